Source: an optimization exercise on an open RTL-to-GDS flow (aim: small area and a short achievable clock period). Production flows keep margins and buffers that such runs may drop.
Where RTL was checked, it was by simulation tests only, not by an equivalence proof against the original.
Runs are listed by start time; runs that overlapped did not see each other's results, and the first one shown may already differ from the original design.
The series may have gaps, and a smaller design here may also do less where the tests do not look.
Function not checked in runs 1 to 5, 7, 9, 10, 12, 13, 15 and 17: the RTL went through the layout flow alone.

$ cat config.mk
export PLATFORM = sky130hd
export DESIGN_NAME = full_mult
export DESIGN_NICKNAME = full_mult
export VERILOG_FILES = /design/flow/design.v
export SDC_FILE = /design/flow/constraint.sdc
export NUM_CORES = 4
export LEC_CHECK = 0
export CAP_MARGIN = 20
export CORE_MARGIN = 2
export CORE_UTILIZATION = 25
export PLACE_DENSITY = 0.45
export SLEW_MARGIN = 20
$ cat constraint.sdc
create_clock -name core_clock -period 9.0 [get_ports {src_clk}]
set_input_delay 1.8000 -clock core_clock [delete_from_list [all_inputs] [get_ports {src_clk}]]
set_output_delay 1.8000 -clock core_clock [all_outputs]
set_load 0.01 [all_outputs]
$ cat design.v
module Mem_Manager
(
    input clk,
    input rst,
    output reg part_real_done,
    output reg we_out,
    output reg [(7 - 1):0] Dir_M1,
    output reg [(7 - 1):0] Dir_M2
);
reg [(7 - 1):0] count;
reg [(7 - 1):0] slowcount;
always @(posedge clk or negedge rst)
begin
    if (!rst)
    begin
        we_out         <= 1'b1;
        count          <= 7'd0;
        slowcount      <= 7'd0;
        Dir_M1         <= 7'd0;
        Dir_M2         <= 7'd0;
        part_real_done <= 1'b0;
    end
    else if (count == 7'd56)
    begin
        count  <= 7'd0;
        Dir_M2 <= 7'd0;
        if (slowcount == 7'd56)
        begin
            slowcount      <= 7'd0;
            Dir_M1         <= 7'd0;
            part_real_done <= 1^part_real_done;  
        end
        else
        begin
            slowcount <= slowcount + 7'd8;
            Dir_M1    <= slowcount + 7'd8;
        end
    end
    else
    begin
        count  <= count + 7'd8;
        Dir_M2 <= count + 7'd8;
    end
end
endmodule
module single_port_ram
#(parameter DATA_WIDTH=8, parameter ADDR_WIDTH=6, parameter PARALLEL_READ=8)
(
	input signed [(DATA_WIDTH-1):0] data,
	input [(ADDR_WIDTH-1):0] addr,
	input we,clk,
	output signed [((DATA_WIDTH*PARALLEL_READ)-1):0] q
);
	reg [DATA_WIDTH-1:0] ram[2**ADDR_WIDTH-1:0];
	reg [ADDR_WIDTH-1:0] addr_reg;
	always @ (posedge clk)
	begin
		if (we)
			ram[addr] <= data;
		addr_reg <= addr;
	end
	genvar k;
	generate
		for (k = 0; k < PARALLEL_READ; k = k + 1) begin : rd
			wire [ADDR_WIDTH-1:0] a = addr_reg + k;
			assign q[(DATA_WIDTH*(PARALLEL_READ-k))-1 -: DATA_WIDTH] = ram[a];
		end
	endgenerate
endmodule
module Q_RAM
(
    input [3:0]we,
    input clk,we_in,
    input signed [(8-1):0] data_m1_real,data_m1_imag,data_m2_real,data_m2_imag,    
    input  [(7 - 1):0] Dir_M1, Dir_M2,  
    output reg we_out,
    output signed [((8*8)-1):0] Br_m1,
    output signed [((8*8)-1):0] Br_m2,
    output signed [((8*8)-1):0] Bi_m1,
    output signed [((8*8)-1):0] Bi_m2
);
single_port_ram M1_Real
(
    .data (data_m1_real),
    .addr (Dir_M1[(6-1):0]),
    .we   (we[0]),
    .clk  (clk),
    .q    (Br_m1)
);
single_port_ram M2_Real
(
    .data (data_m2_real),
    .addr (Dir_M2[(6-1):0]),
    .we   (we[1]),
    .clk  (clk),
    .q    (Br_m2)
);
single_port_ram M1_Imag
(
    .data (data_m1_imag),
    .addr (Dir_M1[(6-1):0]),
    .we   (we[2]),
    .clk  (clk),
    .q    (Bi_m1)
);
single_port_ram M2_Imag
(
    .data (data_m2_imag),
    .addr (Dir_M2[(6-1):0]),
    .we   (we[3]),
    .clk  (clk),
    .q    (Bi_m2)
);
always @(posedge clk) begin
    we_out <= we_in;
end
endmodule
module Block_Select 
(
    input state,
    input signed [((8*8)-1):0] Br_m1,
    input signed [((8*8)-1):0] Br_m2,
    input signed [((8*8)-1):0] Bi_m1,
    input signed [((8*8)-1):0] Bi_m2,
    output signed [((8*8)-1):0] MX_1,
    output signed [((8*8)-1):0] MX_2,
    output signed [((8*8)-1):0] MY_1,
    output signed [((8*8)-1):0] MY_2
);
assign MX_1 = Br_m1;
assign MX_2 = (state==1'b0)? Br_m2:Bi_m2;   
assign MY_1 = Bi_m1;                             
assign MY_2 = (state==1'b0)? Bi_m2:Br_m2;
endmodule
module Fxp_Mult
(
input signed [((8*8)-1):0] Mult_1,
input signed [((8*8)-1):0] Mult_2,
output signed [((8*8)-1):0] Out_1
);
wire signed [(2*(8*8)-1):0] Prod;
genvar k;
generate
    for (k = 0; k < 8; k = k + 1) begin : lane
        assign Prod[(2*8*(k+1))-1 -: 2*8] =
            $signed(Mult_1[(8*(k+1))-1 -: 8]) * $signed(Mult_2[(8*(k+1))-1 -: 8]);
        assign Out_1[(8*(k+1))-1 -: 8] = Prod[(2*8*(k+1))-1 -: 8];
    end
endgenerate
endmodule
module pipe_Sum_0
(
input clk, we_in,
input signed [((8*8)-1):0] In_1,
output reg we_out,
output signed [((4*8) - 1):0] partial_sum_0
);
reg signed[(8-1):0] buffer [0:(8 - 1)];
reg signed [8:0] suma_acumulada [0:3]; 
integer b;
always @(*)
begin
    for (b = 0; b < 8; b = b + 1)
        buffer[b] = In_1[(8*b) +: 8];
end
always @(posedge clk)
begin
        we_out <= we_in;
        suma_acumulada[0] <= buffer[0] + buffer[1];
        suma_acumulada[1] <= buffer[2] + buffer[3];
        suma_acumulada[2] <= buffer[4] + buffer[5];
        suma_acumulada[3] <= buffer[6] + buffer[7];
end
assign partial_sum_0 [(8*1)-1 -: 8] = suma_acumulada[0][8:1];
assign partial_sum_0 [(8*2)-1 -: 8] = suma_acumulada[1][8:1];
assign partial_sum_0 [(8*3)-1 -: 8] = suma_acumulada[2][8:1];
assign partial_sum_0 [(8*4)-1 -: 8] = suma_acumulada[3][8:1];
endmodule
module pipe_Sum_1
(
input clk, we_in,
input signed [((8*4)-1):0] In_2,
output reg we_out,
output signed [((8*2)-1):0] partial_sum_1
);
reg signed [(8-1):0] buffer_1 [0:((8/2) - 1)];
reg signed [8:0] suma_acumulada_1 [0:((8/4) - 1)];
integer b;
always @(*)
begin
    for (b = 0; b < (8/2); b = b + 1)
        buffer_1[b] = In_2[(8*b) +: 8];
end
always @(posedge clk)
begin
        we_out <= we_in;
        suma_acumulada_1[0] <= buffer_1[0] + buffer_1[1];
        suma_acumulada_1[1] <= buffer_1[2] + buffer_1[3];
end
assign partial_sum_1[(8*1)-1 -: 8] = suma_acumulada_1[0][8:1];
assign partial_sum_1[(8*2)-1 -: 8] = suma_acumulada_1[1][8:1];
endmodule
module pipe_Sum_2
(
input clk, we_in,
input signed [((8*2)-1):0] In_3,
output reg we_out,
output signed [((8)-1):0] partial_sum_2
);
reg signed [((8)-1):0] buffer_2 [0:1];
reg signed [8:0] temp;
always @(*)
begin
    buffer_2[0] = In_3[(8*1)-1 -: 8];
    buffer_2[1] = In_3[(8*2)-1 -: 8];
end
always @(posedge clk)
begin
    we_out <= we_in;
    temp <= buffer_2[0] + buffer_2[1];
end
assign partial_sum_2 = temp[8:1];
endmodule
module pipe_Sum_3
(
 input clk, we_in1, we_in2, state,
 input signed [((8)-1):0] partial_sum_2,
 input signed [((8)-1):0] partial_sum_3,
output reg we_out,
 output signed [((8)-1):0] result
);
reg signed [8:0] temp;
always @(posedge clk)
begin
    if (we_in1 == 1 && we_in2==1)
        we_out <= 1'b1;
    else
        we_out <= 1'b0;
    if (!state)
        temp <= partial_sum_2 - partial_sum_3;
    else
        temp <= partial_sum_2 + partial_sum_3;
end
assign result = temp[8:1];
endmodule
module full_mult 
(
input [3:0]we, 
input src_clk, rst,
input signed [(8-1):0] data_m1_real,data_m1_imag,data_m2_real,data_m2_imag,    
input[(7 - 1):0] Dir_M1, Dir_M2,
output signed [((8)-1):0] coefficient
);
wire flag;
wire [(7 - 1):0] Dir_Matrix_1, Dir_Matrix_2;
wire [(7 - 1):0] Dir_Mmanager_1, Dir_Mmanager_2;
wire signed [((8*8)-1):0] Br_m1;
wire signed [((8*8)-1):0] Br_m2;
wire signed [((8*8)-1):0] Bi_m1;
wire signed [((8*8)-1):0] Bi_m2;
wire signed [((8*8)-1):0] MX_1;
wire signed [((8*8)-1):0] MX_2;
wire signed [((8*8)-1):0] MY_1;
wire signed [((8*8)-1):0] MY_2;
wire signed [((8*8)-1):0] Out_1;
wire signed [((8*8)-1):0] Out_2;
wire signed [((8*4)-1):0] sum_0;
wire signed [((8*4)-1):0] sum_1;
wire signed [((8*2)-1):0] sum_2;
wire signed [((8*2)-1):0] sum_3;
wire signed [((8)-1):0] sum_4;
wire signed [((8)-1):0] sum_5;
wire we_out0;
wire we_out1;
wire we_out2;
wire we_out3;
wire we_out4;
wire we_out12;
wire we_out13;
wire we_out14;
wire we_out_final;
reg [3:0] flag_pipe;
always @(posedge src_clk)
    flag_pipe <= {flag_pipe[2:0], flag};
assign Dir_Matrix_1 = (we == 4'b0000)? Dir_Mmanager_1:Dir_M1;
assign Dir_Matrix_2 = (we == 4'b0000)? Dir_Mmanager_2:Dir_M2;
Mem_Manager DUT 
(
    .clk(src_clk),
    .rst(rst),
    .part_real_done (flag),
	 .we_out(we_out0),
    .Dir_M1(Dir_Mmanager_1),
    .Dir_M2(Dir_Mmanager_2)
);
Q_RAM Q_RAM
(
    .we(we),
	 .we_in(we_out0),
    .clk(src_clk),
    .data_m1_real(data_m1_real), 
    .data_m1_imag(data_m1_imag), 
    .data_m2_real(data_m2_real), 
    .data_m2_imag(data_m2_imag), 
	.we_out(we_out1),
    .Dir_M1(Dir_Matrix_1),   
    .Dir_M2(Dir_Matrix_2),  
    .Br_m1(Br_m1),
    .Br_m2(Br_m2),
    .Bi_m1(Bi_m1),
    .Bi_m2(Bi_m2) 
);
Block_Select Select
(
    .state (flag_pipe[0]),
    .Br_m1 (Br_m1),
    .Br_m2 (Br_m2),
    .Bi_m1 (Bi_m1),
    .Bi_m2 (Bi_m2),
    .MX_1  (MX_1),
    .MX_2  (MX_2),
    .MY_1  (MY_1),
    .MY_2  (MY_2)
 );
Fxp_Mult Mult_0
(
    .Mult_1 (MX_1),
    .Mult_2 (MX_2),
    .Out_1 (Out_1)
);
Fxp_Mult Mult_1
(
    .Mult_1 (MY_1),
    .Mult_2 (MY_2),
    .Out_1 (Out_2)
);
pipe_Sum_0  Firstsum_0
(
    .clk (src_clk),
	 .In_1 (Out_1),
	 .we_in(we_out1),
	 .we_out(we_out2),
    .partial_sum_0 (sum_0)
);
pipe_Sum_0  Firstsum_1
(
    .clk (src_clk),
	 .In_1 (Out_2),
	 .we_in(we_out1),
	 .we_out(we_out12),
    .partial_sum_0 (sum_1)
);
pipe_Sum_1 Secondsum_0
(
    .clk (src_clk),
    .In_2 (sum_0),
    .we_in(we_out2),
	 .we_out(we_out3),
    .partial_sum_1 (sum_2)
);
pipe_Sum_1 Secondsum_1
(
    .clk  (src_clk),
    .In_2 (sum_1),
	 .we_in(we_out12),
    .we_out (we_out13),
    .partial_sum_1 (sum_3)
);
pipe_Sum_2 Thirdsum_0
(
    .clk (src_clk),    
    .In_3 (sum_2),
    .we_in(we_out3),
	 .we_out(we_out4),
    .partial_sum_2 (sum_4)
);
pipe_Sum_2 Thirdsum_1
(
    .clk (src_clk),    
    .In_3 (sum_3),
	.we_in(we_out13),
	 .we_out (we_out14),
    .partial_sum_2 (sum_5)
);
pipe_Sum_3 Result
( 
	 .clk (src_clk),
	 .we_in1(we_out4),
	 .we_in2(we_out14),
	 .state (flag_pipe[3]),
	 .partial_sum_2 (sum_4),
	 .partial_sum_3 (sum_5),
    .we_out(we_out_final),
    .result (coefficient)
);
endmodule
$ cat run.sh
#!/bin/bash
# synth_recipe.tcl (not shown) runs the flow's synth.tcl, then flattens the netlist and writes it again
# the make line also repeats each setting of config.mk as NAME=value (left out here)
make -C /OpenROAD-flow-scripts/flow DESIGN_CONFIG=/design/flow/config.mk WORK_HOME=/design/flow/orfs CLKGATE_MAP_FILE= SYNTH_SCRIPT=/design/flow/synth_recipe.tcl finish
==> notes.md, run 1 <==
- Minimum clock period: about 8.8 ns
- Maximum Capacitance Violations: 0
- Max-slew headroom: 0.144
- Gr usage total: 0.199
- Vias per inst: 5.55
- Clk buf depth: 4
- RSZ-0062 raised after global routing: yes
- Post-route cell area: 223000 um2
- Hold crit path type: reg2reg
- Netlist Area Pre-Place: approximately 190000 um2
- Status: no timing/DRC/antenna violations
- Share of layout cells above drive strength 1: 0.377
- PnR worst setup slack: 0.222 ns
- Worst Path Buf+Inv: 10
- Place WS: -0.258 ns
- Worst Path Arrival: 9.62 ns
- Slowest CP cell: fa_1
- Clk slew on worst S/H paths: 0.06 ns
- Largest net degree at the start of global routing: 150
- First-pass GRT wire length: 1070000 um
- DR pass1 iterations: 6
- Placed cells: 23594
- Post-synthesis sequential area ratio: 0.340
- Top Ports: 60
- Vias in the first global route: approximately 130k
- Synth area leader: mux4_2
- Crit path max fanout: 16
- Core Area: 755000 um2
- Synth warn: 13
- WS Path Type: reg2reg
- Chip width: 875 um
- Initial antenna violation count: just under 50
- RD Place Congestion: 0.945
- H-tree Lvls: 5
- Die Ht: a little under 900 um
- Wire per inst: 32.9 um
- Congestion Overflow GR: 0
- CTS Hold Bufs: 0
- Post-Layout Cell Count: approximately 24000
- Initial drt markers: 17269
- Count leader, synth: mux4_2
- Synth-to-Final Area Change: 17.8%
- Initial core utilization: 0.251
- Port Buffers: 57
- Final period util: 0.975
- Distinct cell type count after synthesis: 82
- Nets: 15326
- Critical Path Sink Type: flip-flop
- Final hold slack: roughly 0.33 ns
- CTS tree: built
- Area of the multi-input gates: approximately 120000 um2
- Share of the synthesized area in the top cell type: 0.350
- CTS sink count: 2193
- Synthesized Nets: 14383
- Syn Inst Count: 12907
- Post-synth EDFFs: 2048
- ANT nets after route: 0
- Clk Latency, worst-skew pair: a little over 1 ns
- Post-synth ARST share: 0.00410
- DP Area: 212000 um2
- Fmax: 114 MHz
- Main synth FF type: edfxtp_1
- Crit-path leading delay family: adder cells
- DRT Wirelength: 796000 um
- Root Buffer Master: clkbuf_16
- Most frequent CP cell: fa_1
- # setup viols final: 0
- Commonest cells post-synth: mux4_2 (2947), edfxtp_1 (2048), inv_1 (1201)
- DRC: 0
- Rows: 319
- Max Slew Vio Count: 0
- Detailed Place HPWL: 583000 um
- Final Hold Fails: 0
- Max incr delay on CP: 0.54 ns
- Die area: about 770000 um2
- Flip-flop and latch area: 64500 um2
- Worst EP required: 9.84 ns
- Fill cells: 75600
- CTS Buf Count: 287
- Number of synthesized register bits: 2193
- Clk_skew: 0.0953 ns
- Worst slew pin tran: 1.28 ns
- Nature of the critical path startpoint: flip-flop
- Synth top area cells: mux4_2 (35%), edfxtp_1 (32%), fa_1 (9.2%), ha_1 (3.7%), inv_1 (2.4%)
- Via count of the routed design: 134310
- Syn avg cell area: 14.7 um2
[per-layer routing]
| layer | track usage | vias up | routed length (um) |
|---|---|---|---|
| li1 | - | 53007 | - |
| met4 | 0.100 | 16 | 49200 |
| met1 | 0.255 | 71700 | 301000 |
| met3 | 0.0594 | 1496 | 90200 |
| met5 | 0 | - | 111 |
| met2 | 0.307 | 8091 | 355000 |
[cells in the final DEF (no fill, tap or decap), types with 40 or more instances in the layout]
cell type | netlist | routed
mux4_2 | 2947 | 2947
edfxtp_1 | 2048 | 2048
inv_1 | 1201 | 1199
buf_4 | 82 | 1199
nor2_1 | 963 | 887
fa_1 | 867 | 867
nand2_1 | 625 | 614
ha_1 | 557 | 549
clkbuf_16 | 0 | 325
xnor2_1 | 261 | 238
mux2i_1 | 250 | 218
nor2b_1 | 210 | 208
a21oi_1 | 200 | 196
and2_1 | 161 | 162
o21ai_0 | 162 | 152
buf_12 | 0 | 149
nand3_1 | 135 | 131
nand2b_1 | 128 | 128
dfxtp_1 | 136 | 123
nor3_1 | 109 | 107
mux2_2 | 83 | 82
a22oi_1 | 79 | 75
o22ai_1 | 78 | 74
or2_2 | 73 | 73
nor2_2 | 0 | 67
xor2_1 | 82 | 67
clkinv_2 | 0 | 44
clkbuf_1 | 281 | 44
clkinv_1 | 0 | 44
a22o_1 | 41 | 41
o21ai_1 | 38 | 41
o211ai_1 | 40 | 40
[cells by family (layout without fill, tap and decap cells)]
group / after synthesis / in the layout / share of synthesized area
flops: 2193 / 2193 / 0.340
simple gates: 2579 / 2579 / 0.0631
other cells: 0 / 24 / 0
xor+xnor: 358 / 358 / 0.0171
fa+ha+maj: 1424 / 1424 / 0.128
mux: 3304 / 3304 / 0.370
buf+inv: 2050 / 3212 / 0.0460
compound gates: 999 / 999 / 0.0355
[timing repair]
item / in CTS / in global routing
gates cloned: 0 / 30
pin swaps: 0 / 10
setup buffers: 1 / 45
endpoints found under the setup margin: 15 / 44
resized for setup: 8 / 190
[layout make-up]
class,count,share of cell area
diodes,24,0.000269
clock buffers,346,0.0342
clock inverters,162,0.00750
inverters,1209,0.0204
multi-input cells,8664,0.528
flip-flops and latches,2193,0.289
well taps,10111,0.0566
repair buffers,1495,0.0643
[metrics by stage]
| step | util | TNS [ns] |
|---|---|---|
| 3_3_place_gp | 0.281 | -2.12 |
| 6_report | 0.296 | 0 |
| 5_1_grt | 0.296 | -0.117 |
| 4_1_cts | 0.293 | 0 |
| 2_1_floorplan | - | 0 |
| 3_5_place_dp | 0.281 | -1.24 |
[worst paths after layout]
path / startpoint / to / slack, ns / depth (start not counted)
max in group asynchronous: rst / DUT.Dir_M2[6] / 7.57 / 1
setup reg to reg: Q_RAM.M2_Real.addr_reg[0] / Firstsum_1.suma_acumulada[1][8] / 0.22 / 33
setup / recovery: Q_RAM.M2_Real.addr_reg[0] / Firstsum_1.suma_acumulada[1][8] / 0.22 / 33
hold reg to reg: flag_pipe[2] / flag_pipe[3] / 0.33 / 0
min in group asynchronous: rst / DUT.Dir_M2[4] / 1.14 / 1
hold / removal: flag_pipe[2] / flag_pipe[3] / 0.33 / 0
Power of run 1 is not shown: default switching activity piles up to over one toggle a cycle in this logic, so the estimate is an artifact.
==> run 2, diff against run 1 <==
==> design.v (replaced) <==
module full_mult
(
    input  [3:0] we,
    input  src_clk, rst,
    input  signed [7:0] data_m1_real, data_m1_imag, data_m2_real, data_m2_imag,
    input  [6:0] Dir_M1, Dir_M2,
    output signed [7:0] coefficient
);
reg [511:0] m1r, m1i, m2r, m2i;
integer w;
always @(posedge src_clk) begin
    for (w = 0; w < 64; w = w + 1) begin
        if (we[0] && Dir_M1[5:0] == w) m1r[8*w +: 8] <= data_m1_real;
        if (we[2] && Dir_M1[5:0] == w) m1i[8*w +: 8] <= data_m1_imag;
        if (we[1] && Dir_M2[5:0] == w) m2r[8*w +: 8] <= data_m2_real;
        if (we[3] && Dir_M2[5:0] == w) m2i[8*w +: 8] <= data_m2_imag;
    end
end
reg [6:0] n;
reg [7:0] ih, jh;    
always @(posedge src_clk or negedge rst) begin
    if (!rst) begin
        n  <= 7'd0;
        ih <= 8'd1;
        jh <= 8'd1;
    end else begin
        n  <= n + 7'd1;
        jh <= {jh[6:0], jh[7]};
        if (n[2:0] == 3'd7) ih <= {ih[6:0], ih[7]};
    end
end
reg [63:0] ar, ai, br, bi;
integer r;
always @(*) begin
    ar = 64'd0; ai = 64'd0; br = 64'd0; bi = 64'd0;
    for (r = 0; r < 8; r = r + 1) begin
        ar = ar | (m1r[64*r +: 64] & {64{ih[r]}});
        ai = ai | (m1i[64*r +: 64] & {64{ih[r]}});
        br = br | (m2r[64*r +: 64] & {64{jh[r]}});
        bi = bi | (m2i[64*r +: 64] & {64{jh[r]}});
    end
end
reg [63:0] s1_ar, s1_ai, s1_bx, s1_by;
reg s1_im;
always @(posedge src_clk) begin
    s1_ar <= ar;
    s1_ai <= ai;
    s1_bx <= n[6] ? bi : br;
    s1_by <= n[6] ? br : bi;
    s1_im <= n[6];
end
reg [63:0] s2_px, s2_py;
reg s2_im;
integer k;
reg signed [15:0] tx, ty;
always @(posedge src_clk) begin
    for (k = 0; k < 8; k = k + 1) begin
        tx = $signed(s1_ar[8*k +: 8]) * $signed(s1_bx[8*k +: 8]);
        ty = $signed(s1_ai[8*k +: 8]) * $signed(s1_by[8*k +: 8]);
        s2_px[8*k +: 8] <= tx[15:8];
        s2_py[8*k +: 8] <= ty[15:8];
    end
    s2_im <= s1_im;
end
reg [31:0] s3_x, s3_y;
reg s3_im;
integer q;
reg signed [8:0] sx, sy;
always @(posedge src_clk) begin
    for (q = 0; q < 4; q = q + 1) begin
        sx = $signed(s2_px[16*q +: 8]) + $signed(s2_px[16*q+8 +: 8]);
        sy = $signed(s2_py[16*q +: 8]) + $signed(s2_py[16*q+8 +: 8]);
        s3_x[8*q +: 8] <= sx[8:1];
        s3_y[8*q +: 8] <= sy[8:1];
    end
    s3_im <= s2_im;
end
reg signed [8:0] lx0, lx1, ly0, ly1, lx, ly;
reg [7:0] s4_x, s4_y;
reg s4_im;
always @(*) begin
    lx0 = $signed(s3_x[7:0])   + $signed(s3_x[15:8]);
    lx1 = $signed(s3_x[23:16]) + $signed(s3_x[31:24]);
    ly0 = $signed(s3_y[7:0])   + $signed(s3_y[15:8]);
    ly1 = $signed(s3_y[23:16]) + $signed(s3_y[31:24]);
    lx  = $signed(lx0[8:1]) + $signed(lx1[8:1]);
    ly  = $signed(ly0[8:1]) + $signed(ly1[8:1]);
end
always @(posedge src_clk) begin
    s4_x  <= lx[8:1];
    s4_y  <= ly[8:1];
    s4_im <= s3_im;
end
reg signed [8:0] fin;
reg [7:0] s5;
always @(*) begin
    if (s4_im) fin = $signed(s4_x) + $signed(s4_y);
    else       fin = $signed(s4_x) - $signed(s4_y);
end
always @(posedge src_clk)
    s5 <= fin[8:1];
assign coefficient = s5;
endmodule
==> notes.md, run 2 <==
- Commonest cells post-synth: edfxtp_1 (2048), inv_1 (1216), a22oi_1 (1024)
- Final Hold Fails: 0 (unchanged)
- ANT nets after route: 0 (unchanged)
- Worst Reg-to-Reg Cells: 14 (-58%)
- RD Place Congestion: 0.825 (-13%)
- Synth-to-Final Area Change: 14.4%
- Worst-path cell chain: nand2_1, fa_1, inv_1, fa_1, fa_1, inv_1, fa_1, inv_1, ha_1, or3_1, o211a_1, o41ai_2, o21bai_1, xor2_1
- Largest net degree at the start of global routing: 98 (-35%)
- Wire per inst: 22.1 um (-33%)
- Syn Inst Count: 9346 (-28%)
- Post-synthesis sequential area ratio: 0.569 (+0.229)
- Fill cells: 50716 (-33%)
- Post-CTS resize count: 0 (-8)
- DR pass1 iterations: 5 (-1)
- Fmax: 189 MHz (+66%)
- Synthesized Nets: 10801 (-25%)
- Congestion Overflow GR: 0 (unchanged)
- Initial core utilization: 0.251 (about the same)
- Hold depth: 0 (unchanged)
- Post-CTS Setup Bufs: 0 (-1)
- Via count of the routed design: 73786 (-45%)
- Worst Path Arrival: 5.99 ns (-3.63 ns)
- Worst slew pin tran: 1.27 ns (-0.0130 ns)
- CTS sink count: 2547 (+16%)
- Count leader, synth: edfxtp_1
- Chip width: 714 um (-18%)
- DRT Wirelength: 364000 um (-54%)
- Critical Path Sink Type: flip-flop
- Root Buffer Master: clkbuf_16
- Die area: 509000 um2 (-33%)
- Distinct cell type count after synthesis: 58 (-29%)
- Gr usage total: 0.140 (-0.0589)
- Nets: 10976 (-28%)
- Syn avg cell area: 13.5 um2 (-8.3%)
- Core Area: 502000 um2 (-34%)
- Number of synthesized register bits: 2547 (+16%)
- # setup viols final: 0 (unchanged)
- Share of the synthesized area in the top cell type: 0.488 (+0.139)
- Synth top area cells: edfxtp_1 (49%), fa_1 (14%), dfxtp_1 (7.6%), a22oi_1 (6.1%), ha_1 (5.4%)
- CTS Buf Count: 293 (+2.1%)
- DRC: 0 (unchanged)
- Rows: 260 (-18%)
- Clk_skew: 0.0635 ns (-0.0317 ns)
- Port Buffers: 57 (unchanged)
- Max incr delay on CP: 0.82 ns (+0.28 ns)
- Netlist Area Pre-Place: 126000 um2 (-34%)
- Post-synth ARST share: 0.00903 (+0.00493)
- Post-synth EDFFs: 2048 (unchanged)
- CTS Hold Bufs: 0 (unchanged)
- Clk buf depth: 4 (unchanged)
- Max-slew headroom: 0.147 (+0.00349)
- Vias in the first global route: 77867 (-40%)
- Hold crit path type: reg2reg
- Top Ports: 60 (unchanged)
- Nature of the critical path startpoint: flip-flop
- Most common cell after layout, fill and taps aside: edfxtp_1
- Slowest CP cell: xor2_1
- Max Slew Vio Count: 0 (unchanged)
- Main synth FF type: edfxtp_1
- Commonest cells after routing, fill and taps aside: edfxtp_1 (2048), inv_1 (1215), a22oi_1 (1024), fa_1 (863), and2_1 (633)
- Hold path start: s2_im
- Maximum Capacitance Violations: 0 (unchanged)
- Vias per inst: 4.48 (-19%)
- Detailed Place HPWL: 244000 um (-58%)
- Status: no timing/DRC/antenna violations
- Worst EP required: 9.69 ns (-0.15 ns)
- Minimum clock period: 5.29 ns (-3.48 ns)
- WS Path Type: reg2reg
- Crit path max fanout: 8 (-8)
- CTS tree: built
- RSZ-0062 raised after global routing: no
- Clk Latency, worst-skew pair: 0.91 ns (-0.10 ns)
- Initial drt markers: 5134 (-70%)
- Initial antenna violation count: 28 (-43%)
- First-pass GRT wire length: 533000 um (-50%)
- Die Ht: 714 um (-18%)
- Post-Layout Cell Count: 16452 (-32%)
- Share of layout cells above drive strength 1: 0.0653 (-0.312)
- Worst Setup SP: s1_by[26]
- Synth warn: 1 (-12)
- H-tree Lvls: 5 (unchanged)
- Sum Neg Setup Slack: 0 ns (unchanged)
- Most frequent CP cell: fa_1
- Clk slew on worst S/H paths: 0.06 ns (about the same)
- Origin of the critical flop-to-flop path: s1_by[26]
- Placed cells: 15904 (-33%)
- Synth area leader: edfxtp_1
- Final period util: 0.588 (-0.387)
run 2: changes by cell type after synthesis, moves of 95 or more:
cell	delta
mux2i_1	-248
a22oi_1	+945
nand4_1	+177
nand3_1	-101
and2_1	+472
dfxtp_1	+340
buf_2	-350
nand2b_1	-95
mux4_2	-2947
nand2_1	-352
nor2_1	-454
run 2: kinds of logic (layout without fill, tap and decap cells):
kind of cell	Yosys count	after routing	share of synthesized area
AO/OA/AOI/OAI	1591	1591	0.0886
flip-flops	2547	2547	0.569
XOR/XNOR	283	283	0.0197
buffers and inverters	1486	1899	0.0443
other	0	12	0
AND/OR/NAND/NOR	2010	2010	0.0855
adder cells (fa/ha/maj)	1403	1403	0.191
multiplexers	26	26	0.00231
run 2: critical path: cells and delay by family, from the launching register on:
family | cells | cell delay (ns)
adder cells (fa/ha/maj) | 5 | 2.23
buffers and inverters | 3 | 0.17
XOR/XNOR | 1 | 0.82
AND/OR/NAND/NOR | 2 | 0.53
AO/OA/AOI/OAI | 3 | 0.83
flip-flops | 1 | 0.54
run 2: area by class of cell:
cell class / count / area [um2] / area share
Timing Repair Buffer: 150 / 1140 / 0.00791
Antenna cell: 12 / 30.0 / 0.000208
Multi-Input combinational cell: 5313 / 48800 / 0.339
Sequential cell: 2547 / 71700 / 0.498
Inverter: 1216 / 4570 / 0.0317
Clock buffer: 392 / 8030 / 0.0557
Clock inverter: 141 / 1430 / 0.00995
Tap cell: 6681 / 8360 / 0.0580
run 2: path summary, 6_finish.rpt:
| check | to | slack, ns |
|---|---|---|
| setup reg to reg | s2_py[30] | 3.71 |
| min in group asynchronous | jh[1] | 0.98 |
| hold reg to reg | s3_im | 0.33 |
| setup / recovery | s2_py[30] | 3.71 |
| max in group asynchronous | n[6] | 7.38 |
| hold / removal | s3_im | 0.33 |
run 2: stage by stage:
stage                     cell area (um2)  hold WS, ns   util  worst slack (ns)
after floorplan                    126000        0.310      -              4.65
after global placement             134000        0.322  0.268              3.63
after detailed placement           135000        0.312  0.268              3.68
after CTS                          144000        0.326  0.287              3.70
after global routing               144000        0.330  0.287              3.47
final                              144000        0.326  0.287              3.71
run 2: routing by layer:
metal  vias to the layer above  wire length [um]  track usage
li1                      33490                 -            -
met1                     38277            161000        0.186
met2                      1614            179000        0.244
met3                       401             17500       0.0191
met4                         4              7080       0.0294
met5                         -                22            0
Power of run 2 is not shown: the default activity estimate is doubtful for this run.
==> run 3, diff against run 2 <==
--- a/design.v
+++ b/design.v
@@ -1,3 +1,93 @@
+module mulhi8 (input [7:0] a, input [7:0] b, output [7:0] p);
+    wire t1 = (a[0] & b[6]) ^ (a[1] & b[5]);
+    wire t2 = (a[0] & b[6]) & (a[1] & b[5]);
+    wire t3 = ~(a[0] & b[7]) ^ (a[1] & b[6]) ^ (a[2] & b[5]);
+    wire t4 = (~(a[0] & b[7]) & (a[1] & b[6])) | (~(a[0] & b[7]) & (a[2] & b[5])) | ((a[1] & b[6]) & (a[2] & b[5]));
+    wire t5 = (a[3] & b[4]) ^ (a[4] & b[3]);
+    wire t6 = (a[3] & b[4]) & (a[4] & b[3]);
+    wire t7 = ~(a[1] & b[7]) ^ (a[2] & b[6]) ^ (a[3] & b[5]);
+    wire t8 = (~(a[1] & b[7]) & (a[2] & b[6])) | (~(a[1] & b[7]) & (a[3] & b[5])) | ((a[2] & b[6]) & (a[3] & b[5]));
+    wire t9 = (a[4] & b[4]) ^ (a[5] & b[3]) ^ (a[6] & b[2]);
+    wire t10 = ((a[4] & b[4]) & (a[5] & b[3])) | ((a[4] & b[4]) & (a[6] & b[2])) | ((a[5] & b[3]) & (a[6] & b[2]));
+    wire t11 = ~(a[2] & b[7]) ^ (a[3] & b[6]) ^ (a[4] & b[5]);
+    wire t12 = (~(a[2] & b[7]) & (a[3] & b[6])) | (~(a[2] & b[7]) & (a[4] & b[5])) | ((a[3] & b[6]) & (a[4] & b[5]));
+    wire t13 = (a[0] & b[4]) ^ (a[1] & b[3]);
+    wire t14 = (a[0] & b[4]) & (a[1] & b[3]);
+    wire t15 = (a[0] & b[5]) ^ (a[1] & b[4]) ^ (a[2] & b[3]);
+    wire t16 = ((a[0] & b[5]) & (a[1] & b[4])) | ((a[0] & b[5]) & (a[2] & b[3])) | ((a[1] & b[4]) & (a[2] & b[3]));
+    wire t17 = (a[3] & b[2]) ^ (a[4] & b[1]);
+    wire t18 = (a[3] & b[2]) & (a[4] & b[1]);
+    wire t19 = t1 ^ (a[2] & b[4]) ^ (a[3] & b[3]);
+    wire t20 = (t1 & (a[2] & b[4])) | (t1 & (a[3] & b[3])) | ((a[2] & b[4]) & (a[3] & b[3]));
+    wire t21 = (a[4] & b[2]) ^ (a[5] & b[1]) ^ (a[6] & b[0]);
+    wire t22 = ((a[4] & b[2]) & (a[5] & b[1])) | ((a[4] & b[2]) & (a[6] & b[0])) | ((a[5] & b[1]) & (a[6] & b[0]));
+    wire t23 = t3 ^ t5 ^ (a[5] & b[2]);
+    wire t24 = (t3 & t5) | (t3 & (a[5] & b[2])) | (t5 & (a[5] & b[2]));
+    wire t25 = (a[6] & b[1]) ^ ~(a[7] & b[0]) ^ t2;
+    wire t26 = ((a[6] & b[1]) & ~(a[7] & b[0])) | ((a[6] & b[1]) & t2) | (~(a[7] & b[0]) & t2);
+    wire t27 = t7 ^ t9 ^ ~(a[7] & b[1]);
+    wire t28 = (t7 & t9) | (t7 & ~(a[7] & b[1])) | (t9 & ~(a[7] & b[1]));
+    wire t29 = 1'b1 ^ t4 ^ t6;
+    wire t30 = (1'b1 & t4) | (1'b1 & t6) | (t4 & t6);
+    wire t31 = t11 ^ (a[5] & b[4]) ^ (a[6] & b[3]);
+    wire t32 = (t11 & (a[5] & b[4])) | (t11 & (a[6] & b[3])) | ((a[5] & b[4]) & (a[6] & b[3]));
+    wire t33 = ~(a[7] & b[2]) ^ t8 ^ t10;
+    wire t34 = (~(a[7] & b[2]) & t8) | (~(a[7] & b[2]) & t10) | (t8 & t10);
+    wire t35 = ~(a[3] & b[7]) ^ (a[4] & b[6]) ^ (a[5] & b[5]);
+    wire t36 = (~(a[3] & b[7]) & (a[4] & b[6])) | (~(a[3] & b[7]) & (a[5] & b[5])) | ((a[4] & b[6]) & (a[5] & b[5]));
+    wire t37 = (a[6] & b[4]) ^ ~(a[7] & b[3]) ^ t12;
+    wire t38 = ((a[6] & b[4]) & ~(a[7] & b[3])) | ((a[6] & b[4]) & t12) | (~(a[7] & b[3]) & t12);
+    wire t39 = ~(a[4] & b[7]) ^ (a[5] & b[6]) ^ (a[6] & b[5]);
+    wire t40 = (~(a[4] & b[7]) & (a[5] & b[6])) | (~(a[4] & b[7]) & (a[6] & b[5])) | ((a[5] & b[6]) & (a[6] & b[5]));
+    wire t41 = (a[0] & b[3]) ^ (a[1] & b[2]);
+    wire t42 = (a[0] & b[3]) & (a[1] & b[2]);
+    wire t43 = t13 ^ (a[2] & b[2]) ^ (a[3] & b[1]);
+    wire t44 = (t13 & (a[2] & b[2])) | (t13 & (a[3] & b[1])) | ((a[2] & b[2]) & (a[3] & b[1]));
+    wire t45 = t15 ^ t17 ^ (a[5] & b[0]);
+    wire t46 = (t15 & t17) | (t15 & (a[5] & b[0])) | (t17 & (a[5] & b[0]));
+    wire t47 = t19 ^ t21 ^ t16;
+    wire t48 = (t19 & t21) | (t19 & t16) | (t21 & t16);
+    wire t49 = t23 ^ t25 ^ t20;
+    wire t50 = (t23 & t25) | (t23 & t20) | (t25 & t20);
+    wire t51 = t27 ^ t29 ^ t24;
+    wire t52 = (t27 & t29) | (t27 & t24) | (t29 & t24);
+    wire t53 = t31 ^ t33 ^ t28;
+    wire t54 = (t31 & t33) | (t31 & t28) | (t33 & t28);
+    wire t55 = t35 ^ t37 ^ t32;
+    wire t56 = (t35 & t37) | (t35 & t32) | (t37 & t32);
+    wire t57 = t39 ^ ~(a[7] & b[4]) ^ t36;
+    wire t58 = (t39 & ~(a[7] & b[4])) | (t39 & t36) | (~(a[7] & b[4]) & t36);
+    wire t59 = ~(a[5] & b[7]) ^ (a[6] & b[6]) ^ ~(a[7] & b[5]);
+    wire t60 = (~(a[5] & b[7]) & (a[6] & b[6])) | (~(a[5] & b[7]) & ~(a[7] & b[5])) | ((a[6] & b[6]) & ~(a[7] & b[5]));
+    wire t61 = (a[0] & b[2]) ^ (a[1] & b[1]);
+    wire t62 = (a[0] & b[2]) & (a[1] & b[1]);
+    wire t63 = t41 ^ (a[2] & b[1]) ^ (a[3] & b[0]);
+    wire t64 = (t41 & (a[2] & b[1])) | (t41 & (a[3] & b[0])) | ((a[2] & b[1]) & (a[3] & b[0]));
+    wire t65 = t43 ^ (a[4] & b[0]) ^ t42;
+    wire t66 = (t43 & (a[4] & b[0])) | (t43 & t42) | ((a[4] & b[0]) & t42);
+    wire t67 = t45 ^ t14 ^ t44;
+    wire t68 = (t45 & t14) | (t45 & t44) | (t14 & t44);
+    wire t69 = t47 ^ t18 ^ t46;
+    wire t70 = (t47 & t18) | (t47 & t46) | (t18 & t46);
+    wire t71 = t49 ^ t22 ^ t48;
+    wire t72 = (t49 & t22) | (t49 & t48) | (t22 & t48);
+    wire t73 = t51 ^ t26 ^ t50;
+    wire t74 = (t51 & t26) | (t51 & t50) | (t26 & t50);
+    wire t75 = t53 ^ t30 ^ t52;
+    wire t76 = (t53 & t30) | (t53 & t52) | (t30 & t52);
+    wire t77 = t55 ^ t34 ^ t54;
+    wire t78 = (t55 & t34) | (t55 & t54) | (t34 & t54);
+    wire t79 = t57 ^ t38 ^ t56;
+    wire t80 = (t57 & t38) | (t57 & t56) | (t38 & t56);
+    wire t81 = t59 ^ t40 ^ t58;
+    wire t82 = (t59 & t40) | (t59 & t58) | (t40 & t58);
+    wire t83 = ~(a[6] & b[7]) ^ ~(a[7] & b[6]) ^ t60;
+    wire t84 = (~(a[6] & b[7]) & ~(a[7] & b[6])) | (~(a[6] & b[7]) & t60) | (~(a[7] & b[6]) & t60);
+    wire [15:0] r0 = {1'b1, (a[7] & b[7]), t83, t81, t79, t77, t75, t73, t71, t69, t67, t65, t63, t61, (a[0] & b[1]), (a[0] & b[0])};
+    wire [15:0] r1 = {1'b0, t84, t82, t80, t78, t76, t74, t72, t70, t68, t66, t64, t62, (a[2] & b[0]), (a[1] & b[0]), 1'b0};
+    wire [15:0] s = r0 + r1;
+    assign p = s[15:8];
+endmodule
 module full_mult
 (
     input  [3:0] we,
@@ -51,15 +141,17 @@
 end
 reg [63:0] s2_px, s2_py;
 reg s2_im;
-integer k;
-reg signed [15:0] tx, ty;
+wire [63:0] px, py;
+genvar g;
+generate
+    for (g = 0; g < 8; g = g + 1) begin : lane
+        mulhi8 mx (.a(s1_ar[8*g +: 8]), .b(s1_bx[8*g +: 8]), .p(px[8*g +: 8]));
+        mulhi8 my (.a(s1_ai[8*g +: 8]), .b(s1_by[8*g +: 8]), .p(py[8*g +: 8]));
+    end
+endgenerate
 always @(posedge src_clk) begin
-    for (k = 0; k < 8; k = k + 1) begin
-        tx = $signed(s1_ar[8*k +: 8]) * $signed(s1_bx[8*k +: 8]);
-        ty = $signed(s1_ai[8*k +: 8]) * $signed(s1_by[8*k +: 8]);
-        s2_px[8*k +: 8] <= tx[15:8];
-        s2_py[8*k +: 8] <= ty[15:8];
-    end
+    s2_px <= px;
+    s2_py <= py;
     s2_im <= s1_im;
 end
 reg [31:0] s3_x, s3_y;
--- a/config.mk
+++ b/config.mk
@@ -5,8 +5,10 @@
 export SDC_FILE = /design/flow/constraint.sdc
 export NUM_CORES = 4
 export LEC_CHECK = 0
+export ABC_CLOCK_PERIOD_IN_PS = 4000
 export CAP_MARGIN = 20
 export CORE_MARGIN = 2
-export CORE_UTILIZATION = 25
-export PLACE_DENSITY = 0.45
+export CORE_UTILIZATION = 45
+export PLACE_DENSITY = 0.6
+export SETUP_SLACK_MARGIN = 5
 export SLEW_MARGIN = 20
==> notes.md, run 3 <==
- # setup viols final: 0 (unchanged)
- DRC: 0 (unchanged)
- CTS sink count: 2547 (unchanged)
- Rows: 185 (-29%)
- CTS Buf Count: 290 (-1.0%)
- Post-synth EDFFs: 2048 (unchanged)
- Top Ports: 60 (unchanged)
- Vias per inst: 5.63 (+26%)
- H-tree Lvls: 5 (unchanged)
- Reg-to-Reg End: s2_px[54]
- WS Path Type: reg2reg
- Distinct cell type count after synthesis: 65 (+12%)
- Final Hold Fails: 0 (unchanged)
- GRT busiest layer: met2
- Core Area: 254000 um2 (-49%)
- Die area: 260000 um2 (-49%)
- Worst-path cell chain: and2_4, fa_1, fa_1, inv_2, fa_1, inv_1, fa_1, ha_2, a2111oi_4, o21ai_1, o22a_1, a211o_1, a2111oi_4, a21oi_2, xor2_2
- CTS Hold Bufs: 0 (unchanged)
- Max-slew headroom: 0.216 (+0.0687)
- CTS tree: built
- Synthesized Nets: 9472 (-12%)
- DP Area: 120000 um2 (-11%)
- Status: no timing/DRC/antenna violations
- Max Slew Vio Count: 0 (unchanged)
- Worst Path Buf+Inv: 2 (-1)
- Nature of the critical path startpoint: flip-flop
- Initial core utilization: 0.453 (+0.202)
- Initial drt markers: 6631 (+29%)
- Synth top area cells: edfxtp_1 (53%), fa_1 (10%), dfxtp_1 (8.3%), a22oi_1 (6.7%), ha_1 (4.6%)
- Clk buf depth: 4 (unchanged)
- Maximum Capacitance Violations: 0 (unchanged)
- RD Place Congestion: 0.864 (+4.8%)
- Grt met3 use: 0.0406 (+0.0214)
- Slowest CP cell: fa_1
- Share of the synthesized area in the top cell type: 0.533 (+0.0448)
- Netlist Area Pre-Place: 115000 um2 (-8.4%)
- Number of synthesized register bits: 2547 (unchanged)
- Root Buffer Master: clkbuf_16
- Most common cell after layout, fill and taps aside: edfxtp_1
- Crit-path leading delay family: adder cells
- Hold depth: 0 (unchanged)
- ANT nets after route: 0 (unchanged)
- Hold path start: s2_im
- Fill cells: 20906 (-59%)
- Share of layout cells above drive strength 1: 0.138 (+0.0725)
- DRT Wirelength: 307000 um (-16%)
- Gr usage total: 0.234 (+0.0940)
- Crit path max fanout: 8 (unchanged)
- Routing usage on met1: 0.315 (+0.129)
- Post-synth ARST share: 0.00903 (unchanged)
- Max incr delay on CP: 0.52 ns (-0.30 ns)
- Hold crit path type: reg2reg
- Worst Path Arrival: 5.24 ns (-0.75 ns)
- Post-synthesis sequential area ratio: 0.621 (+0.0522)
- Congestion Overflow GR: 0 (unchanged)
- Wire per inst: 24.8 um (+12%)
- Detailed Place HPWL: 196000 um (-20%)
- Most frequent CP cell: fa_1
- Clk slew on worst S/H paths: 0.06 ns (about the same)
- First-pass GRT wire length: 453000 um (-15%)
- Commonest cells post-synth: edfxtp_1 (2048), a22oi_1 (1025), inv_1 (864)
- Worst EP required: 9.77 ns (+0.08 ns)
- Synth warn: 1 (unchanged)
- Main synth FF type: edfxtp_1
- Final period util: 0.497 (-0.0914)
- Chip width: 510 um (-29%)
- Minimum clock period: 4.47 ns (-0.823 ns)
- Die Ht: 510 um (-29%)
- FF-to-FF setup slack: 4.53 ns (+0.82 ns)
- Fmax: 224 MHz (+18%)
- Count leader, synth: edfxtp_1
- Worst slew pin tran: 1.17 ns (-0.0972 ns)
- Commonest cells after routing, fill and taps aside: edfxtp_1 (2048), a22oi_1 (1024), inv_1 (846), fa_1 (570), nand2_1 (545)
- Port Buffers: 57 (unchanged)
- Clk_skew: 0.102 ns (+0.0389 ns)
- Synth area leader: edfxtp_1
- Nets: 9816 (-11%)
- Worst Reg-to-Reg Cells: 15 (+1)
- RSZ-0062 raised after global routing: yes
- Syn Inst Count: 8417 (-9.9%)
- Largest net degree at the start of global routing: 97 (-1.0%)
- Worst hold endpoint: s3_im
- Sum Neg Setup Slack: 0 ns (unchanged)
- Via count of the routed design: 69626 (-5.6%)
- Origin of the critical flop-to-flop path: s1_bx[53]
- Syn avg cell area: 13.7 um2 (+1.7%)
- Met2 global-route usage: 0.385 (+0.140)
- Post-route cell area: 133000 um2 (-7.9%)
- Initial antenna violation count: 29 (+3.6%)
- Clk Latency, worst-skew pair: 0.96 ns (+0.05 ns)
- Vias in the first global route: 71109 (-8.7%)
- DR pass1 iterations: 6 (+1)
- Synth-to-Final Area Change: 15.1%
- Critical Path Sink Type: flip-flop
[run 3: cell types whose count changed in the layout (fill, tap and decap cells not counted), moves of 42 or more]
cell	change
inv_1	-369
fa_1	-293
nand2_1	+272
dfxtp_1	-203
and2_1	-182
buf_4	+168
dfxtp_4	+165
ha_1	-156
xnor2_1	-102
nor2b_1	-83
o21ai_0	-49
and3_1	-45
a21oi_1	-42
[run 3: logic make-up (layout without fill, tap and decap cells)]
logic type	after synthesis	after routing	share of synthesized area
AOI/OAI and AO/OA	1567	1567	0.0964
DFF	2547	2547	0.621
buffers and inverters	1134	1691	0.0369
other	0	18	0
and+or+nand+nor	1979	1979	0.0849
adders and majority gates	1003	1003	0.146
muxes	17	17	0.00166
xor gates and xnor gates	170	170	0.0129
[run 3: metal layers]
metal / routed length [um] / share of wire
met3: 21300 / 0.069
met5: 34 / 0.00011
met1: 127000 / 0.41
met2: 147000 / 0.48
met4: 11100 / 0.036
[run 3: stage by stage]
| stage | cells | setup slack [ns] | hold slack (ns) | util |
|---|---|---|---|---|
| final | 12358 | 4.53 | 0.326 | 0.522 |
| after global routing | 12344 | 4.40 | 0.331 | 0.522 |
| after CTS | 12254 | 4.48 | 0.326 | 0.515 |
| after detailed placement | 11626 | 4.02 | 0.313 | 0.470 |
| after global placement | 11626 | 4.09 | 0.311 | 0.470 |
| after floorplan | 8417 | 4.88 | 0.310 | - |
[run 3: timing repair]
item	in CTS	in global routing
pin swaps	137	121
endpoints found under the setup margin	104	157
buffers inserted	123	86
cloned	0	0
resized for setup	432	228
[run 3: cell type report]
cell class,instances,area (um2),area share
inverters,864,3250,0.0245
repair buffers,322,2570,0.0193
clock inverters,142,1320,0.00991
multi-input cells,4736,41200,0.311
flip-flops and latches,2547,72300,0.545
well taps,3366,4210,0.0317
diodes,18,45.0,0.000339
clock buffers,363,7770,0.0585
[run 3: worst register-to-register path, stage by stage, from the launching register on]
cell       delay [ns]
dfxtp_4          0.37
and2_4           0.17
fa_1             0.47
fa_1             0.52
inv_2            0.04
fa_1             0.48
inv_1            0.05
fa_1             0.45
ha_2             0.23
a2111oi_4        0.18
o21ai_1          0.12
o22a_1           0.24
a211o_1          0.33
a2111oi_4        0.37
a21oi_2          0.10
xor2_2           0.22
[run 3: worst max-delay path by stage]
stage / startpoint / endpoint / slack [ns] / cells past startpoint
floorplan: s1_bx[42] / s2_px[45] / 4.88 / 15
global placement: Dir_M2[3] / m2r[90] / 4.09 / 4
detailed placement: Dir_M2[3] / m2r[90] / 4.02 / 4
CTS: s1_ar[50] / s2_px[55] / 4.48 / 15
global route: s1_bx[53] / s2_px[54] / 4.40 / 15
finish: s1_bx[53] / s2_px[54] / 4.53 / 15
Power of run 3 is not shown: the default activity estimate is doubtful for this run.
==> run 4, diff against run 3 <==
--- a/design.v
+++ b/design.v
@@ -1,4 +1,4 @@
-module mulhi8 (input [7:0] a, input [7:0] b, output [7:0] p);
+module mulcs8 (input [7:0] a, input [7:0] b, output [7:0] h0, output [7:0] h1, output c);
     wire t1 = (a[0] & b[6]) ^ (a[1] & b[5]);
     wire t2 = (a[0] & b[6]) & (a[1] & b[5]);
     wire t3 = ~(a[0] & b[7]) ^ (a[1] & b[6]) ^ (a[2] & b[5]);
@@ -85,8 +85,10 @@
     wire t84 = (~(a[6] & b[7]) & ~(a[7] & b[6])) | (~(a[6] & b[7]) & t60) | (~(a[7] & b[6]) & t60);
     wire [15:0] r0 = {1'b1, (a[7] & b[7]), t83, t81, t79, t77, t75, t73, t71, t69, t67, t65, t63, t61, (a[0] & b[1]), (a[0] & b[0])};
     wire [15:0] r1 = {1'b0, t84, t82, t80, t78, t76, t74, t72, t70, t68, t66, t64, t62, (a[2] & b[0]), (a[1] & b[0]), 1'b0};
-    wire [15:0] s = r0 + r1;
-    assign p = s[15:8];
+    wire [8:0] lo = r0[7:0] + r1[7:0];
+    assign h0 = r0[15:8];
+    assign h1 = r1[15:8];
+    assign c = lo[8];
 endmodule
 module full_mult
 (
@@ -139,20 +141,32 @@
     s1_by <= n[6] ? br : bi;
     s1_im <= n[6];
 end
-reg [63:0] s2_px, s2_py;
+reg [63:0] s2_hx0, s2_hx1, s2_hy0, s2_hy1;
+reg [7:0]  s2_cx, s2_cy;
 reg s2_im;
-wire [63:0] px, py;
+wire [63:0] hx0, hx1, hy0, hy1;
+wire [7:0]  cx, cy;
 genvar g;
 generate
     for (g = 0; g < 8; g = g + 1) begin : lane
-        mulhi8 mx (.a(s1_ar[8*g +: 8]), .b(s1_bx[8*g +: 8]), .p(px[8*g +: 8]));
-        mulhi8 my (.a(s1_ai[8*g +: 8]), .b(s1_by[8*g +: 8]), .p(py[8*g +: 8]));
+        mulcs8 mx (.a(s1_ar[8*g +: 8]), .b(s1_bx[8*g +: 8]),
+                   .h0(hx0[8*g +: 8]), .h1(hx1[8*g +: 8]), .c(cx[g]));
+        mulcs8 my (.a(s1_ai[8*g +: 8]), .b(s1_by[8*g +: 8]),
+                   .h0(hy0[8*g +: 8]), .h1(hy1[8*g +: 8]), .c(cy[g]));
     end
 endgenerate
 always @(posedge src_clk) begin
-    s2_px <= px;
-    s2_py <= py;
-    s2_im <= s1_im;
+    s2_hx0 <= hx0; s2_hx1 <= hx1; s2_cx <= cx;
+    s2_hy0 <= hy0; s2_hy1 <= hy1; s2_cy <= cy;
+    s2_im  <= s1_im;
+end
+reg [63:0] px, py;
+integer k;
+always @(*) begin
+    for (k = 0; k < 8; k = k + 1) begin
+        px[8*k +: 8] = s2_hx0[8*k +: 8] + s2_hx1[8*k +: 8] + s2_cx[k];
+        py[8*k +: 8] = s2_hy0[8*k +: 8] + s2_hy1[8*k +: 8] + s2_cy[k];
+    end
 end
 reg [31:0] s3_x, s3_y;
 reg s3_im;
@@ -160,8 +174,8 @@
 reg signed [8:0] sx, sy;
 always @(posedge src_clk) begin
     for (q = 0; q < 4; q = q + 1) begin
-        sx = $signed(s2_px[16*q +: 8]) + $signed(s2_px[16*q+8 +: 8]);
-        sy = $signed(s2_py[16*q +: 8]) + $signed(s2_py[16*q+8 +: 8]);
+        sx = $signed(px[16*q +: 8]) + $signed(px[16*q+8 +: 8]);
+        sy = $signed(py[16*q +: 8]) + $signed(py[16*q+8 +: 8]);
         s3_x[8*q +: 8] <= sx[8:1];
         s3_y[8*q +: 8] <= sy[8:1];
     end
--- a/config.mk
+++ b/config.mk
@@ -9,6 +9,8 @@
 export CAP_MARGIN = 20
 export CORE_MARGIN = 2
 export CORE_UTILIZATION = 45
+export CTS_BUF_LIST = sky130_fd_sc_hd__clkbuf_8
+export CTS_CLUSTER_SIZE = 20
 export PLACE_DENSITY = 0.6
 export SETUP_SLACK_MARGIN = 5
 export SLEW_MARGIN = 20
==> notes.md, run 4 <==
- Status: no timing/DRC/antenna violations
- RD Place Congestion: 0.871 (+0.76%)
- Chip width: 516 um (+1.1%)
- Commonest cells post-synth: edfxtp_1 (2048), a22oi_1 (1024), inv_1 (726)
- # setup viols final: 0 (unchanged)
- GRT busiest layer: met2
- Worst Path Arrival: 4.35 ns (-0.89 ns)
- Distinct cell type count after synthesis: 53 (-18%)
- Post-synth EDFFs: 2048 (unchanged)
- Root Buffer Master: clkbuf_8
- CTS tree: built
- Place WS: 4.27 ns (+0.250 ns)
- Final cell utilization of the core: 0.502 (-0.0194)
- Nets: 9798 (-0.18%)
- Most common cell after layout, fill and taps aside: edfxtp_1
- Fmax: 266 MHz (+19%)
- Crit path max fanout: 8 (unchanged)
- Synthesized Nets: 9518 (+0.49%)
- CTS Buf Count: 427 (+47%)
- Minimum clock period: 3.76 ns (-0.712 ns)
- First-pass GRT wire length: 452000 um (-0.19%)
- Clk slew on worst S/H paths: 0.07 ns (about the same)
- Max-slew headroom: 0.184 (-0.0323)
- H-tree Lvls: 5 (unchanged)
- Commonest cells after routing, fill and taps aside: edfxtp_1 (2048), a22oi_1 (1024), inv_1 (847), and2_1 (630), fa_1 (607)
- Number of synthesized register bits: 2659 (+4.4%)
- Clk_skew: 0.0780 ns (-0.0244 ns)
- Share of layout cells above drive strength 1: 0.0787 (-0.0590)
- Routing usage on met1: 0.307 (-0.00848)
- Gr usage total: 0.227 (-0.00753)
- Worst Setup EP: m1r[110]
- Critical Path Sink Type: flip-flop
- Syn Inst Count: 8447 (+0.36%)
- Largest net degree at the start of global routing: 82 (-15%)
- Final period util: 0.418 (-0.0791)
- Maximum Capacitance Violations: 0 (unchanged)
- DP Area: 122000 um2 (+2.0%)
- Post-CTS Setup Bufs: 0 (-100%)
- Port Buffers: 57 (unchanged)
- Vias per inst: 5.54 (-1.6%)
- Initial core utilization: 0.453 (about the same)
- Rows: 187 (+1.1%)
- Synth top area cells: edfxtp_1 (52%), fa_1 (10%), dfxtp_1 (10%), a22oi_1 (6.5%), ha_1 (4.4%)
- DRC: 0 (unchanged)
- Via count of the routed design: 69967 (+0.49%)
- Die Ht: 516 um (+1.1%)
- DRT Wirelength: 304000 um (-0.88%)
- Sum Neg Setup Slack: 0 ns (unchanged)
- FF-to-FF setup slack: 5.29 ns (+0.76 ns)
- Initial antenna violation count: 40 (+38%)
- Vias in the first global route: 71002 (-0.15%)
- Worst Reg-to-Reg Cells: 6 (-9)
- ANT nets after route: 0 (unchanged)
- Synth-to-Final Area Change: 10.8%
- Syn avg cell area: 14.0 um2 (+1.9%)
- RSZ-0062 raised after global routing: no
- Core Area: 260000 um2 (+2.3%)
- Synth warn: 1 (unchanged)
- Post-synth ARST share: 0.00865 (-0.000380)
- Main synth FF type: edfxtp_1
- Wire per inst: 24.1 um (-2.9%)
- Congestion Overflow GR: 0 (unchanged)
- Clk buf depth: 4 (unchanged)
- Met2 global-route usage: 0.370 (-0.0150)
- Netlist Area Pre-Place: 118000 um2 (+2.2%)
- Hold crit path type: reg2reg
- CTS Hold Bufs: 0 (unchanged)
- Clk Latency, worst-skew pair: 1.05 ns (+0.09 ns)
- Post-route cell area: 131000 um2 (-1.5%)
- Detailed Place HPWL: 200000 um (+2.2%)
- PnR worst setup slack: 5.24 ns (+0.712 ns)
- Max Slew Vio Count: 0 (unchanged)
- Fill cells: 22291 (+6.6%)
- Initial drt markers: 6635 (+0.060%)
- Reg-to-Reg End: s1_bx[57]
- Die area: 266000 um2 (+2.2%)
- Synth area leader: edfxtp_1
- WS Path Type: in2reg
- Origin of the critical flop-to-flop path: jh[5]
- Top Ports: 60 (unchanged)
- DR pass1 iterations: 5 (-1)
- CTS sink count: 2659 (+4.4%)
- Nature of the critical path startpoint: input pin
- Worst slew pin tran: 1.22 ns (+0.0484 ns)
- Share of the synthesized area in the top cell type: 0.522 (-0.0117)
- Post-CTS resize count: 0 (-100%)
- Worst Setup SP: Dir_M1[0]
- Final Hold Fails: 0 (unchanged)
- Worst EP required: 9.59 ns (-0.18 ns)
- Post-synthesis sequential area ratio: 0.626 (+0.00544)
- Grt met3 use: 0.0354 (-0.00516)
- Count leader, synth: edfxtp_1
## run 4: changes by cell type in the layout (fill, tap and decap cells not counted), moves of 40 or more
cell	change
dfxtp_4	-165
and2_1	+179
dfxtp_1	+315
ha_4	-40
buf_4	-190
clkbuf_1	-55
clkbuf_8	+465
clkbuf_16	-295
## run 4: through the flow
step	hold WS [ns]	instances
finish	0.316	12622
global route	0.313	12613
CTS	0.305	12577
detailed placement	0.312	11794
global placement	0.314	11794
floorplan	0.310	8447
## run 4: how the worst min path moves through the flow
stage / start / to / cells after the start
after floorplan: s1_im / s2_im / 0
after global placement: s1_im / s2_im / 0
after detailed placement: s1_im / s2_im / 0
after CTS: s3_im / s4_im / 0
after global routing: s3_im / s4_im / 0
final: s3_im / s4_im / 0
## run 4: critical path: stages
cell,delay (ns)
clkdlybuf4s50_1,0.64
nor2b_1,0.30
nand3_1,0.69
nor2_1,0.90
## run 4: cell families (layout without fill, tap and decap cells)
family / after synthesis / in the layout / share of synthesized area
adder cells (fa/ha/maj): 1019 / 1019 / 0.147
AO/OA/AOI/OAI: 1533 / 1533 / 0.0917
buffers and inverters: 996 / 1630 / 0.0328
other: 0 / 45 / 0
XOR/XNOR: 158 / 158 / 0.0117
AND/OR/NAND/NOR: 2072 / 2072 / 0.0897
flip-flops: 2659 / 2659 / 0.626
multiplexers: 10 / 10 / 0.000945
## run 4: layout make-up
type | instances | area [um2] | area share
antenna | 45 | 113 | 0.000862
clock buffer | 478 | 6580 | 0.0503
clock inverter | 305 | 1890 | 0.0145
inverter | 726 | 2730 | 0.0209
multi-input combinational | 4792 | 40200 | 0.308
sequential | 2659 | 73900 | 0.566
tap | 3496 | 4370 | 0.0335
timing repair buffer | 121 | 896 | 0.00686
## run 4: metal layers
layer	up-vias	routed length (um)
li1	31316	-
met1	35656	128000
met2	2537	145000
met3	446	20200
met4	12	11100
met5	-	67
Power of run 4 is not shown: the default activity estimate is doubtful for this run.
==> run 5, diff against run 4 <==
--- a/config.mk
+++ b/config.mk
@@ -8,9 +8,10 @@
 export ABC_CLOCK_PERIOD_IN_PS = 4000
 export CAP_MARGIN = 20
 export CORE_MARGIN = 2
-export CORE_UTILIZATION = 45
-export CTS_BUF_LIST = sky130_fd_sc_hd__clkbuf_8
-export CTS_CLUSTER_SIZE = 20
-export PLACE_DENSITY = 0.6
+export CORE_UTILIZATION = 55
+export CTS_BUF_LIST = sky130_fd_sc_hd__clkbuf_8 sky130_fd_sc_hd__clkbuf_16
+export CTS_CLUSTER_DIAMETER = 60
+export CTS_CLUSTER_SIZE = 30
+export PLACE_DENSITY = 0.7
 export SETUP_SLACK_MARGIN = 5
 export SLEW_MARGIN = 20
==> notes.md, run 5 <==
- Post-synth EDFFs: 2048 (unchanged)
- Sum Neg Setup Slack: 0 ns (unchanged)
- Rows: 169 (-9.6%)
- Chip width: 467 um (-9.5%)
- Hold crit path type: reg2reg
- Count leader, synth: edfxtp_1
- Synth warn: 1 (unchanged)
- ANT nets after route: 0 (unchanged)
- Clk slew on worst S/H paths: 0.09 ns (+0.02 ns)
- Port Buffers: 57 (unchanged)
- Netlist Area Pre-Place: 118000 um2 (unchanged)
- Commonest cells post-synth: edfxtp_1 (2048), a22oi_1 (1024), inv_1 (726)
- CTS tree: built
- WS Path Type: in2reg
- CTS Hold Bufs: 0 (unchanged)
- Crit path max fanout: 16 (+8)
- Status: no timing/DRC/antenna violations
- Final period util: 0.438 (+0.0208)
- Root Buffer Master: clkbuf_16
- Share of the synthesized area in the top cell type: 0.522 (unchanged)
- Share of layout cells above drive strength 1: 0.0495 (-0.0292)
- Main synth FF type: edfxtp_1
- Synth area leader: edfxtp_1
- Final hold slack: 0.335 ns (+0.0187 ns)
- Commonest cells after routing, fill and taps aside: edfxtp_1 (2048), a22oi_1 (1024), inv_1 (734), and2_1 (630), fa_1 (607)
- Die area: 218000 um2 (-18%)
- Worst Reg-to-Reg Cells: 6 (unchanged)
- Worst hold endpoint: s4_im
- H-tree Lvls: 4 (-1)
- Nets: 9531 (-2.7%)
- Max Slew Vio Count: 0 (unchanged)
- Post-Layout Cell Count: 11457 (-9.2%)
- Vias in the first global route: 68852 (-3.0%)
- DRC: 0 (unchanged)
- Synthesized Nets: 9518 (unchanged)
- Critical Path Sink Type: flip-flop
- Clk Latency, worst-skew pair: 0.88 ns (-0.17 ns)
- Final Hold Fails: 0 (unchanged)
- Initial core utilization: 0.555 (+0.102)
- CTS sink count: 2659 (unchanged)
- Slowest CP cell: nor2_1
- CTS Buf Count: 162 (-62%)
- Hold depth: 0 (unchanged)
- Nature of the critical path startpoint: input pin
- RSZ-0062 raised after global routing: no
- FF-to-FF setup slack: 5.09 ns (-0.20 ns)
- Crit-path leading delay family: simple AND/OR/NAND/NOR gates
- Most common cell after layout, fill and taps aside: edfxtp_1
- Core Area: 213000 um2 (-18%)
- Largest net degree at the start of global routing: 83 (+1.2%)
- Via count of the routed design: 68954 (-1.4%)
- Gr usage total: 0.263 (+0.0357)
- Detailed Place HPWL: 191000 um (-4.5%)
- Maximum Capacitance Violations: 0 (unchanged)
- Worst-path cell chain: clkdlybuf4s50_1, nor2b_1, nand2_1, nor2_1
- Post-CTS resize count: 0 (unchanged)
- Die Ht: 467 um (-9.5%)
- RD Place Congestion: 0.879 (+0.99%)
- Top Ports: 60 (unchanged)
- First-pass GRT wire length: 429000 um (-5.1%)
- Syn Inst Count: 8447 (unchanged)
- Max-slew headroom: 0.200 (+0.0169)
- Hold path start: s3_im
- Placed cells: 11117 (-5.7%)
- Post-synth ARST share: 0.00865 (unchanged)
- Synth top area cells: edfxtp_1 (52%), fa_1 (10%), dfxtp_1 (10%), a22oi_1 (6.5%), ha_1 (4.4%)
- Max incr delay on CP: 1.00 ns (+0.10 ns)
- Clk buf depth: 3 (-1)
- Post-CTS Setup Bufs: 0 (unchanged)
- Synth-to-Final Area Change: 8.07%
- Fmax: 253 MHz (-4.8%)
- Vias per inst: 6.02 (+8.6%)
- Worst EP required: 9.43 ns (-0.16 ns)
- Number of synthesized register bits: 2659 (unchanged)
- Worst Path Arrival: 4.37 ns (+0.02 ns)
- Worst slew pin tran: 1.20 ns (-0.0248 ns)
- Origin of the critical flop-to-flop path: jh[6]
- Syn avg cell area: 14.0 um2 (unchanged)
- Post-synthesis sequential area ratio: 0.626 (unchanged)
- Wire per inst: 25.0 um (+3.6%)
- # setup viols final: 0 (unchanged)
- DR pass1 iterations: 6 (+1)
- DRT Wirelength: 286000 um (-6.0%)
- Worst Path Buf+Inv: 1 (unchanged)
- Congestion Overflow GR: 0 (unchanged)
- Minimum clock period: 3.95 ns (+0.188 ns)
- Initial drt markers: 7392 (+11%)
- Final cell utilization of the core: 0.600 (+0.0973)
- Initial antenna violation count: 29 (-28%)
- Distinct cell type count after synthesis: 53 (unchanged)
- Clk_skew: 0.0772 ns (-0.000792 ns)
- Reg-to-Reg End: s1_bx[18]
run 5: cell count changes in the layout (fill, tap and decap cells not counted), moves of 16 or more:
| cell | change |
|---|---|
| bufinv_16 | -16 |
| clkbuf_16 | +164 |
| clkbuf_8 | -476 |
| clkinv_1 | -81 |
| clkinv_2 | -49 |
| clkinv_8 | +21 |
| inv_1 | -113 |
| inv_8 | +16 |
run 5: logic make-up after synthesis:
| logic type | Yosys count | synth area share |
|---|---|---|
| xor+xnor | 158 | 0.0117 |
| fa+ha+maj | 1019 | 0.147 |
| mux | 10 | 0.000945 |
| simple gates | 2072 | 0.0897 |
| buf+inv | 996 | 0.0328 |
| compound gates | 1533 | 0.0917 |
| flops | 2659 | 0.626 |
run 5: layer usage:
metal,global-route usage,share of wire,vias up
met5,0,0.00044,-
met3,0.0426,0.078,437
met2,0.426,0.48,2990
met4,0.104,0.042,20
li1,-,-,30626
met1,0.356,0.40,34881
run 5: worst max path at each step:
stage	from	end	depth (start not counted)
3_5_place_dp	Dir_M1[5]	m1r[335]	4
4_1_cts	Dir_M1[5]	m1r[270]	4
5_1_grt	jh[6]	s1_bx[57]	6
2_1_floorplan	s1_ar[2]	s2_cx[0]	10
6_report	Dir_M1[5]	m1r[270]	4
3_3_place_gp	Dir_M2[5]	m2i[281]	4
run 5: worst register-to-register path: cells and delay by family, from the launching register on:
family / cells / cell delay [ns]
AOI/OAI and AO/OA: 2 / 1.09
DFF: 1 / 0.77
buffers and inverters: 2 / 1.44
and+or+nand+nor: 2 / 0.37
run 5: metrics by stage:
| stage | setup WS, ns | cell area, um2 |
|---|---|---|
| after detailed placement | 4.34 | 121000 |
| after floorplan | 5.93 | 118000 |
| after global placement | 4.37 | 121000 |
| after global routing | 5.05 | 127000 |
| final | 5.05 | 127000 |
| after CTS | 5.20 | 127000 |
run 5: final cells by class:
class / instances / area [um2]
inverters: 726 / 2730
flip-flops and latches: 2659 / 73900
well taps: 2821 / 3530
repair buffers: 119 / 878
diodes: 38 / 95.1
fillers: 15926 / 85100
clock inverters: 136 / 1940
clock buffers: 166 / 4130
multi-input cells: 4792 / 40200
Power of run 5 is not shown: the default activity estimate is doubtful for this run.
==> run 6, diff against run 5 <==
--- a/design.v
+++ b/design.v
@@ -98,14 +98,26 @@
     input  [6:0] Dir_M1, Dir_M2,
     output signed [7:0] coefficient
 );
+reg [3:0] wr_we;
+reg [5:0] wr_a1, wr_a2;
+reg [7:0] wr_d1r, wr_d1i, wr_d2r, wr_d2i;
+always @(posedge src_clk) begin
+    wr_we  <= we;
+    wr_a1  <= Dir_M1[5:0];
+    wr_a2  <= Dir_M2[5:0];
+    wr_d1r <= data_m1_real;
+    wr_d1i <= data_m1_imag;
+    wr_d2r <= data_m2_real;
+    wr_d2i <= data_m2_imag;
+end
 reg [511:0] m1r, m1i, m2r, m2i;
 integer w;
 always @(posedge src_clk) begin
     for (w = 0; w < 64; w = w + 1) begin
-        if (we[0] && Dir_M1[5:0] == w) m1r[8*w +: 8] <= data_m1_real;
-        if (we[2] && Dir_M1[5:0] == w) m1i[8*w +: 8] <= data_m1_imag;
-        if (we[1] && Dir_M2[5:0] == w) m2r[8*w +: 8] <= data_m2_real;
-        if (we[3] && Dir_M2[5:0] == w) m2i[8*w +: 8] <= data_m2_imag;
+        if (wr_we[0] && wr_a1 == w) m1r[8*w +: 8] <= wr_d1r;
+        if (wr_we[2] && wr_a1 == w) m1i[8*w +: 8] <= wr_d1i;
+        if (wr_we[1] && wr_a2 == w) m2r[8*w +: 8] <= wr_d2r;
+        if (wr_we[3] && wr_a2 == w) m2i[8*w +: 8] <= wr_d2i;
     end
 end
 reg [6:0] n;
@@ -121,11 +133,27 @@
         if (n[2:0] == 3'd7) ih <= {ih[6:0], ih[7]};
     end
 end
+reg [7:0] byp1r, byp1i, byp2r, byp2i;
+integer k;
+always @(*) begin
+    for (k = 0; k < 8; k = k + 1) begin
+        byp1r[k] = wr_we[0] && wr_a1 == k;
+        byp1i[k] = wr_we[2] && wr_a1 == k;
+        byp2r[k] = wr_we[1] && wr_a2 == k;
+        byp2i[k] = wr_we[3] && wr_a2 == k;
+    end
+end
 reg [63:0] ar, ai, br, bi;
 integer r;
 always @(*) begin
     ar = 64'd0; ai = 64'd0; br = 64'd0; bi = 64'd0;
-    for (r = 0; r < 8; r = r + 1) begin
+    for (k = 0; k < 8; k = k + 1) begin
+        ar[8*k +: 8] = (m1r[8*k +: 8] & {8{ih[0] & ~byp1r[k]}})  | (wr_d1r & {8{byp1r[k]}});
+        ai[8*k +: 8] = (m1i[8*k +: 8] & {8{ih[0] & ~byp1i[k]}}) | (wr_d1i & {8{byp1i[k]}});
+        br[8*k +: 8] = (m2r[8*k +: 8] & {8{jh[0] & ~byp2r[k]}})  | (wr_d2r & {8{byp2r[k]}});
+        bi[8*k +: 8] = (m2i[8*k +: 8] & {8{jh[0] & ~byp2i[k]}}) | (wr_d2i & {8{byp2i[k]}});
+    end
+    for (r = 1; r < 8; r = r + 1) begin
         ar = ar | (m1r[64*r +: 64] & {64{ih[r]}});
         ai = ai | (m1i[64*r +: 64] & {64{ih[r]}});
         br = br | (m2r[64*r +: 64] & {64{jh[r]}});
@@ -161,7 +189,6 @@
     s2_im  <= s1_im;
 end
 reg [63:0] px, py;
-integer k;
 always @(*) begin
     for (k = 0; k < 8; k = k + 1) begin
         px[8*k +: 8] = s2_hx0[8*k +: 8] + s2_hx1[8*k +: 8] + s2_cx[k];
--- a/config.mk
+++ b/config.mk
@@ -8,10 +8,10 @@
 export ABC_CLOCK_PERIOD_IN_PS = 4000
 export CAP_MARGIN = 20
 export CORE_MARGIN = 2
-export CORE_UTILIZATION = 55
-export CTS_BUF_LIST = sky130_fd_sc_hd__clkbuf_8 sky130_fd_sc_hd__clkbuf_16
+export CORE_UTILIZATION = 45
+export CTS_BUF_LIST = sky130_fd_sc_hd__clkbuf_16
 export CTS_CLUSTER_DIAMETER = 60
 export CTS_CLUSTER_SIZE = 30
-export PLACE_DENSITY = 0.7
+export PLACE_DENSITY = 0.6
 export SETUP_SLACK_MARGIN = 5
 export SLEW_MARGIN = 20
==> notes.md, run 6 <==
- Status: no timing/DRC/antenna violations
- Number of synthesized register bits: 2707 (+1.8%)
- Slowest CP cell: nor2_2
- Post-synth EDFFs: 2048 (unchanged)
- Clk_skew: 0.0645 ns (-0.0127 ns)
- Worst EP required: 9.71 ns (+0.28 ns)
- Minimum clock period: 3.75 ns (-0.198 ns)
- Commonest cells after routing, fill and taps aside: edfxtp_1 (2048), inv_1 (761), nand2_1 (671), and2_1 (647), fa_1 (607)
- Most common cell after layout, fill and taps aside: edfxtp_1
- Nature of the critical path startpoint: flip-flop
- Via count of the routed design: 70985 (+2.9%)
- Max Slew Vio Count: 0 (unchanged)
- Clk buf depth: 4 (+1)
- Max incr delay on CP: 0.86 ns (-0.14 ns)
- Distinct cell type count after synthesis: 59 (+11%)
- ANT nets after route: 0 (unchanged)
- Die Ht: 522 um (+12%)
- Worst Path Arrival: 4.46 ns (+0.09 ns)
- Worst Path Buf+Inv: 0 (-1)
- CTS tree: built
- Post-synthesis sequential area ratio: 0.619 (-0.00722)
- DR pass1 iterations: 8 (+2)
- # setup viols final: 0 (unchanged)
- Synthesized Nets: 9696 (+1.9%)
- Core Area: 267000 um2 (+26%)
- Gr usage total: 0.228 (-0.0349)
- Final Hold Fails: 0 (unchanged)
- Top Ports: 60 (unchanged)
- Worst slew pin tran: 1.18 ns (-0.0137 ns)
- Sum Neg Setup Slack: 0 ns (unchanged)
- WS Path Type: reg2reg
- Detailed Place HPWL: 208000 um (+8.9%)
- Fill cells: 22668 (+42%)
- Rows: 190 (+12%)
- Syn Inst Count: 8625 (+2.1%)
- Main synth FF type: edfxtp_1
- Die area: 273000 um2 (+25%)
- Wire per inst: 25.3 um (+1.3%)
- Worst-path cell chain: nand4b_1, nor2_2, nor2b_1, a221o_1, mux2_2
- Initial antenna violation count: 18 (-38%)
- Post-CTS Setup Bufs: 0 (unchanged)
- Synth top area cells: edfxtp_1 (51%), dfxtp_1 (11%), fa_1 (10%), ha_1 (4.3%), and2_1 (3.3%)
- Crit-path leading delay family: simple AND/OR/NAND/NOR gates
- Final period util: 0.416 (-0.0220)
- Synth warn: 1 (unchanged)
- CTS sink count: 2707 (+1.8%)
- RSZ-0062 raised after global routing: no
- Clk Latency, worst-skew pair: 0.93 ns (+0.05 ns)
- Share of the synthesized area in the top cell type: 0.509 (-0.0126)
- Initial core utilization: 0.452 (-0.103)
- Congestion Overflow GR: 0 (unchanged)
- Root Buffer Master: clkbuf_16
- Initial drt markers: 7853 (+6.2%)
- Largest net degree at the start of global routing: 83 (unchanged)
- Vias in the first global route: 70986 (+3.1%)
- RD Place Congestion: 0.865 (-1.6%)
- DRT Wirelength: 313000 um (+9.4%)
- Vias per inst: 5.74 (-4.7%)
- Maximum Capacitance Violations: 0 (unchanged)
- Final cell utilization of the core: 0.495 (-0.104)
- Chip width: 522 um (+12%)
- Synth area leader: edfxtp_1
- Commonest cells post-synth: edfxtp_1 (2048), inv_1 (751), nand2_1 (671)
- Hold crit path type: reg2reg
- H-tree Lvls: 4 (unchanged)
- Max-slew headroom: 0.208 (+0.00740)
- Share of layout cells above drive strength 1: 0.0707 (+0.0212)
- Crit path max fanout: 17 (+1)
- Netlist Area Pre-Place: 121000 um2 (+2.5%)
- CTS Buf Count: 191 (+18%)
- Critical Path Sink Type: flip-flop
- Clk slew on worst S/H paths: 0.09 ns (about the same)
- Nets: 9721 (+2.0%)
- DRC: 0 (unchanged)
- Synth-to-Final Area Change: 9.66%
- DP Area: 125000 um2 (+3.4%)
- Syn avg cell area: 14.0 um2 (+0.37%)
- Port Buffers: 57 (unchanged)
- First-pass GRT wire length: 463000 um (+7.7%)
- Fmax: 267 MHz (+5.3%)
- Count leader, synth: edfxtp_1
- Post-synth ARST share: 0.00850 (-0.000153)
- Post-route cell area: 133000 um2 (+4.0%)
run 6: worst paths after layout:
path / slack [ns] / from / endpoint / cells past startpoint
min in group asynchronous: 1.29 / rst / jh[4] / 2
min reg2reg: 0.33 / s2_im / s3_im / 0
max in group asynchronous: 7.17 / rst / ih[1] / 2
min: 0.33 / s2_im / s3_im / 0
max: 5.25 / wr_a2[2] / s1_bx[59] / 5
max reg2reg: 5.25 / wr_a2[2] / s1_bx[59] / 5
run 6: area by class of cell:
| cell class | count | area, um2 | share of cell area |
|---|---|---|---|
| antenna | 13 | 32.5 | 0.000246 |
| clock buffer | 195 | 4880 | 0.0368 |
| clock inverter | 159 | 2210 | 0.0167 |
| inverter | 767 | 2880 | 0.0217 |
| multi-input combinational | 4850 | 42000 | 0.317 |
| sequential | 2707 | 74900 | 0.565 |
| tap | 3552 | 4440 | 0.0335 |
| timing repair buffer | 133 | 1140 | 0.00864 |
run 6: cell families after synthesis:
family                     after synthesis  share of synthesized area
buffers and inverters                 1068                     0.0334
and+or+nand+nor                       2245                     0.0924
AOI/OAI and AO/OA                     1295                     0.0878
xor gates and xnor gates               146                     0.0106
adders and majority gates             1019                      0.143
muxes                                  145                     0.0134
DFF                                   2707                      0.619
run 6: routing by layer:
metal | vias to the layer above | global-route usage | wire length (um)
li1 | 31690 | - | -
met1 | 36444 | 0.310 | 129000
met2 | 2419 | 0.374 | 151000
met3 | 426 | 0.0370 | 23000
met4 | 6 | 0.0697 | 10200
met5 | - | 0 | 45
run 6: metrics by stage:
stage / std cells / hold WS (ns) / setup WS (ns)
floorplan: 8625 / 0.310 / 5.93
global placement: 12008 / 0.319 / 5.35
detailed placement: 12008 / 0.322 / 5.21
CTS: 12362 / 0.337 / 5.17
global route: 12364 / 0.336 / 5.10
finish: 12376 / 0.334 / 5.25
run 6: timing repair:
item	4_1_cts	5_1_grt
gates resized for setup	0	1
setup endpoints to repair	0	3
hold buffers	0	0
Power of run 6 is not shown: the default activity estimate is doubtful for this run.
==> run 7, diff against run 6 <==
--- a/design.v
+++ b/design.v
@@ -98,26 +98,14 @@
     input  [6:0] Dir_M1, Dir_M2,
     output signed [7:0] coefficient
 );
-reg [3:0] wr_we;
-reg [5:0] wr_a1, wr_a2;
-reg [7:0] wr_d1r, wr_d1i, wr_d2r, wr_d2i;
-always @(posedge src_clk) begin
-    wr_we  <= we;
-    wr_a1  <= Dir_M1[5:0];
-    wr_a2  <= Dir_M2[5:0];
-    wr_d1r <= data_m1_real;
-    wr_d1i <= data_m1_imag;
-    wr_d2r <= data_m2_real;
-    wr_d2i <= data_m2_imag;
-end
 reg [511:0] m1r, m1i, m2r, m2i;
 integer w;
 always @(posedge src_clk) begin
     for (w = 0; w < 64; w = w + 1) begin
-        if (wr_we[0] && wr_a1 == w) m1r[8*w +: 8] <= wr_d1r;
-        if (wr_we[2] && wr_a1 == w) m1i[8*w +: 8] <= wr_d1i;
-        if (wr_we[1] && wr_a2 == w) m2r[8*w +: 8] <= wr_d2r;
-        if (wr_we[3] && wr_a2 == w) m2i[8*w +: 8] <= wr_d2i;
+        if (we[0] && Dir_M1[5:0] == w) m1r[8*w +: 8] <= data_m1_real;
+        if (we[2] && Dir_M1[5:0] == w) m1i[8*w +: 8] <= data_m1_imag;
+        if (we[1] && Dir_M2[5:0] == w) m2r[8*w +: 8] <= data_m2_real;
+        if (we[3] && Dir_M2[5:0] == w) m2i[8*w +: 8] <= data_m2_imag;
     end
 end
 reg [6:0] n;
@@ -133,27 +121,11 @@
         if (n[2:0] == 3'd7) ih <= {ih[6:0], ih[7]};
     end
 end
-reg [7:0] byp1r, byp1i, byp2r, byp2i;
-integer k;
-always @(*) begin
-    for (k = 0; k < 8; k = k + 1) begin
-        byp1r[k] = wr_we[0] && wr_a1 == k;
-        byp1i[k] = wr_we[2] && wr_a1 == k;
-        byp2r[k] = wr_we[1] && wr_a2 == k;
-        byp2i[k] = wr_we[3] && wr_a2 == k;
-    end
-end
 reg [63:0] ar, ai, br, bi;
 integer r;
 always @(*) begin
     ar = 64'd0; ai = 64'd0; br = 64'd0; bi = 64'd0;
-    for (k = 0; k < 8; k = k + 1) begin
-        ar[8*k +: 8] = (m1r[8*k +: 8] & {8{ih[0] & ~byp1r[k]}})  | (wr_d1r & {8{byp1r[k]}});
-        ai[8*k +: 8] = (m1i[8*k +: 8] & {8{ih[0] & ~byp1i[k]}}) | (wr_d1i & {8{byp1i[k]}});
-        br[8*k +: 8] = (m2r[8*k +: 8] & {8{jh[0] & ~byp2r[k]}})  | (wr_d2r & {8{byp2r[k]}});
-        bi[8*k +: 8] = (m2i[8*k +: 8] & {8{jh[0] & ~byp2i[k]}}) | (wr_d2i & {8{byp2i[k]}});
-    end
-    for (r = 1; r < 8; r = r + 1) begin
+    for (r = 0; r < 8; r = r + 1) begin
         ar = ar | (m1r[64*r +: 64] & {64{ih[r]}});
         ai = ai | (m1i[64*r +: 64] & {64{ih[r]}});
         br = br | (m2r[64*r +: 64] & {64{jh[r]}});
@@ -189,6 +161,7 @@
     s2_im  <= s1_im;
 end
 reg [63:0] px, py;
+integer k;
 always @(*) begin
     for (k = 0; k < 8; k = k + 1) begin
         px[8*k +: 8] = s2_hx0[8*k +: 8] + s2_hx1[8*k +: 8] + s2_cx[k];
==> notes.md, run 7 <==
- Status: no timing/DRC/antenna violations
- Root Buffer Master: clkbuf_16
- H-tree Lvls: 4 (unchanged)
- Nature of the critical path startpoint: input pin
- Max incr delay on CP: 0.88 ns (+0.02 ns)
- Final cell utilization of the core: 0.494 (-0.00175)
- ANT nets after route: 0 (unchanged)
- Clk slew on worst S/H paths: 0.08 ns (about the same)
- Sum Neg Setup Slack: 0 ns (unchanged)
- Hold path start: s1_im
- Max Slew Vio Count: 0 (unchanged)
- Final period util: 0.430 (+0.0132)
- Nets: 9539 (-1.9%)
- Initial drt markers: 6516 (-17%)
- Congestion Overflow GR: 0 (unchanged)
- Syn avg cell area: 14.0 um2 (-0.37%)
- Slowest CP cell: nor2_1
- Commonest cells after routing, fill and taps aside: edfxtp_1 (2048), a22oi_1 (1024), inv_1 (729), and2_1 (630), fa_1 (607)
- Share of the synthesized area in the top cell type: 0.522 (+0.0126)
- DRT Wirelength: 299000 um (-4.5%)
- Max-slew headroom: 0.153 (-0.0550)
- Post-CTS resize count: 0 (unchanged)
- # setup viols final: 0 (unchanged)
- Commonest cells post-synth: edfxtp_1 (2048), a22oi_1 (1024), inv_1 (726)
- Synth-to-Final Area Change: 8.95%
- Worst hold endpoint: s2_im
- DRC: 0 (unchanged)
- RSZ-0062 raised after global routing: no
- Share of layout cells above drive strength 1: 0.0512 (-0.0195)
- Post-synthesis sequential area ratio: 0.626 (+0.00722)
- CTS Hold Bufs: 0 (unchanged)
- Clk Latency, worst-skew pair: 0.88 ns (-0.05 ns)
- DR pass1 iterations: 6 (-2)
- Clk_skew: 0.0636 ns (-0.000953 ns)
- Number of synthesized register bits: 2659 (-1.8%)
- Count leader, synth: edfxtp_1
- Vias in the first global route: 68569 (-3.4%)
- WS Path Type: in2reg
- Synth top area cells: edfxtp_1 (52%), fa_1 (10%), dfxtp_1 (10%), a22oi_1 (6.5%), ha_1 (4.4%)
- CTS sink count: 2659 (-1.8%)
- First-pass GRT wire length: 444000 um (-3.9%)
- Top Ports: 60 (unchanged)
- Post-synth ARST share: 0.00865 (+0.000153)
- Post-synth EDFFs: 2048 (unchanged)
- Initial antenna violation count: 42 (+24)
- Minimum clock period: 3.87 ns (+0.119 ns)
- Synth warn: 1 (unchanged)
- CTS tree: built
- Clk buf depth: 3 (-1)
- Fmax: 259 MHz (-3.1%)
- Rows: 187 (-1.6%)
- Detailed Place HPWL: 200000 um (-3.9%)
- Chip width: 516 um (-1.2%)
- Main synth FF type: edfxtp_1
- Wire per inst: 24.6 um (-2.8%)
- Post-CTS Setup Bufs: 0 (unchanged)
- Syn Inst Count: 8447 (-2.1%)
- Synthesized Nets: 9518 (-1.8%)
- Crit path max fanout: 8 (-9)
- Port Buffers: 57 (unchanged)
- Initial core utilization: 0.453 (+0.00137)
- Worst EP required: 9.46 ns (-0.25 ns)
- Worst Path Arrival: 4.32 ns (-0.14 ns)
- Origin of the critical flop-to-flop path: jh[5]
- Final Hold Fails: 0 (unchanged)
- Synth area leader: edfxtp_1
- Distinct cell type count after synthesis: 53 (-10%)
- Hold crit path type: reg2reg
- Die Ht: 516 um (-1.2%)
- Critical Path Sink Type: flip-flop
- Via count of the routed design: 68150 (-4.0%)
- FF-to-FF setup slack: 5.30 ns (+0.05 ns)
- Largest net degree at the start of global routing: 82 (-1.2%)
- Most common cell after layout, fill and taps aside: edfxtp_1
- Worst Reg-to-Reg Cells: 6 (+1)
- Core Area: 260000 um2 (-2.7%)
- Maximum Capacitance Violations: 0 (unchanged)
- Worst-path cell chain: clkdlybuf4s50_1, nor2b_1, nand3_1, nor2_1
- CTS Buf Count: 168 (-12%)
- Netlist Area Pre-Place: 118000 um2 (-2.4%)
- Gr usage total: 0.224 (-0.00375)
- Die area: 266000 um2 (-2.4%)
- Hold depth: 0 (unchanged)
- RD Place Congestion: 0.871 (+0.67%)
- Reg-to-Reg End: s1_bx[51]
- Vias per inst: 5.60 (-2.3%)
- Worst slew pin tran: 1.25 ns (+0.0717 ns)
==> run 7: changes by cell type after synthesis, moves of 55 or more <==
| cell | previous run | this run |
|---|---|---|
| nand3_1 | 294 | 45 |
| a22oi_1 | 256 | 1024 |
| buf_2 | 24 | 104 |
| a21oi_1 | 122 | 247 |
| a221o_1 | 128 | 0 |
| a222oi_1 | 256 | 0 |
| nand2_1 | 671 | 529 |
| and4_1 | 0 | 64 |
| clkbuf_1 | 265 | 158 |
| nand4_1 | 144 | 199 |
| nor2_1 | 332 | 464 |
| a221oi_1 | 142 | 13 |
| a22o_1 | 128 | 0 |
| mux2_2 | 137 | 9 |
==> run 7: worst max-delay path: cells and delay by family <==
family        cells  cell delay [ns]
buf+inv           1             0.75
simple gates      3             1.76
==> run 7: logic make-up (layout without fill, tap and decap cells) <==
family / count (synthesis) / after routing / share of synthesized area
fa+ha+maj: 1019 / 1019 / 0.147
other cells: 0 / 54 / 0
mux: 10 / 10 / 0.000945
xor+xnor: 158 / 158 / 0.0117
buf+inv: 996 / 1159 / 0.0328
flops: 2659 / 2659 / 0.626
compound gates: 1533 / 1533 / 0.0917
simple gates: 2072 / 2072 / 0.0897
==> run 7: area by class of cell <==
type                       count  area, um2
fill                       22289     132000
inverter                     726       2730
timing repair buffer         121        896
sequential                  2659      73900
antenna                       54        135
clock inverter               141       1940
tap                         3496       4370
multi-input combinational   4792      40200
clock buffer                 171       4280
==> run 7: metal layers <==
layer / up-vias / share of wire / track usage
li1: 30690 / - / -
met1: 34988 / 0.42 / 0.308
met2: 2108 / 0.48 / 0.367
met3: 356 / 0.062 / 0.0300
met4: 8 / 0.034 / 0.0752
met5: - / 0.00014 / 0
==> run 7: worst max path at each step <==
| stage | startpoint | to | slack (ns) |
|---|---|---|---|
| finish | Dir_M2[1] | m2r[497] | 5.13 |
| global route | jh[5] | s1_bx[57] | 5.04 |
| CTS | Dir_M1[0] | m1r[107] | 5.21 |
| detailed placement | Dir_M1[0] | m1r[104] | 4.27 |
| global placement | Dir_M1[0] | m1r[105] | 4.32 |
| floorplan | s1_ar[2] | s2_cx[0] | 5.93 |
==> run 7: stage by stage <==
| step | setup slack, ns | cells | instance area (um2) | hold WS, ns |
|---|---|---|---|---|
| 2_1_floorplan | 5.93 | 8447 | 118000 | 0.310 |
| 3_3_place_gp | 4.32 | 11794 | 122000 | 0.314 |
| 3_5_place_dp | 4.27 | 11794 | 122000 | 0.312 |
| 4_1_cts | 5.21 | 12106 | 128000 | 0.330 |
| 5_1_grt | 5.04 | 12149 | 128000 | 0.353 |
| 6_report | 5.13 | 12160 | 128000 | 0.329 |
Power of run 7 is not shown: the default activity estimate is doubtful for this run.
==> run 8, diff against run 7 <==
--- a/design.v
+++ b/design.v
@@ -98,14 +98,26 @@
     input  [6:0] Dir_M1, Dir_M2,
     output signed [7:0] coefficient
 );
+reg [3:0] wr_we;
+reg [5:0] wr_a1, wr_a2;
+reg [7:0] wr_d1r, wr_d1i, wr_d2r, wr_d2i;
+always @(posedge src_clk) begin
+    wr_we  <= we;
+    wr_a1  <= Dir_M1[5:0];
+    wr_a2  <= Dir_M2[5:0];
+    wr_d1r <= data_m1_real;
+    wr_d1i <= data_m1_imag;
+    wr_d2r <= data_m2_real;
+    wr_d2i <= data_m2_imag;
+end
 reg [511:0] m1r, m1i, m2r, m2i;
 integer w;
 always @(posedge src_clk) begin
     for (w = 0; w < 64; w = w + 1) begin
-        if (we[0] && Dir_M1[5:0] == w) m1r[8*w +: 8] <= data_m1_real;
-        if (we[2] && Dir_M1[5:0] == w) m1i[8*w +: 8] <= data_m1_imag;
-        if (we[1] && Dir_M2[5:0] == w) m2r[8*w +: 8] <= data_m2_real;
-        if (we[3] && Dir_M2[5:0] == w) m2i[8*w +: 8] <= data_m2_imag;
+        if (wr_we[0] && wr_a1 == w) m1r[8*w +: 8] <= wr_d1r;
+        if (wr_we[2] && wr_a1 == w) m1i[8*w +: 8] <= wr_d1i;
+        if (wr_we[1] && wr_a2 == w) m2r[8*w +: 8] <= wr_d2r;
+        if (wr_we[3] && wr_a2 == w) m2i[8*w +: 8] <= wr_d2i;
     end
 end
 reg [6:0] n;
@@ -121,11 +133,27 @@
         if (n[2:0] == 3'd7) ih <= {ih[6:0], ih[7]};
     end
 end
+reg [7:0] byp1r, byp1i, byp2r, byp2i;
+integer k;
+always @(*) begin
+    for (k = 0; k < 8; k = k + 1) begin
+        byp1r[k] = wr_we[0] && wr_a1 == k;
+        byp1i[k] = wr_we[2] && wr_a1 == k;
+        byp2r[k] = wr_we[1] && wr_a2 == k;
+        byp2i[k] = wr_we[3] && wr_a2 == k;
+    end
+end
 reg [63:0] ar, ai, br, bi;
 integer r;
 always @(*) begin
     ar = 64'd0; ai = 64'd0; br = 64'd0; bi = 64'd0;
-    for (r = 0; r < 8; r = r + 1) begin
+    for (k = 0; k < 8; k = k + 1) begin
+        ar[8*k +: 8] = (m1r[8*k +: 8] & {8{ih[0] & ~byp1r[k]}})  | (wr_d1r & {8{byp1r[k]}});
+        ai[8*k +: 8] = (m1i[8*k +: 8] & {8{ih[0] & ~byp1i[k]}}) | (wr_d1i & {8{byp1i[k]}});
+        br[8*k +: 8] = (m2r[8*k +: 8] & {8{jh[0] & ~byp2r[k]}})  | (wr_d2r & {8{byp2r[k]}});
+        bi[8*k +: 8] = (m2i[8*k +: 8] & {8{jh[0] & ~byp2i[k]}}) | (wr_d2i & {8{byp2i[k]}});
+    end
+    for (r = 1; r < 8; r = r + 1) begin
         ar = ar | (m1r[64*r +: 64] & {64{ih[r]}});
         ai = ai | (m1i[64*r +: 64] & {64{ih[r]}});
         br = br | (m2r[64*r +: 64] & {64{jh[r]}});
@@ -161,7 +189,6 @@
     s2_im  <= s1_im;
 end
 reg [63:0] px, py;
-integer k;
 always @(*) begin
     for (k = 0; k < 8; k = k + 1) begin
         px[8*k +: 8] = s2_hx0[8*k +: 8] + s2_hx1[8*k +: 8] + s2_cx[k];
--- a/config.mk
+++ b/config.mk
@@ -5,7 +5,7 @@
 export SDC_FILE = /design/flow/constraint.sdc
 export NUM_CORES = 4
 export LEC_CHECK = 0
-export ABC_CLOCK_PERIOD_IN_PS = 4000
+export ABC_CLOCK_PERIOD_IN_PS = 2500
 export CAP_MARGIN = 20
 export CORE_MARGIN = 2
 export CORE_UTILIZATION = 45
==> notes.md, run 8 <==
- # setup viols final: 0 (unchanged)
- DR pass1 iterations: 8 (+2)
- Largest net degree at the start of global routing: 83 (+1.2%)
- Top Ports: 60 (unchanged)
- Origin of the critical flop-to-flop path: wr_a2[2]
- Final Hold Fails: 0 (unchanged)
- Hold crit path type: reg2reg
- Rows: 190 (+1.6%)
- Final hold slack: 0.334 ns (+0.00498 ns)
- CTS Buf Count: 191 (+14%)
- Worst EP required: 9.71 ns (+0.25 ns)
- WS Path Type: reg2reg
- Clk buf depth: 4 (+1)
- Minimum clock period: 3.75 ns (-0.119 ns)
- Max incr delay on CP: 0.86 ns (-0.02 ns)
- Share of layout cells above drive strength 1: 0.0707 (+0.0195)
- GRT busiest layer: met2
- Slowest CP cell: nor2_2
- Status: no timing/DRC/antenna violations
- Die area: 273000 um2 (+2.5%)
- DRC: 0 (unchanged)
- Synth area leader: edfxtp_1
- Worst Path Buf+Inv: 0 (-1)
- Syn Inst Count: 8625 (+2.1%)
- RD Place Congestion: 0.865 (-0.67%)
- Critical Path Sink Type: flip-flop
- Core Area: 267000 um2 (+2.8%)
- Commonest cells post-synth: edfxtp_1 (2048), inv_1 (751), nand2_1 (671)
- Initial core utilization: 0.452 (-0.00137)
- Synth warn: 1 (unchanged)
- Fmax: 267 MHz (+3.2%)
- Gr usage total: 0.228 (+0.00375)
- Wire per inst: 25.3 um (+2.9%)
- Post-synth ARST share: 0.00850 (-0.000153)
- Fill cells: 22668 (+1.7%)
- DRT Wirelength: 313000 um (+4.7%)
- Vias in the first global route: 70986 (+3.5%)
- Vias per inst: 5.74 (+2.3%)
- RSZ-0062 raised after global routing: no
- Number of synthesized register bits: 2707 (+1.8%)
- CTS sink count: 2707 (+1.8%)
- Nature of the critical path startpoint: flip-flop
- Root Buffer Master: clkbuf_16
- Crit path max fanout: 17 (+9)
- Detailed Place HPWL: 208000 um (+4.0%)
- Share of the synthesized area in the top cell type: 0.509 (-0.0126)
- Maximum Capacitance Violations: 0 (unchanged)
- Clk Latency, worst-skew pair: 0.93 ns (+0.05 ns)
- Nets: 9721 (+1.9%)
- Met2 global-route usage: 0.374 (+0.00734)
- Main synth FF type: edfxtp_1
- Commonest cells after routing, fill and taps aside: edfxtp_1 (2048), inv_1 (761), nand2_1 (671), and2_1 (647), fa_1 (607)
- First-pass GRT wire length: 463000 um (+4.1%)
- Count leader, synth: edfxtp_1
- CTS tree: built
- Congestion Overflow GR: 0 (unchanged)
- Post-synthesis sequential area ratio: 0.619 (-0.00722)
- Synthesized Nets: 9696 (+1.9%)
- Crit-path leading delay family: simple AND/OR/NAND/NOR gates
- Post-synth EDFFs: 2048 (unchanged)
- Final period util: 0.416 (-0.0132)
- Via count of the routed design: 70985 (+4.2%)
- Clk slew on worst S/H paths: 0.09 ns (about the same)
- CTS Hold Bufs: 0 (unchanged)
- Worst Setup SP: wr_a2[2]
- Grt met3 use: 0.0370 (+0.00697)
- Worst-path cell chain: nand4b_1, nor2_2, nor2b_1, a221o_1, mux2_2
- Sum Neg Setup Slack: 0 ns (unchanged)
- Most common cell after layout, fill and taps aside: edfxtp_1
- Synth top area cells: edfxtp_1 (51%), dfxtp_1 (11%), fa_1 (10%), ha_1 (4.3%), and2_1 (3.3%)
- Max Slew Vio Count: 0 (unchanged)
- Distinct cell type count after synthesis: 59 (+11%)
- Syn avg cell area: 14.0 um2 (+0.37%)
- Initial drt markers: 7853 (+21%)
- Worst slew pin tran: 1.18 ns (-0.0717 ns)
- Routing usage on met1: 0.310 (+0.00254)
- Synth-to-Final Area Change: 9.66%
- ANT nets after route: 0 (unchanged)
- Final cell utilization of the core: 0.495 (+0.00175)
- Clk_skew: 0.0645 ns (+0.000953 ns)
- Die Ht: 522 um (+1.2%)
- Max-slew headroom: 0.208 (+0.0550)
- Port Buffers: 57 (unchanged)
- Worst Path Arrival: 4.46 ns (+0.14 ns)
- Hold path start: s2_im
- H-tree Lvls: 4 (unchanged)
- Chip width: 522 um (+1.2%)
- Initial antenna violation count: 18 (-57%)
- Netlist Area Pre-Place: 121000 um2 (+2.5%)
-- run 8: layer usage --
layer / share of wire / vias up / wire length, um
li1: - / 31690 / -
met1: 0.41 / 36444 / 129000
met2: 0.48 / 2419 / 151000
met3: 0.074 / 426 / 23000
met4: 0.032 / 6 / 10200
met5: 0.00014 / - / 45
-- run 8: path summary, 6_finish.rpt --
kind                             endpoint  slack, ns  cells past startpoint
min in group asynchronous           jh[4]       1.29                      2
worst min-delay path                s3_im       0.33                      0
worst max register to register  s1_bx[59]       5.25                      5
max in group asynchronous           ih[1]       7.17                      2
worst min register to register      s3_im       0.33                      0
worst max-delay path            s1_bx[59]       5.25                      5
-- run 8: cell families after synthesis --
kind of cell / after synthesis / share of synthesized area
compound gates: 1295 / 0.0878
xor+xnor: 146 / 0.0106
fa+ha+maj: 1019 / 0.143
buf+inv: 1068 / 0.0334
flops: 2707 / 0.619
mux: 145 / 0.0134
simple gates: 2245 / 0.0924
-- run 8: per-stage QoR --
step	instances	instance area, um2	worst slack, ns
after CTS	12362	132000	5.17
after detailed placement	12008	125000	5.21
final	12376	133000	5.25
after floorplan	8625	121000	5.93
after global routing	12364	132000	5.10
after global placement	12008	125000	5.35
-- run 8: timing repair --
action / 4_1_cts / 5_1_grt
setup buffers: 0 / 0
resized for setup: 0 / 1
endpoints found under the setup margin: 0 / 3
-- run 8: worst register-to-register path: stages, from the launching register on --
cell and delay [ns]:
dfxtp_1 0.79, nand4b_1 0.81, nor2_2 0.86, nor2b_1 0.31
a221o_1 0.39, mux2_2 0.40
-- run 8: cell type report --
cell class	count	area, um2	share of cell area
Sequential cell	2707	74900	0.565
Multi-Input combinational cell	4850	42000	0.317
Clock buffer	195	4880	0.0368
Tap cell	3552	4440	0.0335
Inverter	767	2880	0.0217
Clock inverter	159	2210	0.0167
Timing Repair Buffer	133	1140	0.00864
Antenna cell	13	32.5	0.000246
Power of run 8 is not shown: the default activity estimate is doubtful for this run.
==> run 9, diff against run 8 <==
--- a/design.v
+++ b/design.v
@@ -98,6 +98,7 @@
     input  [6:0] Dir_M1, Dir_M2,
     output signed [7:0] coefficient
 );
+reg [511:0] m1r, m1i, m2r, m2i;
 reg [3:0] wr_we;
 reg [5:0] wr_a1, wr_a2;
 reg [7:0] wr_d1r, wr_d1i, wr_d2r, wr_d2i;
@@ -110,10 +111,15 @@
     wr_d2r <= data_m2_real;
     wr_d2i <= data_m2_imag;
 end
-reg [511:0] m1r, m1i, m2r, m2i;
 integer w;
 always @(posedge src_clk) begin
-    for (w = 0; w < 64; w = w + 1) begin
+    for (w = 0; w < 8; w = w + 1) begin
+        if (we[0] && Dir_M1[5:0] == w) m1r[8*w +: 8] <= data_m1_real;
+        if (we[2] && Dir_M1[5:0] == w) m1i[8*w +: 8] <= data_m1_imag;
+        if (we[1] && Dir_M2[5:0] == w) m2r[8*w +: 8] <= data_m2_real;
+        if (we[3] && Dir_M2[5:0] == w) m2i[8*w +: 8] <= data_m2_imag;
+    end
+    for (w = 8; w < 64; w = w + 1) begin
         if (wr_we[0] && wr_a1 == w) m1r[8*w +: 8] <= wr_d1r;
         if (wr_we[2] && wr_a1 == w) m1i[8*w +: 8] <= wr_d1i;
         if (wr_we[1] && wr_a2 == w) m2r[8*w +: 8] <= wr_d2r;
@@ -133,27 +139,11 @@
         if (n[2:0] == 3'd7) ih <= {ih[6:0], ih[7]};
     end
 end
-reg [7:0] byp1r, byp1i, byp2r, byp2i;
-integer k;
-always @(*) begin
-    for (k = 0; k < 8; k = k + 1) begin
-        byp1r[k] = wr_we[0] && wr_a1 == k;
-        byp1i[k] = wr_we[2] && wr_a1 == k;
-        byp2r[k] = wr_we[1] && wr_a2 == k;
-        byp2i[k] = wr_we[3] && wr_a2 == k;
-    end
-end
 reg [63:0] ar, ai, br, bi;
 integer r;
 always @(*) begin
     ar = 64'd0; ai = 64'd0; br = 64'd0; bi = 64'd0;
-    for (k = 0; k < 8; k = k + 1) begin
-        ar[8*k +: 8] = (m1r[8*k +: 8] & {8{ih[0] & ~byp1r[k]}})  | (wr_d1r & {8{byp1r[k]}});
-        ai[8*k +: 8] = (m1i[8*k +: 8] & {8{ih[0] & ~byp1i[k]}}) | (wr_d1i & {8{byp1i[k]}});
-        br[8*k +: 8] = (m2r[8*k +: 8] & {8{jh[0] & ~byp2r[k]}})  | (wr_d2r & {8{byp2r[k]}});
-        bi[8*k +: 8] = (m2i[8*k +: 8] & {8{jh[0] & ~byp2i[k]}}) | (wr_d2i & {8{byp2i[k]}});
-    end
-    for (r = 1; r < 8; r = r + 1) begin
+    for (r = 0; r < 8; r = r + 1) begin
         ar = ar | (m1r[64*r +: 64] & {64{ih[r]}});
         ai = ai | (m1i[64*r +: 64] & {64{ih[r]}});
         br = br | (m2r[64*r +: 64] & {64{jh[r]}});
@@ -189,6 +179,7 @@
     s2_im  <= s1_im;
 end
 reg [63:0] px, py;
+integer k;
 always @(*) begin
     for (k = 0; k < 8; k = k + 1) begin
         px[8*k +: 8] = s2_hx0[8*k +: 8] + s2_hx1[8*k +: 8] + s2_cx[k];
--- a/config.mk
+++ b/config.mk
@@ -5,7 +5,7 @@
 export SDC_FILE = /design/flow/constraint.sdc
 export NUM_CORES = 4
 export LEC_CHECK = 0
-export ABC_CLOCK_PERIOD_IN_PS = 2500
+export ABC_CLOCK_PERIOD_IN_PS = 4000
 export CAP_MARGIN = 20
 export CORE_MARGIN = 2
 export CORE_UTILIZATION = 45
==> notes.md, run 9 <==
- Core Area: 263000 um2 (-1.8%)
- Vias per inst: 5.69 (-0.81%)
- Worst Reg-to-Reg Cells: 6 (+1)
- Distinct cell type count after synthesis: 52 (-12%)
- Detailed Place HPWL: 211000 um (+1.3%)
- Worst Path Arrival: 4.54 ns (+0.08 ns)
- Slowest CP cell: dfstp_4
- Flip-flop and latch area: 75000 um2 (about the same)
- Die area: 269000 um2 (-1.4%)
- Number of synthesized register bits: 2707 (unchanged)
- Final period util: 0.435 (+0.0185)
- Most frequent CP cell: buf_4
- Crit-path leading delay family: buffers and inverters
- Fill cells: 22168 (-2.2%)
- # setup viols final: 0 (unchanged)
- Sum Neg Setup Slack: 0 ns (unchanged)
- DRC: 0 (unchanged)
- Congestion Overflow GR: 0 (unchanged)
- CTS sink count: 2707 (unchanged)
- Synth warn: 1 (unchanged)
- Worst Path Buf+Inv: 2 (+2)
- Post-synthesis sequential area ratio: 0.628 (+0.00903)
- Via count of the routed design: 69548 (-2.0%)
- Die Ht: 518 um (-0.72%)
- Status: no timing/DRC/antenna violations
- RSZ-0062 raised after global routing: no
- Initial antenna violation count: 26 (+8)
- Hold crit path type: reg2reg
- Main synth FF type: edfxtp_1
- Post-Layout Cell Count: 12225 (-1.2%)
- Area of the multi-input gates: 40300 um2 (-3.9%)
- Worst hold endpoint: s4_im
- Initial core utilization: 0.453 (+0.00147)
- Share of layout cells above drive strength 1: 0.0503 (-0.0204)
- Clk Latency, worst-skew pair: 0.90 ns (-0.03 ns)
- Crit path max fanout: 52 (+35)
- Hold depth: 0 (unchanged)
- Gr usage total: 0.233 (+0.00563)
- First-pass GRT wire length: 466000 um (+0.75%)
- Synth top area cells: edfxtp_1 (52%), dfxtp_1 (11%), fa_1 (10%), a22oi_1 (6.5%), ha_1 (4.3%)
- WS Path Type: reg2reg
- Maximum Capacitance Violations: 0 (unchanged)
- Hold path start: s3_im
- Chip width: 518 um (-0.72%)
- Commonest cells post-synth: edfxtp_1 (2048), a22oi_1 (1024), inv_1 (739)
- Origin of the critical flop-to-flop path: jh[0]
- Post-synth ARST share: 0.00850 (unchanged)
- Synth area leader: edfxtp_1
- Final cell utilization of the core: 0.494 (-0.00132)
- Critical Path Sink Type: flip-flop
- Synth-to-Final Area Change: 9.02%
- Worst slew pin tran: 1.20 ns (+0.0215 ns)
- Synthesized Nets: 9606 (-0.93%)
- Placed cells: 11875 (-1.1%)
- Share of the synthesized area in the top cell type: 0.516 (+0.00742)
- Nets: 9607 (-1.2%)
- Netlist Area Pre-Place: 119000 um2 (-1.4%)
- Most common cell after layout, fill and taps aside: edfxtp_1
- Commonest cells after routing, fill and taps aside: edfxtp_1 (2048), a22oi_1 (1024), inv_1 (750), and2_1 (633), fa_1 (607)
- Post-CTS resize count: 0 (unchanged)
- RD Place Congestion: 0.860 (-0.59%)
- Initial drt markers: 7154 (-8.9%)
- CTS Hold Bufs: 0 (unchanged)
- Fmax: 255 MHz (-4.3%)
- DR pass1 iterations: 5 (-3)
- Reg-to-Reg End: s1_bx[55]
- Syn Inst Count: 8535 (-1.0%)
- Max incr delay on CP: 0.97 ns (+0.11 ns)
- Nature of the critical path startpoint: flip-flop
- Clk slew on worst S/H paths: 0.10 ns (about the same)
- DRT Wirelength: 318000 um (+1.5%)
- Worst EP required: 9.62 ns (-0.09 ns)
- Root Buffer Master: clkbuf_16
- Top Ports: 60 (unchanged)
- Clk_skew: 0.0782 ns (+0.0136 ns)
- Vias in the first global route: 69950 (-1.5%)
- FF-to-FF setup slack: 5.09 ns (-0.17 ns)
- H-tree Lvls: 4 (unchanged)
- ANT nets after route: 0 (unchanged)
- Worst-path cell chain: buf_4, buf_4, a22oi_1, nand4_1, nor2_1, a21oi_1
- Minimum clock period: 3.91 ns (+0.167 ns)
- Rows: 188 (-1.1%)
- Port Buffers: 57 (unchanged)
- Max Slew Vio Count: 0 (unchanged)
- Post-synth EDFFs: 2048 (unchanged)
- Max-slew headroom: 0.195 (-0.0131)
- Count leader, synth: edfxtp_1
- Wire per inst: 26.0 um (+2.7%)
- Clk buf depth: 3 (-1)
- CTS Buf Count: 171 (-10%)
- CTS tree: built
- Post-CTS Setup Bufs: 0 (unchanged)
- Syn avg cell area: 14.0 um2 (-0.40%)
- Final Hold Fails: 0 (unchanged)
- Largest net degree at the start of global routing: 87 (+4.8%)
==> run 9: per-layer routing <==
metal / global-route usage / part of all wire
met4: 0.0757 / 0.033
met5: 0 / 0.00014
met1: 0.320 / 0.42
met2: 0.384 / 0.48
met3: 0.0318 / 0.065
==> run 9: kinds of logic (layout without fill, tap and decap cells) <==
family	Yosys count	in the layout	synth area share
buffers and inverters	1008	1159	0.0332
AO/OA/AOI/OAI	1532	1532	0.0911
adder cells (fa/ha/maj)	1019	1019	0.145
AND/OR/NAND/NOR	2104	2104	0.0898
multiplexers	16	16	0.00144
other	0	24	0
flip-flops	2707	2707	0.628
XOR/XNOR	149	149	0.0110
==> run 9: layout make-up <==
class                           count  share of cell area
Antenna cell                       24            0.000463
Clock buffer                      175              0.0337
Clock inverter                    148              0.0154
Inverter                          739              0.0214
Multi-Input combinational cell   4820               0.311
Sequential cell                  2707               0.577
Tap cell                         3515              0.0339
Timing Repair Buffer               97             0.00705
==> run 9: through the flow <==
step                      area (um2)  hold WS [ns]  worst slack, ns
final                         130000         0.337             5.09
after global routing          130000         0.340             5.06
after CTS                     130000         0.338             5.23
after detailed placement      123000         0.320             4.61
after global placement        123000         0.317             4.58
after floorplan               119000         0.310             5.86
==> run 9: worst max-delay path by stage <==
stage               startpoint         to  slack (ns)  cells after the start
floorplan            Dir_M2[5]     m2r[0]        5.86                      3
global placement     Dir_M1[1]     m1r[5]        4.58                      4
detailed placement   Dir_M1[1]     m1r[7]        4.61                      4
CTS                      jh[0]  s1_bx[57]        5.23                      6
global route             jh[0]  s1_bx[54]        5.06                      6
finish                   jh[0]  s1_bx[55]        5.09                      6
Power of run 9 is not shown: the default activity estimate is doubtful for this run.
==> run 10, diff against run 9 <==
--- a/design.v
+++ b/design.v
@@ -127,16 +127,24 @@
     end
 end
 reg [6:0] n;
-reg [7:0] ih, jh;    
+reg [7:0] ih, jh, ih2, jh2;
+reg sw;
+wire [6:0] n_next = n + 7'd1;
 always @(posedge src_clk or negedge rst) begin
     if (!rst) begin
-        n  <= 7'd0;
-        ih <= 8'd1;
-        jh <= 8'd1;
+        n   <= 7'd0;
+        ih  <= 8'd1;
+        jh  <= 8'd1;
+        ih2 <= 8'd1;
+        jh2 <= 8'd1;
+        sw  <= 1'b0;
     end else begin
-        n  <= n + 7'd1;
-        jh <= {jh[6:0], jh[7]};
+        n   <= n_next;
+        jh  <= {jh[6:0], jh[7]};
         if (n[2:0] == 3'd7) ih <= {ih[6:0], ih[7]};
+        ih2 <= 8'd1 << n_next[5:3];
+        jh2 <= 8'd1 << n_next[2:0];
+        if (n[5:0] == 6'd63) sw <= ~sw;
     end
 end
 reg [63:0] ar, ai, br, bi;
@@ -145,9 +153,9 @@
     ar = 64'd0; ai = 64'd0; br = 64'd0; bi = 64'd0;
     for (r = 0; r < 8; r = r + 1) begin
         ar = ar | (m1r[64*r +: 64] & {64{ih[r]}});
-        ai = ai | (m1i[64*r +: 64] & {64{ih[r]}});
+        ai = ai | (m1i[64*r +: 64] & {64{ih2[r]}});
         br = br | (m2r[64*r +: 64] & {64{jh[r]}});
-        bi = bi | (m2i[64*r +: 64] & {64{jh[r]}});
+        bi = bi | (m2i[64*r +: 64] & {64{jh2[r]}});
     end
 end
 reg [63:0] s1_ar, s1_ai, s1_bx, s1_by;
@@ -155,7 +163,7 @@
 always @(posedge src_clk) begin
     s1_ar <= ar;
     s1_ai <= ai;
-    s1_bx <= n[6] ? bi : br;
+    s1_bx <= sw ? bi : br;
     s1_by <= n[6] ? br : bi;
     s1_im <= n[6];
 end
@@ -199,27 +207,26 @@
     end
     s3_im <= s2_im;
 end
-reg signed [8:0] lx0, lx1, ly0, ly1, lx, ly;
-reg [7:0] s4_x, s4_y;
+reg signed [8:0] lx0, lx1, ly0, ly1;
+reg [31:0] s4;
 reg s4_im;
 always @(*) begin
     lx0 = $signed(s3_x[7:0])   + $signed(s3_x[15:8]);
     lx1 = $signed(s3_x[23:16]) + $signed(s3_x[31:24]);
     ly0 = $signed(s3_y[7:0])   + $signed(s3_y[15:8]);
     ly1 = $signed(s3_y[23:16]) + $signed(s3_y[31:24]);
-    lx  = $signed(lx0[8:1]) + $signed(lx1[8:1]);
-    ly  = $signed(ly0[8:1]) + $signed(ly1[8:1]);
-end
-always @(posedge src_clk) begin
-    s4_x  <= lx[8:1];
-    s4_y  <= ly[8:1];
+end
+always @(posedge src_clk) begin
+    s4    <= {ly1[8:1], ly0[8:1], lx1[8:1], lx0[8:1]};
     s4_im <= s3_im;
 end
-reg signed [8:0] fin;
+reg signed [8:0] lx, ly, fin;
 reg [7:0] s5;
 always @(*) begin
-    if (s4_im) fin = $signed(s4_x) + $signed(s4_y);
-    else       fin = $signed(s4_x) - $signed(s4_y);
+    lx = $signed(s4[7:0])   + $signed(s4[15:8]);
+    ly = $signed(s4[23:16]) + $signed(s4[31:24]);
+    if (s4_im) fin = $signed(lx[8:1]) + $signed(ly[8:1]);
+    else       fin = $signed(lx[8:1]) - $signed(ly[8:1]);
 end
 always @(posedge src_clk)
     s5 <= fin[8:1];
--- a/config.mk
+++ b/config.mk
@@ -8,10 +8,10 @@
 export ABC_CLOCK_PERIOD_IN_PS = 4000
 export CAP_MARGIN = 20
 export CORE_MARGIN = 2
-export CORE_UTILIZATION = 45
+export CORE_UTILIZATION = 60
 export CTS_BUF_LIST = sky130_fd_sc_hd__clkbuf_16
 export CTS_CLUSTER_DIAMETER = 60
 export CTS_CLUSTER_SIZE = 30
-export PLACE_DENSITY = 0.6
+export PLACE_DENSITY = 0.75
 export SETUP_SLACK_MARGIN = 5
 export SLEW_MARGIN = 20
==> notes.md, run 10 <==
- Status: no timing/DRC/antenna violations
- Fmax: 271 MHz (+6.2%)
- Worst slew pin tran: 1.25 ns (+0.0482 ns)
- Clk Latency, worst-skew pair: 0.87 ns (-0.03 ns)
- Place WS: 4.87 ns (+0.259 ns)
- Most common cell after layout, fill and taps aside: edfxtp_1
- Rows: 163 (-13%)
- Clk_skew: 0.0558 ns (-0.0223 ns)
- Worst Setup SP: s4[17]
- Area of the multi-input gates: 39500 um2 (-2.1%)
- Main synth FF type: edfxtp_1
- Chip width: 449 um (-13%)
- Fill cells: 13655 (-38%)
- DRC: 0 (unchanged)
- Synth-to-Final Area Change: 7.84%
- Final Hold Fails: 0 (unchanged)
- Syn avg cell area: 14.1 um2 (+1.2%)
- FF-to-FF setup slack: 5.31 ns (+0.23 ns)
- WS Path Type: reg2reg
- Worst Path Arrival: 4.42 ns (-0.12 ns)
- Wire per inst: 26.7 um (+2.9%)
- Worst EP required: 9.74 ns (+0.12 ns)
- Hold crit path type: reg2reg
- CTS Buf Count: 158 (-7.6%)
- Synth area leader: edfxtp_1
- Routing usage on met1: 0.388 (+0.0678)
- Final period util: 0.410 (-0.0253)
- Max Slew Vio Count: 0 (unchanged)
- Crit path max fanout: 2 (-96%)
- First-pass GRT wire length: 443000 um (-5.0%)
- Origin of the critical flop-to-flop path: s4[17]
- Commonest cells post-synth: edfxtp_1 (2048), a22oi_1 (1024), inv_1 (758)
- ANT nets after route: 0 (unchanged)
- Nature of the critical path startpoint: flip-flop
- Netlist Area Pre-Place: 119000 um2 (-0.14%)
- Nets: 9456 (-1.6%)
- DR pass1 iterations: 7 (+2)
- Grt met3 use: 0.0673 (+0.0355)
- Gr usage total: 0.296 (+0.0630)
- Top Ports: 60 (unchanged)
- Share of layout cells above drive strength 1: 0.0504 (+0.0000590)
- DRT Wirelength: 299000 um (-6.0%)
- Vias per inst: 6.19 (+8.8%)
- Post-route cell area: 128000 um2 (-1.2%)
- CTS sink count: 2740 (+1.2%)
- Syn Inst Count: 8418 (-1.4%)
- CTS tree: built
- Worst Setup EP: s5[7]
- Synthesized Nets: 9493 (-1.2%)
- Post-synth EDFFs: 2048 (unchanged)
- Reg-to-Reg End: s5[7]
- Die Ht: 449 um (-13%)
- Worst Reg-to-Reg Cells: 15 (+9)
- Via count of the routed design: 69155 (-0.57%)
- Synth warn: 1 (unchanged)
- Met2 global-route usage: 0.474 (+0.0893)
- Port Buffers: 57 (unchanged)
- Max-slew headroom: 0.165 (-0.0297)
- H-tree Lvls: 4 (unchanged)
- Distinct cell type count after synthesis: 53 (+1.9%)
- Count leader, synth: edfxtp_1
- Largest net degree at the start of global routing: 78 (-10%)
- Core Area: 197000 um2 (-25%)
- Share of the synthesized area in the top cell type: 0.517 (+0.000750)
- Post-Layout Cell Count: 11172 (-8.6%)
- Sum Neg Setup Slack: 0 ns (unchanged)
- DP Area: 122000 um2 (-0.97%)
- Clk buf depth: 3 (unchanged)
- Congestion Overflow GR: 0 (unchanged)
- PnR worst setup slack: 5.31 ns (+0.228 ns)
- Maximum Capacitance Violations: 0 (unchanged)
- Vias in the first global route: 69805 (-0.21%)
- Minimum clock period: 3.69 ns (-0.228 ns)
- RD Place Congestion: 0.898 (+4.5%)
- Synth top area cells: edfxtp_1 (52%), dfxtp_1 (11%), fa_1 (10%), a22oi_1 (6.5%), ha_1 (4.4%)
- # setup viols final: 0 (unchanged)
- Number of synthesized register bits: 2740 (+1.2%)
- Die area: 202000 um2 (-25%)
- Initial drt markers: 8350 (+17%)
- GRT busiest layer: met2
- Root Buffer Master: clkbuf_16
- Critical Path Sink Type: flip-flop
- Flip-flop and latch area: 75700 um2 (+1.0%)
- Clk slew on worst S/H paths: 0.10 ns (about the same)
- Detailed Place HPWL: 197000 um (-6.6%)
- Placed cells: 10859 (-8.6%)
- Post-synthesis sequential area ratio: 0.635 (+0.00720)
- RSZ-0062 raised after global routing: no
- Post-synth ARST share: 0.0146 (+0.00610)
- Commonest cells after routing, fill and taps aside: edfxtp_1 (2048), a22oi_1 (1024), inv_1 (765), dfxtp_1 (620), fa_1 (607)
- Initial core utilization: 0.603 (+0.150)
- CTS Hold Bufs: 0 (unchanged)
- Initial antenna violation count: 28 (+7.7%)
[run 10: cell count changes after synthesis, sizes merged, moves of 34 or more]
cell,previous run,this run
buf,145,81
clkbuf,124,200
nor3,46,12
and2,633,565
a21oi,248,291
nor2,477,435
xnor2,105,141
o21bai,2,60
nand2,540,500
[run 10: cell type report]
cell class	instances	share of cell area
sequential	2740	0.591
clock inverter	133	0.0151
clock buffer	163	0.0318
antenna	15	0.000293
timing repair buffer	84	0.00619
tap	2640	0.0258
inverter	759	0.0222
multi-input combinational	4638	0.308
[run 10: worst min-delay path by stage]
stage,from,to,slack (ns),cells past startpoint
5_1_grt,s1_im,s2_im,0.34,0
3_3_place_gp,s1_im,s2_im,0.31,0
2_1_floorplan,s1_im,s2_im,0.31,0
6_report,s1_im,s2_im,0.33,0
3_5_place_dp,s1_im,s2_im,0.31,0
4_1_cts,s1_im,s2_im,0.33,0
[run 10: critical path, cell delays in order (launching register included)]
cell and delay [ns]:
dfxtp_1 0.35, inv_1 0.06, fa_1 0.48, xnor2_2 0.46, inv_1 0.12, ha_1 0.28, mux2_2 0.29, inv_1 0.08
fa_1 0.21, inv_1 0.05, a21o_1 0.15, a21oi_1 0.21, o21ai_1 0.14, o41ai_1 0.33, xnor2_1 0.19, xnor2_1 0.16
[run 10: through the flow]
step           hold WS, ns  utilization
2_1_floorplan        0.310            -
3_3_place_gp         0.313        0.619
3_5_place_dp         0.312        0.619
4_1_cts              0.335        0.650
5_1_grt              0.340        0.650
6_report             0.335        0.650
[run 10: layer usage]
metal	wire length, um	vias up
li1	-	30211
met1	109000	34631
met2	141000	3709
met3	32400	584
met4	15800	20
met5	117	-
[run 10: what timing repair did]
action / in CTS / in global routing
setup endpoints to repair: 1 / 2
gates resized for setup: 1 / 2
setup buffers: 0 / 0
[run 10: cell families after synthesis]
group	Yosys count	share of synthesized area
xor+xnor	170	0.0126
mux	17	0.00161
compound gates	1568	0.0924
flops	2740	0.635
simple gates	1860	0.0792
buf+inv	1040	0.0328
fa+ha+maj	1023	0.146
Power of run 10 is not shown: the default activity estimate is doubtful for this run.
==> run 11, diff against run 10 <==
==> design.v: back to that of run 6 <==
==> notes.md, run 11 <==
- Share of the synthesized area in the top cell type: 0.509 (-0.00817)
- # setup viols final: 0 (unchanged)
- Syn Inst Count: 8625 (+2.5%)
- Post-route cell area: 130000 um2 (+1.5%)
- Vias per inst: 6.30 (+1.7%)
- Number of synthesized register bits: 2707 (-1.2%)
- Status: no timing/DRC/antenna violations
- Vias in the first global route: 72136 (+3.3%)
- Synth area leader: edfxtp_1
- Initial core utilization: 0.605 (+0.00157)
- Place WS: 5.61 ns (+0.740 ns)
- Post-Layout Cell Count: 11422 (+2.2%)
- Hold path start: s1_im
- Placed cells: 11106 (+2.3%)
- Top Ports: 60 (unchanged)
- Slowest CP cell: nor2_2
- Final period util: 0.399 (-0.0104)
- Post-CTS resize count: 0 (-1)
- CTS Hold Bufs: 0 (unchanged)
- First-pass GRT wire length: 441000 um (-0.27%)
- DR pass1 iterations: 10 (+3)
- Minimum clock period: 3.59 ns (-0.0937 ns)
- Clk Latency, worst-skew pair: 0.88 ns (about the same)
- Syn avg cell area: 14.0 um2 (-0.83%)
- Synth top area cells: edfxtp_1 (51%), dfxtp_1 (11%), fa_1 (10%), ha_1 (4.3%), and2_1 (3.3%)
- H-tree Lvls: 4 (unchanged)
- Rows: 164 (+0.61%)
- Clk_skew: 0.0672 ns (+0.0114 ns)
- Die area: 205000 um2 (+1.6%)
- CTS tree: built
- Maximum Capacitance Violations: 0 (unchanged)
- WS Path Type: reg2reg
- Reg-to-Reg End: s1_bx[62]
- Sum Neg Setup Slack: 0 ns (unchanged)
- Netlist Area Pre-Place: 121000 um2 (+1.6%)
- Port Buffers: 57 (unchanged)
- Post-CTS Setup Bufs: 0 (unchanged)
- Count leader, synth: edfxtp_1
- Synthesized Nets: 9696 (+2.1%)
- Final Hold Fails: 0 (unchanged)
- Clk slew on worst S/H paths: 0.09 ns (about the same)
- Hold depth: 0 (unchanged)
- Distinct cell type count after synthesis: 59 (+11%)
- Post-synthesis sequential area ratio: 0.619 (-0.0162)
- Die Ht: 453 um (+0.79%)
- ANT nets after route: 0 (unchanged)
- Post-synth ARST share: 0.00850 (-0.00610)
- RSZ-0062 raised after global routing: no
- Max incr delay on CP: 0.79 ns (+0.31 ns)
- DRT Wirelength: 294000 um (-1.5%)
- DP Area: 124000 um2 (+1.7%)
- Wire per inst: 25.8 um (-3.7%)
- FF-to-FF setup slack: 5.41 ns (+0.09 ns)
- Main synth FF type: edfxtp_1
- Synth-to-Final Area Change: 7.77% (about the same)
- Hold crit path type: reg2reg
- Gr usage total: 0.287 (-0.00912)
- Initial drt markers: 9240 (+11%)
- Worst-path cell chain: nand4b_1, nor2_2, nor2b_1, a221o_1, mux2_2
- Share of layout cells above drive strength 1: 0.0653 (+0.0150)
- Post-synth EDFFs: 2048 (unchanged)
- Max-slew headroom: 0.204 (+0.0391)
- Synth warn: 1 (unchanged)
- Max Slew Vio Count: 0 (unchanged)
- Via count of the routed design: 71934 (+4.0%)
- Congestion Overflow GR: 0 (unchanged)
- Core Area: 200000 um2 (+1.3%)
- Fmax: 278 MHz (+2.6%)
- Worst EP required: 9.69 ns (-0.05 ns)
- Crit path max fanout: 17 (+15)
- Worst Reg-to-Reg Cells: 5 (-10)
- CTS Buf Count: 164 (+3.8%)
- PnR worst setup slack: 5.41 ns (+0.0937 ns)
- Clk buf depth: 3 (unchanged)
- Commonest cells post-synth: edfxtp_1 (2048), inv_1 (751), nand2_1 (671)
- Critical Path Sink Type: flip-flop
- Worst Path Arrival: 4.29 ns (-0.13 ns)
- Nature of the critical path startpoint: flip-flop
- Initial antenna violation count: 29 (+3.6%)
- Root Buffer Master: clkbuf_16
- Worst slew pin tran: 1.19 ns (-0.0616 ns)
- Worst hold endpoint: s2_im
- Origin of the critical flop-to-flop path: wr_a2[2]
- CTS sink count: 2707 (-1.2%)
- DRC: 0 (unchanged)
- Most common cell after layout, fill and taps aside: edfxtp_1
- Nets: 9687 (+2.4%)
- Commonest cells after routing, fill and taps aside: edfxtp_1 (2048), inv_1 (763), nand2_1 (671), and2_1 (647), fa_1 (607)
- RD Place Congestion: 0.928 (+3.4%)
- Chip width: 453 um (+0.79%)
- Detailed Place HPWL: 196000 um (-0.43%)
- Largest net degree at the start of global routing: 78 (unchanged)
-- run 11: cell families after synthesis --
family | after synthesis | share of synthesized area
AOI/OAI and AO/OA | 1295 | 0.0878
xor gates and xnor gates | 146 | 0.0106
adders and majority gates | 1019 | 0.143
buffers and inverters | 1068 | 0.0334
DFF | 2707 | 0.619
muxes | 145 | 0.0134
and+or+nand+nor | 2245 | 0.0924
-- run 11: worst max-delay path, delay by kind of cell (launching register included) --
family	cells	cell delay, ns
AO/OA/AOI/OAI	1	0.47
multiplexers	1	0.45
flip-flops	1	0.78
AND/OR/NAND/NOR	3	1.71
-- run 11: cell type report --
type / count / area, um2
tap: 2656 / 3320
clock buffer: 166 / 4150
clock inverter: 140 / 1850
inverter: 767 / 2880
sequential: 2707 / 74900
multi-input combinational: 4850 / 42000
fill: 13983 / 69600
antenna: 10 / 25.0
timing repair buffer: 126 / 1090
-- run 11: through the flow --
stage	utilization	hold slack, ns
global route	0.651	0.341
CTS	0.651	0.328
floorplan	-	0.310
finish	0.652	0.334
global placement	0.621	0.315
detailed placement	0.621	0.323
-- run 11: worst max-delay path by stage --
stage | from | to | cells after the start
2_1_floorplan | s1_ar[2] | s2_cx[0] | 10
3_3_place_gp | s1_by[21] | s2_cy[2] | 10
3_5_place_dp | wr_a2[2] | s1_bx[58] | 5
4_1_cts | s5[4] | coefficient[4] | 1
5_1_grt | wr_a2[2] | s1_bx[58] | 5
6_report | wr_a2[2] | s1_bx[62] | 5
-- run 11: per-layer routing --
metal | part of all wire | vias to the layer above | track usage
met4 | 0.053 | 18 | 0.134
met1 | 0.38 | 36180 | 0.383
met3 | 0.10 | 592 | 0.0596
met2 | 0.47 | 3565 | 0.455
met5 | 0.00040 | - | 0
li1 | - | 31579 | -
Power of run 11 is not shown: the default activity estimate is doubtful for this run.
==> run 12, diff against run 11 <==
--- a/design.v
+++ b/design.v
@@ -98,6 +98,7 @@
     input  [6:0] Dir_M1, Dir_M2,
     output signed [7:0] coefficient
 );
+reg [511:0] m1r, m1i, m2r, m2i;
 reg [3:0] wr_we;
 reg [5:0] wr_a1, wr_a2;
 reg [7:0] wr_d1r, wr_d1i, wr_d2r, wr_d2i;
@@ -110,10 +111,15 @@
     wr_d2r <= data_m2_real;
     wr_d2i <= data_m2_imag;
 end
-reg [511:0] m1r, m1i, m2r, m2i;
 integer w;
 always @(posedge src_clk) begin
-    for (w = 0; w < 64; w = w + 1) begin
+    for (w = 0; w < 8; w = w + 1) begin
+        if (we[0] && Dir_M1[5:0] == w) m1r[8*w +: 8] <= data_m1_real;
+        if (we[2] && Dir_M1[5:0] == w) m1i[8*w +: 8] <= data_m1_imag;
+        if (we[1] && Dir_M2[5:0] == w) m2r[8*w +: 8] <= data_m2_real;
+        if (we[3] && Dir_M2[5:0] == w) m2i[8*w +: 8] <= data_m2_imag;
+    end
+    for (w = 8; w < 64; w = w + 1) begin
         if (wr_we[0] && wr_a1 == w) m1r[8*w +: 8] <= wr_d1r;
         if (wr_we[2] && wr_a1 == w) m1i[8*w +: 8] <= wr_d1i;
         if (wr_we[1] && wr_a2 == w) m2r[8*w +: 8] <= wr_d2r;
@@ -121,43 +127,35 @@
     end
 end
 reg [6:0] n;
-reg [7:0] ih, jh;    
+reg [7:0] ih, jh, ih2, jh2;
+reg sw;
+wire [6:0] n_next = n + 7'd1;
 always @(posedge src_clk or negedge rst) begin
     if (!rst) begin
-        n  <= 7'd0;
-        ih <= 8'd1;
-        jh <= 8'd1;
+        n   <= 7'd0;
+        ih  <= 8'd1;
+        jh  <= 8'd1;
+        ih2 <= 8'd1;
+        jh2 <= 8'd1;
+        sw  <= 1'b0;
     end else begin
-        n  <= n + 7'd1;
-        jh <= {jh[6:0], jh[7]};
+        n   <= n_next;
+        jh  <= {jh[6:0], jh[7]};
         if (n[2:0] == 3'd7) ih <= {ih[6:0], ih[7]};
-    end
-end
-reg [7:0] byp1r, byp1i, byp2r, byp2i;
-integer k;
-always @(*) begin
-    for (k = 0; k < 8; k = k + 1) begin
-        byp1r[k] = wr_we[0] && wr_a1 == k;
-        byp1i[k] = wr_we[2] && wr_a1 == k;
-        byp2r[k] = wr_we[1] && wr_a2 == k;
-        byp2i[k] = wr_we[3] && wr_a2 == k;
+        ih2 <= 8'd1 << n_next[5:3];
+        jh2 <= 8'd1 << n_next[2:0];
+        if (n[5:0] == 6'd63) sw <= ~sw;
     end
 end
 reg [63:0] ar, ai, br, bi;
 integer r;
 always @(*) begin
     ar = 64'd0; ai = 64'd0; br = 64'd0; bi = 64'd0;
-    for (k = 0; k < 8; k = k + 1) begin
-        ar[8*k +: 8] = (m1r[8*k +: 8] & {8{ih[0] & ~byp1r[k]}})  | (wr_d1r & {8{byp1r[k]}});
-        ai[8*k +: 8] = (m1i[8*k +: 8] & {8{ih[0] & ~byp1i[k]}}) | (wr_d1i & {8{byp1i[k]}});
-        br[8*k +: 8] = (m2r[8*k +: 8] & {8{jh[0] & ~byp2r[k]}})  | (wr_d2r & {8{byp2r[k]}});
-        bi[8*k +: 8] = (m2i[8*k +: 8] & {8{jh[0] & ~byp2i[k]}}) | (wr_d2i & {8{byp2i[k]}});
-    end
-    for (r = 1; r < 8; r = r + 1) begin
+    for (r = 0; r < 8; r = r + 1) begin
         ar = ar | (m1r[64*r +: 64] & {64{ih[r]}});
-        ai = ai | (m1i[64*r +: 64] & {64{ih[r]}});
+        ai = ai | (m1i[64*r +: 64] & {64{ih2[r]}});
         br = br | (m2r[64*r +: 64] & {64{jh[r]}});
-        bi = bi | (m2i[64*r +: 64] & {64{jh[r]}});
+        bi = bi | (m2i[64*r +: 64] & {64{jh2[r]}});
     end
 end
 reg [63:0] s1_ar, s1_ai, s1_bx, s1_by;
@@ -165,7 +163,7 @@
 always @(posedge src_clk) begin
     s1_ar <= ar;
     s1_ai <= ai;
-    s1_bx <= n[6] ? bi : br;
+    s1_bx <= sw ? bi : br;
     s1_by <= n[6] ? br : bi;
     s1_im <= n[6];
 end
@@ -189,6 +187,7 @@
     s2_im  <= s1_im;
 end
 reg [63:0] px, py;
+integer k;
 always @(*) begin
     for (k = 0; k < 8; k = k + 1) begin
         px[8*k +: 8] = s2_hx0[8*k +: 8] + s2_hx1[8*k +: 8] + s2_cx[k];
@@ -208,29 +207,30 @@
     end
     s3_im <= s2_im;
 end
-reg signed [8:0] lx0, lx1, ly0, ly1, lx, ly;
-reg [7:0] s4_x, s4_y;
+reg signed [8:0] lx0, lx1, ly0, ly1;
+reg [31:0] s4;
 reg s4_im;
 always @(*) begin
     lx0 = $signed(s3_x[7:0])   + $signed(s3_x[15:8]);
     lx1 = $signed(s3_x[23:16]) + $signed(s3_x[31:24]);
     ly0 = $signed(s3_y[7:0])   + $signed(s3_y[15:8]);
     ly1 = $signed(s3_y[23:16]) + $signed(s3_y[31:24]);
-    lx  = $signed(lx0[8:1]) + $signed(lx1[8:1]);
-    ly  = $signed(ly0[8:1]) + $signed(ly1[8:1]);
-end
-always @(posedge src_clk) begin
-    s4_x  <= lx[8:1];
-    s4_y  <= ly[8:1];
+end
+always @(posedge src_clk) begin
+    s4    <= {ly1[8:1], ly0[8:1], lx1[8:1], lx0[8:1]};
     s4_im <= s3_im;
 end
-reg signed [8:0] fin;
+wire [7:0] fa = s4[7:0], fb = s4[15:8];
+wire [7:0] fc = s4[23:16] ^ {8{~s4_im}}, fd = s4[31:24] ^ {8{~s4_im}};
+wire e1 = s4[0] ^ s4[8];
+wire e2 = s4[16] ^ s4[24];
+wire signed [10:0] se1 = {10'd0, e1}, se2 = {10'd0, e2};
+wire signed [10:0] fk = s4_im ? -se1 - se2 : 11'sd2 - se1 + se2;
+reg signed [10:0] fsum;
 reg [7:0] s5;
-always @(*) begin
-    if (s4_im) fin = $signed(s4_x) + $signed(s4_y);
-    else       fin = $signed(s4_x) - $signed(s4_y);
-end
+always @(*)
+    fsum = $signed(fa) + $signed(fb) + $signed(fc) + $signed(fd) + fk;
 always @(posedge src_clk)
-    s5 <= fin[8:1];
+    s5 <= fsum[9:2];
 assign coefficient = s5;
 endmodule
==> notes.md, run 12 <==
- Status: no timing/DRC/antenna violations
- DR pass1 iterations: 8 (-2)
- Via count of the routed design: 72013 (+0.11%)
- Commonest cells post-synth: edfxtp_1 (2048), a22oi_1 (1024), inv_1 (877)
- Max Slew Vio Count: 0 (unchanged)
- Worst Path Arrival: 4.41 ns (+0.12 ns)
- Commonest cells after routing, fill and taps aside: edfxtp_1 (2048), a22oi_1 (1024), inv_1 (892), nand2_1 (653), fa_1 (629)
- Die Ht: 452 um (-0.22%)
- Main synth FF type: edfxtp_1
- DRC: 0 (unchanged)
- Reg-to-Reg End: s5[7]
- H-tree Lvls: 4 (unchanged)
- Final cell utilization of the core: 0.649 (-0.00249)
- Initial core utilization: 0.603 (-0.00139)
- Share of layout cells above drive strength 1: 0.0468 (-0.0186)
- RD Place Congestion: 0.903 (-2.8%)
- Number of synthesized register bits: 2740 (+1.2%)
- Post-synthesis mux area share: 0.00175 (-0.0117)
- # setup viols final: 0 (unchanged)
- Worst hold endpoint: s4_im
- Placed cells: 11210 (+0.94%)
- Core Area: 199000 um2 (-0.21%)
- Post-route cell area: 129000 um2 (-0.59%)
- Chip width: 452 um (-0.22%)
- Post-synth ARST share: 0.0146 (+0.00610)
- Post-Synth Adder-Cell Area: 0.147 (+0.00366)
- ANT nets after route: 0 (unchanged)
- Hold crit path type: reg2reg
- Worst Reg-to-Reg Cells: 14 (+9)
- Area of the multi-input gates: 40300 um2 (-4.0%)
- Rows: 164 (unchanged)
- Top Ports: 60 (unchanged)
- Clk slew on worst S/H paths: 0.09 ns (about the same)
- Vias in the first global route: 72123 (-0.018%)
- Worst EP required: 9.70 ns (about the same)
- Clk_skew: 0.0677 ns (+0.000477 ns)
- CTS Hold Bufs: 0 (unchanged)
- WS Path Type: reg2reg
- Die area: 204000 um2 (-0.43%)
- Nets: 9809 (+1.3%)
- Clk buf depth: 3 (unchanged)
- Critical Path Sink Type: flip-flop
- Synthesized Nets: 9855 (+1.6%)
- Synth warn: 1 (unchanged)
- Worst slew pin tran: 1.26 ns (+0.0668 ns)
- Hold depth: 0 (unchanged)
- RSZ-0062 raised after global routing: no
- Initial antenna violation count: 28 (-3.4%)
- Syn Inst Count: 8768 (+1.7%)
- Synth Area in XOR/XNOR: 0.00684 (-0.00374)
- Wire per inst: 26.5 um (+3.0%)
- Gr usage total: 0.299 (+0.0118)
- Maximum Capacitance Violations: 0 (unchanged)
- Simple-gate share of the synthesized area: 0.0854 (-0.00702)
- Largest family of logic cells by synthesized area: adder cells
- Synth top area cells: edfxtp_1 (51%), dfxtp_1 (11%), fa_1 (10%), a22oi_1 (6.4%), ha_1 (4.2%)
- Vias per inst: 6.25 (-0.78%)
- Distinct cell type count after synthesis: 54 (-8.5%)
- CTS tree: built
- Congestion Overflow GR: 0 (unchanged)
- DRT Wirelength: 306000 um (+3.9%)
- Post-synthesis sequential area ratio: 0.628 (+0.00892)
- DP Area: 123000 um2 (-0.62%)
- Final Hold Fails: 0 (unchanged)
- Nature of the critical path startpoint: flip-flop
- First-pass GRT wire length: 452000 um (+2.3%)
- Port Buffers: 57 (unchanged)
- Detailed Place HPWL: 201000 um (+2.6%)
- Synth area leader: edfxtp_1
- FF-to-FF setup slack: 5.29 ns (-0.11 ns)
- Final period util: 0.412 (+0.0127)
- Post-Layout Cell Count: 11524 (+0.89%)
- Minimum clock period: 3.71 ns (+0.115 ns)
- Netlist Area Pre-Place: 120000 um2 (-0.43%)
- Origin of the critical flop-to-flop path: s4_im
- Hold path start: s3_im
- Sum Neg Setup Slack: 0 ns (unchanged)
- Fill cells: 13940 (-0.31%)
- Initial drt markers: 8245 (-11%)
- Worst Setup SP: s4_im
- Largest net degree at the start of global routing: 85 (+9.0%)
- CTS sink count: 2740 (+1.2%)
- Crit path max fanout: 12 (-5)
- Max-slew headroom: 0.159 (-0.0457)
- Post-synth EDFFs: 2048 (unchanged)
- Most common cell after layout, fill and taps aside: edfxtp_1
- Fmax: 270 MHz (-3.1%)
- CTS Buf Count: 159 (-3.0%)
- Root Buffer Master: clkbuf_16
- Synth-to-Final Area Change: 7.61%
- Syn avg cell area: 13.7 um2 (-2.1%)
- Share of the synthesized area in the top cell type: 0.511 (+0.00222)
- Count leader, synth: edfxtp_1
- Flip-flop and latch area: 75700 um2 (+1.1%)
- Clk Latency, worst-skew pair: 0.89 ns (about the same)
- Compound-cell area share of the yosys netlist: 0.0940 (+0.00628)
## run 12: cell count changes in the layout (fill, tap and decap cells not counted), moves of 117 or more
cell,change
a22oi_1,+768
a222oi_1,-256
nand3_1,-243
and2_1,-193
nor2_1,+184
a221oi_1,-136
inv_1,+129
mux2_2,-129
a221o_1,-128
a22o_1,-128
a21oi_1,+117
## run 12: area by class of cell
class,instances,share of cell area
diodes,14,0.000271
clock buffers,163,0.0315
clock inverters,130,0.0141
inverters,879,0.0255
multi-input cells,4850,0.311
flip-flops and latches,2740,0.585
well taps,2656,0.0257
repair buffers,92,0.00651
## run 12: worst max-delay path by stage
stage          depth (start not counted)      to
5_1_grt                               12   s5[7]
6_report                              14   s5[7]
3_5_place_dp                          12   s5[7]
3_3_place_gp                           4  m2r[1]
4_1_cts                               12   s5[7]
2_1_floorplan                         14   s5[7]
## run 12: stage by stage
stage | hold WS (ns) | setup WS, ns
5_1_grt | 0.349 | 5.10
2_1_floorplan | 0.310 | 5.22
3_5_place_dp | 0.318 | 4.77
4_1_cts | 0.342 | 5.04
3_3_place_gp | 0.313 | 4.77
6_report | 0.340 | 5.29
## run 12: kinds of logic after synthesis
| logic type | count (synthesis) |
|---|---|
| AO/OA/AOI/OAI | 1603 |
| AND/OR/NAND/NOR | 2098 |
| flip-flops | 2740 |
| adder cells (fa/ha/maj) | 1035 |
| XOR/XNOR | 94 |
| buffers and inverters | 1178 |
| multiplexers | 20 |
## run 12: what timing repair did
action,4_1_cts,5_1_grt
setup buffers,0,6
pin swaps,0,0
endpoints found under the setup margin,3,2
gates resized for setup,1,1
cloned,0,0
hold endpoints to repair,0,0
## run 12: critical path: stages, from the launching register on
cell,delay [ns]
dfxtp_4,0.41
buf_4,0.15
xor2_1,0.17
fa_1,0.49
inv_1,0.05
fa_1,0.48
inv_1,0.06
fa_1,0.48
inv_1,0.07
fa_1,0.39
a21o_1,0.20
a211oi_2,0.21
nor2_1,0.09
o41ai_2,0.23
xnor2_1,0.11
## run 12: routing by layer
layer	GRT usage	vias to the layer above	part of all wire
met4	0.138	12	0.051
met1	0.390	36113	0.36
met5	0	-	0.00021
met2	0.485	3930	0.48
li1	-	31328	-
met3	0.0625	630	0.11
Power of run 12 is not shown: the default activity estimate is doubtful for this run.
==> run 13, diff against run 12 <==
==> config.mk (replaced) <==
export PLATFORM = sky130hd
export DESIGN_NAME = full_mult
export DESIGN_NICKNAME = full_mult
export VERILOG_FILES = /design/flow/design.v
export SDC_FILE = /design/flow/constraint.sdc
export NUM_CORES = 4
export LEC_CHECK = 0
export CAP_MARGIN = 20
export CORE_MARGIN = 2
export CORE_UTILIZATION = 70
export CTS_BUF_LIST = sky130_fd_sc_hd__clkbuf_16
export CTS_CLUSTER_DIAMETER = 60
export CTS_CLUSTER_SIZE = 30
export PLACE_DENSITY = 0.85
export SETUP_SLACK_MARGIN = 5
export SLEW_MARGIN = 20
==> notes.md, run 13 <==
- Status: no timing/DRC/antenna violations
- Vias in the first global route: 74727 (+3.6%)
- DRC: 0 (unchanged)
- # setup viols final: 0 (unchanged)
- Root Buffer Master: clkbuf_16
- Post-synth ARST share: 0.0146 (unchanged)
- Core Area: 171000 um2 (-14%)
- H-tree Lvls: 4 (unchanged)
- Hold crit path type: reg2reg
- Main synth FF type: edfxtp_1
- Vias per inst: 6.69 (+7.1%)
- Sum Neg Setup Slack: 0 ns (unchanged)
- Commonest cells post-synth: edfxtp_1 (2048), a22oi_1 (1024), inv_1 (877)
- Max incr delay on CP: 0.51 ns (+0.02 ns)
- Share of layout cells above drive strength 1: 0.0449 (-0.00186)
- CTS tree: built
- Max-slew headroom: 0.163 (+0.00420)
- Fill cells: 9466 (-32%)
- DR pass1 iterations: 7 (-1)
- Netlist Area Pre-Place: 120000 um2 (unchanged)
- Gr usage total: 0.357 (+0.0578)
- Synth warn: 1 (unchanged)
- Maximum Capacitance Violations: 0 (unchanged)
- Die area: 175000 um2 (-14%)
- Compound-cell area share of the yosys netlist: 0.0940 (unchanged)
- Number of synthesized register bits: 2740 (unchanged)
- Final Hold Fails: 0 (unchanged)
- Initial antenna violation count: 37 (+32%)
- CTS sink count: 2740 (unchanged)
- Critical Path Sink Type: flip-flop
- Die Ht: 419 um (-7.4%)
- Largest family of logic cells by synthesized area: adder cells
- Port Buffers: 57 (unchanged)
- RD Place Congestion: 0.910 (+0.84%)
- Chip width: 419 um (-7.4%)
- Synth area leader: edfxtp_1
- Post-Synth Adder-Cell Area: 0.147 (unchanged)
- Synth-to-Final Area Change: 6.83%
- Largest net degree at the start of global routing: 70 (-18%)
- Rows: 152 (-7.3%)
- WS Path Type: reg2reg
- Post-synthesis mux area share: 0.00175 (unchanged)
- Initial drt markers: 11042 (+34%)
- Worst-path cell chain: buf_12, xor2_1, fa_1, fa_1, inv_1, fa_1, and3_1, fa_1, a21o_1, a211oi_2, nor2_1, o41ai_2, xnor2_1
- Minimum clock period: 3.74 ns (+0.0339 ns)
- ANT nets after route: 0 (unchanged)
- Slowest CP cell: fa_1
- CTS Hold Bufs: 0 (unchanged)
- Syn avg cell area: 13.7 um2 (unchanged)
- Clk_skew: 0.0607 ns (-0.00700 ns)
- Flip-flop and latch area: 75700 um2 (about the same)
- Most frequent CP cell: fa_1
- Detailed Place HPWL: 201000 um (about the same)
- Crit path max fanout: 8 (-4)
- Commonest cells after routing, fill and taps aside: edfxtp_1 (2048), a22oi_1 (1024), inv_1 (894), nand2_1 (653), fa_1 (629)
- Top Ports: 60 (unchanged)
- Share of the synthesized area in the top cell type: 0.511 (unchanged)
- Initial core utilization: 0.703 (+0.0997)
- Nature of the critical path startpoint: flip-flop
- First-pass GRT wire length: 457000 um (+1.3%)
- Fmax: 267 MHz (-0.91%)
- DRT Wirelength: 311000 um (+1.6%)
- Congestion Overflow GR: 0 (unchanged)
- Most common cell after layout, fill and taps aside: edfxtp_1
- Via count of the routed design: 74285 (+3.2%)
- Simple-gate share of the synthesized area: 0.0854 (unchanged)
- Synth Area in XOR/XNOR: 0.00684 (unchanged)
- RSZ-0062 raised after global routing: no
- Wire per inst: 28.0 um (+5.5%)
- Post-synth EDFFs: 2048 (unchanged)
- Worst EP required: 9.71 ns (about the same)
- Count leader, synth: edfxtp_1
- Clk slew on worst S/H paths: 0.08 ns (about the same)
- Synthesized Nets: 9855 (unchanged)
- Syn Inst Count: 8768 (unchanged)
- Synth top area cells: edfxtp_1 (51%), dfxtp_1 (11%), fa_1 (10%), a22oi_1 (6.4%), ha_1 (4.2%)
- CTS Buf Count: 151 (-5.0%)
- Distinct cell type count after synthesis: 54 (unchanged)
- Area of the multi-input gates: 40300 um2 (about the same)
- Max Slew Vio Count: 0 (unchanged)
- Final period util: 0.416 (+0.00377)
- FF-to-FF setup slack: 5.26 ns (-0.03 ns)
- Nets: 9803 (-0.061%)
- Worst Path Arrival: 4.45 ns (+0.04 ns)
- Clk buf depth: 3 (unchanged)
- Worst slew pin tran: 1.25 ns (-0.00628 ns)
- Clk Latency, worst-skew pair: 0.89 ns (about the same)
- Post-synthesis sequential area ratio: 0.628 (unchanged)
==> run 13: cell types whose count changed in the layout (fill, tap and decap cells not counted), sizes merged <==
cell / delta
clkbuf: -8
diode: +14
clkinv: -8
buf: +2
bufinv: +1
clkinvlp: +1
==> run 13: layer usage <==
metal  GRT usage  vias to the layer above  share of wire
li1            -                    31309              -
met2       0.560                     5429           0.46
met1       0.438                    36460           0.33
met4       0.223                       30          0.073
met3       0.105                     1057           0.13
met5           0                        -        0.00066
==> run 13: cell type report <==
type / instances / share of cell area
Timing Repair Buffer: 94 / 0.00668
Multi-Input combinational cell: 4850 / 0.314
Sequential cell: 2740 / 0.589
Inverter: 879 / 0.0257
Tap cell: 2233 / 0.0217
Clock buffer: 155 / 0.0302
Antenna cell: 28 / 0.000545
Clock inverter: 124 / 0.0122
==> run 13: logic make-up after synthesis <==
family	after synthesis
simple gates	2098
buf+inv	1178
flops	2740
mux	20
xor+xnor	94
compound gates	1603
fa+ha+maj	1035
==> run 13: through the flow <==
step | utilization | hold slack [ns] | std cells | instance area, um2 | setup WS [ns]
after floorplan | - | 0.310 | 8768 | 120000 | 5.22
after global placement | 0.718 | 0.312 | 10791 | 123000 | 4.73
after detailed placement | 0.718 | 0.312 | 10791 | 123000 | 4.65
after CTS | 0.750 | 0.327 | 11070 | 128000 | 5.12
after global routing | 0.751 | 0.343 | 11079 | 128000 | 5.09
final | 0.751 | 0.328 | 11103 | 129000 | 5.26
==> run 13: critical path, delay by kind of cell (launching register included) <==
kind / cells / cell delay, ns
adder cells (fa/ha/maj): 4 / 1.82
AO/OA/AOI/OAI: 3 / 0.65
XOR/XNOR: 2 / 0.28
AND/OR/NAND/NOR: 2 / 0.28
flip-flops: 1 / 0.39
buffers and inverters: 2 / 0.19
==> run 13: worst paths after layout <==
| check | start | endpoint | depth (start not counted) |
|---|---|---|---|
| max in group asynchronous | rst | ih[1] | 1 |
| hold / removal | s3_im | s4_im | 0 |
| setup / recovery | s4_im | s5[7] | 13 |
| setup reg to reg | s4_im | s5[7] | 13 |
| hold reg to reg | s3_im | s4_im | 0 |
| min in group asynchronous | rst | ih2[5] | 1 |
==> run 13: timing repair <==
action,in CTS,in global routing
buffers inserted,0,5
pin swaps,0,0
endpoints found under the setup margin,3,1
resized for setup,2,0
hold endpoints to repair,0,0
Power of run 13 is not shown: the default activity estimate is doubtful for this run.
==> run 14, diff against run 13 <==
--- a/design.v
+++ b/design.v
@@ -207,30 +207,29 @@
     end
     s3_im <= s2_im;
 end
-reg signed [8:0] lx0, lx1, ly0, ly1;
-reg [31:0] s4;
+reg signed [8:0] lx0, lx1, ly0, ly1, lx, ly;
+reg [7:0] s4_x, s4_y;
 reg s4_im;
 always @(*) begin
     lx0 = $signed(s3_x[7:0])   + $signed(s3_x[15:8]);
     lx1 = $signed(s3_x[23:16]) + $signed(s3_x[31:24]);
     ly0 = $signed(s3_y[7:0])   + $signed(s3_y[15:8]);
     ly1 = $signed(s3_y[23:16]) + $signed(s3_y[31:24]);
-end
-always @(posedge src_clk) begin
-    s4    <= {ly1[8:1], ly0[8:1], lx1[8:1], lx0[8:1]};
+    lx  = $signed(lx0[8:1]) + $signed(lx1[8:1]);
+    ly  = $signed(ly0[8:1]) + $signed(ly1[8:1]);
+end
+always @(posedge src_clk) begin
+    s4_x  <= lx[8:1];
+    s4_y  <= ly[8:1];
     s4_im <= s3_im;
 end
-wire [7:0] fa = s4[7:0], fb = s4[15:8];
-wire [7:0] fc = s4[23:16] ^ {8{~s4_im}}, fd = s4[31:24] ^ {8{~s4_im}};
-wire e1 = s4[0] ^ s4[8];
-wire e2 = s4[16] ^ s4[24];
-wire signed [10:0] se1 = {10'd0, e1}, se2 = {10'd0, e2};
-wire signed [10:0] fk = s4_im ? -se1 - se2 : 11'sd2 - se1 + se2;
-reg signed [10:0] fsum;
+reg signed [8:0] fin;
 reg [7:0] s5;
-always @(*)
-    fsum = $signed(fa) + $signed(fb) + $signed(fc) + $signed(fd) + fk;
+always @(*) begin
+    if (s4_im) fin = $signed(s4_x) + $signed(s4_y);
+    else       fin = $signed(s4_x) - $signed(s4_y);
+end
 always @(posedge src_clk)
-    s5 <= fsum[9:2];
+    s5 <= fin[8:1];
 assign coefficient = s5;
 endmodule
--- a/config.mk
+++ b/config.mk
@@ -5,12 +5,13 @@
 export SDC_FILE = /design/flow/constraint.sdc
 export NUM_CORES = 4
 export LEC_CHECK = 0
+export ABC_CLOCK_PERIOD_IN_PS = 4000
 export CAP_MARGIN = 20
 export CORE_MARGIN = 2
-export CORE_UTILIZATION = 70
+export CORE_UTILIZATION = 60
 export CTS_BUF_LIST = sky130_fd_sc_hd__clkbuf_16
 export CTS_CLUSTER_DIAMETER = 60
 export CTS_CLUSTER_SIZE = 30
-export PLACE_DENSITY = 0.85
+export PLACE_DENSITY = 0.75
 export SETUP_SLACK_MARGIN = 5
 export SLEW_MARGIN = 20
==> notes.md, run 14 <==
- Core Area: 198000 um2 (+16%)
- Post-synth ARST share: 0.0147 (+0.0000857)
- Vias per inst: 6.28 (-6.2%)
- RD Place Congestion: 0.903 (-0.75%)
- Clk_skew: 0.0693 ns (+0.00865 ns)
- Initial drt markers: 9092 (-18%)
- Number of synthesized register bits: 2724 (-0.58%)
- Rows: 163 (+7.2%)
- Clk slew on worst S/H paths: 0.09 ns (about the same)
- Synth warn: 1 (unchanged)
- DRT Wirelength: 303000 um (-2.5%)
- Simple-gate share of the synthesized area: 0.0904 (+0.00500)
- CTS sink count: 2724 (-0.58%)
- Synth Area in XOR/XNOR: 0.0110 (+0.00421)
- Post-synthesis sequential area ratio: 0.629 (about the same)
- Die Ht: 451 um (+7.7%)
- Clk buf depth: 3 (unchanged)
- Crit-path leading delay family: buffers and inverters
- Initial antenna violation count: 26 (-30%)
- Worst-path cell chain: clkdlybuf4s50_1
- Gr usage total: 0.298 (-0.0590)
- Post-Layout Cell Count: 11342 (+2.2%)
- DR pass1 iterations: 7 (unchanged)
- Largest family of logic cells by synthesized area: adder cells
- Post-CTS Setup Bufs: 0 (unchanged)
- Synthesized Nets: 9657 (-2.0%)
- Syn Inst Count: 8582 (-2.1%)
- Max incr delay on CP: 0.53 ns (+0.02 ns)
- Worst EP required: 7.20 ns (-2.51 ns)
- # setup viols final: 0 (unchanged)
- ANT nets after route: 0 (unchanged)
- Die area: 203000 um2 (+16%)
- Post-CTS resize count: 0 (-2)
- Max-slew headroom: 0.188 (+0.0258)
- Congestion Overflow GR: 0 (unchanged)
- Placed cells: 11029 (+2.2%)
- Slowest CP cell: clkdlybuf4s50_1
- Compound-cell area share of the yosys netlist: 0.0909 (-0.00313)
- Vias in the first global route: 71490 (-4.3%)
- Final cell utilization of the core: 0.652 (-0.0988)
- Post-route cell area: 129000 um2 (+0.36%)
- Port Buffers: 57 (unchanged)
- Nature of the critical path startpoint: flip-flop
- Largest net degree at the start of global routing: 85 (+21%)
- Critical Path Sink Type: output pin
- Post-synthesis mux area share: 0.00143 (-0.000315)
- Worst Path Arrival: 1.69 ns (-2.76 ns)
- Via count of the routed design: 71196 (-4.2%)
- CTS tree: built
- Detailed Place HPWL: 197000 um (-2.0%)
- Crit path max fanout: 1 (-7)
- Minimum clock period: 3.49 ns (-0.247 ns)
- Wire per inst: 26.7 um (-4.6%)
- Commonest cells post-synth: edfxtp_1 (2048), a22oi_1 (1024), inv_1 (744)
- Worst Path Buf+Inv: 1 (-1)
- CTS Hold Bufs: 0 (unchanged)
- Fmax: 286 MHz (+7.1%)
- Count leader, synth: edfxtp_1
- Root Buffer Master: clkbuf_16
- Status: no timing/DRC/antenna violations
- Post-synth EDFFs: 2048 (unchanged)
- Max Slew Vio Count: 0 (unchanged)
- Commonest cells after routing, fill and taps aside: edfxtp_1 (2048), a22oi_1 (1024), inv_1 (747), and2_1 (638), fa_1 (607)
- Hold crit path type: reg2reg
- Main synth FF type: edfxtp_1
- H-tree Lvls: 4 (unchanged)
- Synth-to-Final Area Change: 7.76%
- Synth area leader: edfxtp_1
- Sum Neg Setup Slack: 0 ns (unchanged)
- Post-Synth Adder-Cell Area: 0.145 (-0.00189)
- Final period util: 0.388 (-0.0275)
- Share of the synthesized area in the top cell type: 0.514 (+0.00258)
- Worst slew pin tran: 1.21 ns (-0.0374 ns)
- Share of layout cells above drive strength 1: 0.0489 (+0.00399)
- Top Ports: 60 (unchanged)
- Nets: 9630 (-1.8%)
- Netlist Area Pre-Place: 120000 um2 (-0.50%)
- Final Hold Fails: 0 (unchanged)
- Syn avg cell area: 13.9 um2 (+1.7%)
- Most common cell after layout, fill and taps aside: edfxtp_1
- Synth top area cells: edfxtp_1 (51%), dfxtp_1 (11%), fa_1 (10%), a22oi_1 (6.4%), ha_1 (4.3%)
- Clk Latency, worst-skew pair: 0.91 ns (+0.02 ns)
- RSZ-0062 raised after global routing: no
- Maximum Capacitance Violations: 0 (unchanged)
- DRC: 0 (unchanged)
- Chip width: 451 um (+7.7%)
- DP Area: 123000 um2 (-0.15%)
- Initial core utilization: 0.605 (-0.0978)
- Distinct cell type count after synthesis: 55 (+1.9%)
- WS Path Type: reg2out
- First-pass GRT wire length: 448000 um (-2.0%)
- CTS Buf Count: 161 (+6.6%)
[run 14: cell types whose count changed in the layout (fill, tap and decap cells not counted), sizes merged, moves of 20 or more]
cell	delta
xnor2	+38
and2	+184
o21ai	-20
nor2	-38
fa	-22
o41ai	+23
inv	-135
nand2	-115
a21boi	-35
o21a	-33
[run 14: path summary, 6_finish.rpt]
check,slack (ns),to,cells after the start,start
min,0.33,s4_im,0,s3_im
max in group asynchronous,7.35,jh[6],2,rst
max reg2reg,5.60,s2_cy[3],10,s1_by[29]
min reg2reg,0.33,s4_im,0,s3_im
max,5.51,coefficient[2],1,s5[2]
min in group asynchronous,1.04,ih2[3],2,rst
[run 14: layout make-up]
| cell class | count | area [um2] |
|---|---|---|
| Clock inverter | 139 | 2100 |
| Tap cell | 2640 | 3300 |
| Inverter | 745 | 2800 |
| Multi-Input combinational cell | 4848 | 40600 |
| Fill cell | 13807 | 68800 |
| Timing Repair Buffer | 75 | 721 |
| Antenna cell | 9 | 22.5 |
| Clock buffer | 162 | 4050 |
| Sequential cell | 2724 | 75400 |
[run 14: layer usage]
layer | up-vias | wire (um) | GRT usage
li1 | 30935 | - | -
met1 | 35750 | 112000 | 0.392
met2 | 3885 | 141000 | 0.468
met3 | 614 | 32100 | 0.0664
met4 | 12 | 17500 | 0.153
met5 | - | 124 | 0
[run 14: stage by stage]
step	hold WS (ns)	worst slack, ns
after detailed placement	0.313	4.85
final	0.334	5.51
after global placement	0.312	4.84
after floorplan	0.310	5.86
after global routing	0.340	5.43
after CTS	0.335	5.44
[run 14: cells by family after synthesis]
| family | after synthesis |
|---|---|
| compound gates | 1533 |
| xor+xnor | 151 |
| fa+ha+maj | 1023 |
| buf+inv | 1010 |
| flops | 2724 |
| mux | 16 |
| simple gates | 2125 |
Power of run 14 is not shown: the default activity estimate is doubtful for this run.
==> run 15, diff against run 14 <==
--- a/design.v
+++ b/design.v
@@ -83,7 +83,7 @@
     wire t82 = (t59 & t40) | (t59 & t58) | (t40 & t58);
     wire t83 = ~(a[6] & b[7]) ^ ~(a[7] & b[6]) ^ t60;
     wire t84 = (~(a[6] & b[7]) & ~(a[7] & b[6])) | (~(a[6] & b[7]) & t60) | (~(a[7] & b[6]) & t60);
-    wire [15:0] r0 = {1'b1, (a[7] & b[7]), t83, t81, t79, t77, t75, t73, t71, t69, t67, t65, t63, t61, (a[0] & b[1]), (a[0] & b[0])};
+    wire [15:0] r0 = {1'b0, (a[7] & b[7]), t83, t81, t79, t77, t75, t73, t71, t69, t67, t65, t63, t61, (a[0] & b[1]), (a[0] & b[0])};
     wire [15:0] r1 = {1'b0, t84, t82, t80, t78, t76, t74, t72, t70, t68, t66, t64, t62, (a[2] & b[0]), (a[1] & b[0]), 1'b0};
     wire [8:0] lo = r0[7:0] + r1[7:0];
     assign h0 = r0[15:8];
@@ -186,41 +186,58 @@
     s2_hy0 <= hy0; s2_hy1 <= hy1; s2_cy <= cy;
     s2_im  <= s1_im;
 end
-reg [63:0] px, py;
-integer k;
-always @(*) begin
-    for (k = 0; k < 8; k = k + 1) begin
-        px[8*k +: 8] = s2_hx0[8*k +: 8] + s2_hx1[8*k +: 8] + s2_cx[k];
-        py[8*k +: 8] = s2_hy0[8*k +: 8] + s2_hy1[8*k +: 8] + s2_cy[k];
-    end
-end
+wire [31:0] l1x, l1y;
+generate
+    for (g = 0; g < 4; g = g + 1) begin : avg1
+        wire [7:0] xa = s2_hx0[16*g +: 8], xb = s2_hx1[16*g +: 8];
+        wire [7:0] xc = s2_hx0[16*g+8 +: 8], xd = s2_hx1[16*g+8 +: 8];
+        wire [7:0] xs1 = xa ^ xb ^ xc;
+        wire [8:0] xc1 = {(xa & xb) | (xa & xc) | (xb & xc), s2_cx[2*g]};
+        wire [8:0] xs2 = {1'b0, xs1} ^ xc1 ^ {1'b0, xd};
+        wire [8:0] xk2 = ({1'b0, xs1} & xc1) | ({1'b0, xs1} & {1'b0, xd}) | (xc1 & {1'b0, xd});
+        wire [8:0] xsum = xs2 + {xk2[7:0], s2_cx[2*g+1]};
+        assign l1x[8*g +: 8] = {~xsum[8], xsum[7:1]};
+        wire [7:0] ya = s2_hy0[16*g +: 8], yb = s2_hy1[16*g +: 8];
+        wire [7:0] yc = s2_hy0[16*g+8 +: 8], yd = s2_hy1[16*g+8 +: 8];
+        wire [7:0] ys1 = ya ^ yb ^ yc;
+        wire [8:0] yc1 = {(ya & yb) | (ya & yc) | (yb & yc), s2_cy[2*g]};
+        wire [8:0] ys2 = {1'b0, ys1} ^ yc1 ^ {1'b0, yd};
+        wire [8:0] yk2 = ({1'b0, ys1} & yc1) | ({1'b0, ys1} & {1'b0, yd}) | (yc1 & {1'b0, yd});
+        wire [8:0] ysum = ys2 + {yk2[7:0], s2_cy[2*g+1]};
+        assign l1y[8*g +: 8] = {~ysum[8], ysum[7:1]};
+    end
+endgenerate
 reg [31:0] s3_x, s3_y;
 reg s3_im;
-integer q;
-reg signed [8:0] sx, sy;
-always @(posedge src_clk) begin
-    for (q = 0; q < 4; q = q + 1) begin
-        sx = $signed(px[16*q +: 8]) + $signed(px[16*q+8 +: 8]);
-        sy = $signed(py[16*q +: 8]) + $signed(py[16*q+8 +: 8]);
-        s3_x[8*q +: 8] <= sx[8:1];
-        s3_y[8*q +: 8] <= sy[8:1];
-    end
+always @(posedge src_clk) begin
+    s3_x  <= l1x;
+    s3_y  <= l1y;
     s3_im <= s2_im;
 end
-reg signed [8:0] lx0, lx1, ly0, ly1, lx, ly;
+wire [7:0] tx, ty;
+generate
+    for (g = 0; g < 2; g = g + 1) begin : avg23
+        wire [31:0] v = g ? s3_y : s3_x;
+        wire [6:0] a = {~v[7],  v[6:1]},   b = {~v[15], v[14:9]};
+        wire [6:0] c = {~v[23], v[22:17]}, d = {~v[31], v[30:25]};
+        wire [6:0] s1 = a ^ b ^ c;
+        wire [7:0] c1 = {(a & b) | (a & c) | (b & c), v[0] & v[8]};
+        wire [7:0] s2 = {1'b0, s1} ^ c1 ^ {1'b0, d};
+        wire [7:0] k2 = ({1'b0, s1} & c1) | ({1'b0, s1} & {1'b0, d}) | (c1 & {1'b0, d});
+        wire [8:0] u = {1'b0, s2} + {k2, v[16] & v[24]};
+        wire [7:0] t = {~u[8], u[7:1]};
+        if (g) begin : gy
+            assign ty = t;
+        end else begin : gx
+            assign tx = t;
+        end
+    end
+endgenerate
 reg [7:0] s4_x, s4_y;
 reg s4_im;
-always @(*) begin
-    lx0 = $signed(s3_x[7:0])   + $signed(s3_x[15:8]);
-    lx1 = $signed(s3_x[23:16]) + $signed(s3_x[31:24]);
-    ly0 = $signed(s3_y[7:0])   + $signed(s3_y[15:8]);
-    ly1 = $signed(s3_y[23:16]) + $signed(s3_y[31:24]);
-    lx  = $signed(lx0[8:1]) + $signed(lx1[8:1]);
-    ly  = $signed(ly0[8:1]) + $signed(ly1[8:1]);
-end
-always @(posedge src_clk) begin
-    s4_x  <= lx[8:1];
-    s4_y  <= ly[8:1];
+always @(posedge src_clk) begin
+    s4_x  <= tx;
+    s4_y  <= ty;
     s4_im <= s3_im;
 end
 reg signed [8:0] fin;
==> notes.md, run 15 <==
- CTS Hold Bufs: 0 (unchanged)
- Syn Inst Count: 7894 (-8.0%)
- Port Buffers: 57 (unchanged)
- Crit path max fanout: 8 (+7)
- Placed cells: 10218 (-7.4%)
- Post-synth ARST share: 0.0147 (unchanged)
- Largest net degree at the start of global routing: 71 (-16%)
- Worst Path Buf+Inv: 1 (unchanged)
- Slowest CP cell: nor2_1
- Most common cell after layout, fill and taps aside: edfxtp_1
- Hold path start: s2_im
- Vias in the first global route: 66684 (-6.7%)
- Final Hold Fails: 0 (unchanged)
- Post-Layout Cell Count: 10517 (-7.3%)
- Syn avg cell area: 14.8 um2 (+6.0%)
- Clk_skew: 0.0701 ns (+0.000741 ns)
- Distinct cell type count after synthesis: 51 (-7.3%)
- Crit-path leading delay family: simple AND/OR/NAND/NOR gates
- Place WS: 4.58 ns (-0.277 ns)
- Post-CTS Setup Bufs: 0 (unchanged)
- CTS Buf Count: 152 (-5.6%)
- Worst slew pin tran: 1.21 ns (+0.0000964 ns)
- Simple-gate share of the synthesized area: 0.0845 (-0.00593)
- Clk Latency, worst-skew pair: 0.87 ns (-0.04 ns)
- DR pass1 iterations: 9 (+2)
- Max incr delay on CP: 0.79 ns (+0.26 ns)
- Synth Area in XOR/XNOR: 0.00593 (-0.00512)
- PnR worst setup slack: 5.45 ns (-0.0519 ns)
- Die Ht: 445 um (-1.2%)
- Maximum Capacitance Violations: 0 (unchanged)
- Vias per inst: 6.31 (+0.49%)
- Detailed Place HPWL: 187000 um (-5.0%)
- DRT Wirelength: 292000 um (-3.7%)
- Sum Neg Setup Slack: 0 ns (unchanged)
- Post-synth EDFFs: 2048 (unchanged)
- Fmax: 282 MHz (-1.5%)
- Worst-path cell chain: clkdlybuf4s50_1, or3_1, or3_1, nor2_1
- Hold crit path type: reg2reg
- Post-Synth Adder-Cell Area: 0.153 (+0.00827)
- Initial core utilization: 0.605 (about the same)
- Fill cells: 13270 (-3.9%)
- Share of the synthesized area in the top cell type: 0.527 (+0.0132)
- RD Place Congestion: 0.886 (-1.9%)
- Area of the multi-input gates: 38300 um2 (-5.6%)
- Top Ports: 60 (unchanged)
- Number of synthesized register bits: 2724 (unchanged)
- Synth-to-Final Area Change: 7.54%
- Commonest cells after routing, fill and taps aside: edfxtp_1 (2048), a22oi_1 (1024), fa_1 (711), and2_1 (677), dfxtp_1 (604)
- Nature of the critical path startpoint: input pin
- Final period util: 0.394 (+0.00577)
- First-pass GRT wire length: 429000 um (-4.3%)
- # setup viols final: 0 (unchanged)
- WS Path Type: in2reg
- Synth area leader: edfxtp_1
- Congestion Overflow GR: 0 (unchanged)
- DRC: 0 (unchanged)
- Minimum clock period: 3.55 ns (+0.0519 ns)
- Worst Path Arrival: 4.03 ns (+2.34 ns)
- Worst EP required: 9.48 ns (+2.28 ns)
- Max Slew Vio Count: 0 (unchanged)
- Initial antenna violation count: 27 (+3.8%)
- ANT nets after route: 0 (unchanged)
- Chip width: 445 um (-1.2%)
- Share of layout cells above drive strength 1: 0.0485 (-0.000375)
- Origin of the critical flop-to-flop path: avg1[3].ya[0]
- Most frequent CP cell: or3_1
- Synth top area cells: edfxtp_1 (53%), fa_1 (12%), dfxtp_1 (11%), a22oi_1 (6.6%), and2_1 (3.6%)
- Via count of the routed design: 66343 (-6.8%)
- Worst Setup SP: Dir_M1[3]
- Netlist Area Pre-Place: 117000 um2 (-2.5%)
- Nets: 8903 (-7.5%)
- Critical Path Sink Type: flip-flop
- Synth warn: 1 (unchanged)
- Main synth FF type: edfxtp_1
- Root Buffer Master: clkbuf_16
- CTS sink count: 2724 (unchanged)
- Largest family of logic cells by synthesized area: adder cells
- Clk slew on worst S/H paths: 0.11 ns (+0.02 ns)
- Core Area: 193000 um2 (-2.4%)
- RSZ-0062 raised after global routing: no
- Compound-cell area share of the yosys netlist: 0.0835 (-0.00740)
- Die area: 198000 um2 (-2.5%)
- Post-synthesis mux area share: 0.000868 (-0.000564)
- Commonest cells post-synth: edfxtp_1 (2048), a22oi_1 (1024), fa_1 (711)
- Wire per inst: 27.7 um (+3.9%)
- CTS tree: built
- Gr usage total: 0.295 (-0.00264)
- Post-CTS resize count: 0 (unchanged)
- Initial drt markers: 8717 (-4.1%)
- Max-slew headroom: 0.188 (-0.000786)
- Count leader, synth: edfxtp_1
- Final cell utilization of the core: 0.650 (-0.00171)
- Synthesized Nets: 8949 (-7.3%)
- Status: no timing/DRC/antenna violations
- Flip-flop and latch area: 75400 um2 (about the same)
- Clk buf depth: 3 (unchanged)
- H-tree Lvls: 4 (unchanged)
- Rows: 161 (-1.2%)
- Post-synthesis sequential area ratio: 0.645 (+0.0161)
## run 15: changes by cell type in the layout (fill, tap and decap cells not counted), sizes merged, moves of 32 or more
| cell | before | now |
|---|---|---|
| inv | 818 | 643 |
| a21oi | 255 | 214 |
| and2 | 638 | 678 |
| o21ai | 78 | 29 |
| ha | 416 | 292 |
| nand2 | 538 | 399 |
| nor2b | 60 | 26 |
| fa | 607 | 711 |
| nor3 | 49 | 17 |
| xnor2 | 104 | 56 |
| nor2 | 479 | 429 |
## run 15: logic make-up (layout without fill, tap and decap cells)
group,count (synthesis),count (layout)
mux,9,9
buf+inv,833,916
fa+ha+maj,1003,1003
simple gates,1885,1885
flops,2724,2724
other cells,0,14
compound gates,1361,1361
xor+xnor,79,79
## run 15: stage by stage
step           area, um2  hold slack [ns]
4_1_cts           125000            0.345
5_1_grt           125000            0.353
6_report          125000            0.344
3_3_place_gp      120000            0.314
2_1_floorplan     117000            0.310
3_5_place_dp      120000            0.323
## run 15: area by class of cell
cell class,instances,area share
Clock inverter,130,0.0156
Antenna cell,14,0.000279
Inverter,563,0.0169
Tap cell,2526,0.0252
Sequential cell,2724,0.601
Multi-Input combinational cell,4337,0.305
Timing Repair Buffer,70,0.00552
Clock buffer,153,0.0305
## run 15: path summary, 6_finish.rpt
check                           endpoint  slack [ns]  depth (start not counted)
worst max-delay path             m1r[12]        5.45                          4
worst min-delay path               s3_im        0.34                          0
worst max register to register  s3_y[31]        5.54                          9
worst min register to register     s3_im        0.34                          0
max in group asynchronous             sw        7.55                          1
min in group asynchronous          jh[1]        0.94                          1
## run 15: routing by layer
layer  GRT usage  routed length [um]  up-vias
met1       0.396              108000    33523
li1            -                   -    28522
met3      0.0647               31700      570
met2       0.466              137000     3720
met4       0.134               15000        8
met5           0                  52        -
Power of run 15 is not shown: the default activity estimate is doubtful for this run.
==> run 16, diff against run 15 <==
==> design.v: back to that of run 14 <==
==> flow/run.sh (new file) <==
#!/bin/bash
set -euo pipefail
export SETUP_SLACK_MARGIN=6
export BUFFER_PORTS_ARGS="-buffer_cell sky130_fd_sc_hd__buf_4"
bash standard.sh > standard.log 2>&1
==> standard.sh (new file) <==
#!/bin/bash
# synth_recipe.tcl (not shown) runs the flow's synth.tcl, then flattens the netlist and writes it again
# the make line also repeats each setting of config.mk as NAME=value (left out here)
make -C /OpenROAD-flow-scripts/flow DESIGN_CONFIG=/design/flow/config.mk WORK_HOME=/design/flow/orfs CLKGATE_MAP_FILE= SYNTH_SCRIPT=/design/flow/synth_recipe.tcl "${@:-finish}"
--- a/config.mk
+++ b/config.mk
@@ -5,7 +5,6 @@
 export SDC_FILE = /design/flow/constraint.sdc
 export NUM_CORES = 4
 export LEC_CHECK = 0
-export ABC_CLOCK_PERIOD_IN_PS = 4000
 export CAP_MARGIN = 20
 export CORE_MARGIN = 2
 export CORE_UTILIZATION = 60
@@ -13,5 +12,4 @@
 export CTS_CLUSTER_DIAMETER = 60
 export CTS_CLUSTER_SIZE = 30
 export PLACE_DENSITY = 0.75
-export SETUP_SLACK_MARGIN = 5
 export SLEW_MARGIN = 20
removed: run.sh
==> notes.md, run 16 <==
- Detailed Place HPWL: 196000 um (+4.6%)
- Origin of the critical flop-to-flop path: s1_bx[38]
- DRC: 0 (unchanged)
- DR pass1 iterations: 9 (unchanged)
- Worst EP required: 9.73 ns (+0.25 ns)
- CTS tree: built
- Via count of the routed design: 71155 (+7.3%)
- Sum Neg Setup Slack: 0 ns (unchanged)
- Vias in the first global route: 71540 (+7.3%)
- Worst Setup SP: s1_bx[38]
- Flip-flop and latch area: 75700 um2 (+0.32%)
- Hold crit path type: reg2reg
- Clk slew on worst S/H paths: 0.08 ns (-0.03 ns)
- First-pass GRT wire length: 447000 um (+4.3%)
- Max-slew headroom: 0.176 (-0.0112)
- Clk buf depth: 3 (unchanged)
- Most common cell after layout, fill and taps aside: edfxtp_1
- Worst Setup EP: s2_cx[4]
- Share of the synthesized area in the top cell type: 0.514 (-0.0132)
- Syn avg cell area: 13.9 um2 (-5.7%)
- Syn Inst Count: 8582 (+8.7%)
- Minimum clock period: 3.27 ns (-0.272 ns)
- Die Ht: 451 um (+1.3%)
- Vias per inst: 6.24 (-1.0%)
- Max Slew Vio Count: 0 (unchanged)
- Post-synthesis sequential area ratio: 0.629 (-0.0161)
- Root Buffer Master: clkbuf_16
- Share of layout cells above drive strength 1: 0.0794 (+0.0309)
- Synth-to-Final Area Change: 8.27%
- H-tree Lvls: 4 (unchanged)
- Reg-to-Reg End: s2_cx[4]
- Die area: 203000 um2 (+2.5%)
- WS Path Type: reg2reg
- Commonest cells after routing, fill and taps aside: edfxtp_1 (2048), a22oi_1 (1024), inv_1 (758), and2_1 (620), fa_1 (602)
- RD Place Congestion: 0.896 (+1.0%)
- Chip width: 451 um (+1.3%)
- Initial antenna violation count: 21 (-22%)
- Clk Latency, worst-skew pair: 0.89 ns (+0.02 ns)
- Final period util: 0.364 (-0.0302)
- Nets: 9676 (+8.7%)
- Crit path max fanout: 2 (-6)
- Area of the multi-input gates: 40900 um2 (+6.9%)
- Largest net degree at the start of global routing: 100 (+41%)
- Netlist Area Pre-Place: 120000 um2 (+2.6%)
- Maximum Capacitance Violations: 0 (unchanged)
- Worst slew pin tran: 1.23 ns (+0.0176 ns)
- Final Hold Fails: 0 (unchanged)
- Worst Path Arrival: 4.00 ns (-0.03 ns)
- Gr usage total: 0.298 (+0.00269)
- Synth top area cells: edfxtp_1 (51%), dfxtp_1 (11%), fa_1 (10%), a22oi_1 (6.4%), ha_1 (4.3%)
- Clk_skew: 0.0865 ns (+0.0164 ns)
- Status: no timing/DRC/antenna violations
- Core Area: 198000 um2 (+2.5%)
- Post-synth ARST share: 0.0147 (unchanged)
- DRT Wirelength: 303000 um (+3.9%)
- CTS Hold Bufs: 0 (unchanged)
- FF-to-FF setup slack: 5.73 ns (+0.19 ns)
- Port Buffers: 57 (unchanged)
- Fill cells: 13755 (+3.7%)
- CTS Buf Count: 161 (+5.9%)
- Synth warn: 1 (unchanged)
- Congestion Overflow GR: 0 (unchanged)
- Main synth FF type: edfxtp_1
- Nature of the critical path startpoint: flip-flop
- Top Ports: 60 (unchanged)
- Fmax: 305 MHz (+8.3%)
- RSZ-0062 raised after global routing: yes
- Wire per inst: 26.6 um (-4.1%)
- Post-synth EDFFs: 2048 (unchanged)
- Initial drt markers: 8431 (-3.3%)
- ANT nets after route: 0 (unchanged)
- Synth area leader: edfxtp_1
- Distinct cell type count after synthesis: 55 (+7.8%)
- Number of synthesized register bits: 2724 (unchanged)
- Count leader, synth: edfxtp_1
- Critical Path Sink Type: flip-flop
- Worst Reg-to-Reg Cells: 10 (+1)
- # setup viols final: 0 (unchanged)
- CTS sink count: 2724 (unchanged)
- Rows: 163 (+1.2%)
- Synthesized Nets: 9657 (+7.9%)
- Commonest cells post-synth: edfxtp_1 (2048), a22oi_1 (1024), inv_1 (744)
- Initial core utilization: 0.605 (about the same)
-- run 16: per-layer routing --
| layer | up-vias | global-route usage | routed length [um] |
|---|---|---|---|
| met5 | - | 0 | 21 |
| li1 | 31046 | - | - |
| met4 | 4 | 0.130 | 14700 |
| met2 | 3702 | 0.482 | 144000 |
| met1 | 35791 | 0.389 | 113000 |
| met3 | 612 | 0.0665 | 31000 |
-- run 16: worst min path at each step --
stage / startpoint / endpoint / cells after the start
after detailed placement: s3_im / s4_im / 0
after global placement: s3_im / s4_im / 0
after global routing: s1_im / s2_im / 0
after CTS: s1_im / s2_im / 0
after floorplan: s1_im / s2_im / 0
final: s1_im / s2_im / 0
-- run 16: layout make-up --
class,instances,share of cell area
antenna,15,0.000290
clock inverter,139,0.0142
tap,2640,0.0255
multi-input combinational,4848,0.316
sequential,2724,0.584
inverter,745,0.0216
clock buffer,163,0.0315
timing repair buffer,121,0.00740
-- run 16: cells by family after synthesis --
logic type               after synthesis  share of synthesized area
flip-flops                          2724                      0.629
AND/OR/NAND/NOR                     2125                     0.0904
buffers and inverters               1010                     0.0327
multiplexers                          16                    0.00143
AO/OA/AOI/OAI                       1533                     0.0909
adder cells (fa/ha/maj)             1023                      0.145
XOR/XNOR                             151                     0.0110
-- run 16: critical path: stages, from the launching register on --
cell and delay, ns:
dfxtp_4 0.35, and2_4 0.15, fa_1 0.52, inv_2 0.05, fa_1 0.49, fa_1 0.55
inv_2 0.05, fa_2 0.57, ha_4 0.21, a21oi_2 0.14, o21ai_2 0.08
-- run 16: timing repair --
item,CTS,global route
pin swaps,8,29
gates resized for setup,122,105
buffers inserted,30,20
endpoints found under the setup margin,27,49
-- run 16: stage by stage --
step / setup WS, ns / area, um2 / utilization / hold slack (ns) / cells
final: 5.73 / 130000 / 0.655 / 0.330 / 11395
after global routing: 5.66 / 130000 / 0.655 / 0.337 / 11381
after detailed placement: 5.21 / 123000 / 0.620 / 0.312 / 11027
after CTS: 5.69 / 129000 / 0.652 / 0.332 / 11359
after floorplan: 5.98 / 120000 / - / 0.310 / 8582
after global placement: 5.18 / 123000 / 0.620 / 0.313 / 11027
Power of run 16 is not shown: the default activity estimate is doubtful for this run.
==> run 17, diff against run 16 <==
--- a/design.v
+++ b/design.v
@@ -83,12 +83,19 @@
     wire t82 = (t59 & t40) | (t59 & t58) | (t40 & t58);
     wire t83 = ~(a[6] & b[7]) ^ ~(a[7] & b[6]) ^ t60;
     wire t84 = (~(a[6] & b[7]) & ~(a[7] & b[6])) | (~(a[6] & b[7]) & t60) | (~(a[7] & b[6]) & t60);
-    wire [15:0] r0 = {1'b1, (a[7] & b[7]), t83, t81, t79, t77, t75, t73, t71, t69, t67, t65, t63, t61, (a[0] & b[1]), (a[0] & b[0])};
+    wire [15:0] r0 = {1'b0, (a[7] & b[7]), t83, t81, t79, t77, t75, t73, t71, t69, t67, t65, t63, t61, (a[0] & b[1]), (a[0] & b[0])};
     wire [15:0] r1 = {1'b0, t84, t82, t80, t78, t76, t74, t72, t70, t68, t66, t64, t62, (a[2] & b[0]), (a[1] & b[0]), 1'b0};
-    wire [8:0] lo = r0[7:0] + r1[7:0];
+    wire [7:0] gl = r0[7:0] & r1[7:0];
+    wire [7:0] pl = r0[7:0] | r1[7:0];
+    wire [1:0] g2 = {gl[7] | (pl[7] & gl[6]), gl[5] | (pl[5] & gl[4])};
+    wire [1:0] p2 = {pl[7] & pl[6], pl[5] & pl[4]};
+    wire [1:0] g2l = {gl[3] | (pl[3] & gl[2]), gl[1] | (pl[1] & gl[0])};
+    wire [1:0] p2l = {pl[3] & pl[2], pl[1] & pl[0]};
+    wire g4h = g2[1] | (p2[1] & g2[0]), p4h = p2[1] & p2[0];
+    wire g4l = g2l[1] | (p2l[1] & g2l[0]);
     assign h0 = r0[15:8];
     assign h1 = r1[15:8];
-    assign c = lo[8];
+    assign c = g4h | (p4h & g4l);
 endmodule
 module full_mult
 (
@@ -99,31 +106,13 @@
     output signed [7:0] coefficient
 );
 reg [511:0] m1r, m1i, m2r, m2i;
-reg [3:0] wr_we;
-reg [5:0] wr_a1, wr_a2;
-reg [7:0] wr_d1r, wr_d1i, wr_d2r, wr_d2i;
-always @(posedge src_clk) begin
-    wr_we  <= we;
-    wr_a1  <= Dir_M1[5:0];
-    wr_a2  <= Dir_M2[5:0];
-    wr_d1r <= data_m1_real;
-    wr_d1i <= data_m1_imag;
-    wr_d2r <= data_m2_real;
-    wr_d2i <= data_m2_imag;
-end
 integer w;
 always @(posedge src_clk) begin
-    for (w = 0; w < 8; w = w + 1) begin
+    for (w = 0; w < 64; w = w + 1) begin
         if (we[0] && Dir_M1[5:0] == w) m1r[8*w +: 8] <= data_m1_real;
         if (we[2] && Dir_M1[5:0] == w) m1i[8*w +: 8] <= data_m1_imag;
         if (we[1] && Dir_M2[5:0] == w) m2r[8*w +: 8] <= data_m2_real;
         if (we[3] && Dir_M2[5:0] == w) m2i[8*w +: 8] <= data_m2_imag;
-    end
-    for (w = 8; w < 64; w = w + 1) begin
-        if (wr_we[0] && wr_a1 == w) m1r[8*w +: 8] <= wr_d1r;
-        if (wr_we[2] && wr_a1 == w) m1i[8*w +: 8] <= wr_d1i;
-        if (wr_we[1] && wr_a2 == w) m2r[8*w +: 8] <= wr_d2r;
-        if (wr_we[3] && wr_a2 == w) m2i[8*w +: 8] <= wr_d2i;
     end
 end
 reg [6:0] n;
@@ -186,41 +175,58 @@
     s2_hy0 <= hy0; s2_hy1 <= hy1; s2_cy <= cy;
     s2_im  <= s1_im;
 end
-reg [63:0] px, py;
-integer k;
-always @(*) begin
-    for (k = 0; k < 8; k = k + 1) begin
-        px[8*k +: 8] = s2_hx0[8*k +: 8] + s2_hx1[8*k +: 8] + s2_cx[k];
-        py[8*k +: 8] = s2_hy0[8*k +: 8] + s2_hy1[8*k +: 8] + s2_cy[k];
-    end
-end
+wire [31:0] l1x, l1y;
+generate
+    for (g = 0; g < 4; g = g + 1) begin : avg1
+        wire [7:0] xa = s2_hx0[16*g +: 8], xb = s2_hx1[16*g +: 8];
+        wire [7:0] xc = s2_hx0[16*g+8 +: 8], xd = s2_hx1[16*g+8 +: 8];
+        wire [7:0] xs1 = xa ^ xb ^ xc;
+        wire [8:0] xc1 = {(xa & xb) | (xa & xc) | (xb & xc), s2_cx[2*g]};
+        wire [8:0] xs2 = {1'b0, xs1} ^ xc1 ^ {1'b0, xd};
+        wire [8:0] xk2 = ({1'b0, xs1} & xc1) | ({1'b0, xs1} & {1'b0, xd}) | (xc1 & {1'b0, xd});
+        wire [8:0] xsum = xs2 + {xk2[7:0], s2_cx[2*g+1]};
+        assign l1x[8*g +: 8] = {~xsum[8], xsum[7:1]};
+        wire [7:0] ya = s2_hy0[16*g +: 8], yb = s2_hy1[16*g +: 8];
+        wire [7:0] yc = s2_hy0[16*g+8 +: 8], yd = s2_hy1[16*g+8 +: 8];
+        wire [7:0] ys1 = ya ^ yb ^ yc;
+        wire [8:0] yc1 = {(ya & yb) | (ya & yc) | (yb & yc), s2_cy[2*g]};
+        wire [8:0] ys2 = {1'b0, ys1} ^ yc1 ^ {1'b0, yd};
+        wire [8:0] yk2 = ({1'b0, ys1} & yc1) | ({1'b0, ys1} & {1'b0, yd}) | (yc1 & {1'b0, yd});
+        wire [8:0] ysum = ys2 + {yk2[7:0], s2_cy[2*g+1]};
+        assign l1y[8*g +: 8] = {~ysum[8], ysum[7:1]};
+    end
+endgenerate
 reg [31:0] s3_x, s3_y;
 reg s3_im;
-integer q;
-reg signed [8:0] sx, sy;
-always @(posedge src_clk) begin
-    for (q = 0; q < 4; q = q + 1) begin
-        sx = $signed(px[16*q +: 8]) + $signed(px[16*q+8 +: 8]);
-        sy = $signed(py[16*q +: 8]) + $signed(py[16*q+8 +: 8]);
-        s3_x[8*q +: 8] <= sx[8:1];
-        s3_y[8*q +: 8] <= sy[8:1];
-    end
+always @(posedge src_clk) begin
+    s3_x  <= l1x;
+    s3_y  <= l1y;
     s3_im <= s2_im;
 end
-reg signed [8:0] lx0, lx1, ly0, ly1, lx, ly;
+wire [7:0] tx, ty;
+generate
+    for (g = 0; g < 2; g = g + 1) begin : avg23
+        wire [31:0] v = g ? s3_y : s3_x;
+        wire [6:0] a = {~v[7],  v[6:1]},   b = {~v[15], v[14:9]};
+        wire [6:0] c = {~v[23], v[22:17]}, d = {~v[31], v[30:25]};
+        wire [6:0] s1 = a ^ b ^ c;
+        wire [7:0] c1 = {(a & b) | (a & c) | (b & c), v[0] & v[8]};
+        wire [7:0] s2 = {1'b0, s1} ^ c1 ^ {1'b0, d};
+        wire [7:0] k2 = ({1'b0, s1} & c1) | ({1'b0, s1} & {1'b0, d}) | (c1 & {1'b0, d});
+        wire [8:0] u = {1'b0, s2} + {k2, v[16] & v[24]};
+        wire [7:0] t = {~u[8], u[7:1]};
+        if (g) begin : gy
+            assign ty = t;
+        end else begin : gx
+            assign tx = t;
+        end
+    end
+endgenerate
 reg [7:0] s4_x, s4_y;
 reg s4_im;
-always @(*) begin
-    lx0 = $signed(s3_x[7:0])   + $signed(s3_x[15:8]);
-    lx1 = $signed(s3_x[23:16]) + $signed(s3_x[31:24]);
-    ly0 = $signed(s3_y[7:0])   + $signed(s3_y[15:8]);
-    ly1 = $signed(s3_y[23:16]) + $signed(s3_y[31:24]);
-    lx  = $signed(lx0[8:1]) + $signed(lx1[8:1]);
-    ly  = $signed(ly0[8:1]) + $signed(ly1[8:1]);
-end
-always @(posedge src_clk) begin
-    s4_x  <= lx[8:1];
-    s4_y  <= ly[8:1];
+always @(posedge src_clk) begin
+    s4_x  <= tx;
+    s4_y  <= ty;
     s4_im <= s3_im;
 end
 reg signed [8:0] fin;
==> notes.md, run 17 <==
- Hold depth: 0 (unchanged)
- Most common cell after layout, fill and taps aside: edfxtp_1
- Synthesized Nets: 8751 (-9.4%)
- Clk slew on worst S/H paths: 0.09 ns (about the same)
- Rows: 160 (-1.8%)
- Final period util: 0.364 (+0.000429)
- Initial core utilization: 0.603 (-0.00171)
- Sum Neg Setup Slack: 0 ns (unchanged)
- Syn Inst Count: 7792 (-9.2%)
- Vias in the first global route: 66370 (-7.2%)
- Worst slew pin tran: 1.06 ns (-0.169 ns)
- GRT busiest layer: met2
- Max-slew headroom: 0.290 (+0.114)
- Die Ht: 441 um (-2.1%)
- Netlist Area Pre-Place: 115000 um2 (-4.2%)
- Commonest cells post-synth: edfxtp_1 (2048), a22oi_1 (1033), fa_1 (711)
- PnR worst setup slack: 5.72 ns (-0.00386 ns)
- Main synth FF type: edfxtp_1
- Number of synthesized register bits: 2676 (-1.8%)
- Routing usage on met1: 0.393 (+0.00437)
- Top Ports: 60 (unchanged)
- DRT Wirelength: 280000 um (-7.7%)
- Clk Latency, worst-skew pair: 0.88 ns (about the same)
- Nature of the critical path startpoint: flip-flop
- Post-synthesis sequential area ratio: 0.648 (+0.0194)
- Initial antenna violation count: 16 (-24%)
- Clk buf depth: 3 (unchanged)
- Initial drt markers: 7767 (-7.9%)
- Vias per inst: 6.27 (+0.34%)
- Synth area leader: edfxtp_1
- Share of layout cells above drive strength 1: 0.126 (+0.0466)
- Share of the synthesized area in the top cell type: 0.537 (+0.0227)
- Detailed Place HPWL: 181000 um (-7.9%)
- Max Slew Vio Count: 0 (unchanged)
- Nets: 8792 (-9.1%)
- Die area: 195000 um2 (-4.2%)
- Placed cells: 10105 (-8.4%)
- Congestion Overflow GR: 0 (unchanged)
- Minimum clock period: 3.28 ns (+0.00386 ns)
- DR pass1 iterations: 6 (-3)
- Clk_skew: 0.0578 ns (-0.0287 ns)
- Maximum Capacitance Violations: 0 (unchanged)
- Syn avg cell area: 14.7 um2 (+5.5%)
- Final Hold Fails: 0 (unchanged)
- Via count of the routed design: 65678 (-7.7%)
- Fmax: 305 MHz (-0.12%)
- Synth top area cells: edfxtp_1 (54%), fa_1 (12%), dfxtp_1 (10%), a22oi_1 (6.8%), and2_1 (3.2%)
- CTS tree: built
- Hold crit path type: reg2reg
- Synth warn: 1 (unchanged)
- Chip width: 441 um (-2.1%)
- Post-synth ARST share: 0.0149 (+0.000263)
- Worst EP required: 9.76 ns (+0.03 ns)
- Post-synth EDFFs: 2048 (unchanged)
- Place WS: 4.73 ns (-0.481 ns)
- Core Area: 190000 um2 (-4.0%)
- First-pass GRT wire length: 416000 um (-7.0%)
- Largest net degree at the start of global routing: 97 (-3.0%)
- RSZ-0062 raised after global routing: yes
- Worst Reg-to-Reg Cells: 11 (+1)
- CTS Buf Count: 153 (-5.0%)
- Synth-to-Final Area Change: 9.69%
- # setup viols final: 0 (unchanged)
- WS Path Type: reg2reg
- Post-Layout Cell Count: 10482 (-8.0%)
- Worst Path Arrival: 4.04 ns (+0.04 ns)
- Distinct cell type count after synthesis: 57 (+3.6%)
- Met2 global-route usage: 0.460 (-0.0223)
- Critical Path Sink Type: flip-flop
- Crit path max fanout: 4 (+2)
- RD Place Congestion: 0.892 (-0.38%)
- DRC: 0 (unchanged)
- Root Buffer Master: clkbuf_16
- Commonest cells after routing, fill and taps aside: edfxtp_1 (2048), a22oi_1 (1033), fa_1 (701), inv_1 (587), and2_1 (577)
- Grt met3 use: 0.0527 (-0.0139)
- CTS sink count: 2676 (-1.8%)
- ANT nets after route: 0 (unchanged)
- H-tree Lvls: 4 (unchanged)
- Gr usage total: 0.289 (-0.00855)
- Wire per inst: 26.7 um (+0.29%)
- Port Buffers: 57 (unchanged)
- CTS Hold Bufs: 0 (unchanged)
- Count leader, synth: edfxtp_1
- Status: no timing/DRC/antenna violations
## run 17: kinds of logic after synthesis
kind of cell / synth area share
muxes: 0.000884
buffers and inverters: 0.0290
xor gates and xnor gates: 0.00581
and+or+nand+nor: 0.0827
adders and majority gates: 0.148
DFF: 0.648
AOI/OAI and AO/OA: 0.0855
## run 17: layout make-up
class	count	area [um2]
multi-input cells	4235	38500
clock inverters	126	1780
flip-flops and latches	2676	74700
diodes	10	25.0
fillers	12704	64300
well taps	2511	3140
inverters	589	2210
clock buffers	157	3930
repair buffers	178	1370
## run 17: through the flow
step	hold slack, ns	area [um2]	util
after floorplan	0.310	115000	-
after global placement	0.313	118000	0.621
after detailed placement	0.320	118000	0.621
after CTS	0.340	125000	0.656
after global routing	0.345	126000	0.662
final	0.337	126000	0.662
## run 17: per-layer routing
metal  wire [um]  up-vias
met5          57        -
met1      107000    33513
met4       13900        8
met3       25500      496
met2      133000     3340
li1            -    28321
## run 17: path summary, 6_finish.rpt
path,from,slack [ns],end
max,s1_ar[32],5.72,s2_cx[4]
min,s1_im,0.34,s2_im
max reg2reg,s1_ar[32],5.72,s2_cx[4]
min reg2reg,s1_im,0.34,s2_im
max in group asynchronous,rst,7.40,sw
min in group asynchronous,rst,0.96,ih[4]
## run 17: worst max-delay path, cell delays in order (launching register included)
cell,delay (ns)
dfxtp_4,0.37
and2_1,0.16
ha_1,0.28
inv_1,0.05
fa_1,0.47
inv_1,0.05
fa_1,0.48
inv_1,0.05
fa_1,0.46
maj3_2,0.33
maj3_2,0.31
a31oi_1,0.19
## run 17: timing repair
| action | CTS | global route |
|---|---|---|
| endpoints found under the hold margin | 0 | 0 |
| setup endpoints to repair | 672 | 900 |
| pin swaps | 24 | 48 |
| gates resized for setup | 266 | 232 |
| buffers inserted | 31 | 53 |
Power of run 17 is not shown: the default activity estimate is doubtful for this run.
==> run 18, diff against run 17 <==
--- a/design.v
+++ b/design.v
@@ -106,13 +106,31 @@
     output signed [7:0] coefficient
 );
 reg [511:0] m1r, m1i, m2r, m2i;
+reg [3:0] wr_we;
+reg [5:0] wr_a1, wr_a2;
+reg [7:0] wr_d1r, wr_d1i, wr_d2r, wr_d2i;
+always @(posedge src_clk) begin
+    wr_we  <= we;
+    wr_a1  <= Dir_M1[5:0];
+    wr_a2  <= Dir_M2[5:0];
+    wr_d1r <= data_m1_real;
+    wr_d1i <= data_m1_imag;
+    wr_d2r <= data_m2_real;
+    wr_d2i <= data_m2_imag;
+end
 integer w;
 always @(posedge src_clk) begin
-    for (w = 0; w < 64; w = w + 1) begin
+    for (w = 0; w < 8; w = w + 1) begin
         if (we[0] && Dir_M1[5:0] == w) m1r[8*w +: 8] <= data_m1_real;
         if (we[2] && Dir_M1[5:0] == w) m1i[8*w +: 8] <= data_m1_imag;
         if (we[1] && Dir_M2[5:0] == w) m2r[8*w +: 8] <= data_m2_real;
         if (we[3] && Dir_M2[5:0] == w) m2i[8*w +: 8] <= data_m2_imag;
+    end
+    for (w = 8; w < 64; w = w + 1) begin
+        if (wr_we[0] && wr_a1 == w) m1r[8*w +: 8] <= wr_d1r;
+        if (wr_we[2] && wr_a1 == w) m1i[8*w +: 8] <= wr_d1i;
+        if (wr_we[1] && wr_a2 == w) m2r[8*w +: 8] <= wr_d2r;
+        if (wr_we[3] && wr_a2 == w) m2i[8*w +: 8] <= wr_d2i;
     end
 end
 reg [6:0] n;
==> notes.md, run 18 <==
- Flip-flop and latch area: 75700 um2 (+1.4%)
- Max-slew headroom: 0.201 (-0.0889)
- Vias in the first global route: 66984 (+0.93%)
- Simple-gate share of the synthesized area: 0.0848 (+0.00212)
- Hold path start: s3_im
- Die area: 197000 um2 (+1.3%)
- Critical Path Sink Type: flip-flop
- Worst-path cell chain: and2_1, ha_1, inv_1, fa_1, inv_1, fa_1, inv_1, fa_1, maj3_2, maj3_2, a21oi_2
- CTS Hold Bufs: 0 (unchanged)
- Maximum Capacitance Violations: 0 (unchanged)
- Area of the multi-input gates: 38000 um2 (-1.5%)
- Hold crit path type: reg2reg
- Commonest cells post-synth: edfxtp_1 (2048), a22oi_1 (1026), fa_1 (711)
- RD Place Congestion: 0.901 (+0.99%)
- Main synth FF type: edfxtp_1
- Distinct cell type count after synthesis: 71 (+25%)
- Initial antenna violation count: 16 (unchanged)
- Crit path max fanout: 5 (+1)
- Reg-to-Reg End: s2_cy[5]
- Number of synthesized register bits: 2724 (+1.8%)
- Clk slew on worst S/H paths: 0.10 ns (about the same)
- H-tree Lvls: 4 (unchanged)
- Worst Path Arrival: 4.00 ns (-0.04 ns)
- Chip width: 444 um (+0.66%)
- Clk_skew: 0.0625 ns (+0.00474 ns)
- Final cell utilization of the core: 0.653 (-0.00928)
- First-pass GRT wire length: 433000 um (+4.3%)
- Synthesized Nets: 8864 (+1.3%)
- Post-synth ARST share: 0.0147 (-0.000263)
- Core Area: 192000 um2 (+1.3%)
- Worst Setup SP: s1_by[45]
- Syn Inst Count: 7905 (+1.5%)
- Max incr delay on CP: 0.48 ns (about the same)
- CTS sink count: 2724 (+1.8%)
- Wire per inst: 28.0 um (+5.0%)
- Synth warn: 1 (unchanged)
- Hold depth: 0 (unchanged)
- Most common cell after layout, fill and taps aside: edfxtp_1
- Top Ports: 60 (unchanged)
- Syn avg cell area: 14.7 um2 (-0.12%)
- Congestion Overflow GR: 0 (unchanged)
- Port Buffers: 57 (unchanged)
- Post-synthesis mux area share: 0.00130 (+0.000419)
- Final Hold Fails: 0 (unchanged)
- Largest family of logic cells by synthesized area: adder cells
- Synth-to-Final Area Change: 8.08%
- Clk buf depth: 3 (unchanged)
- Crit-path leading delay family: adder cells
- Sum Neg Setup Slack: 0 ns (unchanged)
- Nets: 8858 (+0.75%)
- Post-synth EDFFs: 2048 (unchanged)
- Status: no timing/DRC/antenna violations
- FF-to-FF setup slack: 5.77 ns (+0.05 ns)
- Post-synthesis sequential area ratio: 0.648 (about the same)
- Vias per inst: 6.39 (+1.9%)
- Worst Reg-to-Reg Cells: 11 (unchanged)
- Synth area leader: edfxtp_1
- Commonest cells after routing, fill and taps aside: edfxtp_1 (2048), a22oi_1 (1026), fa_1 (707), inv_1 (577), and2_1 (573)
- CTS Buf Count: 153 (unchanged)
- # setup viols final: 0 (unchanged)
- Initial drt markers: 8868 (+14%)
- Post-Synth Adder-Cell Area: 0.147 (-0.00104)
- Worst slew pin tran: 1.19 ns (+0.132 ns)
- Synth top area cells: edfxtp_1 (53%), fa_1 (12%), dfxtp_1 (11%), a22oi_1 (6.6%), and2_1 (3.1%)
- Share of the synthesized area in the top cell type: 0.529 (-0.00703)
- Root Buffer Master: clkbuf_16
- Rows: 161 (+0.63%)
- Fmax: 310 MHz (+1.6%)
- CTS tree: built
- Largest net degree at the start of global routing: 78 (-20%)
- RSZ-0062 raised after global routing: yes
- Die Ht: 444 um (+0.66%)
- DRT Wirelength: 296000 um (+5.9%)
- Nature of the critical path startpoint: flip-flop
- Slowest CP cell: fa_1
- Share of layout cells above drive strength 1: 0.0924 (-0.0336)
- Max Slew Vio Count: 0 (unchanged)
- Stages on worst setup path: 11 (unchanged)
- Compound-cell area share of the yosys netlist: 0.0868 (+0.00137)
- Fill cells: 13083 (+3.0%)
- Via count of the routed design: 67479 (+2.7%)
- Clk Latency, worst-skew pair: 0.87 ns (about the same)
- Gr usage total: 0.299 (+0.00984)
- Count leader, synth: edfxtp_1
- Worst EP required: 9.77 ns (about the same)
- Worst hold endpoint: s4_im
- Detailed Place HPWL: 190000 um (+5.3%)
- DR pass1 iterations: 6 (unchanged)
- Initial core utilization: 0.604 (about the same)
- Worst Path Buf+Inv: 3 (unchanged)
- Netlist Area Pre-Place: 116000 um2 (+1.3%)
- Origin of the critical flop-to-flop path: s1_by[45]
- WS Path Type: reg2reg
- DRC: 0 (unchanged)
- ANT nets after route: 0 (unchanged)
- Minimum clock period: 3.23 ns (-0.0520 ns)
- Final period util: 0.359 (-0.00578)
- Synth Area in XOR/XNOR: 0.00369 (-0.00211)
[run 18: metrics by stage]
stage | worst slack [ns] | hold WS, ns | cell area, um2 | instances
2_1_floorplan | 5.87 | 0.310 | 116000 | 7905
3_3_place_gp | 5.22 | 0.311 | 119000 | 10210
6_report | 5.77 | 0.335 | 126000 | 10568
3_5_place_dp | 5.18 | 0.314 | 119000 | 10210
5_1_grt | 5.67 | 0.341 | 125000 | 10556
4_1_cts | 5.80 | 0.336 | 125000 | 10518
[run 18: worst register-to-register path: cells and delay by family (launching register included)]
family	cells	cell delay (ns)
adder cells (fa/ha/maj)	6	2.32
flip-flops	1	0.38
AND/OR/NAND/NOR	1	0.17
buffers and inverters	3	0.16
AO/OA/AOI/OAI	1	0.11
[run 18: cells by family after synthesis]
| group | after synthesis |
|---|---|
| fa+ha+maj | 946 |
| xor+xnor | 49 |
| flops | 2724 |
| buf+inv | 872 |
| mux | 14 |
| compound gates | 1390 |
| simple gates | 1910 |
[run 18: timing repair]
item                       CTS  global route
pin swaps                   15            42
gates resized for setup    136           152
hold endpoints to repair     0             0
setup endpoints to repair   27            61
buffers inserted            22            34
[run 18: cell type report]
cell class                 count  area share
inverter                     579      0.0173
clock inverter               132      0.0120
antenna                       12    0.000239
multi-input combinational   4309       0.303
sequential                  2724       0.603
timing repair buffer         132     0.00851
tap                         2526      0.0252
clock buffer                 154      0.0307
[run 18: worst max path at each step]
stage	endpoint	slack, ns
floorplan	s2_cy[6]	5.87
global route	s2_cx[7]	5.67
finish	s2_cy[5]	5.77
global placement	m1r[40]	5.22
CTS	s2_cx[7]	5.80
detailed placement	m1r[41]	5.18
[run 18: layer usage]
metal  wire length [um]  global-route usage  share of wire  up-vias
met5                 34                   0        0.00011        -
met4              15500               0.136          0.052        6
met3              30600              0.0581           0.10      597
met2             140000               0.473           0.47     3856
met1             110000               0.406           0.37    34332
li1                   -                   -              -    28688
Power of run 18 is not shown: the default activity estimate is doubtful for this run.
==> run 19, diff against run 18 <==
--- a/design.v
+++ b/design.v
@@ -1,4 +1,5 @@
-module mulcs8 (input [7:0] a, input [7:0] b, output [7:0] h0, output [7:0] h1, output c);
+module mulcs8 (input [7:0] a, input [7:0] b, output [7:0] h0, output [7:0] h1,
+               output [1:0] l0, output [1:0] l1, output c6);
     wire t1 = (a[0] & b[6]) ^ (a[1] & b[5]);
     wire t2 = (a[0] & b[6]) & (a[1] & b[5]);
     wire t3 = ~(a[0] & b[7]) ^ (a[1] & b[6]) ^ (a[2] & b[5]);
@@ -85,17 +86,17 @@
     wire t84 = (~(a[6] & b[7]) & ~(a[7] & b[6])) | (~(a[6] & b[7]) & t60) | (~(a[7] & b[6]) & t60);
     wire [15:0] r0 = {1'b0, (a[7] & b[7]), t83, t81, t79, t77, t75, t73, t71, t69, t67, t65, t63, t61, (a[0] & b[1]), (a[0] & b[0])};
     wire [15:0] r1 = {1'b0, t84, t82, t80, t78, t76, t74, t72, t70, t68, t66, t64, t62, (a[2] & b[0]), (a[1] & b[0]), 1'b0};
-    wire [7:0] gl = r0[7:0] & r1[7:0];
-    wire [7:0] pl = r0[7:0] | r1[7:0];
-    wire [1:0] g2 = {gl[7] | (pl[7] & gl[6]), gl[5] | (pl[5] & gl[4])};
-    wire [1:0] p2 = {pl[7] & pl[6], pl[5] & pl[4]};
-    wire [1:0] g2l = {gl[3] | (pl[3] & gl[2]), gl[1] | (pl[1] & gl[0])};
-    wire [1:0] p2l = {pl[3] & pl[2], pl[1] & pl[0]};
-    wire g4h = g2[1] | (p2[1] & g2[0]), p4h = p2[1] & p2[0];
-    wire g4l = g2l[1] | (p2l[1] & g2l[0]);
+    wire [5:0] gl = r0[5:0] & r1[5:0];
+    wire [5:0] pl = r0[5:0] | r1[5:0];
+    wire g10 = gl[1] | (pl[1] & gl[0]);
+    wire g32 = gl[3] | (pl[3] & gl[2]), p32 = pl[3] & pl[2];
+    wire g54 = gl[5] | (pl[5] & gl[4]), p54 = pl[5] & pl[4];
+    wire g30 = g32 | (p32 & g10);
     assign h0 = r0[15:8];
     assign h1 = r1[15:8];
-    assign c = g4h | (p4h & g4l);
+    assign l0 = r0[7:6];
+    assign l1 = r1[7:6];
+    assign c6 = g54 | (p54 & g30);
 endmodule
 module full_mult
 (
@@ -175,23 +176,39 @@
     s1_im <= n[6];
 end
 reg [63:0] s2_hx0, s2_hx1, s2_hy0, s2_hy1;
-reg [7:0]  s2_cx, s2_cy;
+reg [15:0] s2_lx0, s2_lx1, s2_ly0, s2_ly1;
+reg [7:0]  s2_cx6, s2_cy6;
 reg s2_im;
 wire [63:0] hx0, hx1, hy0, hy1;
-wire [7:0]  cx, cy;
+wire [15:0] lx0, lx1, ly0, ly1;
+wire [7:0]  cx6, cy6;
 genvar g;
 generate
     for (g = 0; g < 8; g = g + 1) begin : lane
         mulcs8 mx (.a(s1_ar[8*g +: 8]), .b(s1_bx[8*g +: 8]),
-                   .h0(hx0[8*g +: 8]), .h1(hx1[8*g +: 8]), .c(cx[g]));
+                   .h0(hx0[8*g +: 8]), .h1(hx1[8*g +: 8]),
+                   .l0(lx0[2*g +: 2]), .l1(lx1[2*g +: 2]), .c6(cx6[g]));
         mulcs8 my (.a(s1_ai[8*g +: 8]), .b(s1_by[8*g +: 8]),
-                   .h0(hy0[8*g +: 8]), .h1(hy1[8*g +: 8]), .c(cy[g]));
+                   .h0(hy0[8*g +: 8]), .h1(hy1[8*g +: 8]),
+                   .l0(ly0[2*g +: 2]), .l1(ly1[2*g +: 2]), .c6(cy6[g]));
     end
 endgenerate
 always @(posedge src_clk) begin
-    s2_hx0 <= hx0; s2_hx1 <= hx1; s2_cx <= cx;
-    s2_hy0 <= hy0; s2_hy1 <= hy1; s2_cy <= cy;
+    s2_hx0 <= hx0; s2_hx1 <= hx1; s2_lx0 <= lx0; s2_lx1 <= lx1; s2_cx6 <= cx6;
+    s2_hy0 <= hy0; s2_hy1 <= hy1; s2_ly0 <= ly0; s2_ly1 <= ly1; s2_cy6 <= cy6;
     s2_im  <= s1_im;
+end
+reg [7:0] s2_cx, s2_cy;
+integer k;
+always @(*) begin
+    for (k = 0; k < 8; k = k + 1) begin
+        s2_cx[k] = (s2_lx0[2*k+1] & s2_lx1[2*k+1])
+                 | ((s2_lx0[2*k+1] | s2_lx1[2*k+1])
+                    & ((s2_lx0[2*k] & s2_lx1[2*k]) | ((s2_lx0[2*k] | s2_lx1[2*k]) & s2_cx6[k])));
+        s2_cy[k] = (s2_ly0[2*k+1] & s2_ly1[2*k+1])
+                 | ((s2_ly0[2*k+1] | s2_ly1[2*k+1])
+                    & ((s2_ly0[2*k] & s2_ly1[2*k]) | ((s2_ly0[2*k] | s2_ly1[2*k]) & s2_cy6[k])));
+    end
 end
 wire [31:0] l1x, l1y;
 generate
==> notes.md, run 19 <==
- Status: no timing/DRC/antenna violations
- Grt met3 use: 0.0674 (+0.00928)
- CTS Hold Bufs: 0 (unchanged)
- Commonest cells post-synth: edfxtp_1 (2048), a22oi_1 (1032), fa_1 (711)
- Fmax: 326 MHz (+5.1%)
- Max incr delay on CP: 0.32 ns (-0.16 ns)
- Congestion Overflow GR: 0 (unchanged)
- Initial drt markers: 8548 (-3.6%)
- Clk slew on worst S/H paths: 0.11 ns (about the same)
- Flip-flop and latch area: 76700 um2 (+1.3%)
- Clk buf depth: 3 (unchanged)
- Final hold slack: 0.322 ns (-0.0129 ns)
- Worst-path cell chain: buf_6
- Vias per inst: 6.31 (-1.1%)
- Distinct cell type count after synthesis: 54 (-24%)
- RD Place Congestion: 0.892 (-1.0%)
- WS Path Type: reg2out
- Die area: 199000 um2 (+1.2%)
- DR pass1 iterations: 6 (unchanged)
- Fill cells: 13398 (+2.4%)
- Synth area leader: edfxtp_1
- Root Buffer Master: clkbuf_16
- Worst Path Buf+Inv: 1 (-2)
- Syn avg cell area: 14.6 um2 (-0.51%)
- ANT nets after route: 0 (unchanged)
- RSZ-0062 raised after global routing: yes
- # setup viols final: 0 (unchanged)
- Critical Path Sink Type: output pin
- DRC: 0 (unchanged)
- Initial core utilization: 0.603 (about the same)
- Via count of the routed design: 67983 (+0.75%)
- First-pass GRT wire length: 437000 um (+0.92%)
- Post-synth EDFFs: 2048 (unchanged)
- Post-synth ARST share: 0.0143 (-0.000337)
- Gr usage total: 0.300 (+0.00123)
- CTS tree: built
- Core Area: 195000 um2 (+1.3%)
- Port Buffers: 57 (unchanged)
- Syn Inst Count: 8042 (+1.7%)
- Commonest cells after routing, fill and taps aside: edfxtp_1 (2048), a22oi_1 (1032), fa_1 (700), dfxtp_1 (655), inv_1 (634)
- Share of the synthesized area in the top cell type: 0.523 (-0.00633)
- Synth top area cells: edfxtp_1 (52%), fa_1 (12%), dfxtp_1 (12%), a22oi_1 (6.6%), and2_1 (3.0%)
- Wire per inst: 27.7 um (-1.3%)
- Routing usage on met1: 0.398 (-0.00809)
- Slowest CP cell: dfxtp_2
- PnR worst setup slack: 5.93 ns (+0.156 ns)
- Rows: 162 (+0.62%)
- Final period util: 0.341 (-0.0173)
- Crit-path leading delay family: flip-flops
- Chip width: 447 um (+0.60%)
- Synth warn: 1 (unchanged)
- Detailed Place HPWL: 192000 um (+0.82%)
- Crit path max fanout: 1 (-4)
- Clk_skew: 0.0678 ns (+0.00524 ns)
- Nets: 8959 (+1.1%)
- Minimum clock period: 3.07 ns (-0.156 ns)
- Maximum Capacitance Violations: 0 (unchanged)
- Top Ports: 60 (unchanged)
- Place WS: 5.27 ns (+0.0924 ns)
- Worst Path Arrival: 1.27 ns (-2.73 ns)
- Post-synthesis sequential area ratio: 0.651 (+0.00315)
- Max Slew Vio Count: 0 (unchanged)
- Share of layout cells above drive strength 1: 0.0650 (-0.0274)
- Synthesized Nets: 9001 (+1.5%)
- Max-slew headroom: 0.194 (-0.00709)
- FF-to-FF setup slack: 5.98 ns (+0.21 ns)
- GRT busiest layer: met2
- H-tree Lvls: 4 (unchanged)
- CTS Buf Count: 157 (+2.6%)
- Initial antenna violation count: 30 (+14)
- Die Ht: 447 um (+0.60%)
- Clk Latency, worst-skew pair: 0.88 ns (about the same)
- Count leader, synth: edfxtp_1
- Hold crit path type: reg2reg
- Area of the multi-input gates: 37800 um2 (-0.53%)
- Worst EP required: 7.20 ns (-2.57 ns)
- Most common cell after layout, fill and taps aside: edfxtp_1
- Netlist Area Pre-Place: 118000 um2 (+1.2%)
- Number of synthesized register bits: 2788 (+2.3%)
- CTS sink count: 2788 (+2.3%)
- DRT Wirelength: 298000 um (+0.59%)
- Met2 global-route usage: 0.471 (-0.00125)
- Largest net degree at the start of global routing: 71 (-9.0%)
- Main synth FF type: edfxtp_1
- Worst slew pin tran: 1.21 ns (+0.0109 ns)
- Sum Neg Setup Slack: 0 ns (unchanged)
- Nature of the critical path startpoint: flip-flop
- Vias in the first global route: 68481 (+2.2%)
- Synth-to-Final Area Change: 7.71%
- Final Hold Fails: 0 (unchanged)
## run 19: cell type report
type,instances,area share
Timing Repair Buffer,83,0.00539
Antenna cell,9,0.000178
Inverter,622,0.0185
Sequential cell,2788,0.606
Clock buffer,159,0.0314
Clock inverter,134,0.0145
Tap cell,2624,0.0259
Multi-Input combinational cell,4348,0.298
## run 19: final timing paths
check                                    from             end  cells after the start
worst max-delay path                    s5[5]  coefficient[5]                      1
worst min-delay path                    s2_im           s3_im                      0
worst max register to register  avg1[1].xc[0]        s3_x[15]                     11
worst min register to register          s2_im           s3_im                      0
max in group asynchronous                 rst          ih2[7]                      1
min in group asynchronous                 rst           jh[1]                      1
## run 19: per-stage QoR
| step | cells | utilization | cell area, um2 |
|---|---|---|---|
| after floorplan | 8042 | - | 118000 |
| after CTS | 10745 | 0.649 | 126000 |
| after detailed placement | 10450 | 0.618 | 120000 |
| after global placement | 10450 | 0.618 | 120000 |
| final | 10767 | 0.650 | 127000 |
| after global routing | 10760 | 0.650 | 127000 |
## run 19: kinds of logic (layout without fill, tap and decap cells)
group / Yosys count / in the layout / synth area share
AO/OA/AOI/OAI: 1426 / 1426 / 0.0861
XOR/XNOR: 56 / 56 / 0.00417
multiplexers: 9 / 9 / 0.000862
AND/OR/NAND/NOR: 1923 / 1923 / 0.0844
adder cells (fa/ha/maj): 934 / 934 / 0.144
other: 0 / 9 / 0
buffers and inverters: 906 / 998 / 0.0292
flip-flops: 2788 / 2788 / 0.651
## run 19: metal layers
layer | wire [um] | share of wire | vias up
met5 | 89 | 0.00030 | -
met4 | 17500 | 0.059 | 14
met3 | 33200 | 0.11 | 690
met2 | 139000 | 0.47 | 4048
met1 | 108000 | 0.36 | 34282
li1 | - | - | 28949
## run 19: repair_timing
action / in CTS / in global routing
resized for setup: 21 / 41
pin swaps: 3 / 26
setup buffers: 2 / 11
endpoints found under the setup margin: 22 / 34
Power of run 19 is not shown: the default activity estimate is doubtful for this run.
==> run 20, diff against run 19 <==
--- a/config.mk
+++ b/config.mk
@@ -7,9 +7,9 @@
 export LEC_CHECK = 0
 export CAP_MARGIN = 20
 export CORE_MARGIN = 2
-export CORE_UTILIZATION = 60
+export CORE_UTILIZATION = 70
 export CTS_BUF_LIST = sky130_fd_sc_hd__clkbuf_16
 export CTS_CLUSTER_DIAMETER = 60
 export CTS_CLUSTER_SIZE = 30
-export PLACE_DENSITY = 0.75
+export PLACE_DENSITY = 0.85
 export SLEW_MARGIN = 20
==> notes.md, run 20 <==
- Die area: 171000 um2 (-14%)
- Syn Inst Count: 8042 (unchanged)
- Worst Path Arrival: 1.28 ns (about the same)
- DRC: 0 (unchanged)
- Most common cell after layout, fill and taps aside: edfxtp_1
- Post-synthesis sequential area ratio: 0.651 (unchanged)
- Root Buffer Master: clkbuf_16
- # setup viols final: 0 (unchanged)
- Hold crit path type: reg2reg
- Commonest cells post-synth: edfxtp_1 (2048), a22oi_1 (1032), fa_1 (711)
- Sum Neg Setup Slack: 0 ns (unchanged)
- Status: no timing/DRC/antenna violations
- Commonest cells after routing, fill and taps aside: edfxtp_1 (2048), a22oi_1 (1032), fa_1 (705), dfxtp_1 (656), inv_1 (633)
- Worst Path Buf+Inv: 1 (unchanged)
- ANT nets after route: 0 (unchanged)
- Wire per inst: 28.7 um (+3.9%)
- Core Area: 167000 um2 (-14%)
- Syn avg cell area: 14.6 um2 (unchanged)
- Gr usage total: 0.351 (+0.0506)
- Crit-path leading delay family: flip-flops
- Nature of the critical path startpoint: flip-flop
- Congestion Overflow GR: 0 (unchanged)
- Distinct cell type count after synthesis: 54 (unchanged)
- Vias in the first global route: 71131 (+3.9%)
- Clk buf depth: 3 (unchanged)
- Netlist Area Pre-Place: 118000 um2 (unchanged)
- Synth area leader: edfxtp_1
- First-pass GRT wire length: 438000 um (+0.24%)
- Via count of the routed design: 69532 (+2.3%)
- Max incr delay on CP: 0.36 ns (+0.04 ns)
- Final period util: 0.343 (+0.00156)
- RD Place Congestion: 0.915 (+2.6%)
- Critical Path Sink Type: output pin
- CTS Buf Count: 146 (-7.0%)
- Synth-to-Final Area Change: 6.88%
- Fill cells: 9155 (-32%)
- Final Hold Fails: 0 (unchanged)
- CTS tree: built
- Clk_skew: 0.0477 ns (-0.0201 ns)
- Detailed Place HPWL: 189000 um (-1.2%)
- Post-synth EDFFs: 2048 (unchanged)
- PnR worst setup slack: 5.92 ns (-0.0141 ns)
- Synth warn: 1 (unchanged)
- Chip width: 414 um (-7.4%)
- Maximum Capacitance Violations: 0 (unchanged)
- Initial drt markers: 10818 (+27%)
- Slowest CP cell: dfxtp_4
- Largest net degree at the start of global routing: 81 (+14%)
- Top Ports: 60 (unchanged)
- Initial antenna violation count: 21 (-30%)
- H-tree Lvls: 4 (unchanged)
- Synth top area cells: edfxtp_1 (52%), fa_1 (12%), dfxtp_1 (12%), a22oi_1 (6.6%), and2_1 (3.0%)
- Nets: 8949 (-0.11%)
- Initial core utilization: 0.704 (+0.100)
- Count leader, synth: edfxtp_1
- RSZ-0062 raised after global routing: yes
- Top Metal Used: met5
- Main synth FF type: edfxtp_1
- Share of the synthesized area in the top cell type: 0.523 (unchanged)
- DRT Wirelength: 297000 um (-0.37%)
- Number of synthesized register bits: 2788 (unchanged)
- Minimum clock period: 3.08 ns (+0.0141 ns)
- DR pass1 iterations: 8 (+2)
- Worst slew pin tran: 1.28 ns (+0.0727 ns)
- Crit path max fanout: 1 (unchanged)
- Clk Latency, worst-skew pair: 0.85 ns (-0.03 ns)
- Routed wl met2: 139000 um (-0.47%)
- Max-slew headroom: 0.145 (-0.0488)
- Rows: 150 (-7.4%)
- Share of layout cells above drive strength 1: 0.0624 (-0.00265)
- Max Slew Vio Count: 0 (unchanged)
- WS Path Type: reg2out
- Synthesized Nets: 9001 (unchanged)
- CTS sink count: 2788 (unchanged)
- Worst EP required: 7.20 ns (about the same)
- Place WS: 5.17 ns (-0.101 ns)
- Worst-path cell chain: buf_6
- Port Buffers: 57 (unchanged)
- WL met3: 37500 um (+13%)
- Clk slew on worst S/H paths: 0.09 ns (-0.02 ns)
- Post-synth ARST share: 0.0143 (unchanged)
- Vias per inst: 6.73 (+6.6%)
- Die Ht: 414 um (-7.4%)
- WL met1: 98900 um (-8.2%)
- Fmax: 324 MHz (-0.46%)
[run 20: area by class of cell]
cell class              count  area (um2)  area share
well taps                2204        2760      0.0219
inverters                 622        2340      0.0186
multi-input cells        4348       37800       0.301
repair buffers             84         674     0.00537
flip-flops and latches   2788       76700       0.611
clock buffers             153        3830      0.0305
clock inverters           116        1510      0.0120
diodes                     12        30.0    0.000239
[run 20: final timing paths]
| check | start | to | slack [ns] | cells after the start |
|---|---|---|---|---|
| min | s3_im | s4_im | 0.35 | 0 |
| min in group asynchronous | rst | jh[7] | 0.96 | 1 |
| max in group asynchronous | rst | ih[3] | 7.53 | 1 |
| min reg2reg | s3_im | s4_im | 0.35 | 0 |
| max | s5[4] | coefficient[4] | 5.92 | 1 |
| max reg2reg | jh2[4] | s1_bx[28] | 5.93 | 4 |
[run 20: repair_timing]
action	CTS	global route
hold buffers	0	0
pin swaps	4	32
resized for setup	24	40
buffers inserted	2	9
endpoints found under the setup margin	20	37
[run 20: per-stage QoR]
stage / cells / hold slack, ns / instance area (um2) / util
6_report: 10327 / 0.346 / 126000 / 0.752
3_5_place_dp: 10033 / 0.328 / 120000 / 0.718
2_1_floorplan: 8042 / 0.310 / 118000 / -
5_1_grt: 10321 / 0.340 / 126000 / 0.752
3_3_place_gp: 10033 / 0.314 / 120000 / 0.718
4_1_cts: 10304 / 0.344 / 125000 / 0.751
[run 20: worst register-to-register path, stage by stage (launching register included)]
cell and delay, ns:
dfrtp_2 0.89, buf_4 0.64, a22oi_1 0.21, and4_1 0.27, a21oi_1 0.85
[run 20: cell families (layout without fill, tap and decap cells)]
family | count (synthesis) | after routing | synth area share
compound gates | 1426 | 1426 | 0.0861
other cells | 0 | 12 | 0
fa+ha+maj | 934 | 934 | 0.144
flops | 2788 | 2788 | 0.651
xor+xnor | 56 | 56 | 0.00417
mux | 9 | 9 | 0.000862
buf+inv | 906 | 975 | 0.0292
simple gates | 1923 | 1923 | 0.0844
[run 20: routing by layer]
layer	up-vias	global-route usage
met1	34681	0.443
li1	28889	-
met2	5055	0.543
met4	12	0.224
met3	895	0.0945
met5	-	0
Power of run 20 is not shown: the default activity estimate is doubtful for this run.
==> run 21, diff against run 20 <==
==> flow/run.sh (replaced) <==
#!/bin/bash
set -euo pipefail
export SETUP_SLACK_MARGIN=6.3
export BUFFER_PORTS_ARGS="-buffer_cell sky130_fd_sc_hd__buf_4"
bash standard.sh > standard.log 2>&1
--- a/config.mk
+++ b/config.mk
@@ -7,9 +7,9 @@
 export LEC_CHECK = 0
 export CAP_MARGIN = 20
 export CORE_MARGIN = 2
-export CORE_UTILIZATION = 70
+export CORE_UTILIZATION = 60
 export CTS_BUF_LIST = sky130_fd_sc_hd__clkbuf_16
 export CTS_CLUSTER_DIAMETER = 60
 export CTS_CLUSTER_SIZE = 30
-export PLACE_DENSITY = 0.85
+export PLACE_DENSITY = 0.75
 export SLEW_MARGIN = 20
==> notes.md, run 21 <==
- Status: no timing/DRC/antenna violations
- Fill cells: 13073 (+43%)
- Max incr delay on CP: 0.33 ns (-0.03 ns)
- Hold path start: s2_im
- Root Buffer Master: clkbuf_16
- Slowest CP cell: dfxtp_2
- Vias in the first global route: 68642 (-3.5%)
- Chip width: 447 um (+7.9%)
- Synth area leader: edfxtp_1
- Origin of the critical flop-to-flop path: avg1[1].yc[0]
- Synth-to-Final Area Change: 10.4%
- Worst EP required: 7.20 ns (about the same)
- RD Place Congestion: 0.886 (-3.2%)
- DR pass1 iterations: 9 (+1)
- Syn Inst Count: 8042 (unchanged)
- Commonest cells after routing, fill and taps aside: edfxtp_1 (2048), a22oi_1 (1032), fa_1 (668), inv_1 (625), and2_1 (524)
- RSZ-0062 raised after global routing: yes
- Final Hold Fails: 0 (unchanged)
- Largest net degree at the start of global routing: 67 (-17%)
- Max-slew headroom: 0.186 (+0.0408)
- Clk_skew: 0.0579 ns (+0.0102 ns)
- Detailed Place HPWL: 193000 um (+1.7%)
- Hold depth: 0 (unchanged)
- CTS tree: built
- Initial drt markers: 8287 (-23%)
- Distinct cell type count after synthesis: 54 (unchanged)
- Sum Neg Setup Slack: 0 ns (unchanged)
- Main synth FF type: edfxtp_1
- WS Path Type: reg2out
- Synth top area cells: edfxtp_1 (52%), fa_1 (12%), dfxtp_1 (12%), a22oi_1 (6.6%), and2_1 (3.0%)
- Post-synth ARST share: 0.0143 (unchanged)
- Most common cell after layout, fill and taps aside: edfxtp_1
- Initial antenna violation count: 31 (+48%)
- Worst hold endpoint: s3_im
- Crit path max fanout: 1 (unchanged)
- Initial core utilization: 0.603 (-0.100)
- Max Slew Vio Count: 0 (unchanged)
- Clk Latency, worst-skew pair: 0.88 ns (+0.03 ns)
- Worst-path cell chain: buf_6
- Clk buf depth: 3 (unchanged)
- # setup viols final: 0 (unchanged)
- CTS Hold Bufs: 0 (unchanged)
- CTS sink count: 2788 (unchanged)
- Maximum Capacitance Violations: 0 (unchanged)
- Critical Path Sink Type: output pin
- Congestion Overflow GR: 0 (unchanged)
- Wire per inst: 27.5 um (-4.2%)
- Die area: 199000 um2 (+16%)
- Minimum clock period: 3.09 ns (+0.000680 ns)
- Synth warn: 1 (unchanged)
- H-tree Lvls: 4 (unchanged)
- Final period util: 0.343 (about the same)
- DRT Wirelength: 302000 um (+1.9%)
- Synthesized Nets: 9001 (unchanged)
- Gr usage total: 0.303 (-0.0479)
- First-pass GRT wire length: 440000 um (+0.33%)
- CTS Buf Count: 156 (+6.8%)
- DRC: 0 (unchanged)
- Fmax: 324 MHz (about the same)
- Nets: 9161 (+2.4%)
- Commonest cells post-synth: edfxtp_1 (2048), a22oi_1 (1032), fa_1 (711)
- Flip-flop and latch area: 77400 um2 (+0.94%)
- Post-synthesis sequential area ratio: 0.651 (unchanged)
- Clk slew on worst S/H paths: 0.10 ns (about the same)
- Share of the synthesized area in the top cell type: 0.523 (unchanged)
- Reg-to-Reg End: s3_y[15]
- Worst Reg-to-Reg Cells: 10 (+6)
- Core Area: 195000 um2 (+17%)
- Worst Path Arrival: 1.29 ns (about the same)
- Share of layout cells above drive strength 1: 0.146 (+0.0838)
- Crit-path leading delay family: flip-flops
- Number of synthesized register bits: 2788 (unchanged)
- Port Buffers: 57 (unchanged)
- Hold crit path type: reg2reg
- Nature of the critical path startpoint: flip-flop
- Via count of the routed design: 68847 (-0.99%)
- Count leader, synth: edfxtp_1
- Worst slew pin tran: 1.22 ns (-0.0603 ns)
- ANT nets after route: 0 (unchanged)
- Syn avg cell area: 14.6 um2 (unchanged)
- Area of the multi-input gates: 38800 um2 (+2.6%)
- Netlist Area Pre-Place: 118000 um2 (unchanged)
- Vias per inst: 6.27 (-6.9%)
- Rows: 162 (+8.0%)
- FF-to-FF setup slack: 6.05 ns (+0.12 ns)
- Top Ports: 60 (unchanged)
- Die Ht: 447 um (+7.9%)
- Worst Path Buf+Inv: 1 (unchanged)
- Post-synth EDFFs: 2048 (unchanged)
-- run 21: per-layer routing --
layer	part of all wire	global-route usage	vias up
met1	0.36	0.405	34872
met2	0.47	0.469	3907
met5	0.00038	0	-
met4	0.057	0.155	18
li1	-	-	29380
met3	0.11	0.0710	670
-- run 21: repair_timing --
| action | in CTS | in global routing |
|---|---|---|
| setup endpoints to repair | 287 | 531 |
| buffers inserted | 104 | 101 |
| resized for setup | 415 | 290 |
| pin swaps | 79 | 118 |
| endpoints found under the hold margin | 0 | 0 |
-- run 21: cell type report --
type                            count  share of cell area
Antenna cell                       24            0.000463
Clock buffer                      160              0.0308
Clock inverter                    129              0.0129
Inverter                          622              0.0180
Multi-Input combinational cell   4348               0.299
Sequential cell                  2788               0.597
Tap cell                         2624              0.0253
Timing Repair Buffer              286              0.0173
-- run 21: stage by stage --
| stage | hold WS, ns | util | instance area, um2 | cells | worst slack (ns) |
|---|---|---|---|---|---|
| 2_1_floorplan | 0.310 | - | 118000 | 8042 | 6.17 |
| 3_3_place_gp | 0.316 | 0.620 | 121000 | 10461 | 5.60 |
| 3_5_place_dp | 0.312 | 0.620 | 121000 | 10461 | 5.56 |
| 4_1_cts | 0.337 | 0.658 | 128000 | 10854 | 5.86 |
| 5_1_grt | 0.357 | 0.666 | 130000 | 10971 | 5.86 |
| 6_report | 0.336 | 0.666 | 130000 | 10981 | 5.91 |
-- run 21: worst max-delay path by stage --
stage | from | endpoint | slack, ns | depth (start not counted)
after floorplan | Dir_M1[5] | m1i[0] | 6.17 | 3
after global placement | Dir_M1[5] | m1i[62] | 5.60 | 4
after detailed placement | Dir_M1[5] | m1i[62] | 5.56 | 4
after CTS | s5[0] | coefficient[0] | 5.86 | 1
after global routing | s5[0] | coefficient[0] | 5.86 | 1
final | s5[0] | coefficient[0] | 5.91 | 1
-- run 21: kinds of logic after synthesis --
logic type,after synthesis,share of synthesized area
mux,9,0.000862
xor+xnor,56,0.00417
compound gates,1426,0.0861
fa+ha+maj,934,0.144
flops,2788,0.651
simple gates,1923,0.0844
buf+inv,906,0.0292
Power of run 21 is not shown: the default activity estimate is doubtful for this run.
==> run 22, diff against run 21 <==
==> flow/run.sh (replaced) <==
#!/bin/bash
set -euo pipefail
export SETUP_SLACK_MARGIN=6
export BUFFER_PORTS_ARGS="-buffer_cell sky130_fd_sc_hd__buf_4"
bash standard.sh > standard.log 2>&1
--- a/config.mk
+++ b/config.mk
@@ -9,7 +9,7 @@
 export CORE_MARGIN = 2
 export CORE_UTILIZATION = 60
 export CTS_BUF_LIST = sky130_fd_sc_hd__clkbuf_16
-export CTS_CLUSTER_DIAMETER = 60
-export CTS_CLUSTER_SIZE = 30
+export CTS_CLUSTER_DIAMETER = 50
+export CTS_CLUSTER_SIZE = 36
 export PLACE_DENSITY = 0.75
 export SLEW_MARGIN = 20
==> notes.md, run 22 <==
- Commonest cells after routing, fill and taps aside: edfxtp_1 (2048), a22oi_1 (1032), fa_1 (701), dfxtp_1 (649), inv_1 (634)
- H-tree Lvls: 4 (unchanged)
- Simple-gate share of the synthesized area: 0.0844 (unchanged)
- Compound-cell area share of the yosys netlist: 0.0861 (unchanged)
- Via count of the routed design: 68611 (-0.34%)
- Hold path start: s1_im
- Port Buffers: 57 (unchanged)
- Max incr delay on CP: 0.33 ns (about the same)
- Crit path max fanout: 1 (unchanged)
- Clk buf depth: 3 (unchanged)
- Syn Inst Count: 8042 (unchanged)
- Synth Area in XOR/XNOR: 0.00417 (unchanged)
- Gr usage total: 0.304 (+0.00102)
- Root Buffer Master: clkbuf_16
- Fmax: 319 MHz (-1.4%)
- Chip width: 447 um (unchanged)
- Maximum Capacitance Violations: 0 (unchanged)
- CTS sink count: 2788 (unchanged)
- Post-synth ARST share: 0.0143 (unchanged)
- Detailed Place HPWL: 192000 um (-0.49%)
- Initial antenna violation count: 15 (-52%)
- Syn avg cell area: 14.6 um2 (unchanged)
- Synth warn: 1 (unchanged)
- Netlist Area Pre-Place: 118000 um2 (unchanged)
- Origin of the critical flop-to-flop path: avg1[1].xc[0]
- CTS tree: built
- Worst EP required: 7.20 ns (about the same)
- Clk slew on worst S/H paths: 0.10 ns (about the same)
- Critical Path Sink Type: output pin
- Distinct cell type count after synthesis: 54 (unchanged)
- Post-Synth Adder-Cell Area: 0.144 (unchanged)
- Initial core utilization: 0.603 (unchanged)
- Congestion Overflow GR: 0 (unchanged)
- Post-synthesis sequential area ratio: 0.651 (unchanged)
- Clk_skew: 0.0764 ns (+0.0185 ns)
- Largest family of logic cells by synthesized area: adder cells
- Hold depth: 0 (unchanged)
- Share of the synthesized area in the top cell type: 0.523 (unchanged)
- Count leader, synth: edfxtp_1
- WS Path Type: reg2out
- Worst Path Buf+Inv: 1 (unchanged)
- Worst Setup SP: s5[5]
- Initial drt markers: 8554 (+3.2%)
- Worst Reg-to-Reg Cells: 11 (+1)
- Minimum clock period: 3.13 ns (+0.0446 ns)
- RD Place Congestion: 0.892 (+0.65%)
- Number of synthesized register bits: 2788 (unchanged)
- Status: no timing/DRC/antenna violations
- Core Area: 195000 um2 (unchanged)
- Largest net degree at the start of global routing: 71 (+6.0%)
- Share of layout cells above drive strength 1: 0.0771 (-0.0691)
- DRT Wirelength: 301000 um (-0.38%)
- FF-to-FF setup slack: 5.91 ns (-0.14 ns)
- ANT nets after route: 0 (unchanged)
- Synth-to-Final Area Change: 9.38%
- Wire per inst: 27.7 um (+0.62%)
- Nets: 9010 (-1.6%)
- Nature of the critical path startpoint: flip-flop
- # setup viols final: 0 (unchanged)
- First-pass GRT wire length: 442000 um (+0.58%)
- DRC: 0 (unchanged)
- Sum Neg Setup Slack: 0 ns (unchanged)
- Max-slew headroom: 0.187 (+0.000636)
- Synth area leader: edfxtp_1
- Synth top area cells: edfxtp_1 (52%), fa_1 (12%), dfxtp_1 (12%), a22oi_1 (6.6%), and2_1 (3.0%)
- CTS Hold Bufs: 0 (unchanged)
- Hold crit path type: reg2reg
- Worst slew pin tran: 1.22 ns (-0.00141 ns)
- Die Ht: 447 um (unchanged)
- Most common cell after layout, fill and taps aside: edfxtp_1
- Rows: 162 (unchanged)
- Vias per inst: 6.31 (+0.66%)
- DR pass1 iterations: 8 (-1)
- Post-synthesis mux area share: 0.000862 (unchanged)
- Final Hold Fails: 0 (unchanged)
- RSZ-0062 raised after global routing: yes
- Stages on worst setup path: 1 (unchanged)
- Max Slew Vio Count: 0 (unchanged)
- Die area: 199000 um2 (unchanged)
- Synthesized Nets: 9001 (unchanged)
- Worst Path Arrival: 1.33 ns (+0.04 ns)
- Commonest cells post-synth: edfxtp_1 (2048), a22oi_1 (1032), fa_1 (711)
- Worst-path cell chain: buf_6
- Top Ports: 60 (unchanged)
- CTS Buf Count: 207 (+33%)
- Clk Latency, worst-skew pair: 0.91 ns (+0.03 ns)
- Slowest CP cell: dfxtp_2
- Crit-path leading delay family: flip-flops
- Main synth FF type: edfxtp_1
- Vias in the first global route: 69184 (+0.79%)
- Post-synth EDFFs: 2048 (unchanged)
- Final period util: 0.348 (+0.00495)
[run 22: cell families (layout without fill, tap and decap cells)]
family,after synthesis,in the layout
other cells,0,10
flops,2788,2788
simple gates,1923,1923
xor+xnor,56,56
fa+ha+maj,934,934
buf+inv,906,1102
compound gates,1426,1426
mux,9,9
[run 22: cell type report]
class	count	area (um2)
fill	13162	66200
clock buffer	207	5180
timing repair buffer	84	681
antenna	10	25.0
tap	2624	3280
inverter	622	2340
sequential	2788	76700
clock inverter	189	2590
multi-input combinational	4348	37800
[run 22: path summary, 6_finish.rpt]
path                             endpoint
min reg2reg                         s2_im
min                                 s2_im
max reg2reg                      s3_x[15]
min in group asynchronous           jh[7]
max in group asynchronous          ih2[2]
max                        coefficient[5]
[run 22: timing repair]
| item | 4_1_cts | 5_1_grt |
|---|---|---|
| hold endpoints to repair | 0 | 0 |
| pin swaps | 3 | 24 |
| setup endpoints to repair | 23 | 36 |
| buffers inserted | 2 | 12 |
| resized for setup | 24 | 39 |
[run 22: stage by stage]
step                cell area (um2)  utilization  setup WS, ns  std cells  hold slack, ns
global route                 129000        0.660          5.83      10864           0.321
global placement             120000        0.618          5.28      10450           0.311
floorplan                    118000            -          6.07       8042           0.310
detailed placement           120000        0.618          5.27      10450           0.313
CTS                          128000        0.659          5.81      10848           0.313
finish                       129000        0.660          5.87      10872           0.325
[run 22: metal layers]
layer,global-route usage,share of wire,routed length [um],vias to the layer above
li1,-,-,-,29147
met1,0.403,0.36,109000,34637
met2,0.482,0.47,143000,4140
met3,0.0652,0.11,33000,679
met4,0.148,0.055,16700,8
met5,0,0.00018,55,-
Power of run 22 is not shown: the default activity estimate is doubtful for this run.
==> run 23, diff against run 22 <==
--- a/config.mk
+++ b/config.mk
@@ -9,7 +9,8 @@
 export CORE_MARGIN = 2
 export CORE_UTILIZATION = 60
 export CTS_BUF_LIST = sky130_fd_sc_hd__clkbuf_16
-export CTS_CLUSTER_DIAMETER = 50
-export CTS_CLUSTER_SIZE = 36
+export CTS_CLUSTER_DIAMETER = 60
+export CTS_CLUSTER_SIZE = 30
 export PLACE_DENSITY = 0.75
 export SLEW_MARGIN = 20
+export TNS_END_PERCENT = 30
==> notes.md, run 23 <==
- Initial antenna violation count: 25 (+10)
- Nature of the critical path startpoint: flip-flop
- FF-to-FF setup slack: 5.88 ns (-0.03 ns)
- Post-synthesis sequential area ratio: 0.651 (unchanged)
- Worst slew pin tran: 1.18 ns (-0.0320 ns)
- Stages on worst setup path: 4 (+3)
- First-pass GRT wire length: 433000 um (-2.2%)
- Chip width: 447 um (unchanged)
- Congestion Overflow GR: 0 (unchanged)
- Max-slew headroom: 0.207 (+0.0207)
- Slowest CP cell: dfrtp_2
- CTS sink count: 2788 (unchanged)
- ANT nets after route: 0 (unchanged)
- Synth-to-Final Area Change: 7.93%
- H-tree Lvls: 4 (unchanged)
- DRC: 0 (unchanged)
- PnR worst setup slack: 5.88 ns (+0.0141 ns)
- Wire per inst: 27.3 um (-1.5%)
- Worst EP required: 9.63 ns (+2.43 ns)
- Routed wl met2: 138000 um (-3.0%)
- Rows: 162 (unchanged)
- Worst Setup SP: jh2[6]
- Via count of the routed design: 67311 (-1.9%)
- Worst Reg-to-Reg Cells: 4 (-7)
- Place WS: 5.16 ns (-0.112 ns)
- WL met1: 109000 um (+0.22%)
- Share of the synthesized area in the top cell type: 0.523 (unchanged)
- Worst-path cell chain: buf_4, a22oi_1, and4_1, a21oi_1
- Initial core utilization: 0.603 (unchanged)
- Syn avg cell area: 14.6 um2 (unchanged)
- # setup viols final: 0 (unchanged)
- Synthesized Nets: 9001 (unchanged)
- Final hold slack: 0.339 ns (+0.0136 ns)
- Post-synth EDFFs: 2048 (unchanged)
- Minimum clock period: 3.12 ns (-0.0141 ns)
- Critical Path Sink Type: flip-flop
- Final Hold Fails: 0 (unchanged)
- Final period util: 0.346 (-0.00157)
- CTS Buf Count: 163 (-21%)
- Largest net degree at the start of global routing: 67 (-5.6%)
- Count leader, synth: edfxtp_1
- Distinct cell type count after synthesis: 54 (unchanged)
- Worst Path Arrival: 3.75 ns (+2.42 ns)
- Reg-to-Reg End: s1_by[2]
- Vias per inst: 6.25 (-1.0%)
- Vias in the first global route: 67863 (-1.9%)
- Worst Path Buf+Inv: 1 (unchanged)
- Share of layout cells above drive strength 1: 0.0651 (-0.0120)
- Commonest cells post-synth: edfxtp_1 (2048), a22oi_1 (1032), fa_1 (711)
- Crit-path leading delay family: compound AO/OA/AOI/OAI gates
- Commonest cells after routing, fill and taps aside: edfxtp_1 (2048), a22oi_1 (1032), fa_1 (705), dfxtp_1 (663), inv_1 (621)
- Top Ports: 60 (unchanged)
- Root Buffer Master: clkbuf_16
- Synth top area cells: edfxtp_1 (52%), fa_1 (12%), dfxtp_1 (12%), a22oi_1 (6.6%), and2_1 (3.0%)
- Clk_skew: 0.0788 ns (+0.00236 ns)
- Initial drt markers: 8366 (-2.2%)
- Nets: 8962 (-0.53%)
- Most common cell after layout, fill and taps aside: edfxtp_1
- CTS tree: built
- Clk slew on worst S/H paths: 0.10 ns (about the same)
- Final cell utilization of the core: 0.651 (-0.00874)
- Synth area leader: edfxtp_1
- Syn Inst Count: 8042 (unchanged)
- Max Slew Vio Count: 0 (unchanged)
- WL met3: 31600 um (-4.4%)
- Clk buf depth: 3 (unchanged)
- DR pass1 iterations: 6 (-2)
- Max incr delay on CP: 0.89 ns (+0.56 ns)
- Core Area: 195000 um2 (unchanged)
- Number of synthesized register bits: 2788 (unchanged)
- DRT Wirelength: 294000 um (-2.3%)
- Hold crit path type: reg2reg
- Crit path max fanout: 35 (+34)
- Origin of the critical flop-to-flop path: jh2[6]
- Top Metal Used: met5
- Post-synth ARST share: 0.0143 (unchanged)
- Maximum Capacitance Violations: 0 (unchanged)
- Die Ht: 447 um (unchanged)
- Detailed Place HPWL: 190000 um (-0.94%)
- Synth warn: 1 (unchanged)
- RD Place Congestion: 0.878 (-1.6%)
- RSZ-0062 raised after global routing: yes
- WS Path Type: reg2reg
- Netlist Area Pre-Place: 118000 um2 (unchanged)
- Gr usage total: 0.297 (-0.00694)
- Clk Latency, worst-skew pair: 0.89 ns (-0.02 ns)
- Status: no timing/DRC/antenna violations
- Die area: 199000 um2 (unchanged)
- Main synth FF type: edfxtp_1
- Fmax: 321 MHz (+0.45%)
- Sum Neg Setup Slack: 0 ns (unchanged)
- Port Buffers: 57 (unchanged)
- Worst Setup EP: s1_by[2]
==> run 23: cell types whose count changed in the layout (fill, tap and decap cells not counted), sizes merged <==
cell      delta
inv         -17
clkbuf      -43
diode        -2
bufinv       -6
clkinvlp     +2
buf          -4
clkinv      -27
==> run 23: metrics by stage <==
stage	area, um2	std cells
global placement	120000	10456
CTS	127000	10763
detailed placement	120000	10456
finish	127000	10775
floorplan	118000	8042
global route	127000	10771
==> run 23: kinds of logic (layout without fill, tap and decap cells) <==
kind of cell / after synthesis / count (layout) / synth area share
mux: 9 / 9 / 0.000862
simple gates: 1923 / 1923 / 0.0844
compound gates: 1426 / 1426 / 0.0861
other cells: 0 / 8 / 0
buf+inv: 906 / 1007 / 0.0292
flops: 2788 / 2788 / 0.651
fa+ha+maj: 934 / 934 / 0.144
xor+xnor: 56 / 56 / 0.00417
==> run 23: final cells by class <==
type | count | area (um2)
Antenna cell | 8 | 20.0
Multi-Input combinational cell | 4348 | 37700
Inverter | 622 | 2340
Clock buffer | 164 | 4100
Fill cell | 13421 | 67900
Clock inverter | 141 | 2100
Sequential cell | 2788 | 76700
Timing Repair Buffer | 80 | 619
Tap cell | 2624 | 3280
==> run 23: per-layer routing <==
metal	vias up	global-route usage
met5	-	0
met4	8	0.138
met3	597	0.0698
met2	3645	0.469
met1	34104	0.394
li1	28957	-
==> run 23: worst register-to-register path: stages (launching register included) <==
cell and delay, ns:
dfrtp_2 0.89, buf_4 0.61, a22oi_1 0.20, and4_1 0.30, a21oi_1 0.87
==> run 23: timing repair <==
item	CTS	global route
pin swaps	2	10
resized for setup	8	28
setup buffers	2	3
hold buffers	0	0
setup endpoints to repair	21	36
cloned	0	0
==> run 23: how the worst min path moves through the flow <==
stage	cells past startpoint	to	start
final	0	s4_im	s3_im
after CTS	0	s4_im	s3_im
after global routing	0	s4_im	s3_im
after global placement	0	s2_im	s1_im
after floorplan	0	s2_im	s1_im
after detailed placement	0	s2_im	s1_im
Power of run 23 is not shown: the default activity estimate is doubtful for this run.
==> run 24, diff against run 23 <==
--- a/config.mk
+++ b/config.mk
@@ -9,8 +9,7 @@
 export CORE_MARGIN = 2
 export CORE_UTILIZATION = 60
 export CTS_BUF_LIST = sky130_fd_sc_hd__clkbuf_16
-export CTS_CLUSTER_DIAMETER = 60
+export CTS_CLUSTER_DIAMETER = 80
 export CTS_CLUSTER_SIZE = 30
 export PLACE_DENSITY = 0.75
 export SLEW_MARGIN = 20
-export TNS_END_PERCENT = 30
==> notes.md, run 24 <==
- Status: no timing/DRC/antenna violations
- DRT Wirelength: 296000 um (+0.78%)
- Worst-path cell chain: buf_6
- Syn avg cell area: 14.6 um2 (unchanged)
- Reg-to-Reg End: s3_y[23]
- Vias per inst: 6.32 (+1.2%)
- Crit-path leading delay family: flip-flops
- Nature of the critical path startpoint: flip-flop
- Netlist Area Pre-Place: 118000 um2 (unchanged)
- Area of the multi-input gates: 37800 um2 (+0.17%)
- Synth top area cells: edfxtp_1 (52%), fa_1 (12%), dfxtp_1 (12%), a22oi_1 (6.6%), and2_1 (3.0%)
- Hold crit path type: reg2reg
- Post-synth ARST share: 0.0143 (unchanged)
- Hold path start: s2_im
- Hold depth: 0 (unchanged)
- Initial antenna violation count: 23 (-8.0%)
- Commonest cells after routing, fill and taps aside: edfxtp_1 (2048), a22oi_1 (1032), fa_1 (700), inv_1 (670), dfxtp_1 (655)
- Post-synthesis sequential area ratio: 0.651 (unchanged)
- Root Buffer Master: clkbuf_16
- Final Hold Fails: 0 (unchanged)
- Minimum clock period: 3.03 ns (-0.0895 ns)
- Synthesized Nets: 9001 (unchanged)
- Largest net degree at the start of global routing: 71 (+6.0%)
- Share of the synthesized area in the top cell type: 0.523 (unchanged)
- Sum Neg Setup Slack: 0 ns (unchanged)
- WS Path Type: reg2out
- Worst EP required: 7.20 ns (-2.43 ns)
- Critical Path Sink Type: output pin
- Congestion Overflow GR: 0 (unchanged)
- CTS sink count: 2788 (unchanged)
- Gr usage total: 0.298 (+0.000563)
- Worst slew pin tran: 1.21 ns (+0.0213 ns)
- Top Ports: 60 (unchanged)
- Most common cell after layout, fill and taps aside: edfxtp_1
- Clk Latency, worst-skew pair: 0.84 ns (-0.05 ns)
- Number of synthesized register bits: 2788 (unchanged)
- Worst hold endpoint: s3_im
- Main synth FF type: edfxtp_1
- Initial core utilization: 0.603 (unchanged)
- First-pass GRT wire length: 434000 um (+0.34%)
- Die Ht: 447 um (unchanged)
- RSZ-0062 raised after global routing: yes
- Die area: 199000 um2 (unchanged)
- Rows: 162 (unchanged)
- ANT nets after route: 0 (unchanged)
- Distinct cell type count after synthesis: 54 (unchanged)
- Fmax: 330 MHz (+3.0%)
- Synth warn: 1 (unchanged)
- Crit path max fanout: 1 (-97%)
- Port Buffers: 57 (unchanged)
- Synth-to-Final Area Change: 6.24%
- Chip width: 447 um (unchanged)
- DRC: 0 (unchanged)
- Flip-flop and latch area: 76700 um2 (about the same)
- Slowest CP cell: dfxtp_2
- DR pass1 iterations: 6 (unchanged)
- Fill cells: 13622 (+1.5%)
- Count leader, synth: edfxtp_1
- Clk slew on worst S/H paths: 0.11 ns (about the same)
- CTS tree: built
- Detailed Place HPWL: 192000 um (+0.94%)
- Origin of the critical flop-to-flop path: avg1[2].ya[0]
- Worst Path Buf+Inv: 1 (unchanged)
- Initial drt markers: 8253 (-1.4%)
- Post-synth EDFFs: 2048 (unchanged)
- Share of layout cells above drive strength 1: 0.0534 (-0.0117)
- Nets: 8920 (-0.47%)
- Clk buf depth: 3 (unchanged)
- Max-slew headroom: 0.194 (-0.0137)
- CTS Buf Count: 120 (-26%)
- Max incr delay on CP: 0.33 ns (-0.56 ns)
- Syn Inst Count: 8042 (unchanged)
- Wire per inst: 27.7 um (+1.5%)
- Commonest cells post-synth: edfxtp_1 (2048), a22oi_1 (1032), fa_1 (711)
- Max Slew Vio Count: 0 (unchanged)
- Worst Path Arrival: 1.23 ns (-2.52 ns)
- Maximum Capacitance Violations: 0 (unchanged)
- Final period util: 0.336 (-0.00994)
- # setup viols final: 0 (unchanged)
- RD Place Congestion: 0.892 (+1.6%)
- FF-to-FF setup slack: 6.02 ns (+0.14 ns)
- Synth area leader: edfxtp_1
- Worst Reg-to-Reg Cells: 11 (+7)
- Core Area: 195000 um2 (unchanged)
- H-tree Lvls: 3 (-1)
- Via count of the routed design: 67623 (+0.46%)
- Clk_skew: 0.0513 ns (-0.0274 ns)
- Vias in the first global route: 67902 (+0.057%)
run 24: what timing repair did:
action                     4_1_cts  5_1_grt
hold buffers                     0        0
setup endpoints to repair       25       33
setup buffers                    2        8
cloned                           0        0
resized for setup               24       35
pin swaps                        3       21
run 24: worst max-delay path by stage:
stage	end	from	slack [ns]	cells after the start
floorplan	m1r[10]	Dir_M1[5]	6.07	3
global placement	m1i[5]	Dir_M1[5]	5.28	4
detailed placement	m1i[3]	Dir_M1[5]	5.27	4
CTS	coefficient[5]	s5[5]	5.91	1
global route	coefficient[4]	s5[4]	5.92	1
finish	coefficient[4]	s5[4]	5.97	1
run 24: stage by stage:
step,cells,area [um2],setup slack (ns),hold WS [ns],util
2_1_floorplan,8042,118000,6.07,0.310,-
4_1_cts,10682,125000,5.91,0.344,0.640
5_1_grt,10696,125000,5.92,0.349,0.641
3_5_place_dp,10450,120000,5.27,0.313,0.618
3_3_place_gp,10450,120000,5.28,0.311,0.618
6_report,10701,125000,5.97,0.337,0.641
run 24: layout make-up:
class	instances	share of cell area
timing repair buffer	81	0.00547
tap	2624	0.0263
sequential	2788	0.614
inverter	622	0.0187
multi-input combinational	4348	0.303
clock inverter	109	0.00844
clock buffer	121	0.0242
antenna	8	0.000160
run 24: routing by layer:
layer,vias up,share of wire,track usage
met3,627,0.11,0.0656
met4,8,0.055,0.139
li1,28783,-,-
met2,4004,0.47,0.472
met1,34201,0.36,0.395
met5,-,0.00018,0
run 24: kinds of logic after synthesis:
kind of cell | after synthesis | synth area share
flops | 2788 | 0.651
xor+xnor | 56 | 0.00417
mux | 9 | 0.000862
simple gates | 1923 | 0.0844
fa+ha+maj | 934 | 0.144
compound gates | 1426 | 0.0861
buf+inv | 906 | 0.0292
Power of run 24 is not shown: the default activity estimate is doubtful for this run.
==> run 25, diff against run 24 <==
--- a/config.mk
+++ b/config.mk
@@ -9,7 +9,7 @@
 export CORE_MARGIN = 2
 export CORE_UTILIZATION = 60
 export CTS_BUF_LIST = sky130_fd_sc_hd__clkbuf_16
-export CTS_CLUSTER_DIAMETER = 80
+export CTS_CLUSTER_DIAMETER = 100
 export CTS_CLUSTER_SIZE = 30
 export PLACE_DENSITY = 0.75
 export SLEW_MARGIN = 20
==> notes.md, run 25 <==
- Max Slew Vio Count: 0 (unchanged)
- Share of layout cells above drive strength 1: 0.0477 (-0.00574)
- Worst EP required: 7.20 ns (about the same)
- Synth top area cells: edfxtp_1 (52%), fa_1 (12%), dfxtp_1 (12%), a22oi_1 (6.6%), and2_1 (3.0%)
- Share of the synthesized area in the top cell type: 0.523 (unchanged)
- Clk buf depth: 3 (unchanged)
- Vias in the first global route: 67476 (-0.63%)
- Post-Layout Cell Count: 10664 (-0.35%)
- Count leader, synth: edfxtp_1
- Clk slew on worst S/H paths: 0.11 ns (about the same)
- Worst-path cell chain: buf_6
- Rows: 162 (unchanged)
- Crit path max fanout: 1 (unchanged)
- Clk Latency, worst-skew pair: 0.82 ns (-0.02 ns)
- Core Area: 195000 um2 (unchanged)
- Worst Path Buf+Inv: 1 (unchanged)
- DRC: 0 (unchanged)
- Largest family of logic cells by synthesized area: adder cells
- Stages on worst setup path: 1 (unchanged)
- Nets: 8906 (-0.16%)
- Initial core utilization: 0.603 (unchanged)
- Post-synth ARST share: 0.0143 (unchanged)
- Post-synthesis mux area share: 0.000862 (unchanged)
- Worst slew pin tran: 1.19 ns (-0.0124 ns)
- Synth-to-Final Area Change: 5.51%
- Synthesized Nets: 9001 (unchanged)
- WS Path Type: reg2out
- Initial antenna violation count: 25 (+8.7%)
- Compound-cell area share of the yosys netlist: 0.0861 (unchanged)
- Final period util: 0.341 (+0.00469)
- Die area: 199000 um2 (unchanged)
- FF-to-FF setup slack: 5.98 ns (-0.04 ns)
- Gr usage total: 0.297 (-0.000881)
- Most common cell after layout, fill and taps aside: edfxtp_1
- Final cell utilization of the core: 0.637 (-0.00438)
- # setup viols final: 0 (unchanged)
- Syn avg cell area: 14.6 um2 (unchanged)
- Slowest CP cell: dfxtp_2
- Number of synthesized register bits: 2788 (unchanged)
- Distinct cell type count after synthesis: 54 (unchanged)
- Synth area leader: edfxtp_1
- Crit-path leading delay family: flip-flops
- Nature of the critical path startpoint: flip-flop
- Minimum clock period: 3.07 ns (+0.0423 ns)
- Die Ht: 447 um (unchanged)
- H-tree Lvls: 3 (unchanged)
- Commonest cells after routing, fill and taps aside: edfxtp_1 (2048), a22oi_1 (1032), fa_1 (699), inv_1 (687), dfxtp_1 (655)
- Post-Synth Adder-Cell Area: 0.144 (unchanged)
- Commonest cells post-synth: edfxtp_1 (2048), a22oi_1 (1032), fa_1 (711)
- Final Hold Fails: 0 (unchanged)
- Sum Neg Setup Slack: 0 ns (unchanged)
- Vias per inst: 6.34 (+0.32%)
- Largest net degree at the start of global routing: 71 (unchanged)
- Placed cells: 10450 (unchanged)
- Hold crit path type: reg2reg
- Initial drt markers: 8489 (+2.9%)
- Maximum Capacitance Violations: 0 (unchanged)
- Reg-to-Reg End: s3_x[15]
- CTS sink count: 2788 (unchanged)
- Top Ports: 60 (unchanged)
- Worst Setup SP: s5[5]
- ANT nets after route: 0 (unchanged)
- Wire per inst: 27.7 um (about the same)
- Max incr delay on CP: 0.33 ns (about the same)
- Fmax: 326 MHz (-1.4%)
- Critical Path Sink Type: output pin
- Worst Path Arrival: 1.27 ns (+0.04 ns)
- Netlist Area Pre-Place: 118000 um2 (unchanged)
- Status: no timing/DRC/antenna violations
- Congestion Overflow GR: 0 (unchanged)
- CTS Buf Count: 106 (-12%)
- RD Place Congestion: 0.892 (unchanged)
- Main synth FF type: edfxtp_1
- Synth warn: 1 (unchanged)
- Worst Setup EP: coefficient[5]
- DR pass1 iterations: 6 (unchanged)
- Worst Reg-to-Reg Cells: 11 (unchanged)
- Chip width: 447 um (unchanged)
- Detailed Place HPWL: 192000 um (unchanged)
- Syn Inst Count: 8042 (unchanged)
- DRT Wirelength: 295000 um (-0.35%)
- Root Buffer Master: clkbuf_16
- Via count of the routed design: 67607 (-0.024%)
- First-pass GRT wire length: 433000 um (-0.38%)
- Clk_skew: 0.0494 ns (-0.00196 ns)
- RSZ-0062 raised after global routing: yes
- Post-synth EDFFs: 2048 (unchanged)
- Synth Area in XOR/XNOR: 0.00417 (unchanged)
- Origin of the critical flop-to-flop path: avg1[1].xc[0]
- Post-synthesis sequential area ratio: 0.651 (unchanged)
- Port Buffers: 57 (unchanged)
- Simple-gate share of the synthesized area: 0.0844 (unchanged)
- CTS tree: built
- Max-slew headroom: 0.202 (+0.00844)
## run 25: cell types whose count changed in the layout (fill, tap and decap cells not counted), sizes merged
cell      before  now
clkinvlp       3    0
bufinv         3    0
inv          700  701
clkinv        25    6
clkbuf       121  109
diode          8    7
## run 25: area by class of cell
class,instances,area [um2]
repair buffers,81,654
well taps,2624,3280
multi-input cells,4348,37800
fillers,13734,70800
clock buffers,109,2730
inverters,622,2340
clock inverters,85,512
flip-flops and latches,2788,76700
diodes,7,17.5
## run 25: cells by family (layout without fill, tap and decap cells)
logic type      count (synthesis)  count (layout)
other cells                     0               7
xor+xnor                       56              56
flops                        2788            2788
fa+ha+maj                     934             934
compound gates               1426            1426
mux                             9               9
buf+inv                       906             897
simple gates                 1923            1923
## run 25: repair_timing
action / CTS / global route
pin swaps: 3 / 24
setup buffers: 2 / 10
gates resized for setup: 24 / 38
gates cloned: 0 / 0
hold buffers: 0 / 0
setup endpoints to repair: 25 / 35
## run 25: worst min path at each step
| stage | cells after the start | startpoint | end |
|---|---|---|---|
| floorplan | 0 | s1_im | s2_im |
| global placement | 0 | s2_im | s3_im |
| CTS | 0 | s1_im | s2_im |
| finish | 0 | s2_im | s3_im |
| detailed placement | 0 | s1_im | s2_im |
| global route | 0 | s1_im | s2_im |
## run 25: routing by layer
layer  up-vias  global-route usage  wire [um]
met3       631              0.0600      33000
met2      4053               0.468     138000
met4        10               0.144      16600
met5         -                   0         68
met1     34173               0.398     108000
li1      28740                   -          -
## run 25: per-stage QoR
stage | area (um2) | worst slack (ns) | hold slack [ns]
floorplan | 118000 | 6.07 | 0.310
global placement | 120000 | 5.28 | 0.311
detailed placement | 120000 | 5.27 | 0.313
CTS | 124000 | 5.88 | 0.342
global route | 124000 | 5.89 | 0.352
finish | 124000 | 5.93 | 0.344
Power of run 25 is not shown: the default activity estimate is doubtful for this run.

==> afterwards: timing with drivers on the ports <==
The flow's constraints put no driver on any port. The routed layouts listed below were extracted and timed again, unchanged, in two steps.
Step 1 sets driving cells, clkbuf_16 on the clock port and buf_2 on the other inputs (assumed; they add their load-dependent delay and slew).
Step 2 also shifts input and output timing later by t, the mid clock arrival at the registers, as if the neighbouring blocks saw the same clock.
Three values: no drivers, after step 1, after step 2; two values: the first two.
run	t (ns)	slack for setup (ns)	hold WS [ns]	worst data-port slew with drivers (ns)
run 1	1.088	0.222 / 0.222 / 0.222	0.332 / 0.332 / 0.332	0.20
run 2	0.978	3.707 / 3.707 / 3.707	0.326 / 0.326 / 0.326	0.14
run 3	1.002	4.529 / 4.529 / 4.057	0.326 / 0.326 / 0.326	0.09
run 4	1.089	5.241 / 5.243 / 4.212	0.316 / 0.316 / 0.316	0.04
run 5	0.932	5.054 / 5.086 / 4.157	0.335 / 0.335 / 0.335	0.05
run 6	0.986	5.252 / 5.252 / 5.252	0.334 / 0.334 / 0.334	0.05
run 7	0.939	5.133 / 5.192 / 4.254	0.329 / 0.329 / 0.329	0.05
run 8	0.986	5.252 / 5.252 / 5.252	0.334 / 0.334 / 0.334	0.05
run 9	0.949	5.085 / 5.085 / 4.555	0.337 / 0.337 / 0.337	0.07
run 10	0.941	5.313 / 5.313 / 4.822	0.335 / 0.335 / 0.335	0.15
run 11	0.940	5.407 / 5.407 / 5.407	0.334 / 0.334 / 0.334	0.05
run 12	0.946	5.292 / 5.291 / 4.746	0.340 / 0.340 / 0.340	0.16
run 13	0.947	5.258 / 5.255 / 4.716	0.328 / 0.328 / 0.328	0.18
run 14	0.959	5.506 / 5.419 / 4.795	0.334 / 0.334 / 0.334	0.08
run 15	0.931	5.454 / 5.407 / 4.592	0.344 / 0.344 / 0.344	0.16
run 16	0.933	5.725 / 5.725 / 5.169	0.330 / 0.330 / 0.330	0.11
run 17	0.939	5.721 / 5.721 / 4.858	0.337 / 0.337 / 0.337	0.07
run 18	0.922	5.773 / 5.773 / 5.182	0.335 / 0.335 / 0.335	0.10
run 19	0.932	5.929 / 5.844 / 5.174	0.322 / 0.322 / 0.322	0.06
run 20	0.910	5.915 / 5.833 / 5.229	0.346 / 0.346 / 0.346	0.09
run 21	0.931	5.915 / 5.831 / 5.541	0.336 / 0.336 / 0.336	0.06
run 22	0.961	5.870 / 5.781 / 5.188	0.325 / 0.325 / 0.325	0.06
run 23	0.943	5.884 / 5.851 / 5.114	0.339 / 0.339 / 0.339	0.05
run 24	0.895	5.974 / 5.894 / 5.168	0.337 / 0.337 / 0.337	0.06
run 25	0.886	5.931 / 5.845 / 5.207	0.344 / 0.344 / 0.344	0.06
After both steps setup and hold are still met in every run listed. The setup slack of run 4, which loses most, moves by +0.002 ns with the drivers and by -1.029 ns with both steps.
